From an optimization exercise on the open Yosys and OpenROAD flow, aimed at small area; shortcuts taken in it are not production practice. Where RTL was checked, it was by simulation tests only, not by an equivalence proof against the original. The runs stand in the order in which they began. Some may have run side by side, so a run need not build on the results above it, and the first need not be the original design. Some runs may be left out. An edit can pass the tests and still lose a function that they never use. Function not checked in run 4: the RTL went through the layout flow alone. The clock cells of runs 10 to 16 come from the design's own scripts or RTL, not from TritonCTS. The clock input has no modelled driver; a real chip could not lean on it and would need a root buffer or a full tree. No activity file was given, so power comes from the tool's default toggle rates.

File: design/flow/run.sh
#!/bin/bash
# synth_recipe.tcl (not shown) runs the flow's synth.tcl, then flattens the netlist and writes it again
# the make line also repeats each setting of config.mk as NAME=value (left out here)
make -C /OpenROAD-flow-scripts/flow DESIGN_CONFIG=/design/flow/config.mk WORK_HOME=/design/flow/orfs CLKGATE_MAP_FILE= SYNTH_SCRIPT=/design/flow/synth_recipe.tcl finish
File: design/flow/config.mk
export PLATFORM = sky130hd
export DESIGN_NAME = matrix2
export DESIGN_NICKNAME = matrix2
export VERILOG_FILES = /design/flow/design.v
export SDC_FILE = /design/flow/constraint.sdc
export NUM_CORES = 4
export LEC_CHECK = 0
export CAP_MARGIN = 20
export CORE_MARGIN = 2
export CORE_UTILIZATION = 40
export SLEW_MARGIN = 20
File: design/flow/constraint.sdc
create_clock -name core_clock -period 10.0 [get_ports {clk}]
set_input_delay 2.0000 -clock core_clock [delete_from_list [all_inputs] [get_ports {clk}]]
set_output_delay 2.0000 -clock core_clock [all_outputs]
set_load 0.01 [all_outputs]
File: design/flow/design.v
module matrix2 (clk,reset,segout,scanout);
input clk,reset;
output reg[7:0] segout;
output reg[2:0] scanout;
localparam [12:0] DIV = 13'd6103;
reg[12:0] cnt_scan;
reg[6:0] i;
reg clk1;
reg [7:0] q[0:7] ;
wire step = (cnt_scan == DIV) && !clk1;
always@(posedge clk or negedge reset)
begin
	if(!reset) begin
		cnt_scan<=0;
		clk1<=1'b0;
	end
	else begin
		cnt_scan<=cnt_scan+1;
		if (cnt_scan == DIV) begin
			cnt_scan <=0;
			clk1 <= ~clk1;
		end
	end
end
always @(posedge clk or negedge reset)
begin
	if (reset == 0)
	begin
		i <= 7'd0;
		q[0] <= 8'b11111111;
		q[1] <= 8'b11111111;
		q[2] <= 8'b11111111;
		q[3] <= 8'b11111111;
		q[4] <= 8'b11111111;
		q[5] <= 8'b11111111;
		q[6] <= 8'b11111111;
		q[7] <= 8'b11111111;
	end
	else if (step) begin
		case(i)
		1:
		begin
		q[0] <= 8'b11101111;
		i <= i + 7'd1;
		end
		2:
		begin
		q[0] <= 8'b11011111;
		q[1] <= 8'b11011111;
		i <= i + 7'd1;
		end
		3:
		begin
		q[0] <= 8'b10111111;
		q[1] <= 8'b10111111;
		q[2] <= 8'b10111111;
		i <= i + 7'd1;
		end
		4:
		begin
		q[0] <= 8'b01111111;
		q[1] <= 8'b01111111;
		q[2] <= 8'b01111111;
		q[3] <= 8'b01111111;
		i <= i + 7'd1;
		end
		5:
		begin
		q[0] <= 8'b11111111;
		q[1] <= 8'b01111111;
		q[2] <= 8'b01111111;
		q[3] <= 8'b01111111;
		q[4] <= 8'b01111111;
		i <= i + 7'd1;
		end
		6:
		begin
		q[1] <= 8'b11111111;
		q[2] <= 8'b01111111;
		q[3] <= 8'b01111111;
		q[4] <= 8'b01111111;
		q[5] <= 8'b01111111;
		i <= i + 7'd1;
		end
		7:
		begin
		q[2] <= 8'b11111111;
		q[3] <= 8'b01111111;
		q[4] <= 8'b01111111;
		q[5] <= 8'b01111111;
		q[6] <= 8'b01111111;
		i <= i + 7'd1;
		end
		8:
		begin
		q[3] <= 8'b11111111;
		q[4] <= 8'b01111111;
		q[5] <= 8'b01111111;
		q[6] <= 8'b01111111;
		q[7] <= 8'b01111111;
		i <= i + 7'd1;
		end
		9:
		begin
		q[0] <= 8'b11101111;
		i <= i + 7'd1;
		end
		10:
		begin
		q[0] <= 8'b11100111;
		q[1] <= 8'b11101111;
		i <= i + 7'd1;
		end
		11:
		begin
		q[0] <= 8'b11101111;
		q[1] <= 8'b11100111;
		q[2] <= 8'b11101111;
		i <= i + 7'd1;
		end
		12:
		begin
		q[0] <= 8'b11011111;
		q[1] <= 8'b10001111;
		q[2] <= 8'b11111111;
		i <= i + 7'd1;
		end
		13:
		begin
		q[0] <= 8'b11111111;
		q[1] <= 8'b11011111;
		q[2] <= 8'b10001111;
		i <= i + 7'd1;
		end
		14:
		begin
		q[1] <= 8'b11111111;
		q[2] <= 8'b11011111;
		q[3] <= 8'b10001111;
		i <= i + 7'd1;
		end
		15:
		begin
		q[2] <= 8'b11111111;
		q[3] <= 8'b11011111;
		q[4] <= 8'b00001111;
		i <= i + 7'd1;
		end
		16:
		begin
		q[3] <= 8'b11111111;
		q[4] <= 8'b01011111;
		q[5] <= 8'b00001111;
		i <= i + 7'd1;
		end
		17:
		begin
		q[4] <= 8'b01111111;
		q[5] <= 8'b01011111;
		q[6] <= 8'b00001111;
		i <= i + 7'd1;
		end
		18:
		begin
		q[5] <= 8'b01111111;
		q[6] <= 8'b01011111;
		q[7] <= 8'b00001111;
		i <= i + 7'd1;
		end
		19:
		begin
		q[0] <= 8'b11101111;
		i <= i + 7'd1;
		end
		20:
		begin
		q[0] <= 8'b11101111;
		q[1] <= 8'b11101111;
		i <= i + 7'd1;
		end
		21:
		begin
		q[0] <= 8'b11100111;
		q[1] <= 8'b11110111;
		q[2] <= 8'b11110111;
		i <= i + 7'd1;
		end
		22:
		begin
		q[0] <= 8'b11111011;
		q[1] <= 8'b11100011;
		q[2] <= 8'b11111111;
		i <= i + 7'd1;
		end
		23:
		begin
		q[0] <= 8'b11111111;
		q[1] <= 8'b11111101;
		q[2] <= 8'b11110001;
		i <= i + 7'd1;
		end
		24:
		begin
		q[1] <= 8'b11111111;
		q[2] <= 8'b11111110;
		q[3] <= 8'b11111000;
		i <= i + 7'd1;
		end
		25:
		begin
		q[2] <= 8'b11111111;
		q[3] <= 8'b11111110;
		q[4] <= 8'b01111000;
		i <= i + 7'd1;
		end
		26:
		begin
		q[3] <= 8'b11111111;
		q[4] <= 8'b01111110;
		q[5] <= 8'b01111000;
		i <= i + 7'd1;
		end
		27:
		begin
		q[4] <= 8'b01111111;
		q[5] <= 8'b01111110;
		q[6] <= 8'b01011000;
		i <= i + 7'd1;
		end
		28:
		begin
		q[5] <= 8'b01111111;
		q[6] <= 8'b01011110;
		q[7] <= 8'b00001000;
		i <= i + 7'd1;
		end
		29:
		begin
		q[0] <= 8'b11101111;
		i <= i + 7'd1;
		end
		30:
		begin
		q[0] <= 8'b11100111;
		q[1] <= 8'b11101111;
		i <= i + 7'd1;
		end
		31:
		begin
		q[0] <= 8'b11101111;
		q[1] <= 8'b11100111;
		q[2] <= 8'b11101111;
		i <= i + 7'd1;
		end
		32:
		begin
		q[0] <= 8'b11111111;
		q[1] <= 8'b11110111;
		q[2] <= 8'b11110011;
		q[3] <= 8'b11110111;
		i <= i + 7'd1;
		end
		33:
		begin
		q[1] <= 8'b11111111;
		q[2] <= 8'b11110111;
		q[3] <= 8'b11110011;
		q[4] <= 8'b01110111;
		i <= i + 7'd1;
		end
		34:
		begin
		q[2] <= 8'b11111111;
		q[3] <= 8'b11110111;
		q[4] <= 8'b01110011;
		q[5] <= 8'b01110111;
		i <= i + 7'd1;
		end
		35:
		begin
		q[3] <= 8'b11111111;
		q[4] <= 8'b01110111;
		q[5] <= 8'b01110011;
		q[6] <= 8'b01010110;
		i <= i + 7'd1;
		end
		36:
		begin
		q[4] <= 8'b01111111;
		q[5] <= 8'b01110111;
		q[6] <= 8'b01010010;
		q[7] <= 8'b00000000;
		i <= i + 7'd1;
		end
		37:
		begin
		q[4] <= 8'b01111111;
		q[5] <= 8'b01110111;
		q[6] <= 8'b01010010;
		q[7] <= 8'b11111111;
		i <= i + 7'd1;
		end
		38:
		begin
		q[4] <= 8'b11111111;
		q[5] <= 8'b01111111;
		q[6] <= 8'b01110111;
		q[7] <= 8'b01010010;		
		i <= i + 7'd1;
		end
		39:
		begin
		q[0] <= 8'b11101111;
		i <= i + 7'd1;
		end
		40:
		begin
		q[0] <= 8'b11101111;
		q[1] <= 8'b11101111;
		i <= i + 7'd1;
		end
		41:
		begin
		q[0] <= 8'b11001111;
		q[1] <= 8'b11011111;
		q[2] <= 8'b11011111;
		i <= i + 7'd1;
		end
		42:
		begin
		q[0] <= 8'b11111111;
		q[1] <= 8'b11001111;
		q[2] <= 8'b11011111;
		q[3] <= 8'b11011111;
		i <= i + 7'd1;
		end
		43:
		begin
		q[1] <= 8'b11111111;
		q[2] <= 8'b10011111;
		q[3] <= 8'b10111111;
		q[4] <= 8'b10111111;
		i <= i + 7'd1;
		end
		44:
		begin
		q[2] <= 8'b11111111;
		q[3] <= 8'b10011111;
		q[4] <= 8'b10111111;
		q[5] <= 8'b00111111;
		i <= i + 7'd1;
		end
		45:
		begin
		q[3] <= 8'b11111111;
		q[4] <= 8'b10011111;
		q[5] <= 8'b00111111;
		q[6] <= 8'b00110111;
		i <= i + 7'd1;
		end
		46:
		begin
		q[4] <= 8'b11111111;
		q[5] <= 8'b00011111;
		q[6] <= 8'b00110111;
		q[7] <= 8'b00010010;
		i <= i + 7'd1;
		end
		47:
		begin
		q[0] <= 8'b11101111;
		i <= i + 7'd1;
		end
		48:
		begin
		q[0] <= 8'b11001111;
		q[1] <= 8'b11101111;
		i <= i + 7'd1;
		end
		49:
		begin
		q[0] <= 8'b11101111;
		q[1] <= 8'b11100111;
		q[2] <= 8'b11110111;
		i <= i + 7'd1;
		end
		50:
		begin
		q[0] <= 8'b11111111;
		q[1] <= 8'b11110111;
		q[2] <= 8'b11110011;
		q[3] <= 8'b11111011;
		i <= i + 7'd1;
		end
		51:
		begin
		q[1] <= 8'b11111111;
		q[2] <= 8'b11111011;
		q[3] <= 8'b11111001;
		q[4] <= 8'b11111101;
		i <= i + 7'd1;
		end
		52:
		begin
		q[2] <= 8'b11111111;
		q[3] <= 8'b11111011;
		q[4] <= 8'b11111001;
		q[5] <= 8'b00011101;
		i <= i + 7'd1;
		end
		53:
		begin
		q[3] <= 8'b11111111;
		q[4] <= 8'b11111011;
		q[5] <= 8'b00011001;
		q[6] <= 8'b00110101;
		i <= i + 7'd1;
		end
		54:
		begin
		q[4] <= 8'b11111111;
		q[5] <= 8'b00011011;
		q[6] <= 8'b00110001;
		q[7] <= 8'b00010000;
		i <= i + 7'd1;
		end
		55:
		begin
		q[0] <= 8'b10000111;
		i <= i + 7'd1;
		end
		56:
		begin
		q[0] <= 8'b11101111;
		q[1] <= 8'b11101111;
		i <= i + 7'd1;
		end
		57:
		begin
		q[0] <= 8'b11101111;
		q[1] <= 8'b11101111;
		q[2] <= 8'b11101111;
		i <= i + 7'd1;
		end
		58:
		begin
		q[0] <= 8'b11101111;
		q[1] <= 8'b11101111;
		q[2] <= 8'b11101111;
		q[3] <= 8'b11101111;
		i <= i + 7'd1;
		end
		59:
		begin
		q[0] <= 8'b11111111;
		q[1] <= 8'b11101111;
		q[2] <= 8'b11101111;
		q[3] <= 8'b11101111;
		q[4] <= 8'b11101111;
		i <= i + 7'd1;
		end
		60:
		begin
		q[1] <= 8'b11111111;
		q[2] <= 8'b11101111;
		q[3] <= 8'b11101111;
		q[4] <= 8'b11101111;
		q[5] <= 8'b00001011;
		i <= i + 7'd1;
		end
		61:
		begin
		q[2] <= 8'b11111111;
		q[3] <= 8'b11101111;
		q[4] <= 8'b11101111;
		q[5] <= 8'b00001011;
		q[6] <= 8'b00100001;
		i <= i + 7'd1;
		end
		62:
		begin
		q[3] <= 8'b11111111;
		q[4] <= 8'b11101111;
		q[5] <= 8'b00001011;
		q[6] <= 8'b00100001;
		q[7] <= 8'b00000000;
		i <= i + 7'd1;
		end
		63:
		begin
		q[7] <= 8'b11111111;
		i <= i + 7'd1;
		end
		64:
		begin
		q[4] <= 8'b11111111;
		q[5] <= 8'b11101111;
		q[6] <= 8'b00001011;
		q[7] <= 8'b00100001;
		i <= i + 7'd1;
		end
		65:
		begin
		q[4] <= 8'b11111111;
		q[5] <= 8'b11101111;
		q[6] <= 8'b00001011;
		q[7] <= 8'b00100001;
		i <= i + 7'd1;
		end
		default:
		begin
		q[0] <= 8'b11111111;
		q[1] <= 8'b11111111;
		q[2] <= 8'b11111111;
		q[3] <= 8'b11111111;
		q[4] <= 8'b11111111;
		q[5] <= 8'b11111111;
		q[6] <= 8'b11111111;
		q[7] <= 8'b11111111;
		i <= 7'd1;	
		end		
		endcase
	end
end
always@(*)
begin
	scanout = cnt_scan[5:3];
end
	always@(*) 
	begin
		case(scanout)
			0: segout=q[0];
			1: segout=q[1];
			2: segout=q[2];
			3: segout=q[3];
			4: segout=q[4];
			5: segout=q[5];
			6: segout=q[6];
			7: segout=q[7];
		default:
			segout=8'b11111111;
		endcase
	end
endmodule
==> results of run 1 <==
[layout by cell type, fill, tap and decap left out, types with 11 or more instances in the layout]
cell             Yosys  layout
a211oi_1            12      12
a21oi_1             26      26
buf_4                5      18
clkdlybuf4s50_1      0      11
dfrtp_1             21      21
dfstp_2             61      61
inv_1               18      18
mux2_2              59      59
mux2i_1             16      16
nand2_1             65      65
nand2b_1            14      14
nand3_1             39      39
nand4_1             13      13
nor2_1              72      72
nor2b_1             20      20
nor3_1              28      28
nor4_1              13      13
o211ai_1            14      14
o21ai_0             24      24
o22ai_1             15      15
[critical path: cells and delay by family, from the launching register on]
family	cells	cell delay, ps
AO/OA/AOI/OAI	3	460
AND/OR/NAND/NOR	1	380
buffers and inverters	2	960
flip-flops	1	890
[worst max path at each step]
stage / slack [ps] / from / end / cells past startpoint
finish: 4960 / cnt_scan[3] / segout[2] / 6
global route: 4810 / cnt_scan[3] / segout[2] / 6
CTS: 4990 / cnt_scan[3] / segout[2] / 6
detailed placement: 5350 / cnt_scan[3] / segout[2] / 6
global placement: 5440 / cnt_scan[3] / segout[2] / 6
floorplan: 6390 / cnt_scan[3] / segout[1] / 6
[per-stage QoR]
| stage | hold WS (ps) | util [%] | worst slack, ps |
|---|---|---|---|
| 4_1_cts | 472 | 43.9 | 4990 |
| 5_1_grt | 492 | 44.1 | 4810 |
| 2_1_floorplan | 433 | - | 6390 |
| 6_report | 468 | 44.1 | 4960 |
| 3_3_place_gp | 452 | 42.2 | 5440 |
| 3_5_place_dp | 464 | 42.2 | 5350 |
[per-layer routing]
layer	up-vias	share of wire, %	track usage, %
met5	-	0	0
met4	0	4.5	12.8
met3	82	8.7	7.02
met2	397	44	48.3
met1	3285	43	44.7
li1	2942	-	-
[cell families (layout without fill, tap and decap cells)]
kind of cell               count (synthesis)  in the layout  synth area share, %
xor gates and xnor gates                  13             13                 1.66
AOI/OAI and AO/OA                        173            173                 18.4
adders and majority gates                  5              5                0.912
DFF                                       82             82                 31.0
buffers and inverters                     84             65                 5.91
and+or+nand+nor                          359            359                 29.8
muxes                                     76             76                 12.3
[registers in the layout, summed over array words and instances (netlist names)]
name / count
i: 7
clk1: 1
q: 61
cnt_scan: 13
[layout make-up]
class / count / area (sq um)
clock inverters: 6 / 48.8
inverters: 18 / 67.6
multi-input cells: 626 / 4330
well taps: 220 / 275
fillers: 1695 / 9340
clock buffers: 10 / 239
flip-flops and latches: 82 / 2130
repair buffers: 31 / 270
==> impl_metrics.json, run 1 <==
{
  "ctsHoldBuffers": 0,
  "synth_ff_type": "dfstp_2",
  "yosysWarnings": 2,
  "final.setup.tns_ps": 0,
  "cts_root_buf": "clkbuf_16",
  "r2r-start": "i[5]",
  "reg2reg_depth": 8,
  "yosys-top-cells-area": "dfstp_2, mux2_2, dfrtp_1",
  "maxCapViolCount": 0,
  "synth_commonest_cells": "nor2_1, nand2_1, dfstp_2",
  "synthesis.area_sq_mm": 0.00686,
  "cts_resized": 0,
  "hold_depth": 1,
  "cts.clk_slew.worst_paths_ps": 60,
  "synth_fp_nets": 799,
  "drt_iter0_markers": 641,
  "crit_required_ps": 8000,
  "netlist-cell-type-count": 85,
  "placed_area_sq_mm": 0.00705,
  "arrival_ps": 3040,
  "grt-ovfl-total": 0,
  "syn_inst": 792,
  "path_class": "flop to output port",
  "clk_latency_ps": 350,
  "min-delay-start": "cnt_scan[0]",
  "dpl.hpwl_mm": 21.6,
  "antenna_found_initial": 0,
  "r2r-end": "q[1][2]",
  "slew_viol_final": 0,
  "clock_sinks": 82,
  "die_h_um": 135,
  "setup_viol": 0,
  "finalHoldViolCount": 0,
  "firstDrtPassIters": 6,
  "globalplace.congestion": 1.02,
  "wire_per_inst_um": 28.9,
  "relSlewSlack_pct": 24.2,
  "cp_cell_sequence": "inv_1 -> nor2_1 -> a221o_1 -> o21ai_0 -> o21ai_0 -> clkdlybuf4s50_1",
  "fp.dieW_um": 135,
  "cp-start-kind": "flop",
  "rows": 47,
  "rrSetupSlack_ps": 5650,
  "via_count": 6706,
  "cts_tree": "yes",
  "cp_max_fo": 22,
  "port_buffers": 12,
  "status": "complete, no violations",
  "instances_no_fill": 993,
  "finalCritPeriodShare_pct": 50.4,
  "hold_path.class": "flop to flop",
  "diodes": 0,
  "grt_pass1_vias": 6366,
  "cp_common_cell": "o21ai_0",
  "yosysMostFrequentCell": "nor2_1",
  "worstHoldEndpoint": "cnt_scan[0]",
  "postCtsSetupBuffers": 0,
  "nNetsFinal": 775,
  "viasPerCell": 6.75,
  "dp_cells": 976,
  "htreeDepth": 3,
  "min_period_ps": 5040,
  "clk_path_buf_depth": 2,
  "synth_top_area_share_pct": 23.4,
  "synth_edf_count": 0,
  "io_pins": 13,
  "finalWirelength_mm": 28.7,
  "syn_to_final_growth_pct": 7.22,
  "worst_pin_slew_ps": 1130,
  "ant_nets": 0,
  "slowest_delay_ps": 890,
  "async_flop_share_pct": 100,
  "dieArea_sq_mm": 0.0182,
  "yosysTopAreaCell": "dfstp_2",
  "rsz0062_at_grt": "false",
  "critPathCaptureType": "output port",
  "numCtsBuffers": 9,
  "synth.avg_cell_area_sq_um": 8.67,
  "cpMaxStageDelayCell": "dfrtp_1",
  "grt_max_degree": 83,
  "clock.fmax_mhz": 198,
  "core_sq_mm": 0.0167,
  "synth_seq_cells": 82,
  "route.detailed.drc": 0,
  "design_area_sq_mm": 0.00736,
  "grt_pass1_wl_mm": 42.8,
  "initial_utilization_pct": 41.1,
  "drive_gt1_share_pct": 24.6,
  "yosysSeqAreaShare_pct": 31.0,
  "fin_skew_ps": 9.87,
  "grt_usage_pct": 32.1
}
Power of run 1 is not shown: the default activity estimate is doubtful for this run.
==> run 2, diff against run 1 <==
==> design/flow/design.v (replaced) <==
module matrix2 (clk,reset,segout,scanout);
input clk,reset;
output [7:0] segout;
output [2:0] scanout;
reg [2:0] a;
reg [2:0] s;
reg [6:0] u;
reg p;           
reg [6:0] i;     
wire [7:0] seg;
wire [2:0] scan = s;
wire ta   = a[0] & a[1] & a[2];
wire ts   = ta & s[0] & s[1] & s[2];
wire last = u[6] & u[4] & u[3] & u[2] & u[1] & u[0];
wire wrap = ta & s[1] & last;
wire clr  = wrap | ~reset;
wire step = wrap & ~p;
wire iend = i[6] & i[1];
wire u1 = ts & u[0];
wire u2 = u1 & u[1];
wire u3 = u2 & u[2];
wire u4 = u3 & u[3];
wire u5 = u4 & u[4];
wire u6 = u5 & u[5];
wire i1 = step & i[0];
wire i2 = i1 & i[1];
wire i3 = i2 & i[2];
wire i4 = i3 & i[3];
wire i5 = i4 & i[4];
wire i6 = i5 & i[5];
always @(posedge clk) begin
  a <= {a[2] ^ (a[1] & a[0]), a[1] ^ a[0], ~a[0]} & {3{reset}};
  s <= {s[2] ^ (ta & s[1] & s[0]), s[1] ^ (ta & s[0]), s[0] ^ ta} & {3{~clr}};
  u <= (u ^ {u6, u5, u4, u3, u2, u1, ts}) & {7{~clr}};
  p <= (p ^ wrap) & reset;
  if (!reset)
    i <= 7'd0;
  else if (step & iend)
    i <= 7'd1;
  else
    i <= i ^ {i6, i5, i4, i3, i2, i1, step};
end
  wire n19, n20, n21, n22, n23, n24, n25,
    n26, n27, n28, n29, n30, n31, n32, n33,
    n34, n35, n36, n37, n38, n39, n40, n41,
    n42, n43, n44, n45, n46, n47, n48, n49,
    n50, n51, n52, n53, n54, n55, n56, n57,
    n58, n59, n60, n61, n62, n63, n64, n66,
    n67, n68, n69, n70, n71, n72, n73, n74,
    n75, n76, n77, n78, n79, n80, n81, n82,
    n83, n84, n85, n86, n87, n88, n89, n90,
    n91, n92, n93, n94, n95, n96, n97, n98,
    n99, n100, n101, n102, n103, n104, n105,
    n106, n107, n108, n109, n110, n111, n112,
    n113, n114, n115, n116, n117, n118, n119,
    n120, n121, n122, n123, n124, n125, n126,
    n127, n128, n129, n130, n131, n132, n133,
    n134, n135, n136, n137, n138, n139, n140,
    n141, n142, n143, n144, n145, n146, n147,
    n148, n150, n151, n152, n153, n154, n155,
    n156, n157, n158, n159, n160, n162, n163,
    n164, n165, n166, n167, n168, n169, n170,
    n171, n172, n173, n174, n175, n176, n177,
    n178, n179, n180, n181, n182, n183, n184,
    n185, n186, n187, n188, n190, n191, n192,
    n193, n194, n195, n196, n197, n198, n199,
    n200, n201, n202, n203, n204, n205, n206,
    n207, n208, n209, n210, n211, n212, n213,
    n214, n215, n216, n217, n218, n219, n220,
    n221, n222, n224, n225, n226, n227, n228,
    n229, n230, n231, n232, n233, n234, n235,
    n236, n237, n238, n239, n240, n241, n242,
    n243, n244, n245, n246, n247, n248, n249,
    n250, n251, n252, n254, n255, n256, n257,
    n258, n259, n260, n261, n263, n264, n265,
    n266;
  assign n19 = i[6] & scan[2];
  assign n20 = ~i[1] & ~i[0];
  assign n21 = ~scan[0] & ~n20;
  assign n22 = scan[0] & n20;
  assign n23 = ~n21 & ~n22;
  assign n24 = n19 & n23;
  assign n25 = scan[1] & n24;
  assign n26 = ~i[4] & ~i[3];
  assign n27 = ~i[5] & n26;
  assign n28 = i[1] & i[0];
  assign n29 = ~i[2] & ~n28;
  assign n30 = n27 & n29;
  assign n31 = i[6] & ~n30;
  assign n32 = ~n25 & ~n31;
  assign n33 = ~scan[1] & ~scan[0];
  assign n34 = scan[1] & scan[0];
  assign n35 = ~n33 & ~n34;
  assign n36 = ~n23 & n35;
  assign n37 = n19 & n36;
  assign n38 = n32 & ~n37;
  assign n39 = i[2] & ~n20;
  assign n40 = n27 & ~n39;
  assign n41 = ~scan[0] & ~n26;
  assign n42 = ~i[0] & scan[0];
  assign n43 = i[0] & ~scan[0];
  assign n44 = ~n42 & ~n43;
  assign n45 = i[2] & i[1];
  assign n46 = n26 & n45;
  assign n47 = ~n44 & n46;
  assign n48 = ~n41 & ~n47;
  assign n49 = i[5] & ~n35;
  assign n50 = ~n48 & n49;
  assign n51 = ~n40 & ~n50;
  assign n52 = i[1] & ~scan[1];
  assign n53 = ~n42 & n52;
  assign n54 = n27 & ~n53;
  assign n55 = ~i[5] & ~i[2];
  assign n56 = ~i[4] & n55;
  assign n57 = ~i[1] & scan[1];
  assign n58 = n42 & n57;
  assign n59 = n56 & n58;
  assign n60 = ~n54 & ~n59;
  assign n61 = scan[2] & ~n60;
  assign n62 = ~scan[2] & n60;
  assign n63 = ~n61 & ~n62;
  assign n64 = n51 & n63;
  assign seg[7] = n38 & ~n64;
  assign n66 = ~i[3] & ~i[2];
  assign n67 = ~scan[0] & ~n66;
  assign n68 = i[4] & i[3];
  assign n69 = ~i[2] & ~scan[2];
  assign n70 = i[5] & n69;
  assign n71 = ~n26 & ~n33;
  assign n72 = n20 & ~n71;
  assign n73 = n70 & n72;
  assign n74 = n68 & n73;
  assign n75 = ~scan[2] & ~n57;
  assign n76 = ~n42 & ~n57;
  assign n77 = ~n52 & ~n76;
  assign n78 = ~n53 & ~n77;
  assign n79 = ~n20 & ~n44;
  assign n80 = ~n78 & n79;
  assign n81 = ~n75 & ~n80;
  assign n82 = ~n52 & ~n57;
  assign n83 = n44 & ~n82;
  assign n84 = i[4] & ~i[3];
  assign n85 = ~n83 & n84;
  assign n86 = n81 & n85;
  assign n87 = scan[2] & n22;
  assign n88 = n55 & ~n87;
  assign n89 = n86 & n88;
  assign n90 = n44 & n89;
  assign n91 = ~n74 & ~n90;
  assign n92 = scan[2] & scan[1];
  assign n93 = ~i[5] & n68;
  assign n94 = ~i[5] & i[2];
  assign n95 = i[4] & n94;
  assign n96 = ~n93 & ~n95;
  assign n97 = n92 & ~n96;
  assign n98 = ~n28 & ~n52;
  assign n99 = n84 & n98;
  assign n100 = i[0] & n33;
  assign n101 = n70 & n100;
  assign n102 = n99 & n101;
  assign n103 = i[5] & i[4];
  assign n104 = scan[2] & n103;
  assign n105 = scan[0] & n104;
  assign n106 = ~n102 & ~n105;
  assign n107 = ~n97 & n106;
  assign n108 = n91 & n107;
  assign n109 = ~n67 & ~n108;
  assign n110 = ~i[4] & i[3];
  assign n111 = i[2] & scan[2];
  assign n112 = ~n69 & ~n111;
  assign n113 = ~n77 & n112;
  assign n114 = i[2] & ~scan[2];
  assign n115 = n77 & ~n114;
  assign n116 = i[5] & ~n115;
  assign n117 = ~n113 & n116;
  assign n118 = n83 & n117;
  assign n119 = ~i[5] & n114;
  assign n120 = ~n70 & ~n119;
  assign n121 = i[1] & ~n120;
  assign n122 = n78 & n121;
  assign n123 = ~n118 & ~n122;
  assign n124 = n110 & ~n123;
  assign n125 = n44 & n124;
  assign n126 = ~n109 & ~n125;
  assign n127 = ~i[5] & ~n126;
  assign n128 = i[5] & n92;
  assign n129 = scan[0] & n26;
  assign n130 = ~n45 & n129;
  assign n131 = n128 & n130;
  assign n132 = n38 & ~n131;
  assign n133 = ~n127 & n132;
  assign n134 = n81 & n117;
  assign n135 = n110 & n134;
  assign n136 = n35 & n70;
  assign n137 = ~n34 & ~n43;
  assign n138 = n119 & n137;
  assign n139 = ~n136 & ~n138;
  assign n140 = ~i[1] & n110;
  assign n141 = n119 & n140;
  assign n142 = i[0] & n141;
  assign n143 = n51 & ~n142;
  assign n144 = ~n139 & ~n143;
  assign n145 = ~n33 & n104;
  assign n146 = ~n144 & ~n145;
  assign n147 = ~n135 & n146;
  assign n148 = n91 & n147;
  assign seg[6] = n133 & n148;
  assign n150 = n48 & n128;
  assign n151 = ~n31 & ~n150;
  assign n152 = ~scan[1] & n142;
  assign n153 = ~scan[2] & ~scan[1];
  assign n154 = n28 & n153;
  assign n155 = n40 & n154;
  assign n156 = ~n37 & ~n155;
  assign n157 = ~n152 & n156;
  assign n158 = n151 & n157;
  assign n159 = ~n89 & n158;
  assign n160 = ~n124 & n159;
  assign seg[5] = n108 & n160;
  assign n162 = n68 & n117;
  assign n163 = i[1] & n84;
  assign n164 = ~n26 & ~n42;
  assign n165 = ~n163 & ~n164;
  assign n166 = i[5] & ~i[2];
  assign n167 = ~n165 & n166;
  assign n168 = i[3] & ~i[1];
  assign n169 = ~n42 & ~n168;
  assign n170 = n95 & n169;
  assign n171 = ~i[6] & i[1];
  assign n172 = ~scan[0] & n171;
  assign n173 = n56 & n172;
  assign n174 = ~n170 & ~n173;
  assign n175 = ~n167 & n174;
  assign n176 = scan[0] & ~n66;
  assign n177 = n28 & ~n176;
  assign n178 = n153 & ~n177;
  assign n179 = ~n175 & n178;
  assign n180 = ~n73 & ~n141;
  assign n181 = n137 & ~n180;
  assign n182 = ~n56 & ~n95;
  assign n183 = i[3] & n154;
  assign n184 = ~n182 & n183;
  assign n185 = ~n24 & ~n184;
  assign n186 = ~n181 & n185;
  assign n187 = ~n179 & n186;
  assign n188 = ~n162 & n187;
  assign seg[4] = n133 & n188;
  assign n190 = n42 & n141;
  assign n191 = ~n163 & ~n190;
  assign n192 = ~n139 & ~n191;
  assign n193 = i[2] & ~n42;
  assign n194 = n26 & ~n193;
  assign n195 = n128 & ~n194;
  assign n196 = ~n74 & ~n195;
  assign n197 = n32 & n196;
  assign n198 = ~n192 & n197;
  assign n199 = ~n28 & n111;
  assign n200 = ~n21 & n199;
  assign n201 = ~i[1] & scan[0];
  assign n202 = n69 & n201;
  assign n203 = ~n200 & ~n202;
  assign n204 = ~scan[1] & ~n203;
  assign n205 = scan[2] & n52;
  assign n206 = ~i[2] & n205;
  assign n207 = ~n42 & n206;
  assign n208 = scan[1] & ~n20;
  assign n209 = n69 & n208;
  assign n210 = i[1] & n43;
  assign n211 = n209 & ~n210;
  assign n212 = ~n207 & ~n211;
  assign n213 = ~n204 & n212;
  assign n214 = i[5] & n26;
  assign n215 = ~n213 & n214;
  assign n216 = ~i[2] & n44;
  assign n217 = n93 & n216;
  assign n218 = ~scan[2] & n57;
  assign n219 = n217 & n218;
  assign n220 = ~n184 & ~n219;
  assign n221 = ~scan[0] & ~n220;
  assign n222 = ~n215 & ~n221;
  assign seg[3] = n198 & n222;
  assign n224 = scan[1] & ~n166;
  assign n225 = ~scan[1] & ~n94;
  assign n226 = n28 & ~n225;
  assign n227 = ~n224 & n226;
  assign n228 = ~n134 & ~n227;
  assign n229 = ~scan[2] & n84;
  assign n230 = ~n228 & n229;
  assign n231 = ~n44 & ~n137;
  assign n232 = n215 & n231;
  assign n233 = scan[0] & n150;
  assign n234 = n38 & ~n233;
  assign n235 = ~n66 & n145;
  assign n236 = i[5] & ~i[3];
  assign n237 = n199 & n236;
  assign n238 = ~n235 & ~n237;
  assign n239 = ~i[4] & ~n36;
  assign n240 = n99 & ~n100;
  assign n241 = ~n239 & ~n240;
  assign n242 = ~n238 & n241;
  assign n243 = i[2] & n23;
  assign n244 = ~i[5] & ~n243;
  assign n245 = n68 & n92;
  assign n246 = ~n244 & n245;
  assign n247 = n205 & n217;
  assign n248 = ~n219 & ~n247;
  assign n249 = ~n246 & n248;
  assign n250 = ~n242 & n249;
  assign n251 = n234 & n250;
  assign n252 = ~n232 & n251;
  assign seg[2] = ~n230 & n252;
  assign n254 = n86 & n117;
  assign n255 = ~n45 & n78;
  assign n256 = ~n58 & n93;
  assign n257 = ~n255 & n256;
  assign n258 = n202 & n257;
  assign n259 = n32 & ~n131;
  assign n260 = n249 & n259;
  assign n261 = ~n258 & n260;
  assign seg[1] = ~n254 & n261;
  assign n263 = ~n52 & n111;
  assign n264 = ~n206 & ~n263;
  assign n265 = ~n209 & n264;
  assign n266 = n257 & ~n265;
  assign seg[0] = n151 & ~n266;
assign scanout = scan;
assign segout = seg;
endmodule
--- a/design/flow/config.mk
+++ b/design/flow/config.mk
@@ -10,2 +10,4 @@
 export CORE_UTILIZATION = 40
+export CTS_BUF_LIST = sky130_fd_sc_hd__clkbuf_4 sky130_fd_sc_hd__clkbuf_8
+export CTS_CLUSTER_SIZE = 30
 export SLEW_MARGIN = 20
==> impl_metrics.json, run 2 <==
{
  "status": "complete, no violations",
  "crit_required_ps": 8000,
  "maxCapViolCount": 0,
  "hold_path.class": "flop to flop",
  "antenna_found_initial": 0,
  "clk_path_buf_depth": 2,
  "io_pins": 13,
  "dieArea_sq_mm": 0.00563,
  "final_cell_mix": "ha_1, dfxtp_1, nor2_1",
  "drive_gt1_share_pct": 7.09,
  "grt_usage_pct": 21.2,
  "rows": 25,
  "clock.fmax_mhz": 181,
  "slowest_delay_ps": 780,
  "finalCritPeriodShare_pct": 55.1,
  "diodes": 0,
  "grt-busiest-layer": "met2",
  "rsz0062_at_grt": "false",
  "cts.clk_slew.worst_paths_ps": 70,
  "worst_pin_slew_ps": 711,
  "cts_resized": 0,
  "critPathCaptureType": "output port",
  "path_class": "flop to output port",
  "synth.avg_cell_area_sq_um": 8.08,
  "syn_inst": 250,
  "final.setup.tns_ps": 0,
  "synth_top_area_share_pct": 20.8,
  "setup_viol": 0,
  "arrival_ps": 3510,
  "synthesis.area_sq_mm": 0.00202,
  "grt-ovfl-total": 0,
  "grt_use_met2_pct": 31.4,
  "core_sq_mm": 0.00479,
  "slew_viol_final": 0,
  "synth_commonest_cells": "ha_1, dfxtp_1, nor2_1",
  "clk_latency_ps": 260,
  "final_common_cell": "ha_1",
  "numCtsBuffers": 3,
  "min_period_ps": 5510,
  "instances_no_fill": 321,
  "async_flop_share_pct": 0,
  "ctsHoldBuffers": 0,
  "grt_pass1_vias": 1859,
  "finalWirelength_mm": 5.62,
  "grt_pass1_wl_mm": 9.05,
  "design_area_sq_mm": 0.00222,
  "synth_seq_cells": 21,
  "synth_edf_count": 0,
  "relSlewSlack_pct": 52.5,
  "cp_cell_sequence": "inv_1 -> ha_1 -> and2_1 -> o221ai_1 -> o21ai_0 -> a311o_1 -> a2111oi_2 -> clkdlybuf4s50_1",
  "globalplace.congestion": 0.973,
  "clock_sinks": 21,
  "cp-start-kind": "flop",
  "grt_util_met3_pct": 3.35,
  "largestRegisters": "i (7), u (7)",
  "fin_skew_ps": 5.21,
  "fp.dieW_um": 75.1,
  "grt_use_met1_pct": 28.6,
  "route.detailed.drc": 0,
  "firstDrtPassIters": 7,
  "netlist-cell-type-count": 60,
  "yosysMostFrequentCell": "ha_1",
  "htreeDepth": 1,
  "viasPerCell": 6.35,
  "yosysWarnings": 1,
  "dpl.hpwl_mm": 4.05,
  "via_count": 2039,
  "finalHoldViolCount": 0,
  "drt_iter0_markers": 394,
  "die_h_um": 75.1,
  "synth_ff_type": "dfxtp_1",
  "placed_area_sq_mm": 0.00217,
  "postCtsSetupBuffers": 0,
  "cp_max_fo": 18,
  "initial_utilization_pct": 42.2,
  "cpMaxStageDelayCell": "dfxtp_1",
  "yosysSeqAreaShare_pct": 20.8,
  "grt_max_degree": 23,
  "port_buffers": 12,
  "yosys-top-cells-area": "dfxtp_1, ha_1, and2_1",
  "ant_nets": 0,
  "cts_tree": "yes",
  "dp_cells": 317,
  "syn_to_final_growth_pct": 9.91,
  "nNetsFinal": 286,
  "synth_fp_nets": 281,
  "yosysTopAreaCell": "dfxtp_1",
  "cts_root_buf": "clkbuf_8",
  "wire_per_inst_um": 17.5
}
-- run 2: changes by cell type after synthesis, moves of 24 or more --
cell and change:
nand3_1 -33, mux2_2 -59, nor2_1 -56, dfstp_2 -61
clkbuf_1 -29, ha_1 +24, nand2_1 -50
-- run 2: stage by stage --
step           hold WS [ps]  setup WS (ps)  util (%)
2_1_floorplan           398           5810         -
4_1_cts                 426           4510      46.4
6_report                425           4490      46.4
5_1_grt                 453           4270      46.4
3_5_place_dp            415           4820      45.4
3_3_place_gp            414           4810      45.4
-- run 2: area by class of cell --
cell class	instances	area, sq um
fillers	466	2570
multi-input cells	204	1490
flip-flops and latches	21	420
repair buffers	13	128
well taps	67	83.8
clock buffers	4	48.8
inverters	12	45.0
-- run 2: worst paths after layout --
kind | from | to | slack, ps | depth (start not counted)
hold / removal | a[0] | a[0] | 430 | 1
setup / recovery | s[2] | segout[6] | 4490 | 8
hold reg to reg | a[0] | a[0] | 430 | 1
setup reg to reg | a[0] | u[6] | 7300 | 13
-- run 2: cells by family (layout without fill, tap and decap cells) --
family                   Yosys count  in the layout  share of synthesized area, %
adder cells (fa/ha/maj)           29             29                          18.0
flip-flops                        21             21                          20.8
AO/OA/AOI/OAI                     59             59                          21.4
XOR/XNOR                           5              5                          2.17
AND/OR/NAND/NOR                  108            108                          31.0
multiplexers                       3              3                          1.49
buffers and inverters             25             29                          5.20
-- run 2: routing by layer --
metal / part of all wire [%] / up-vias / routed length, um
met5: 0 / - / 0
met2: 43 / 161 / 2400
met4: 4.5 / 0 / 252
met3: 9.8 / 35 / 549
met1: 43 / 906 / 2420
li1: - / 937 / -
-- run 2: worst max-delay path, delay by kind of cell (launching register included) --
family | cells | cell delay (ps)
buffers and inverters | 2 | 890
and+or+nand+nor | 1 | 210
adders and majority gates | 1 | 350
AOI/OAI and AO/OA | 4 | 1010
DFF | 1 | 780
Power of run 2 is not shown: the default activity estimate is doubtful for this run.
==> run 3, diff against run 2 <==
==> design/flow/flow/run.sh (new file) <==
#!/bin/bash
# Standard ORFS layout, with two changes to how it is made:
#  - synthesis maps logic with an area-oriented ABC script (flow/abc_area.script,
#    used through ABC_AREA=1 from a copy of the ORFS scripts folder);
#  - port buffers use the smallest buffer, sky130_fd_sc_hd__buf_1.
set -euo pipefail
W=$(pwd)
rm -rf "$W/scripts_own"
mkdir -p "$W/scripts_own"
cp -r "$FLOW_HOME/scripts/." "$W/scripts_own/"
cp "$W/flow/abc_area.script" "$W/scripts_own/abc_area.script"
export SCRIPTS_DIR="$W/scripts_own"
export BUFFER_PORTS_ARGS="-buffer_cell sky130_fd_sc_hd__buf_1"
bash "$W/standard.sh" > "$W/standard_flow.log" 2>&1
==> design/flow/flow/abc_area.script (new file) <==
strash
&get -n
&dch -f
&nf -R 1000 -p -F 8 -A 4
&put
topo
stime -c
==> design/flow/standard.sh (new file) <==
#!/bin/bash
# synth_recipe.tcl (not shown) runs the flow's synth.tcl, then flattens the netlist and writes it again
# the make line also repeats each setting of config.mk as NAME=value (left out here)
make -C /OpenROAD-flow-scripts/flow DESIGN_CONFIG=/design/flow/config.mk WORK_HOME=/design/flow/orfs CLKGATE_MAP_FILE= SYNTH_SCRIPT=/design/flow/synth_recipe.tcl "${@:-finish}"
--- a/design/flow/config.mk
+++ b/design/flow/config.mk
@@ -7,2 +7,3 @@
 export LEC_CHECK = 0
+export ABC_AREA = 1
 export CAP_MARGIN = 20
removed: design/flow/run.sh
==> impl_metrics.json, run 3 <==
{
  "cts_root_buf": "clkbuf_8",
  "via_count": 1831,
  "final.setup.tns_ps": 0,
  "cts_resized": 0,
  "synth_ff_type": "dfxtp_1",
  "hold_depth": 1,
  "dieArea_sq_mm": 0.00494,
  "fin_skew_ps": 5.00,
  "antenna_found_initial": 0,
  "yosysSeqAreaShare_pct": 23.9,
  "route.detailed.drc": 0,
  "fin_hold_ws_ps": 423,
  "maxCapViolCount": 0,
  "synth_fp_nets": 254,
  "finalHoldViolCount": 0,
  "grt-ovfl-total": 0,
  "yosys-top-cells-area": "dfxtp_1, ha_1, nor2b_1",
  "relSlewSlack_pct": 51.2,
  "cp_top_family": "compound AO/OA/AOI/OAI gates",
  "dpl.hpwl_mm": 3.60,
  "min_period_ps": 5730,
  "synth_commonest_cells": "ha_1, dfxtp_1, nor2_1",
  "critPathCaptureType": "output port",
  "syn_inst": 223,
  "slowest_delay_ps": 690,
  "ant_nets": 0,
  "clock.fmax_mhz": 174,
  "grt_max_degree": 22,
  "syn_to_final_growth_pct": 8.90,
  "viasPerCell": 6.29,
  "crit_required_ps": 8000,
  "final_common_cell": "ha_1",
  "die_h_um": 70.3,
  "synthesis.area_sq_mm": 0.00176,
  "synth_edf_count": 0,
  "yosysMostFrequentCell": "ha_1",
  "rsz0062_at_grt": "false",
  "wire_per_inst_um": 16.6,
  "clk_path_buf_depth": 2,
  "globalplace.congestion": 0.994,
  "cts_tree": "yes",
  "htreeDepth": 1,
  "cts.clk_slew.worst_paths_ps": 70,
  "largestRegisters": "i (7), u (7)",
  "rrSetupSlack_ps": 7330,
  "core_sq_mm": 0.00429,
  "initial_utilization_pct": 40.9,
  "hold_path.class": "flop to flop",
  "r2r-end": "u[5]",
  "finalWirelength_mm": 4.83,
  "clk_latency_ps": 260,
  "grt_usage_pct": 20.5,
  "port_buffers": 12,
  "finalCritPeriodShare_pct": 57.3,
  "clock_sinks": 21,
  "synth_seq_cells": 21,
  "slew_viol_final": 0,
  "synth.avg_cell_area_sq_um": 7.88,
  "cp_cell_sequence": "clkinv_1 -> ha_1 -> o31ai_1 -> o32a_1 -> nand2_1 -> a2111oi_0 -> a21oi_1 -> o211ai_1 -> o21ai_0 -> a21oi_1 -> nor3b_1 -> nor3b_1 -> buf_1",
  "setup_viol": 0,
  "status": "complete, no violations",
  "yosysTopAreaCell": "dfxtp_1",
  "ctsHoldBuffers": 0,
  "cpMaxStageDelayCell": "dfxtp_1",
  "drive_gt1_share_pct": 1.67,
  "reg2reg_depth": 12,
  "cp-start-kind": "flop",
  "arrival_ps": 3730,
  "yosysWarnings": 1,
  "numCtsBuffers": 3,
  "io_pins": 13,
  "crit_buf_inv": 2,
  "cp_max_fo": 15,
  "drt_iter0_markers": 326,
  "grt_pass1_wl_mm": 8.22,
  "netlist-cell-type-count": 42,
  "async_flop_share_pct": 0,
  "worstHoldEndpoint": "a[0]",
  "postCtsSetupBuffers": 0,
  "diodes": 0,
  "worst_pin_slew_ps": 731,
  "nNetsFinal": 271,
  "grt_pass1_vias": 1727,
  "final_cell_mix": "ha_1, dfxtp_1, nor2_1",
  "rows": 24,
  "r2r-start": "a[0]",
  "path_class": "flop to output port",
  "firstDrtPassIters": 7,
  "fp.dieW_um": 70.3,
  "min-delay-start": "a[0]",
  "synth_top_area_share_pct": 23.9
}
## run 3: cell types whose count changed in the layout (fill, tap and decap cells not counted), moves of 5 or more
cell	before	now
a21oi_1	7	12
and2_1	15	0
buf_1	0	12
clkdlybuf4s50_1	12	0
clkinv_1	1	11
inv_1	8	0
nand3_1	6	15
nor2b_1	8	13
## run 3: cells by family after synthesis
logic type,after synthesis,share of synthesized area (%)
xor gates and xnor gates,4,1.99
DFF,21,23.9
muxes,1,0.569
adders and majority gates,29,20.6
and+or+nand+nor,106,31.2
AOI/OAI and AO/OA,51,19.3
buffers and inverters,11,2.35
## run 3: stage by stage
step	instance area [sq um]	std cells	setup WS, ps	util, %
finish	1910	291	4270	44.6
global route	1910	291	3850	44.6
CTS	1910	291	4370	44.6
detailed placement	1870	287	4670	43.5
global placement	1870	287	4900	43.5
floorplan	1760	223	5270	-
## run 3: how the worst max path moves through the flow
| stage | start | slack, ps | cells past startpoint | end |
|---|---|---|---|---|
| after global routing | s[1] | 3850 | 13 | segout[6] |
| after floorplan | s[1] | 5270 | 12 | segout[4] |
| after global placement | s[1] | 4900 | 13 | segout[6] |
| after detailed placement | s[1] | 4670 | 13 | segout[6] |
| final | s[1] | 4270 | 13 | segout[6] |
| after CTS | s[1] | 4370 | 13 | segout[6] |
## run 3: per-layer routing
layer / vias up / part of all wire, % / track usage, % / routed length (um)
met1: 818 / 43 / 27.6 / 2090
li1: 861 / - / - / -
met3: 22 / 10 / 3.90 / 486
met5: - / 0 / 0 / 0
met4: 0 / 3.5 / 10.7 / 169
met2: 130 / 43 / 30.9 / 2080
## run 3: final cells by class
class	instances	area, sq um
fill	433	2380
multi-input combinational	191	1300
sequential	21	420
tap	52	65.1
timing repair buffer	12	45.0
clock buffer	3	41.3
inverter	11	41.3
clock inverter	1	5.00
Power of run 3 is not shown: the default activity estimate is doubtful for this run.
==> run 4, diff against run 3 <==
==> design/flow/design.v (replaced) <==
module matrix2 (clk,reset,segout,scanout);
input clk,reset;
output [7:0] segout;
output [2:0] scanout;
reg [2:0] a;
reg [2:0] s;
reg [6:0] u;
reg p;           
reg [2:0] k;
reg [3:0] t;
wire [7:0] seg;
wire [2:0] scan = s;
wire ta   = a[0] & a[1] & a[2];
wire last = u[6] & u[4] & u[3] & u[2] & u[1] & u[0];
wire wrap = ta & s[1] & last;
wire clr  = wrap | ~reset;
wire step = wrap & ~p;
wire ts = ta & s[0] & s[1] & s[2];
wire u1 = ts & u[0];
wire u2 = u1 & u[1];
wire u3 = u2 & u[2];
wire u4 = u3 & u[3];
wire u5 = u4 & u[4];
wire u6 = u5 & u[5];
reg kend;
reg [2:0] knext;
reg [3:0] tnext;
always @(*) begin
  kend = 1'b0; knext = 3'd0; tnext = 4'd0;
  case (k)
    3'd0: begin kend = (t == 4'd9); knext = 3'd1; tnext = 4'd0; end
    3'd1: begin kend = (t == 4'd9); knext = 3'd2; tnext = 4'd0; end
    3'd2: begin kend = (t == 4'd9); knext = 3'd3; tnext = 4'd0; end
    3'd3: begin kend = (t == 4'd9); knext = 3'd4; tnext = 4'd0; end
    3'd4: begin kend = (t == 4'd7); knext = 3'd5; tnext = 4'd0; end
    3'd5: begin kend = (t == 4'd7); knext = 3'd6; tnext = 4'd0; end
    3'd6: begin kend = (t == 4'd10); knext = 3'd0; tnext = 4'd1; end
    default: ;
  endcase
end
wire t1 = step & t[0];
wire t2 = t1 & t[1];
wire t3 = t2 & t[2];
always @(posedge clk) begin
  a <= {a[2] ^ (a[1] & a[0]), a[1] ^ a[0], ~a[0]} & {3{reset}};
  s <= {s[2] ^ (ta & s[1] & s[0]), s[1] ^ (ta & s[0]), s[0] ^ ta} & {3{~clr}};
  u <= (u ^ {u6, u5, u4, u3, u2, u1, ts}) & {7{~clr}};
  p <= (p ^ wrap) & reset;
  if (!reset) begin
    k <= 3'd0; t <= 4'd0;
  end else if (step & kend) begin
    k <= knext; t <= tnext;
  end else
    t <= t ^ {t3, t2, t1, step};
end
  wire n19, n20, n21, n22, n23, n24, n25,
    n26, n27, n28, n29, n30, n31, n32, n33,
    n34, n35, n36, n37, n38, n39, n40, n41,
    n42, n43, n44, n45, n46, n47, n48, n49,
    n50, n51, n52, n53, n54, n55, n56, n57,
    n58, n59, n60, n61, n62, n63, n64, n65,
    n66, n67, n68, n69, n70, n71, n72, n73,
    n74, n75, n76, n77, n78, n79, n80, n81,
    n82, n83, n84, n85, n86, n87, n88, n89,
    n90, n91, n92, n93, n95, n96, n97, n98,
    n99, n100, n101, n102, n103, n104, n105,
    n106, n107, n108, n109, n110, n111, n112,
    n113, n114, n115, n116, n117, n118, n119,
    n120, n121, n122, n123, n124, n125, n126,
    n127, n128, n129, n130, n131, n132, n133,
    n134, n135, n136, n137, n138, n139, n140,
    n141, n142, n143, n144, n145, n146, n147,
    n148, n149, n150, n151, n152, n153, n154,
    n155, n156, n157, n158, n159, n160, n161,
    n162, n163, n164, n165, n166, n167, n168,
    n169, n171, n172, n173, n174, n175, n176,
    n177, n178, n179, n180, n181, n182, n183,
    n184, n186, n187, n188, n189, n190, n191,
    n194, n195, n196, n197, n198, n199, n200,
    n201, n202, n204, n205, n206, n207, n208,
    n209, n211, n212, n213;
  assign n19 = ~t[0] & scan[0];
  assign n20 = scan[1] & n19;
  assign n21 = ~scan[1] & ~n19;
  assign n22 = ~n20 & ~n21;
  assign n23 = ~t[1] & n22;
  assign n24 = ~n20 & ~n23;
  assign n25 = ~scan[2] & n24;
  assign n26 = scan[2] & ~n24;
  assign n27 = t[2] & ~n26;
  assign n28 = ~n25 & n27;
  assign n29 = t[0] & ~scan[0];
  assign n30 = ~n19 & ~n29;
  assign n31 = t[1] & ~n22;
  assign n32 = ~n23 & ~n31;
  assign n33 = ~n30 & ~n32;
  assign n34 = ~t[2] & t[1];
  assign n35 = ~scan[2] & n34;
  assign n36 = n28 & ~n32;
  assign n37 = ~n35 & ~n36;
  assign n38 = ~n33 & ~n37;
  assign n39 = n28 & ~n33;
  assign n40 = t[0] & n35;
  assign n41 = scan[1] & n40;
  assign n42 = ~n39 & ~n41;
  assign n43 = ~n38 & ~n42;
  assign n44 = ~k[2] & ~n43;
  assign n45 = n28 & n44;
  assign n46 = t[3] & scan[2];
  assign n47 = n22 & n46;
  assign n48 = ~n45 & ~n47;
  assign n49 = t[3] & ~n19;
  assign n50 = ~k[1] & ~k[0];
  assign n51 = scan[2] & n50;
  assign n52 = ~n49 & n51;
  assign n53 = k[1] & k[0];
  assign n54 = t[3] & n53;
  assign n55 = ~n30 & n54;
  assign n56 = ~n52 & ~n55;
  assign n57 = n48 & ~n56;
  assign n58 = t[1] & n21;
  assign n59 = t[2] & n50;
  assign n60 = ~t[1] & ~t[0];
  assign n61 = n59 & ~n60;
  assign n62 = ~n58 & n61;
  assign n63 = ~k[1] & t[3];
  assign n64 = ~k[0] & n63;
  assign n65 = n20 & n64;
  assign n66 = ~scan[2] & ~n65;
  assign n67 = ~n62 & n66;
  assign n68 = ~k[2] & ~n67;
  assign n69 = ~n57 & n68;
  assign n70 = scan[2] & scan[1];
  assign n71 = k[2] & ~t[3];
  assign n72 = t[1] & n30;
  assign n73 = ~t[1] & ~n30;
  assign n74 = t[3] & ~n73;
  assign n75 = ~n72 & n74;
  assign n76 = ~n71 & ~n75;
  assign n77 = n70 & ~n76;
  assign n78 = k[2] & scan[2];
  assign n79 = ~t[3] & scan[0];
  assign n80 = scan[1] & ~scan[0];
  assign n81 = ~n79 & ~n80;
  assign n82 = ~n23 & n81;
  assign n83 = n78 & ~n82;
  assign n84 = ~n77 & ~n83;
  assign n85 = ~n53 & ~n63;
  assign n86 = k[2] & ~n85;
  assign n87 = t[1] & t[0];
  assign n88 = ~k[2] & t[1];
  assign n89 = ~t[2] & ~n88;
  assign n90 = ~n87 & n89;
  assign n91 = t[3] & ~n90;
  assign n92 = ~n86 & ~n91;
  assign n93 = n84 & n92;
  assign seg[7] = ~n69 & n93;
  assign n95 = ~k[1] & k[0];
  assign n96 = n30 & n95;
  assign n97 = n53 & n70;
  assign n98 = n79 & n97;
  assign n99 = n92 & ~n98;
  assign n100 = ~k[2] & ~k[1];
  assign n101 = k[0] & ~n100;
  assign n102 = n87 & n101;
  assign n103 = ~n19 & ~n100;
  assign n104 = ~k[0] & ~n103;
  assign n105 = ~t[3] & ~scan[1];
  assign n106 = ~n104 & n105;
  assign n107 = ~n102 & n106;
  assign n108 = n25 & n107;
  assign n109 = n75 & n78;
  assign n110 = ~k[0] & scan[1];
  assign n111 = ~scan[2] & ~scan[0];
  assign n112 = n88 & n111;
  assign n113 = ~n110 & n112;
  assign n114 = ~n109 & ~n113;
  assign n115 = ~n108 & n114;
  assign n116 = ~scan[0] & n87;
  assign n117 = ~t[2] & ~n116;
  assign n118 = ~n115 & n117;
  assign n119 = n99 & ~n118;
  assign n120 = n29 & ~n119;
  assign n121 = k[2] & n120;
  assign n122 = k[1] & ~k[0];
  assign n123 = ~k[2] & n122;
  assign n124 = n38 & n123;
  assign n125 = n42 & n124;
  assign n126 = ~scan[1] & scan[0];
  assign n127 = k[2] & n80;
  assign n128 = ~n126 & ~n127;
  assign n129 = n35 & ~n128;
  assign n130 = ~n120 & ~n129;
  assign n131 = k[1] & ~n84;
  assign n132 = ~scan[1] & n40;
  assign n133 = n100 & n132;
  assign n134 = ~n131 & ~n133;
  assign n135 = k[0] & n134;
  assign n136 = ~n130 & n135;
  assign n137 = k[2] & n77;
  assign n138 = n42 & ~n47;
  assign n139 = ~scan[2] & n60;
  assign n140 = ~scan[0] & n139;
  assign n141 = ~k[0] & ~n140;
  assign n142 = ~k[2] & k[1];
  assign n143 = ~n141 & n142;
  assign n144 = ~n138 & n143;
  assign n145 = ~n137 & ~n144;
  assign n146 = ~n136 & n145;
  assign n147 = ~n125 & n146;
  assign n148 = ~n121 & ~n147;
  assign n149 = n134 & n147;
  assign n150 = ~n148 & ~n149;
  assign n151 = ~n48 & n95;
  assign n152 = k[2] & n38;
  assign n153 = n50 & n152;
  assign n154 = k[1] & n71;
  assign n155 = n60 & n154;
  assign n156 = n92 & ~n155;
  assign n157 = ~n119 & ~n156;
  assign n158 = k[0] & scan[0];
  assign n159 = n78 & n158;
  assign n160 = ~n157 & ~n159;
  assign n161 = scan[0] & n70;
  assign n162 = n71 & n161;
  assign n163 = n56 & n97;
  assign n164 = ~n162 & ~n163;
  assign n165 = n70 & n123;
  assign n166 = n164 & ~n165;
  assign n167 = n160 & n166;
  assign n168 = ~n153 & n167;
  assign n169 = ~n151 & n168;
  assign seg[5] = ~n150 & n169;
  assign n171 = n96 & ~seg[5];
  assign n172 = k[2] & ~n42;
  assign n173 = n44 & n139;
  assign n174 = ~n172 & ~n173;
  assign n175 = n59 & ~n174;
  assign n176 = ~n83 & ~n137;
  assign n177 = ~n50 & ~n176;
  assign n178 = n99 & ~n177;
  assign n179 = ~n175 & n178;
  assign n180 = ~n171 & n179;
  assign n181 = n45 & n96;
  assign n182 = n123 & n161;
  assign n183 = ~n181 & ~n182;
  assign n184 = n160 & n183;
  assign seg[6] = n180 & n184;
  assign n186 = t[3] & ~n180;
  assign n187 = ~t[2] & n25;
  assign n188 = ~n28 & ~n187;
  assign n189 = n154 & ~n188;
  assign n190 = n119 & ~n189;
  assign n191 = n183 & n190;
  assign seg[4] = ~n186 & n191;
  assign seg[3] = ~n148 & ~n157;
  assign n194 = t[2] & n124;
  assign n195 = n99 & ~n194;
  assign n196 = n30 & ~n152;
  assign n197 = ~n42 & n101;
  assign n198 = ~n196 & n197;
  assign n199 = n123 & n132;
  assign n200 = ~n162 & ~n199;
  assign n201 = ~n131 & n200;
  assign n202 = ~n198 & n201;
  assign seg[2] = n195 & n202;
  assign n204 = n45 & n60;
  assign n205 = ~n77 & ~n204;
  assign n206 = n122 & ~n205;
  assign n207 = k[0] & ~n38;
  assign n208 = n172 & n207;
  assign n209 = n195 & ~n208;
  assign seg[1] = ~n206 & n209;
  assign n211 = n123 & ~n139;
  assign n212 = ~n48 & n211;
  assign n213 = n92 & n164;
  assign seg[0] = ~n212 & n213;
assign scanout = scan;
assign segout = seg;
endmodule
--- a/design/flow/flow/run.sh
+++ b/design/flow/flow/run.sh
@@ -1,6 +1,8 @@
 #!/bin/bash
-# Standard ORFS layout, with two changes to how it is made:
+# Standard ORFS layout (standard.sh), with three changes to how it is made:
 #  - synthesis maps logic with an area-oriented ABC script (flow/abc_area.script,
 #    used through ABC_AREA=1 from a copy of the ORFS scripts folder);
+#  - no half/full-adder cells are extracted before ABC (ADDER_MAP_FILE empty);
 #  - port buffers use the smallest buffer, sky130_fd_sc_hd__buf_1.
+# Registers, their names and cell types are those of the standard synthesis.
 set -euo pipefail
@@ -12,2 +14,3 @@
 export SCRIPTS_DIR="$W/scripts_own"
+export ADDER_MAP_FILE=
 export BUFFER_PORTS_ARGS="-buffer_cell sky130_fd_sc_hd__buf_1"
==> design/flow/flow/abc_area.script (replaced) <==
strash
dc2
&get -n
&dch -f
&nf -R 1000 -p -F 8 -A 4
&put
topo
stime -c
--- a/design/flow/config.mk
+++ b/design/flow/config.mk
@@ -11,4 +11,5 @@
 export CORE_UTILIZATION = 40
-export CTS_BUF_LIST = sky130_fd_sc_hd__clkbuf_4 sky130_fd_sc_hd__clkbuf_8
-export CTS_CLUSTER_SIZE = 30
+export CTS_BUF_LIST = sky130_fd_sc_hd__clkbuf_4
+export CTS_CLUSTER_DIAMETER = 100
+export CTS_CLUSTER_SIZE = 50
 export SLEW_MARGIN = 20
==> impl_metrics.json, run 4 <==
{
  "netlist-cell-type-count": 41,
  "rsz0062_at_grt": "false",
  "clock_sinks": 21,
  "yosysMostFrequentCell": "nor2_1",
  "maxCapViolCount": 0,
  "viasPerCell": 6.07,
  "cts_resized": 0,
  "path_class": "flop to output port",
  "instances_no_fill": 271,
  "setup_ws_ps": 3650,
  "fin_hold_ws_ps": 508,
  "cp-start-kind": "flop",
  "ctsHoldBuffers": 0,
  "ant_nets": 0,
  "firstDrtPassIters": 5,
  "clk_path_buf_depth": 2,
  "initial_utilization_pct": 42.4,
  "min_period_ps": 6350,
  "grt-ovfl-total": 0,
  "die_h_um": 64.2,
  "drt_iter0_markers": 214,
  "route.detailed.drc": 0,
  "cts_tree": "yes",
  "slew_viol_final": 0,
  "grt_max_degree": 21,
  "hold_path.class": "flop to flop",
  "core_sq_mm": 0.00342,
  "globalplace.congestion": 0.984,
  "synth_commonest_cells": "nor2_1, nand2_1, dfxtp_1",
  "numCtsBuffers": 3,
  "yosys-top-cells-area": "dfxtp_1, nor2_1, nand2_1",
  "pre_cts_slack_ps": 4040,
  "met3RoutedLength_um": 436,
  "synth_top_area_share_pct": 29.0,
  "grt_usage_pct": 20.8,
  "yosysTopAreaCell": "dfxtp_1",
  "final_common_cell": "nor2_1",
  "htreeDepth": 1,
  "dpl.hpwl_mm": 2.92,
  "largestRegisters": "u (7), t (4)",
  "fin_skew_ps": 8.66,
  "dieArea_sq_mm": 0.00412,
  "rows": 21,
  "io_pins": 13,
  "clk_latency_ps": 300,
  "synth_edf_count": 0,
  "synth_seq_cells": 21,
  "wl_met1_mm": 1.83,
  "postCtsSetupBuffers": 0,
  "synth_ff_type": "dfxtp_1",
  "grt_pass1_wl_mm": 6.92,
  "yosysSeqAreaShare_pct": 29.0,
  "port_buffers": 12,
  "largest_reg_flops": 7,
  "worst_pin_slew_ps": 672,
  "cts_root_buf": "clkbuf_4",
  "syn_inst": 209,
  "grt_pass1_vias": 1430,
  "critPathCaptureType": "output port",
  "wl_met2_mm": 1.63,
  "final_cell_mix": "nor2_1, nand2_1, dfxtp_1",
  "setup_viol": 0,
  "cts.clk_slew.worst_paths_ps": 120,
  "crit_required_ps": 8000,
  "diodes": 0,
  "dp_cells": 267,
  "finalWirelength_mm": 3.98,
  "drive_gt1_share_pct": 1.78,
  "antenna_found_initial": 0,
  "final.setup.tns_ps": 0,
  "synth.avg_cell_area_sq_um": 6.93,
  "fp.dieW_um": 64.2,
  "syn_to_final_growth_pct": 8.98,
  "synth_fp_nets": 211,
  "arrival_ps": 4350,
  "via_count": 1646,
  "top_layer_used": "met4",
  "finalHoldViolCount": 0,
  "regMostFlops": "u",
  "wire_per_inst_um": 14.7,
  "finalCritPeriodShare_pct": 63.5,
  "yosysWarnings": 1,
  "status": "complete, no violations",
  "clock.fmax_mhz": 158,
  "relSlewSlack_pct": 55.1,
  "nNetsFinal": 228,
  "async_flop_share_pct": 0,
  "cp_max_fo": 12,
  "synthesis.area_sq_mm": 0.00145
}
run 4: cell types whose count changed after synthesis, moves of 4 or more:
| cell | change |
|---|---|
| ha_1 | -29 |
| nor2_1 | +15 |
| nand3_1 | -11 |
| nand2_1 | +10 |
| clkinv_1 | -7 |
| nor2b_1 | -7 |
| nor3_1 | +7 |
| a21oi_1 | +4 |
| o21ai_0 | +4 |
run 4: final timing paths:
kind	endpoint	from	cells after the start	slack, ps
max	segout[4]	s[0]	19	3650
min	a[0]	a[0]	1	510
max reg2reg	u[6]	s[2]	8	7560
min reg2reg	a[0]	a[0]	1	510
run 4: final cells by class:
cell class / instances / area, sq um
Fill cell: 375 / 1840
Multi-Input combinational cell: 184 / 1010
Sequential cell: 21 / 420
Tap cell: 46 / 57.6
Timing Repair Buffer: 12 / 45.0
Clock buffer: 3 / 22.5
Inverter: 4 / 15.0
Clock inverter: 1 / 5.00
run 4: cells by family (layout without fill, tap and decap cells):
group	count (synthesis)	in the layout	synth area share [%]
AO/OA/AOI/OAI	62	62	27.7
XOR/XNOR	8	8	4.84
buffers and inverters	4	20	1.04
flip-flops	21	21	29.0
multiplexers	1	1	0.691
AND/OR/NAND/NOR	113	113	36.7
run 4: critical path, stage by stage (launching register included):
cell and delay (ps):
dfxtp_1 580, clkinv_1 220, nor2_1 220, and2_0 240, or2_0 210, nor2_1 80, or3_1 370, o22ai_1 140
o22ai_1 80, nor2_1 150, nor2_1 90, nor3b_1 270, a21o_1 120, nand3_1 70, nand4_1 150, mux2i_1 120
nor4_1 330, o21ai_0 170, a211oi_1 240, buf_1 170
run 4: through the flow:
stage | util, % | instance area (sq um)
floorplan | - | 1450
global placement | 45.4 | 1550
detailed placement | 45.4 | 1550
CTS | 46.2 | 1580
global route | 46.2 | 1580
finish | 46.2 | 1580
run 4: layer usage:
metal / track usage (%) / vias to the layer above
met4: 7.18 / 0
li1: - / 815
met5: 0 / -
met2: 28.9 / 89
met1: 30.3 / 726
met3: 5.81 / 16
Power of run 4 is not shown: the default activity estimate is doubtful for this run.
==> run 5, diff against run 4 <==
==> design/flow/design.v (replaced) <==
module matrix2 (clk,reset,segout,scanout);
input clk,reset;
output [7:0] segout;
output [2:0] scanout;
reg [2:0] a;
reg [2:0] s;
reg [6:0] u;
reg p;           
reg [2:0] k;
reg [3:0] t;
wire [7:0] seg;
wire [2:0] scan = s;
wire ta   = a[0] & a[1] & a[2];
wire last = u[6] & u[4] & u[3] & u[2] & u[1] & u[0];
wire wrap = ta & s[1] & last;
wire clr  = wrap | ~reset;
wire step = wrap & ~p;
wire ts = ta & s[0] & s[1] & s[2];
wire u1 = ts & u[0];
wire u2 = u1 & u[1];
wire u3 = u2 & u[2];
wire u4 = u3 & u[3];
wire u5 = u4 & u[4];
wire u6 = u5 & u[5];
reg kend;
reg [2:0] knext;
reg [3:0] tnext;
always @(*) begin
  kend = 1'b0; knext = 3'd0; tnext = 4'd0;
  case (k)
    3'd7: begin kend = (t == 4'd15); knext = 3'd6; tnext = 4'd0; end
    3'd6: begin kend = (t == 4'd9); knext = 3'd2; tnext = 4'd0; end
    3'd2: begin kend = (t == 4'd9); knext = 3'd3; tnext = 4'd0; end
    3'd3: begin kend = (t == 4'd9); knext = 3'd1; tnext = 4'd0; end
    3'd1: begin kend = (t == 4'd7); knext = 3'd5; tnext = 4'd0; end
    3'd5: begin kend = (t == 4'd7); knext = 3'd0; tnext = 4'd0; end
    3'd0: begin kend = (t == 4'd10); knext = 3'd7; tnext = 4'd7; end
    default: ;
  endcase
end
wire t1 = step & t[0];
wire t2 = t1 & t[1];
wire t3 = t2 & t[2];
wire ld = step & kend;
wire [2:0] kn = ({3{ld}} & knext) | ({3{~ld}} & k);
wire [3:0] tn = ({4{ld}} & tnext) | ({4{~ld}} & (t ^ {t3, t2, t1, step}));
always @(posedge clk) begin
  a <= {a[2] ^ (a[1] & a[0]), a[1] ^ a[0], ~a[0]} & {3{reset}};
  s <= {s[2] ^ (ta & s[1] & s[0]), s[1] ^ (ta & s[0]), s[0] ^ ta} & {3{~clr}};
  u <= (u ^ {u6, u5, u4, u3, u2, u1, ts}) & {7{~clr}};
  p <= (p ^ wrap) & reset;
  k <= (kn & {3{reset}}) | (3'd7 & {3{~reset}});
  t <= (tn & {4{reset}}) | (4'd6 & {4{~reset}});
end
  wire n19, n20, n21, n22, n23, n24, n25,
    n26, n27, n28, n29, n30, n31, n32, n33,
    n34, n35, n36, n37, n38, n39, n40, n41,
    n42, n43, n44, n45, n46, n47, n48, n49,
    n50, n51, n52, n53, n54, n55, n56, n57,
    n58, n59, n60, n61, n62, n63, n65, n66,
    n67, n68, n69, n70, n71, n72, n73, n74,
    n75, n76, n77, n78, n79, n80, n81, n82,
    n83, n84, n85, n86, n87, n88, n89, n90,
    n91, n92, n93, n94, n95, n96, n97, n98,
    n99, n100, n101, n103, n104, n105, n106,
    n107, n108, n109, n110, n111, n112, n113,
    n114, n115, n116, n117, n118, n119, n120,
    n121, n122, n123, n124, n125, n126, n127,
    n128, n130, n131, n132, n133, n134, n135,
    n136, n137, n138, n139, n140, n141, n142,
    n143, n144, n145, n146, n147, n148, n150,
    n151, n152, n153, n154, n155, n156, n157,
    n158, n159, n160, n161, n162, n163, n164,
    n165, n166, n167, n168, n169, n170, n171,
    n172, n173, n174, n175, n176, n177, n179,
    n180, n181, n182, n183, n184, n185, n186,
    n187, n188, n189, n190, n192, n193, n194,
    n196, n197, n198;
  assign n19 = ~t[1] & scan[1];
  assign n20 = ~t[0] & scan[0];
  assign n21 = t[1] & ~scan[1];
  assign n22 = ~n19 & ~n21;
  assign n23 = n20 & n22;
  assign n24 = ~n19 & ~n23;
  assign n25 = scan[2] & ~n24;
  assign n26 = ~scan[2] & n24;
  assign n27 = t[2] & ~n26;
  assign n28 = ~n25 & n27;
  assign n29 = ~t[2] & ~scan[2];
  assign n30 = t[1] & n29;
  assign n31 = t[0] & n30;
  assign n32 = ~n28 & ~n31;
  assign n33 = t[3] & ~n32;
  assign n34 = t[2] & t[1];
  assign n35 = ~t[3] & ~n34;
  assign n36 = k[1] & k[0];
  assign n37 = k[2] & n36;
  assign n38 = ~n35 & n37;
  assign n39 = ~n33 & n38;
  assign n40 = ~k[1] & ~k[0];
  assign n41 = ~n36 & ~n40;
  assign n42 = k[2] & ~n41;
  assign n43 = k[1] & ~t[1];
  assign n44 = ~n40 & ~n43;
  assign n45 = t[1] & t[0];
  assign n46 = ~t[2] & ~n45;
  assign n47 = ~n44 & n46;
  assign n48 = t[3] & ~n47;
  assign n49 = ~n42 & ~n48;
  assign n50 = ~n20 & ~n22;
  assign n51 = ~n23 & ~n50;
  assign n52 = ~k[1] & scan[0];
  assign n53 = t[0] & ~scan[0];
  assign n54 = ~n20 & ~n53;
  assign n55 = k[0] & ~n54;
  assign n56 = ~n52 & ~n55;
  assign n57 = t[3] & ~n56;
  assign n58 = n51 & n57;
  assign n59 = ~scan[1] & ~scan[0];
  assign n60 = ~k[1] & n59;
  assign n61 = scan[2] & ~n60;
  assign n62 = ~n58 & n61;
  assign n63 = n49 & ~n62;
  assign seg[7] = n39 | n63;
  assign n65 = ~n38 & ~n49;
  assign n66 = ~t[3] & n40;
  assign n67 = ~scan[1] & n29;
  assign n68 = n32 & n67;
  assign n69 = ~t[1] & ~t[0];
  assign n70 = ~n45 & ~n69;
  assign n71 = ~scan[0] & ~n70;
  assign n72 = n68 & n71;
  assign n73 = n66 & n72;
  assign n74 = ~n65 & ~n73;
  assign n75 = k[2] & ~k[1];
  assign n76 = ~n40 & ~n75;
  assign n77 = ~seg[7] & ~n76;
  assign n78 = n74 & ~n77;
  assign n79 = k[0] & t[3];
  assign n80 = scan[2] & scan[1];
  assign n81 = ~k[2] & k[1];
  assign n82 = n80 & n81;
  assign n83 = ~n79 & n82;
  assign n84 = scan[0] & n83;
  assign n85 = t[3] & scan[2];
  assign n86 = n32 & ~n85;
  assign n87 = ~n51 & ~n86;
  assign n88 = k[2] & ~k[0];
  assign n89 = n87 & n88;
  assign n90 = n54 & n89;
  assign n91 = ~n84 & ~n90;
  assign n92 = scan[1] & scan[0];
  assign n93 = n30 & ~n92;
  assign n94 = n39 & n93;
  assign n95 = ~n51 & ~n54;
  assign n96 = ~k[2] & ~n36;
  assign n97 = k[0] & n96;
  assign n98 = ~n95 & n97;
  assign n99 = n28 & n98;
  assign n100 = ~n94 & ~n99;
  assign n101 = n91 & n100;
  assign seg[6] = n78 & n101;
  assign n103 = t[1] & scan[0];
  assign n104 = t[3] & ~n103;
  assign n105 = ~k[1] & ~n104;
  assign n106 = ~k[2] & t[3];
  assign n107 = ~t[1] & n106;
  assign n108 = n54 & n107;
  assign n109 = ~n105 & ~n108;
  assign n110 = n80 & ~n109;
  assign n111 = ~n78 & ~n110;
  assign n112 = ~n30 & ~n87;
  assign n113 = n98 & ~n112;
  assign n114 = k[2] & k[0];
  assign n115 = ~n52 & n114;
  assign n116 = t[0] & n115;
  assign n117 = n68 & n116;
  assign n118 = ~k[1] & ~scan[0];
  assign n119 = n110 & ~n118;
  assign n120 = n59 & n70;
  assign n121 = ~k[1] & n85;
  assign n122 = ~n120 & n121;
  assign n123 = n119 & ~n122;
  assign n124 = ~n65 & ~n123;
  assign n125 = ~n83 & n124;
  assign n126 = ~n117 & n125;
  assign n127 = ~n89 & n126;
  assign n128 = ~n113 & n127;
  assign seg[5] = ~n111 & n128;
  assign n130 = n72 & n114;
  assign n131 = ~t[3] & ~n20;
  assign n132 = n68 & n131;
  assign n133 = ~n32 & n40;
  assign n134 = ~n93 & ~n122;
  assign n135 = t[0] & scan[0];
  assign n136 = ~n66 & ~n135;
  assign n137 = n96 & ~n136;
  assign n138 = ~t[0] & ~n96;
  assign n139 = ~n115 & n138;
  assign n140 = ~n137 & ~n139;
  assign n141 = ~n134 & ~n140;
  assign n142 = ~t[1] & n92;
  assign n143 = n122 & ~n142;
  assign n144 = ~n65 & ~n143;
  assign n145 = ~n141 & n144;
  assign n146 = ~n133 & n145;
  assign n147 = ~n132 & n146;
  assign n148 = ~n130 & n147;
  assign seg[4] = n91 & n148;
  assign n150 = ~k[0] & n81;
  assign n151 = k[1] & ~n54;
  assign n152 = n132 & n151;
  assign n153 = ~n32 & ~n95;
  assign n154 = n85 & n95;
  assign n155 = ~n153 & ~n154;
  assign n156 = n81 & ~n155;
  assign n157 = ~n110 & ~n156;
  assign n158 = ~n152 & n157;
  assign n159 = ~n150 & ~n158;
  assign n160 = ~n75 & ~n81;
  assign n161 = ~n139 & n160;
  assign n162 = scan[0] & ~n161;
  assign n163 = ~scan[2] & ~n70;
  assign n164 = n150 & ~n163;
  assign n165 = ~n51 & ~n150;
  assign n166 = n51 & ~n75;
  assign n167 = ~n165 & ~n166;
  assign n168 = ~n164 & n167;
  assign n169 = n28 & n168;
  assign n170 = ~n162 & n169;
  assign n171 = ~n93 & ~n170;
  assign n172 = scan[1] & n75;
  assign n173 = ~t[0] & n150;
  assign n174 = ~n172 & ~n173;
  assign n175 = ~n162 & n174;
  assign n176 = ~n171 & ~n175;
  assign n177 = n74 & ~n176;
  assign seg[3] = ~n159 & n177;
  assign n179 = ~n40 & ~n119;
  assign n180 = ~seg[7] & ~n179;
  assign n181 = t[2] & ~n36;
  assign n182 = ~n51 & n181;
  assign n183 = ~n55 & ~n182;
  assign n184 = ~n160 & ~n183;
  assign n185 = n153 & n184;
  assign n186 = k[0] & n84;
  assign n187 = ~n65 & ~n186;
  assign n188 = n31 & n167;
  assign n189 = n187 & ~n188;
  assign n190 = ~n185 & n189;
  assign seg[2] = ~n180 & n190;
  assign n192 = ~n110 & ~n185;
  assign n193 = ~k[0] & ~n192;
  assign n194 = ~n169 & n187;
  assign seg[1] = ~n193 & n194;
  assign n196 = n87 & n164;
  assign n197 = n83 & ~n164;
  assign n198 = n124 & ~n197;
  assign seg[0] = ~n196 & n198;
assign scanout = scan;
assign segout = seg;
endmodule
==> design/flow/flow/abc_area.script (replaced) <==
strash
&get -n
&dc2
&dch -f
&nf -R 1000 -p -F 8 -A 4
&put
topo
stime -c
--- a/design/flow/config.mk
+++ b/design/flow/config.mk
@@ -13,3 +13,3 @@
 export CTS_CLUSTER_DIAMETER = 100
-export CTS_CLUSTER_SIZE = 50
+export CTS_CLUSTER_SIZE = 10
 export SLEW_MARGIN = 20
==> impl_metrics.json, run 5 <==
{
  "min-delay-start": "u[6]",
  "finalHoldViolCount": 0,
  "largest_reg_flops": 7,
  "synth_mux_area_share_pct": 0,
  "grt_max_degree": 21,
  "dpl.hpwl_mm": 3.11,
  "clk_path_buf_depth": 2,
  "nFillCells": 379,
  "slew_viol_final": 0,
  "cts.clk_slew.worst_paths_ps": 100,
  "grt_pass1_vias": 1528,
  "grt_usage_pct": 21.6,
  "crit_start": "s[0]",
  "wire_per_inst_um": 15.7,
  "clk_latency_ps": 300,
  "cts_resized": 0,
  "nNetsFinal": 221,
  "regMostFlops": "u",
  "postCtsSetupBuffers": 0,
  "rows": 21,
  "seqCellArea_sq_um": 420,
  "cp_top_family": "simple AND/OR/NAND/NOR gates",
  "cp_max_fo": 14,
  "pre_cts_slack_ps": 5120,
  "relSlewSlack_pct": 52.8,
  "drive_gt1_share_pct": 1.83,
  "min_period_ps": 5320,
  "synth_top_family_by_area": "simple AND/OR/NAND/NOR gates",
  "clock_sinks": 21,
  "finalWirelength_mm": 4.14,
  "yosysTopAreaCell": "dfxtp_1",
  "numCtsBuffers": 3,
  "syn_inst": 202,
  "status": "complete, no violations",
  "firstDrtPassIters": 4,
  "viasPerCell": 6.10,
  "drt_iter0_markers": 189,
  "reg2reg_depth": 8,
  "slowest_delay_ps": 650,
  "final.setup.tns_ps": 0,
  "ant_nets": 0,
  "netlist-cell-type-count": 37,
  "cpMaxStageDelayCell": "dfxtp_1",
  "final_common_cell": "nand2_1",
  "via_count": 1610,
  "setup_viol": 0,
  "crit_buf_inv": 2,
  "critical_path_depth": 11,
  "synth_fp_nets": 204,
  "synthSimpleGateAreaFrac_pct": 31.9,
  "critPathCaptureType": "output port",
  "yosysWarnings": 1,
  "setup_ws_ps": 4680,
  "path_class": "flop to output port",
  "arrival_ps": 3320,
  "synth_seq_cells": 21,
  "cp-start-kind": "flop",
  "final_cell_mix": "nand2_1, a21oi_1, nor2_1",
  "diodes": 0,
  "maxCapViolCount": 0,
  "htreeDepth": 1,
  "yosysSeqAreaShare_pct": 29.8,
  "cts_root_buf": "clkbuf_4",
  "cts_tree": "yes",
  "dieArea_sq_mm": 0.00402,
  "core_sq_mm": 0.00336,
  "multi_input_area_sq_um": 972,
  "syn_to_final_growth_pct": 9.40,
  "ctsHoldBuffers": 0,
  "grt-ovfl-total": 0,
  "hold_path.class": "flop to flop",
  "synth_edf_count": 0,
  "globalplace.congestion": 0.977,
  "largestRegisters": "u (7), t (4)",
  "synth.avg_cell_area_sq_um": 6.99,
  "synthAdderAreaFrac_pct": 0.709,
  "synthesis.area_sq_mm": 0.00141,
  "r2r-start": "k[1]",
  "route.detailed.drc": 0,
  "rsz0062_at_grt": "false",
  "io_pins": 13,
  "grt_pass1_wl_mm": 6.90,
  "crit_required_ps": 8000,
  "antenna_found_initial": 0,
  "synth_top_area_share_pct": 29.8,
  "yosysMostFrequentCell": "nand2_1",
  "r2r-end": "t[1]",
  "port_buffers": 12,
  "cp_common_cell": "nand2_1",
  "synth_commonest_cells": "nand2_1, a21oi_1, nor2_1",
  "rrSetupSlack_ps": 7180,
  "yosys-top-cells-area": "dfxtp_1, a21oi_1, nand2_1",
  "finalCritPeriodShare_pct": 53.2,
  "initial_utilization_pct": 42.0,
  "crit_end": "segout[5]",
  "cp_cell_sequence": "clkinv_1 -> nor2_1 -> maj3_1 -> a21o_1 -> nand2_1 -> nor4_1 -> nand2_1 -> o21ai_0 -> nand2b_1 -> a211oi_1 -> buf_1",
  "fp.dieW_um": 63.4,
  "fin_skew_ps": 9.78,
  "synth_ff_type": "dfxtp_1",
  "synth_xor_area_share_pct": 4.96,
  "worst_pin_slew_ps": 707,
  "async_flop_share_pct": 0,
  "clock.fmax_mhz": 188,
  "die_h_um": 63.4,
  "synth-compound-area-share_pct": 31.3
}
## run 5: metrics by stage
stage               std cells  hold slack, ps  utilization [%]  cell area (sq um)
floorplan                 202             437                -               1410
global placement          260             450             45.0               1510
detailed placement        260             473             45.0               1510
CTS                       264             501             45.9               1540
global route              264             542             45.9               1540
finish                    264             497             45.9               1540
## run 5: cell type report
class                      instances  share of cell area, %
clock buffer                       4                   1.94
tap                               46                   3.73
timing repair buffer              12                   2.92
inverter                           5                   1.22
multi-input combinational        176                   63.0
sequential                        21                   27.2
## run 5: layer usage
layer | global-route usage, % | up-vias | share of wire [%]
met3 | 3.21 | 12 | 7.8
met1 | 25.1 | 749 | 41
met5 | 0 | - | 0
met4 | 11.1 | 0 | 2.8
li1 | - | 781 | -
met2 | 38.0 | 68 | 49
## run 5: kinds of logic (layout without fill, tap and decap cells)
group           count (synthesis)  count (layout)
simple gates                   96              96
compound gates                 71              71
fa+ha+maj                       1               1
xor+xnor                        8               8
buf+inv                         5              21
flops                          21              21
## run 5: worst min-delay path by stage
stage / slack [ps] / cells past startpoint / end
6_report: 500 / 2 / u[6]
5_1_grt: 540 / 1 / u[5]
4_1_cts: 500 / 2 / u[6]
3_5_place_dp: 470 / 2 / u[6]
3_3_place_gp: 450 / 2 / u[6]
2_1_floorplan: 440 / 2 / u[6]
## run 5: tightest hold or removal path, stage by stage (launching register included)
cell     delay (ps)
dfxtp_1         350
a21oi_1          50
nor2_1           70
Power of run 5 is not shown: the default activity estimate is doubtful for this run.
==> run 6, diff against run 5 <==
==> design/flow/design.v (replaced) <==
module matrix2 (clk,reset,segout,scanout);
input clk,reset;
output [7:0] segout;
output [2:0] scanout;
reg [2:0] a;
reg [2:0] s;
reg [6:0] u;
reg p;
reg [2:0] k;
reg [3:0] t;
wire [2:0] an, sn, kn2;
wire [6:0] un;
wire pn;
wire [3:0] tn2;
  wire c45, c46, c47, c49, c50, c51, c53,
    c54, c55, c56, c57, c58, c59, c60, c61,
    c62, c63, c65, c66, c67, c69, c70, c71,
    c73, c74, c75, c77, c78, c79, c81, c82,
    c83, c85, c86, c87, c89, c90, c91, c93,
    c94, c95, c97, c99, c100, c101, c103,
    c104, c105, c106, c107, c108, c109, c110,
    c111, c112, c113, c114, c115, c116, c117,
    c118, c119, c120, c121, c122, c123, c124,
    c125, c126, c128, c129, c130, c132, c133,
    c135, c136, c137, c139, c140, c142, c143,
    c144, c146, c147, c148, c149, c150;
  assign an[0] = reset & ~a[0];
  assign c45 = ~a[0] & ~a[1];
  assign c46 = a[0] & a[1];
  assign c47 = reset & ~c46;
  assign an[1] = ~c45 & c47;
  assign c49 = ~a[2] & ~c46;
  assign c50 = a[2] & c46;
  assign c51 = reset & ~c50;
  assign an[2] = ~c49 & c51;
  assign c53 = u[1] & u[2];
  assign c54 = u[6] & c53;
  assign c55 = u[3] & u[4];
  assign c56 = s[1] & u[0];
  assign c57 = c55 & c56;
  assign c58 = c54 & c57;
  assign c59 = c50 & c58;
  assign c60 = reset & ~c59;
  assign c61 = s[0] & c50;
  assign c62 = ~s[0] & ~c50;
  assign c63 = ~c61 & ~c62;
  assign sn[0] = c60 & c63;
  assign c65 = s[1] & c61;
  assign c66 = ~s[1] & ~c61;
  assign c67 = ~c65 & ~c66;
  assign sn[1] = c60 & c67;
  assign c69 = ~s[2] & ~c65;
  assign c70 = s[2] & c65;
  assign c71 = c60 & ~c70;
  assign sn[2] = ~c69 & c71;
  assign c73 = ~u[0] & ~c70;
  assign c74 = u[0] & c70;
  assign c75 = c60 & ~c74;
  assign un[0] = ~c73 & c75;
  assign c77 = ~u[1] & ~c74;
  assign c78 = u[1] & c74;
  assign c79 = c60 & ~c78;
  assign un[1] = ~c77 & c79;
  assign c81 = u[2] & c78;
  assign c82 = ~u[2] & ~c78;
  assign c83 = c60 & ~c82;
  assign un[2] = ~c81 & c83;
  assign c85 = ~u[3] & ~c81;
  assign c86 = u[3] & c81;
  assign c87 = c60 & ~c86;
  assign un[3] = ~c85 & c87;
  assign c89 = ~u[4] & ~c86;
  assign c90 = c55 & c81;
  assign c91 = c60 & ~c90;
  assign un[4] = ~c89 & c91;
  assign c93 = ~u[5] & ~c90;
  assign c94 = u[5] & c90;
  assign c95 = c60 & ~c94;
  assign un[5] = ~c93 & c95;
  assign c97 = ~u[6] & ~c94;
  assign un[6] = c60 & ~c97;
  assign c99 = ~p & c59;
  assign c100 = reset & c99;
  assign c101 = p & c60;
  assign pn = c100 | c101;
  assign c103 = k[0] & k[2];
  assign c104 = k[1] & ~t[2];
  assign c105 = t[3] & c104;
  assign c106 = ~c103 & c105;
  assign c107 = ~t[1] & ~c106;
  assign c108 = c100 & ~c107;
  assign c109 = ~k[1] & k[2];
  assign c110 = ~c104 & ~c109;
  assign c111 = ~k[0] & ~t[2];
  assign c112 = c110 & c111;
  assign c113 = ~t[0] & ~c112;
  assign c114 = k[0] & ~k[1];
  assign c115 = ~t[3] & ~c114;
  assign c116 = k[1] & k[2];
  assign c117 = t[3] & ~c116;
  assign c118 = t[2] & ~c117;
  assign c119 = t[0] & ~c118;
  assign c120 = ~c115 & ~c119;
  assign c121 = t[1] & ~c120;
  assign c122 = ~c113 & ~c121;
  assign c123 = c108 & c122;
  assign c124 = k[2] & c123;
  assign c125 = reset & ~c123;
  assign c126 = ~k[0] & c125;
  assign kn2[0] = ~c124 & ~c126;
  assign c128 = ~k[1] & c125;
  assign c129 = k[0] & ~c116;
  assign c130 = c123 & c129;
  assign kn2[1] = ~c128 & ~c130;
  assign c132 = ~c110 & c123;
  assign c133 = ~k[2] & c125;
  assign kn2[2] = ~c132 & ~c133;
  assign c135 = ~t[0] & ~c99;
  assign c136 = t[0] & c99;
  assign c137 = reset & ~c136;
  assign tn2[0] = ~c135 & c137;
  assign c139 = t[0] & c108;
  assign c140 = ~t[1] & c137;
  assign tn2[1] = ~c139 & ~c140;
  assign c142 = ~t[2] & c125;
  assign c143 = c139 & ~c142;
  assign c144 = ~c139 & c142;
  assign tn2[2] = ~c143 & ~c144;
  assign c146 = t[1] & t[2];
  assign c147 = c136 & c146;
  assign c148 = t[3] & c147;
  assign c149 = ~t[3] & ~c147;
  assign c150 = ~c148 & ~c149;
  assign tn2[3] = c125 & c150;
always @(posedge clk) begin
  a <= an;
  s <= sn;
  u <= un;
  p <= pn;
  k <= kn2;
  t <= tn2;
end
wire [7:0] seg;
  wire r19, r20, r21, r22, r23, r24, r25,
    r26, r27, r28, r29, r30, r31, r32, r33,
    r34, r35, r36, r37, r38, r39, r40, r41,
    r42, r43, r44, r45, r46, r47, r48, r49,
    r50, r51, r52, r53, r54, r55, r56, r57,
    r58, r59, r60, r61, r62, r63, r65, r66,
    r67, r68, r69, r70, r71, r72, r73, r74,
    r75, r76, r77, r78, r79, r80, r81, r82,
    r83, r84, r85, r86, r87, r88, r89, r90,
    r91, r92, r93, r94, r95, r96, r97, r98,
    r99, r100, r101, r103, r104, r105, r106,
    r107, r108, r109, r110, r111, r112, r113,
    r114, r115, r116, r117, r118, r119, r120,
    r121, r122, r123, r124, r125, r126, r127,
    r128, r130, r131, r132, r133, r134, r135,
    r136, r137, r138, r139, r140, r141, r142,
    r143, r144, r145, r146, r147, r148, r150,
    r151, r152, r153, r154, r155, r156, r157,
    r158, r159, r160, r161, r162, r163, r164,
    r165, r166, r167, r168, r169, r170, r171,
    r172, r173, r174, r175, r176, r177, r179,
    r180, r181, r182, r183, r184, r185, r186,
    r187, r188, r189, r190, r192, r193, r194,
    r196, r197, r198;
  assign r19 = ~t[1] & s[1];
  assign r20 = ~t[0] & s[0];
  assign r21 = t[1] & ~s[1];
  assign r22 = ~r19 & ~r21;
  assign r23 = r20 & r22;
  assign r24 = ~r19 & ~r23;
  assign r25 = s[2] & ~r24;
  assign r26 = ~s[2] & r24;
  assign r27 = t[2] & ~r26;
  assign r28 = ~r25 & r27;
  assign r29 = ~t[2] & ~s[2];
  assign r30 = t[1] & r29;
  assign r31 = t[0] & r30;
  assign r32 = ~r28 & ~r31;
  assign r33 = t[3] & ~r32;
  assign r34 = t[2] & t[1];
  assign r35 = ~t[3] & ~r34;
  assign r36 = k[1] & k[0];
  assign r37 = k[2] & r36;
  assign r38 = ~r35 & r37;
  assign r39 = ~r33 & r38;
  assign r40 = ~k[1] & ~k[0];
  assign r41 = ~r36 & ~r40;
  assign r42 = k[2] & ~r41;
  assign r43 = k[1] & ~t[1];
  assign r44 = ~r40 & ~r43;
  assign r45 = t[1] & t[0];
  assign r46 = ~t[2] & ~r45;
  assign r47 = ~r44 & r46;
  assign r48 = t[3] & ~r47;
  assign r49 = ~r42 & ~r48;
  assign r50 = ~r20 & ~r22;
  assign r51 = ~r23 & ~r50;
  assign r52 = ~k[1] & s[0];
  assign r53 = t[0] & ~s[0];
  assign r54 = ~r20 & ~r53;
  assign r55 = k[0] & ~r54;
  assign r56 = ~r52 & ~r55;
  assign r57 = t[3] & ~r56;
  assign r58 = r51 & r57;
  assign r59 = ~s[1] & ~s[0];
  assign r60 = ~k[1] & r59;
  assign r61 = s[2] & ~r60;
  assign r62 = ~r58 & r61;
  assign r63 = r49 & ~r62;
  assign seg[7] = r39 | r63;
  assign r65 = ~r38 & ~r49;
  assign r66 = ~t[3] & r40;
  assign r67 = ~s[1] & r29;
  assign r68 = r32 & r67;
  assign r69 = ~t[1] & ~t[0];
  assign r70 = ~r45 & ~r69;
  assign r71 = ~s[0] & ~r70;
  assign r72 = r68 & r71;
  assign r73 = r66 & r72;
  assign r74 = ~r65 & ~r73;
  assign r75 = k[2] & ~k[1];
  assign r76 = ~r40 & ~r75;
  assign r77 = ~seg[7] & ~r76;
  assign r78 = r74 & ~r77;
  assign r79 = k[0] & t[3];
  assign r80 = s[2] & s[1];
  assign r81 = ~k[2] & k[1];
  assign r82 = r80 & r81;
  assign r83 = ~r79 & r82;
  assign r84 = s[0] & r83;
  assign r85 = t[3] & s[2];
  assign r86 = r32 & ~r85;
  assign r87 = ~r51 & ~r86;
  assign r88 = k[2] & ~k[0];
  assign r89 = r87 & r88;
  assign r90 = r54 & r89;
  assign r91 = ~r84 & ~r90;
  assign r92 = s[1] & s[0];
  assign r93 = r30 & ~r92;
  assign r94 = r39 & r93;
  assign r95 = ~r51 & ~r54;
  assign r96 = ~k[2] & ~r36;
  assign r97 = k[0] & r96;
  assign r98 = ~r95 & r97;
  assign r99 = r28 & r98;
  assign r100 = ~r94 & ~r99;
  assign r101 = r91 & r100;
  assign seg[6] = r78 & r101;
  assign r103 = t[1] & s[0];
  assign r104 = t[3] & ~r103;
  assign r105 = ~k[1] & ~r104;
  assign r106 = ~k[2] & t[3];
  assign r107 = ~t[1] & r106;
  assign r108 = r54 & r107;
  assign r109 = ~r105 & ~r108;
  assign r110 = r80 & ~r109;
  assign r111 = ~r78 & ~r110;
  assign r112 = ~r30 & ~r87;
  assign r113 = r98 & ~r112;
  assign r114 = k[2] & k[0];
  assign r115 = ~r52 & r114;
  assign r116 = t[0] & r115;
  assign r117 = r68 & r116;
  assign r118 = ~k[1] & ~s[0];
  assign r119 = r110 & ~r118;
  assign r120 = r59 & r70;
  assign r121 = ~k[1] & r85;
  assign r122 = ~r120 & r121;
  assign r123 = r119 & ~r122;
  assign r124 = ~r65 & ~r123;
  assign r125 = ~r83 & r124;
  assign r126 = ~r117 & r125;
  assign r127 = ~r89 & r126;
  assign r128 = ~r113 & r127;
  assign seg[5] = ~r111 & r128;
  assign r130 = r72 & r114;
  assign r131 = ~t[3] & ~r20;
  assign r132 = r68 & r131;
  assign r133 = ~r32 & r40;
  assign r134 = ~r93 & ~r122;
  assign r135 = t[0] & s[0];
  assign r136 = ~r66 & ~r135;
  assign r137 = r96 & ~r136;
  assign r138 = ~t[0] & ~r96;
  assign r139 = ~r115 & r138;
  assign r140 = ~r137 & ~r139;
  assign r141 = ~r134 & ~r140;
  assign r142 = ~t[1] & r92;
  assign r143 = r122 & ~r142;
  assign r144 = ~r65 & ~r143;
  assign r145 = ~r141 & r144;
  assign r146 = ~r133 & r145;
  assign r147 = ~r132 & r146;
  assign r148 = ~r130 & r147;
  assign seg[4] = r91 & r148;
  assign r150 = ~k[0] & r81;
  assign r151 = k[1] & ~r54;
  assign r152 = r132 & r151;
  assign r153 = ~r32 & ~r95;
  assign r154 = r85 & r95;
  assign r155 = ~r153 & ~r154;
  assign r156 = r81 & ~r155;
  assign r157 = ~r110 & ~r156;
  assign r158 = ~r152 & r157;
  assign r159 = ~r150 & ~r158;
  assign r160 = ~r75 & ~r81;
  assign r161 = ~r139 & r160;
  assign r162 = s[0] & ~r161;
  assign r163 = ~s[2] & ~r70;
  assign r164 = r150 & ~r163;
  assign r165 = ~r51 & ~r150;
  assign r166 = r51 & ~r75;
  assign r167 = ~r165 & ~r166;
  assign r168 = ~r164 & r167;
  assign r169 = r28 & r168;
  assign r170 = ~r162 & r169;
  assign r171 = ~r93 & ~r170;
  assign r172 = s[1] & r75;
  assign r173 = ~t[0] & r150;
  assign r174 = ~r172 & ~r173;
  assign r175 = ~r162 & r174;
  assign r176 = ~r171 & ~r175;
  assign r177 = r74 & ~r176;
  assign seg[3] = ~r159 & r177;
  assign r179 = ~r40 & ~r119;
  assign r180 = ~seg[7] & ~r179;
  assign r181 = t[2] & ~r36;
  assign r182 = ~r51 & r181;
  assign r183 = ~r55 & ~r182;
  assign r184 = ~r160 & ~r183;
  assign r185 = r153 & r184;
  assign r186 = k[0] & r84;
  assign r187 = ~r65 & ~r186;
  assign r188 = r31 & r167;
  assign r189 = r187 & ~r188;
  assign r190 = ~r185 & r189;
  assign seg[2] = ~r180 & r190;
  assign r192 = ~r110 & ~r185;
  assign r193 = ~k[0] & ~r192;
  assign r194 = ~r169 & r187;
  assign seg[1] = ~r193 & r194;
  assign r196 = r87 & r164;
  assign r197 = r83 & ~r164;
  assign r198 = r124 & ~r197;
  assign seg[0] = ~r196 & r198;
assign scanout = s;
assign segout = seg;
endmodule
--- a/design/flow/flow/run.sh
+++ b/design/flow/flow/run.sh
@@ -15,2 +15,3 @@
 export ADDER_MAP_FILE=
+export CTS_ARGS="-sink_clustering_enable -sink_clustering_size 30 -sink_clustering_max_diameter 500 -buf_list sky130_fd_sc_hd__clkbuf_4 -root_buf sky130_fd_sc_hd__clkbuf_4 -dont_use_dummy_load -repair_clock_nets"
 export BUFFER_PORTS_ARGS="-buffer_cell sky130_fd_sc_hd__buf_1"
==> impl_metrics.json, run 6 <==
{
  "cts_tree": "yes",
  "crit_end": "segout[5]",
  "synth_top_area_share_pct": 30.4,
  "synth_seq_cells": 21,
  "drive_gt1_share_pct": 1.38,
  "via_count": 1608,
  "yosysTopAreaCell": "dfxtp_1",
  "rows": 21,
  "io_pins": 13,
  "cp_cell_sequence": "clkinv_1 -> nor2_1 -> nand2_1 -> o21ai_0 -> a21o_1 -> nand2_1 -> nor4_1 -> nand2_1 -> o21ai_0 -> or2_0 -> a2111oi_0 -> buf_1",
  "synth_ff_type": "dfxtp_1",
  "cpMaxStageDelayCell": "dfxtp_1",
  "synth_edf_count": 0,
  "largestRegisters": "u (7), t (4)",
  "async_flop_share_pct": 0,
  "final_cell_mix": "nand2_1, a21oi_1, nor2_1",
  "grt-ovfl-total": 0,
  "path_class": "flop to output port",
  "antenna_found_initial": 0,
  "port_buffers": 12,
  "grt_max_degree": 19,
  "crit_start": "s[0]",
  "netlist-cell-type-count": 36,
  "crit_required_ps": 8000,
  "cts.clk_slew.worst_paths_ps": 120,
  "maxCapViolCount": 0,
  "placed_area_sq_mm": 0.00149,
  "cts_resized": 0,
  "r2r-end": "t[2]",
  "pre_cts_slack_ps": 4870,
  "globalplace.congestion": 0.923,
  "diodes": 0,
  "worst_pin_slew_ps": 738,
  "grt_pass1_vias": 1440,
  "regMostFlops": "u",
  "dpl.hpwl_mm": 2.87,
  "design_area_sq_mm": 0.00151,
  "route.detailed.drc": 0,
  "slowest_delay_ps": 650,
  "wire_per_inst_um": 15.1,
  "fin_skew_ps": 25.5,
  "setup_viol": 0,
  "syn_to_final_growth_pct": 9.05,
  "synthesis.area_sq_mm": 0.00138,
  "synth_commonest_cells": "nand2_1, a21oi_1, nor2_1",
  "drt_iter0_markers": 166,
  "fp.dieW_um": 62.8,
  "clock.fmax_mhz": 178,
  "synth_fp_nets": 205,
  "htreeDepth": 1,
  "relSlewSlack_pct": 50.4,
  "final_common_cell": "nand2_1",
  "clock_sinks": 21,
  "yosysWarnings": 1,
  "clk_latency_ps": 300,
  "syn_inst": 203,
  "postCtsSetupBuffers": 0,
  "ctsHoldBuffers": 0,
  "min_period_ps": 5610,
  "viasPerCell": 6.09,
  "grt_usage_pct": 21.3,
  "finalWirelength_mm": 3.98,
  "yosysSeqAreaShare_pct": 30.4,
  "core_sq_mm": 0.00334,
  "synth.avg_cell_area_sq_um": 6.81,
  "hold_path.class": "flop to flop",
  "die_h_um": 62.8,
  "reg2reg_depth": 9,
  "r2r-start": "a[1]",
  "dieArea_sq_mm": 0.00394,
  "cp_common_cell": "nand2_1",
  "status": "complete, no violations",
  "setup_ws_ps": 4390,
  "critPathCaptureType": "output port",
  "yosysMostFrequentCell": "nand2_1",
  "firstDrtPassIters": 6,
  "final.setup.tns_ps": 0,
  "numCtsBuffers": 3,
  "grt_pass1_wl_mm": 6.78,
  "arrival_ps": 3610,
  "initial_utilization_pct": 41.4,
  "ant_nets": 0,
  "nNetsFinal": 222,
  "cts_root_buf": "clkbuf_4",
  "cp-start-kind": "flop",
  "rrSetupSlack_ps": 7580,
  "clk_path_buf_depth": 2,
  "rsz0062_at_grt": "false",
  "finalCritPeriodShare_pct": 56.1,
  "largest_reg_flops": 7,
  "cp_max_fo": 13,
  "slew_viol_final": 0,
  "finalHoldViolCount": 0,
  "yosys-top-cells-area": "dfxtp_1, a21oi_1, nand2_1"
}
[run 6: cell count changes in the layout (fill, tap and decap cells not counted), moves of 3 or more]
| cell | previous run | this run |
|---|---|---|
| a21oi_1 | 24 | 27 |
| a211oi_1 | 5 | 2 |
| nand2_1 | 28 | 34 |
| nor2b_1 | 4 | 1 |
| o21ai_0 | 15 | 18 |
| nor2_1 | 23 | 26 |
[run 6: per-stage QoR]
step / hold slack [ps] / util [%] / std cells
3_3_place_gp: 450 / 44.5 / 261
5_1_grt: 507 / 45.2 / 264
3_5_place_dp: 456 / 44.5 / 261
2_1_floorplan: 436 / - / 203
6_report: 476 / 45.2 / 264
4_1_cts: 475 / 45.2 / 264
[run 6: worst min path at each step]
stage	startpoint	depth (start not counted)	end	slack (ps)
after floorplan	u[6]	2	u[6]	440
after global placement	p	2	p	450
after detailed placement	p	2	p	460
after CTS	p	2	p	480
after global routing	p	2	p	510
final	p	2	p	480
[run 6: logic make-up after synthesis]
| logic type | share of synthesized area (%) |
|---|---|
| DFF | 30.4 |
| and+or+nand+nor | 31.6 |
| AOI/OAI and AO/OA | 31.3 |
| xor gates and xnor gates | 5.07 |
| buffers and inverters | 1.63 |
[run 6: layout make-up]
class	count	area, sq um
fill	389	1830
multi-input combinational	176	940
inverter	6	22.5
tap	46	57.6
timing repair buffer	12	45.0
sequential	21	420
clock buffer	3	22.5
[run 6: per-layer routing]
layer  GRT usage [%]  routed length, um  share of wire [%]
met1            29.5               1850                 47
met2            33.6               1770                 45
met3            4.14                284                7.1
met4            5.83                 67                1.7
met5               0                  0                  0
[run 6: worst max-delay path: cells and delay by family, from the launching register on]
family | cells | cell delay, ps
buffers and inverters | 2 | 490
AND/OR/NAND/NOR | 6 | 1410
AO/OA/AOI/OAI | 4 | 760
flip-flops | 1 | 650
Power of run 6 is not shown: the default activity estimate is doubtful for this run.
==> run 7, diff against run 6 <==
--- a/design/flow/flow/run.sh
+++ b/design/flow/flow/run.sh
@@ -15,3 +15,3 @@
 export ADDER_MAP_FILE=
-export CTS_ARGS="-sink_clustering_enable -sink_clustering_size 30 -sink_clustering_max_diameter 500 -buf_list sky130_fd_sc_hd__clkbuf_4 -root_buf sky130_fd_sc_hd__clkbuf_4 -dont_use_dummy_load -repair_clock_nets"
+export CTS_ARGS="-buf_list sky130_fd_sc_hd__clkbuf_8 -root_buf sky130_fd_sc_hd__clkbuf_8 -dont_use_dummy_load -repair_clock_nets"
 export BUFFER_PORTS_ARGS="-buffer_cell sky130_fd_sc_hd__buf_1"
==> impl_metrics.json, run 7 <==
{
  "nNetsFinal": 222,
  "wire_per_inst_um": 15.1,
  "critPathCaptureType": "output port",
  "instances_no_fill": 264,
  "via_count": 1581,
  "async_flop_share_pct": 0,
  "hold_depth": 2,
  "dpl.hpwl_mm": 2.87,
  "cp_max_fo": 13,
  "cp_common_cell": "nand2_1",
  "finalCritPeriodShare_pct": 55.4,
  "hold_path.class": "flop to flop",
  "grt-ovfl-total": 0,
  "cts_tree": "yes",
  "clk_latency_ps": 260,
  "worstHoldEndpoint": "p",
  "rows": 21,
  "syn_to_final_growth_pct": 10.4,
  "clock.fmax_mhz": 180,
  "htreeDepth": 1,
  "netlist-cell-type-count": 36,
  "fp.dieW_um": 62.8,
  "io_pins": 13,
  "postCtsSetupBuffers": 0,
  "status": "complete, no violations",
  "min-delay-start": "p",
  "regMostFlops": "u",
  "clock_sinks": 21,
  "final_common_cell": "nand2_1",
  "synth_ff_type": "dfxtp_1",
  "firstDrtPassIters": 4,
  "path_class": "flop to output port",
  "synthesis.area_sq_mm": 0.00138,
  "grt_use_met1_pct": 29.5,
  "yosysSeqAreaShare_pct": 30.4,
  "rrSetupSlack_ps": 7580,
  "fin_skew_ps": 15.8,
  "synth_top_area_share_pct": 30.4,
  "syn_inst": 203,
  "maxCapViolCount": 0,
  "drt_iter0_markers": 151,
  "cpMaxStageDelayCell": "dfxtp_1",
  "grt_use_met2_pct": 34.1,
  "yosysWarnings": 1,
  "worst_pin_slew_ps": 744,
  "rsz0062_at_grt": "false",
  "cp_cell_sequence": "clkinv_1 -> nor2_1 -> nand2_1 -> o21ai_0 -> a21o_1 -> nand2_1 -> nor4_1 -> nand2_1 -> o21ai_0 -> or2_0 -> a2111oi_0 -> buf_1",
  "synth_edf_count": 0,
  "ant_nets": 0,
  "finalWirelength_mm": 3.99,
  "globalplace.congestion": 0.923,
  "cts.clk_slew.worst_paths_ps": 80,
  "synth_commonest_cells": "nand2_1, a21oi_1, nor2_1",
  "core_sq_mm": 0.00334,
  "grt_util_met3_pct": 4.14,
  "synth.avg_cell_area_sq_um": 6.81,
  "die_h_um": 62.8,
  "cts_resized": 0,
  "arrival_ps": 3540,
  "final_cell_mix": "nand2_1, a21oi_1, nor2_1",
  "min_period_ps": 5540,
  "cts_root_buf": "clkbuf_8",
  "reg2reg_depth": 9,
  "grt-busiest-layer": "met2",
  "yosysTopAreaCell": "dfxtp_1",
  "synth_fp_nets": 205,
  "cp-start-kind": "flop",
  "grt_max_degree": 19,
  "viasPerCell": 5.99,
  "clk_path_buf_depth": 2,
  "slowest_delay_ps": 640,
  "numCtsBuffers": 3,
  "yosysMostFrequentCell": "nand2_1",
  "diodes": 0,
  "yosys-top-cells-area": "dfxtp_1, a21oi_1, nand2_1",
  "synth_seq_cells": 21,
  "largestRegisters": "u (7), t (4)",
  "largest_reg_flops": 7,
  "relSlewSlack_pct": 49.9,
  "final.setup.tns_ps": 0,
  "r2r-start": "a[0]",
  "setup_viol": 0,
  "antenna_found_initial": 0,
  "initial_utilization_pct": 41.4,
  "grt_usage_pct": 21.4,
  "dieArea_sq_mm": 0.00394,
  "port_buffers": 12,
  "dp_cells": 261,
  "route.detailed.drc": 0,
  "ctsHoldBuffers": 0,
  "r2r-end": "t[2]",
  "grt_pass1_wl_mm": 6.84,
  "finalHoldViolCount": 0,
  "drive_gt1_share_pct": 1.38,
  "grt_pass1_vias": 1450,
  "crit_required_ps": 8000,
  "slew_viol_final": 0
}
## run 7: layout make-up
type / count / area [sq um]
sequential: 21 / 420
clock buffer: 3 / 41.3
multi-input combinational: 176 / 940
tap: 46 / 57.6
inverter: 6 / 22.5
fill: 386 / 1810
timing repair buffer: 12 / 45.0
## run 7: cells by family (layout without fill, tap and decap cells)
| group | Yosys count | in the layout | share of synthesized area (%) |
|---|---|---|---|
| and+or+nand+nor | 97 | 97 | 31.6 |
| DFF | 21 | 21 | 30.4 |
| AOI/OAI and AO/OA | 71 | 71 | 31.3 |
| buffers and inverters | 6 | 21 | 1.63 |
| xor gates and xnor gates | 8 | 8 | 5.07 |
## run 7: routing by layer
| metal | routed length (um) | part of all wire (%) | vias to the layer above |
|---|---|---|---|
| met5 | 0 | 0 | - |
| met4 | 58 | 1.5 | 0 |
| met3 | 305 | 7.6 | 13 |
| met2 | 1820 | 46 | 67 |
| met1 | 1810 | 45 | 721 |
| li1 | - | - | 780 |
## run 7: worst max-delay path by stage
| stage | startpoint | end | slack [ps] | cells after the start |
|---|---|---|---|---|
| detailed placement | s[0] | segout[5] | 4870 | 12 |
| finish | s[0] | segout[5] | 4460 | 12 |
| global placement | s[0] | segout[5] | 4770 | 12 |
| global route | s[0] | segout[5] | 4160 | 12 |
| floorplan | s[0] | segout[5] | 5250 | 11 |
| CTS | s[0] | segout[5] | 4570 | 12 |
## run 7: metrics by stage
step                      setup slack [ps]  utilization [%]  instance area, sq um  hold WS [ps]
after global placement                4770             44.5                  1490           450
after global routing                  4160             45.7                  1530           501
after CTS                             4570             45.7                  1530           469
after floorplan                       5250                -                  1380           436
after detailed placement              4870             44.5                  1490           456
final                                 4460             45.7                  1530           477
## run 7: worst max-delay path: cells and delay by family (launching register included)
| kind | cells | cell delay [ps] |
|---|---|---|
| flops | 1 | 640 |
| simple gates | 6 | 1420 |
| compound gates | 4 | 740 |
| buf+inv | 2 | 500 |
Power of run 7 is not shown: the default activity estimate is doubtful for this run.
==> run 8, diff against run 7 <==
--- a/design/flow/flow/run.sh
+++ b/design/flow/flow/run.sh
@@ -5,3 +5,4 @@
 #  - no half/full-adder cells are extracted before ABC (ADDER_MAP_FILE empty);
-#  - port buffers use the smallest buffer, sky130_fd_sc_hd__buf_1.
+#  - port buffers use the smallest buffer, sky130_fd_sc_hd__buf_1;
+#  - clock tree synthesis uses clkbuf_4 buffers and no dummy loads (CTS_ARGS).
 # Registers, their names and cell types are those of the standard synthesis.
@@ -15,3 +16,3 @@
 export ADDER_MAP_FILE=
-export CTS_ARGS="-buf_list sky130_fd_sc_hd__clkbuf_8 -root_buf sky130_fd_sc_hd__clkbuf_8 -dont_use_dummy_load -repair_clock_nets"
+export CTS_ARGS="-sink_clustering_enable -sink_clustering_size 30 -sink_clustering_max_diameter 500 -buf_list sky130_fd_sc_hd__clkbuf_4 -root_buf sky130_fd_sc_hd__clkbuf_4 -dont_use_dummy_load -repair_clock_nets"
 export BUFFER_PORTS_ARGS="-buffer_cell sky130_fd_sc_hd__buf_1"
==> impl_metrics.json, run 8 <==
{
  "synth.avg_cell_area_sq_um": 6.81,
  "min-delay-start": "p",
  "hold_path.class": "flop to flop",
  "fin_skew_ps": 25.5,
  "crit_buf_inv": 2,
  "drt_iter0_markers": 166,
  "yosysTopAreaCell": "dfxtp_1",
  "wire_per_inst_um": 15.1,
  "cts_resized": 0,
  "worstHoldEndpoint": "p",
  "r2r-end": "t[2]",
  "finalWirelength_mm": 3.98,
  "route.detailed.drc": 0,
  "largestRegisters": "u (7), t (4)",
  "async_flop_share_pct": 0,
  "nFillCells": 389,
  "critPathCaptureType": "output port",
  "clock_sinks": 21,
  "cp_max_fo": 13,
  "synth_edf_count": 0,
  "yosysMostFrequentCell": "nand2_1",
  "final_cell_mix": "nand2_1, a21oi_1, nor2_1",
  "via_count": 1608,
  "clk_path_buf_depth": 2,
  "antenna_found_initial": 0,
  "maxCapViolCount": 0,
  "synthesis.area_sq_mm": 0.00138,
  "viasPerCell": 6.09,
  "clock.fmax_mhz": 178,
  "cp-start-kind": "flop",
  "nNetsFinal": 222,
  "netlist-cell-type-count": 36,
  "yosysWarnings": 1,
  "ctsHoldBuffers": 0,
  "synth_commonest_cells": "nand2_1, a21oi_1, nor2_1",
  "port_buffers": 12,
  "final.setup.tns_ps": 0,
  "cts_root_buf": "clkbuf_4",
  "cts.clk_slew.worst_paths_ps": 120,
  "postCtsSetupBuffers": 0,
  "numCtsBuffers": 3,
  "arrival_ps": 3610,
  "yosysSeqAreaShare_pct": 30.4,
  "diodes": 0,
  "grt_pass1_wl_mm": 6.78,
  "grt_pass1_vias": 1440,
  "fp.dieW_um": 62.8,
  "globalplace.congestion": 0.923,
  "cpMaxStageDelayCell": "dfxtp_1",
  "rsz0062_at_grt": "false",
  "synth_seq_cells": 21,
  "synth_top_area_share_pct": 30.4,
  "rrSetupSlack_ps": 7580,
  "relSlewSlack_pct": 50.4,
  "grt-ovfl-total": 0,
  "largest_reg_flops": 7,
  "reg2reg_depth": 9,
  "path_class": "flop to output port",
  "status": "complete, no violations",
  "setup_viol": 0,
  "dpl.hpwl_mm": 2.87,
  "core_sq_mm": 0.00334,
  "regMostFlops": "u",
  "worst_pin_slew_ps": 738,
  "cts_tree": "yes",
  "firstDrtPassIters": 6,
  "final_common_cell": "nand2_1",
  "r2r-start": "a[1]",
  "finalCritPeriodShare_pct": 56.1,
  "drive_gt1_share_pct": 1.38,
  "synth_fp_nets": 205,
  "syn_to_final_growth_pct": 9.05,
  "dieArea_sq_mm": 0.00394,
  "grt_usage_pct": 21.3,
  "slew_viol_final": 0,
  "rows": 21,
  "grt_max_degree": 19,
  "cp_top_family": "simple AND/OR/NAND/NOR gates",
  "min_period_ps": 5610,
  "htreeDepth": 1,
  "cp_cell_sequence": "clkinv_1 -> nor2_1 -> nand2_1 -> o21ai_0 -> a21o_1 -> nand2_1 -> nor4_1 -> nand2_1 -> o21ai_0 -> or2_0 -> a2111oi_0 -> buf_1",
  "crit_required_ps": 8000,
  "initial_utilization_pct": 41.4,
  "synth_ff_type": "dfxtp_1",
  "slowest_delay_ps": 650,
  "io_pins": 13,
  "cp_common_cell": "nand2_1",
  "finalHoldViolCount": 0,
  "clk_latency_ps": 300,
  "yosys-top-cells-area": "dfxtp_1, a21oi_1, nand2_1",
  "syn_inst": 203,
  "die_h_um": 62.8,
  "hold_depth": 2,
  "ant_nets": 0
}
-- run 8: cell counts after synthesis --
Identical to the previous run, type by type.
-- run 8: metrics by stage --
| stage | instances | instance area [sq um] | utilization (%) | hold WS, ps | setup slack [ps] |
|---|---|---|---|---|---|
| after floorplan | 203 | 1380 | - | 436 | 5250 |
| after global placement | 261 | 1490 | 44.5 | 450 | 4770 |
| after global routing | 264 | 1510 | 45.2 | 507 | 4090 |
| final | 264 | 1510 | 45.2 | 476 | 4390 |
| after detailed placement | 261 | 1490 | 44.5 | 456 | 4870 |
| after CTS | 264 | 1510 | 45.2 | 475 | 4500 |
-- run 8: cell families (layout without fill, tap and decap cells) --
group	count (synthesis)	after routing	synth area share, %
AND/OR/NAND/NOR	97	97	31.6
XOR/XNOR	8	8	5.07
AO/OA/AOI/OAI	71	71	31.3
flip-flops	21	21	30.4
buffers and inverters	6	21	1.63
-- run 8: metal layers --
metal	GRT usage [%]	vias up	share of wire, %
li1	-	777	-
met5	0	-	0
met1	29.5	729	47
met4	5.83	0	1.7
met2	33.6	88	45
met3	4.14	14	7.1
-- run 8: layout make-up --
class	count	area [sq um]	area share (%)
Inverter	6	22.5	1.49
Sequential cell	21	420	27.9
Multi-Input combinational cell	176	940	62.3
Timing Repair Buffer	12	45.0	2.99
Clock buffer	3	22.5	1.49
Tap cell	46	57.6	3.82
-- run 8: worst reg2reg max path: cells and delay by family, from the launching register on --
| kind | cells | cell delay [ps] |
|---|---|---|
| AOI/OAI and AO/OA | 2 | 600 |
| xor gates and xnor gates | 1 | 150 |
| DFF | 1 | 380 |
| and+or+nand+nor | 6 | 1140 |
-- run 8: how the worst max path moves through the flow --
stage          start        end  slack [ps]  depth (start not counted)
2_1_floorplan   s[0]  segout[5]        5250                         11
3_3_place_gp    s[0]  segout[5]        4770                         12
3_5_place_dp    s[0]  segout[5]        4870                         12
4_1_cts         s[0]  segout[5]        4500                         12
5_1_grt         s[0]  segout[5]        4090                         12
6_report        s[0]  segout[5]        4390                         12
Power of run 8 is not shown: the default activity estimate is doubtful for this run.
==> run 9, diff against run 8 <==
--- a/design/flow/flow/run.sh
+++ b/design/flow/flow/run.sh
@@ -1,3 +1,3 @@
 #!/bin/bash
-# Standard ORFS layout (standard.sh), with three changes to how it is made:
+# Standard ORFS layout (standard.sh), with four changes to how it is made:
 #  - synthesis maps logic with an area-oriented ABC script (flow/abc_area.script,
@@ -6,3 +6,3 @@
 #  - port buffers use the smallest buffer, sky130_fd_sc_hd__buf_1;
-#  - clock tree synthesis uses clkbuf_4 buffers and no dummy loads (CTS_ARGS).
+#  - the clock tree is one clkbuf_8 at the centre of the registers.
 # Registers, their names and cell types are those of the standard synthesis.
@@ -16,2 +16,7 @@
 export ADDER_MAP_FILE=
+# one clock buffer instead of TritonCTS (flow/cts_one_buffer.tcl)
+sed -i 's|^log_cmd clock_tree_synthesis {\*}\$cts_args|source $::env(ONE_CLOCK_TCL)|' "$W/scripts_own/cts.tcl"
+grep -q ONE_CLOCK_TCL "$W/scripts_own/cts.tcl"
+export ONE_CLOCK_TCL="$W/flow/cts_one_buffer.tcl"
+export ONE_CLOCK_BUFFER=sky130_fd_sc_hd__clkbuf_8
 export CTS_ARGS="-sink_clustering_enable -sink_clustering_size 30 -sink_clustering_max_diameter 500 -buf_list sky130_fd_sc_hd__clkbuf_4 -root_buf sky130_fd_sc_hd__clkbuf_4 -dont_use_dummy_load -repair_clock_nets"
==> design/flow/flow/cts_one_buffer.tcl (new file) <==
# Clock tree for a small design: one clock buffer between the clock port and
# every register, placed at the centre of the registers it drives. Used in
# place of clock_tree_synthesis (sourced from cts.tcl).
set block [ord::get_db_block]
set clk_net [$block findNet clk]
set xs 0
set ys 0
set n 0
foreach it [$clk_net getITerms] {
  set inst [$it getInst]
  set box [$inst getBBox]
  set xs [expr {$xs + ([$box xMin] + [$box xMax]) / 2}]
  set ys [expr {$ys + ([$box yMin] + [$box yMax]) / 2}]
  incr n
}
set dbu [$block getDbUnitsPerMicron]
set x [expr {double($xs) / $n / $dbu}]
set y [expr {double($ys) / $n / $dbu}]
puts "Clock buffer for $n sinks at $x $y"
insert_buffer -buffer_cell $::env(ONE_CLOCK_BUFFER) -net clk -location [list $x $y] \
  -buffer_name clkbuf_root -net_name clk_root
foreach net [list [$block findNet clk] [$block findNet clk_root]] {
  $net setSigType CLOCK
}
==> impl_metrics.json, run 9 <==
{
  "async_flop_share_pct": 0,
  "yosysSeqAreaShare_pct": 30.4,
  "synth_edf_count": 0,
  "dp_cells": 261,
  "initial_utilization_pct": 41.4,
  "io_pins": 13,
  "synth_top_area_share_pct": 30.4,
  "yosysWarnings": 1,
  "synth_xor_area_share_pct": 5.07,
  "dpl.hpwl_mm": 2.87,
  "synthSimpleGateAreaFrac_pct": 31.6,
  "synth-compound-area-share_pct": 31.3,
  "synth_ff_type": "dfxtp_1",
  "haltStage": "4_1_cts",
  "synth_commonest_cells": "nand2_1, a21oi_1, nor2_1",
  "rows": 21,
  "synth_mux_area_share_pct": 0,
  "status": "did not finish",
  "netlist-cell-type-count": 36,
  "synthAdderAreaFrac_pct": 0,
  "syn_inst": 203,
  "yosysMostFrequentCell": "nand2_1",
  "error": "Error: cts.tcl, 36 invalid command name \"NULL\"",
  "fp.dieW_um": 62.8,
  "synthesis.area_sq_mm": 0.00138,
  "synth_fp_nets": 205,
  "placed_area_sq_mm": 0.00149,
  "die_h_um": 62.8,
  "yosysTopAreaCell": "dfxtp_1",
  "synth_seq_cells": 21,
  "synth_top_family_by_area": "simple AND/OR/NAND/NOR gates",
  "yosys-top-cells-area": "dfxtp_1, a21oi_1, nand2_1",
  "globalplace.congestion": 0.923,
  "port_buffers": 12,
  "synth.avg_cell_area_sq_um": 6.81
}
run 9: stage by stage:
stage,hold WS [ps],worst slack [ps]
after detailed placement,456,4870
after global placement,450,4770
after floorplan,436,5250
run 9: worst max-delay path by stage:
stage	start	to	slack [ps]	depth (start not counted)
floorplan	s[0]	segout[5]	5250	11
global placement	s[0]	segout[5]	4770	12
detailed placement	s[0]	segout[5]	4870	12
run 9: power groups by stage:
stage / Combinational (mW) / Clock, mW / Sequential, mW
2_1_floorplan: 0.00216 / 0 / 0.0871
3_3_place_gp: 0.00329 / 0 / 0.0872
3_5_place_dp: 0.00331 / 0 / 0.0872
run 9: logic make-up after synthesis:
kind of cell / after synthesis
flip-flops: 21
AO/OA/AOI/OAI: 71
XOR/XNOR: 8
AND/OR/NAND/NOR: 97
buffers and inverters: 6
==> run 10, diff against run 9 <==
--- a/design/flow/flow/cts_one_buffer.tcl
+++ b/design/flow/flow/cts_one_buffer.tcl
@@ -21,4 +21 @@
   -buffer_name clkbuf_root -net_name clk_root
-foreach net [list [$block findNet clk] [$block findNet clk_root]] {
-  $net setSigType CLOCK
-}
==> impl_metrics.json, run 10 <==
{
  "port_buffers": 12,
  "firstDrtPassIters": 5,
  "syn_inst": 203,
  "critPathCaptureType": "output port",
  "slowest_delay_ps": 650,
  "netlist-cell-type-count": 36,
  "synth_commonest_cells": "nand2_1, a21oi_1, nor2_1",
  "yosysSeqAreaShare_pct": 30.4,
  "synth_top_area_share_pct": 30.4,
  "status": "complete, no violations",
  "cpMaxStageDelayCell": "dfxtp_1",
  "dpl.hpwl_mm": 2.87,
  "via_count": 1573,
  "final_cell_mix": "nand2_1, a21oi_1, nor2_1",
  "setup_viol": 0,
  "finalWirelength_mm": 4.01,
  "rows": 21,
  "ctsHoldBuffers": 0,
  "globalplace.congestion": 0.923,
  "synth_edf_count": 0,
  "route.detailed.drc": 0,
  "synth.avg_cell_area_sq_um": 6.81,
  "drive_gt1_share_pct": 0.463,
  "slew_viol_final": 0,
  "yosys-top-cells-area": "dfxtp_1, a21oi_1, nand2_1",
  "path_class": "flop to output port",
  "largest_reg_flops": 7,
  "postCtsSetupBuffers": 0,
  "fin_skew_ps": 3.27,
  "synth_seq_cells": 21,
  "wl_met1_mm": 1.82,
  "final_common_cell": "nand2_1",
  "regMostFlops": "u",
  "cp-start-kind": "flop",
  "cp_cell_sequence": "clkinv_1 -> nor2_1 -> nand2_1 -> o21ai_0 -> a21o_1 -> nand2_1 -> nor4_1 -> nand2_1 -> o21ai_0 -> or2_0 -> a2111oi_0 -> buf_1",
  "rsz0062_at_grt": "false",
  "synth_xor_area_share_pct": 5.07,
  "drt_iter0_markers": 150,
  "initial_utilization_pct": 41.4,
  "async_flop_share_pct": 0,
  "wire_per_inst_um": 15.3,
  "clk_latency_ps": 180,
  "hold_path.class": "flop to flop",
  "synth_fp_nets": 205,
  "cp_top_family": "simple AND/OR/NAND/NOR gates",
  "arrival_ps": 3550,
  "crit_required_ps": 8000,
  "synth_mux_area_share_pct": 0,
  "final.setup.tns_ps": 0,
  "finalCritPeriodShare_pct": 55.5,
  "ant_nets": 0,
  "cts.clk_slew.worst_paths_ps": 120,
  "yosysMostFrequentCell": "nand2_1",
  "grt_pass1_vias": 1430,
  "finalHoldViolCount": 0,
  "synthAdderAreaFrac_pct": 0,
  "yosysWarnings": 1,
  "synthSimpleGateAreaFrac_pct": 31.6,
  "io_pins": 13,
  "antenna_found_initial": 0,
  "synth_ff_type": "dfxtp_1",
  "relSlewSlack_pct": 45.1,
  "cp_max_fo": 13,
  "cp_common_cell": "nand2_1",
  "cts_resized": 0,
  "maxCapViolCount": 0,
  "largestRegisters": "u (7), t (4)",
  "min_period_ps": 5550,
  "syn_to_final_growth_pct": 8.42,
  "viasPerCell": 6.00,
  "top_layer_used": "met4",
  "grt_usage_pct": 20.3,
  "fp.dieW_um": 62.8,
  "clock.fmax_mhz": 180,
  "synth-compound-area-share_pct": 31.3,
  "wl_met2_mm": 1.80,
  "synthesis.area_sq_mm": 0.00138,
  "dieArea_sq_mm": 0.00394,
  "nNetsFinal": 220,
  "grt-ovfl-total": 0,
  "worst_pin_slew_ps": 816,
  "synth_top_family_by_area": "simple AND/OR/NAND/NOR gates",
  "die_h_um": 62.8,
  "grt_pass1_wl_mm": 6.78,
  "crit_buf_inv": 2,
  "core_sq_mm": 0.00334,
  "met3RoutedLength_um": 319,
  "diodes": 0,
  "grt_max_degree": 22,
  "yosysTopAreaCell": "dfxtp_1"
}
-- run 10: cell counts after synthesis --
Identical to the previous run, type by type.
-- run 10: stage by stage --
stage / setup WS, ps / instance area, sq um / instances / hold slack [ps] / utilization, %
after global routing: 4230 / 1500 / 262 / 506 / 44.9
final: 4450 / 1500 / 262 / 480 / 44.9
after floorplan: 5250 / 1380 / 203 / 436 / -
after global placement: 4770 / 1490 / 261 / 450 / 44.5
after detailed placement: 4870 / 1490 / 261 / 456 / 44.5
after CTS: 4860 / 1500 / 262 / 458 / 44.9
-- run 10: tightest hold or removal path, cell delays in order, from the launching register on --
cell      delay, ps
dfxtp_1         330
clkinv_1         40
o21ai_0          70
-- run 10: cell type report, without the clock buffers --
class                      instances  area, sq um
fill                             389         1840
multi-input combinational        176          940
sequential                        21          420
tap                               46         57.6
timing repair buffer              12         45.0
inverter                           6         22.5
-- run 10: layer usage --
metal	track usage (%)	up-vias
met3	1.80	10
li1	-	772
met1	29.4	724
met5	0	-
met2	33.7	67
met4	2.78	0
-- run 10: path summary, 6_finish.rpt --
kind                            startpoint        end  slack, ps  depth (start not counted)
worst min register to register           p          p        480                          2
worst min-delay path                     p          p        480                          2
worst max register to register        a[0]       t[2]       7560                          9
worst max-delay path                  s[0]  segout[5]       4450                         12
-- run 10: cells by family (layout without fill, tap and decap cells) --
family,after synthesis,in the layout
compound gates,71,71
xor+xnor,8,8
buf+inv,6,19
flops,21,21
simple gates,97,97
Power of run 10 is not shown: the default activity estimate is doubtful for this run.
==> run 11, diff against run 10 <==
--- a/design/flow/flow/run.sh
+++ b/design/flow/flow/run.sh
@@ -6,3 +6,4 @@
 #  - port buffers use the smallest buffer, sky130_fd_sc_hd__buf_1;
-#  - the clock tree is one clkbuf_8 at the centre of the registers.
+#  - the clock tree is two clkbuf_4, each at the centre of half the registers,
+#    driven from the clock port (flow/cts_one_buffer.tcl).
 # Registers, their names and cell types are those of the standard synthesis.
@@ -20,3 +21,4 @@
 export ONE_CLOCK_TCL="$W/flow/cts_one_buffer.tcl"
-export ONE_CLOCK_BUFFER=sky130_fd_sc_hd__clkbuf_8
+export ONE_CLOCK_BUFFER=sky130_fd_sc_hd__clkbuf_4
+export ONE_CLOCK_GROUPS=2
 export CTS_ARGS="-sink_clustering_enable -sink_clustering_size 30 -sink_clustering_max_diameter 500 -buf_list sky130_fd_sc_hd__clkbuf_4 -root_buf sky130_fd_sc_hd__clkbuf_4 -dont_use_dummy_load -repair_clock_nets"
==> design/flow/flow/cts_one_buffer.tcl (replaced) <==
# Clock tree for a small design, used in place of clock_tree_synthesis
# (sourced from cts.tcl): the registers are split into ONE_CLOCK_GROUPS groups
# along the longer side of their spread, and each group gets one clock buffer
# (ONE_CLOCK_BUFFER) at its centre, driven straight from the clock port.
set block [ord::get_db_block]
set dbu [$block getDbUnitsPerMicron]
set clk_net [$block findNet clk]
set sinks {}
foreach it [$clk_net getITerms] {
  set box [[$it getInst] getBBox]
  set x [expr {([$box xMin] + [$box xMax]) / 2.0 / $dbu}]
  set y [expr {([$box yMin] + [$box yMax]) / 2.0 / $dbu}]
  lappend sinks [list $x $y [$it getInst] [[$it getMTerm] getName]]
}
set xs [lsort -real [lmap s $sinks {lindex $s 0}]]
set ys [lsort -real [lmap s $sinks {lindex $s 1}]]
set axis [expr {([lindex $xs end] - [lindex $xs 0]) >= ([lindex $ys end] - [lindex $ys 0]) ? 0 : 1}]
set sinks [lsort -real -index $axis $sinks]
set n [llength $sinks]
set groups $::env(ONE_CLOCK_GROUPS)
for {set g 0} {$g < $groups} {incr g} {
  set lo [expr {$g * $n / $groups}]
  set hi [expr {($g + 1) * $n / $groups - 1}]
  set part [lrange $sinks $lo $hi]
  set cx 0.0
  set cy 0.0
  set pins {}
  foreach s $part {
    set cx [expr {$cx + [lindex $s 0]}]
    set cy [expr {$cy + [lindex $s 1]}]
    lappend pins [get_pins "[[lindex $s 2] getName]/[lindex $s 3]"]
  }
  set cx [expr {$cx / [llength $part]}]
  set cy [expr {$cy / [llength $part]}]
  puts "Clock buffer $g for [llength $part] sinks at $cx $cy"
  insert_buffer -buffer_cell $::env(ONE_CLOCK_BUFFER) -net clk -load_pins $pins \
    -location [list $cx $cy] -buffer_name clkbuf_g$g -net_name clk_g$g
}
==> impl_metrics.json, run 11 <==
{
  "yosysSeqAreaShare_pct": 30.4,
  "clock.fmax_mhz": 181,
  "setup_ws_ps": 4480,
  "synth_commonest_cells": "nand2_1, a21oi_1, nor2_1",
  "grt_usage_pct": 20.5,
  "slowest_delay_ps": 650,
  "path_class": "flop to output port",
  "pre_cts_slack_ps": 4870,
  "synth_top_area_share_pct": 30.4,
  "maxCapViolCount": 0,
  "postCtsSetupBuffers": 0,
  "arrival_ps": 3520,
  "cp_cell_sequence": "clkinv_1 -> nor2_1 -> nand2_1 -> o21ai_0 -> a21o_1 -> nand2_1 -> nor4_1 -> nand2_1 -> o21ai_0 -> or2_0 -> a2111oi_0 -> buf_1",
  "synth.avg_cell_area_sq_um": 6.81,
  "status": "complete, no violations",
  "clk_latency_ps": 170,
  "setup_viol": 0,
  "ctsHoldBuffers": 0,
  "worst_pin_slew_ps": 797,
  "drive_gt1_share_pct": 0.922,
  "fin_skew_ps": 5.89,
  "fp.dieW_um": 62.8,
  "crit_required_ps": 8000,
  "final_common_cell": "nand2_1",
  "rsz0062_at_grt": "false",
  "synth_edf_count": 0,
  "antenna_found_initial": 0,
  "cpMaxStageDelayCell": "dfxtp_1",
  "min_period_ps": 5520,
  "yosysMostFrequentCell": "nand2_1",
  "nNetsFinal": 221,
  "viasPerCell": 6.13,
  "synthesis.area_sq_mm": 0.00138,
  "syn_to_final_growth_pct": 8.51,
  "final_cell_mix": "nand2_1, a21oi_1, nor2_1",
  "nFillCells": 389,
  "finalCritPeriodShare_pct": 55.2,
  "die_h_um": 62.8,
  "min-delay-start": "p",
  "diodes": 0,
  "grt_max_degree": 19,
  "yosysWarnings": 1,
  "via_count": 1613,
  "r2r-start": "a[0]",
  "core_sq_mm": 0.00334,
  "grt_pass1_wl_mm": 6.78,
  "relSlewSlack_pct": 46.3,
  "finalHoldViolCount": 0,
  "firstDrtPassIters": 6,
  "grt_pass1_vias": 1440,
  "port_buffers": 12,
  "syn_inst": 203,
  "async_flop_share_pct": 0,
  "largest_reg_flops": 7,
  "netlist-cell-type-count": 36,
  "synth_seq_cells": 21,
  "dpl.hpwl_mm": 2.87,
  "dieArea_sq_mm": 0.00394,
  "yosysTopAreaCell": "dfxtp_1",
  "slew_viol_final": 0,
  "cp_max_fo": 13,
  "largestRegisters": "u (7), t (4)",
  "route.detailed.drc": 0,
  "cts_resized": 0,
  "critPathCaptureType": "output port",
  "regMostFlops": "u",
  "grt-ovfl-total": 0,
  "hold_path.class": "flop to flop",
  "ant_nets": 0,
  "crit_start": "s[0]",
  "initial_utilization_pct": 41.4,
  "drt_iter0_markers": 210,
  "synth_fp_nets": 205,
  "yosys-top-cells-area": "dfxtp_1, a21oi_1, nand2_1",
  "fin_hold_ws_ps": 481,
  "cp-start-kind": "flop",
  "utilization_pct": 45.0,
  "cp_common_cell": "nand2_1",
  "globalplace.congestion": 0.923,
  "final.setup.tns_ps": 0,
  "synth_ff_type": "dfxtp_1",
  "wire_per_inst_um": 15.2,
  "finalWirelength_mm": 4.00,
  "rows": 21,
  "io_pins": 13,
  "cts.clk_slew.worst_paths_ps": 110
}
-- run 11: final timing paths --
path | endpoint | cells after the start | slack (ps)
hold / removal | p | 2 | 480
setup / recovery | segout[5] | 12 | 4480
setup reg to reg | t[2] | 9 | 7570
hold reg to reg | p | 2 | 480
-- run 11: cell families after synthesis --
family / synth area share [%]
buffers and inverters: 1.63
DFF: 30.4
and+or+nand+nor: 31.6
AOI/OAI and AO/OA: 31.3
xor gates and xnor gates: 5.07
-- run 11: layout make-up, without the clock buffers --
type	count	area, sq um	share of cell area (%)
multi-input cells	176	940	62.6
inverters	6	22.5	1.50
flip-flops and latches	21	420	28.0
repair buffers	12	45.0	3.00
well taps	46	57.6	3.84
-- run 11: critical path: cells and delay by family (launching register included) --
| kind | cells | cell delay [ps] |
|---|---|---|
| and+or+nand+nor | 6 | 1450 |
| buffers and inverters | 2 | 500 |
| DFF | 1 | 650 |
| AOI/OAI and AO/OA | 4 | 760 |
-- run 11: routing by layer --
layer  vias to the layer above  global-route usage, %  share of wire [%]
li1                        779                      -                  -
met1                       733                   29.5                 46
met2                        77                   33.5                 44
met3                        24                   2.16                7.4
met4                         0                   3.33                2.6
met5                         -                      0                  0
-- run 11: stage by stage --
step / std cells / area, sq um
final: 263 / 1500
after global routing: 263 / 1500
after CTS: 263 / 1500
after detailed placement: 261 / 1490
after global placement: 261 / 1490
after floorplan: 203 / 1380
Power of run 11 is not shown: the default activity estimate is doubtful for this run.
==> run 12, diff against run 11 <==
==> design/flow/design.v (replaced) <==
module matrix2 (clk,reset,segout,scanout);
input clk,reset;
output [7:0] segout;
output [2:0] scanout;
reg [2:0] a;
reg [2:0] s;
reg [6:0] u;
reg p;
reg [2:0] k;
reg [3:0] t;
wire [2:0] an, sn, kn2;
wire [6:0] un;
wire pn;
wire [3:0] tn2;
  wire c45, c46, c47, c49, c50, c51, c53,
    c54, c55, c56, c57, c58, c59, c60, c61,
    c62, c63, c65, c66, c67, c69, c70, c71,
    c73, c74, c75, c77, c78, c79, c81, c82,
    c83, c85, c86, c87, c89, c90, c91, c93,
    c94, c95, c97, c99, c100, c101, c103,
    c104, c105, c106, c107, c108, c109, c110,
    c111, c112, c113, c114, c115, c116, c117,
    c118, c119, c120, c121, c122, c123, c124,
    c125, c126, c128, c129, c130, c132, c133,
    c135, c136, c137, c139, c140, c142, c143,
    c144, c146, c147, c148, c149, c150;
  assign an[0] = reset & ~a[0];
  assign c45 = ~a[0] & ~a[1];
  assign c46 = a[0] & a[1];
  assign c47 = reset & ~c46;
  assign an[1] = ~c45 & c47;
  assign c49 = ~a[2] & ~c46;
  assign c50 = a[2] & c46;
  assign c51 = reset & ~c50;
  assign an[2] = ~c49 & c51;
  assign c53 = u[1] & u[2];
  assign c54 = u[6] & c53;
  assign c55 = u[3] & u[4];
  assign c56 = s[1] & u[0];
  assign c57 = c55 & c56;
  assign c58 = c54 & c57;
  assign c59 = c50 & c58;
  assign c60 = reset & ~c59;
  assign c61 = s[0] & c50;
  assign c62 = ~s[0] & ~c50;
  assign c63 = ~c61 & ~c62;
  assign sn[0] = c60 & c63;
  assign c65 = s[1] & c61;
  assign c66 = ~s[1] & ~c61;
  assign c67 = ~c65 & ~c66;
  assign sn[1] = c60 & c67;
  assign c69 = ~s[2] & ~c65;
  assign c70 = s[2] & c65;
  assign c71 = c60 & ~c70;
  assign sn[2] = ~c69 & c71;
  assign c73 = ~u[0] & ~c70;
  assign c74 = u[0] & c70;
  assign c75 = c60 & ~c74;
  assign un[0] = ~c73 & c75;
  assign c77 = ~u[1] & ~c74;
  assign c78 = u[1] & c74;
  assign c79 = c60 & ~c78;
  assign un[1] = ~c77 & c79;
  assign c81 = u[2] & c78;
  assign c82 = ~u[2] & ~c78;
  assign c83 = c60 & ~c82;
  assign un[2] = ~c81 & c83;
  assign c85 = ~u[3] & ~c81;
  assign c86 = u[3] & c81;
  assign c87 = c60 & ~c86;
  assign un[3] = ~c85 & c87;
  assign c89 = ~u[4] & ~c86;
  assign c90 = c55 & c81;
  assign c91 = c60 & ~c90;
  assign un[4] = ~c89 & c91;
  assign c93 = ~u[5] & ~c90;
  assign c94 = u[5] & c90;
  assign c95 = c60 & ~c94;
  assign un[5] = ~c93 & c95;
  assign c97 = ~u[6] & ~c94;
  assign un[6] = c60 & ~c97;
  assign c99 = ~p & c59;
  assign c100 = reset & c99;
  assign c101 = p & c60;
  assign pn = c100 | c101;
  assign c103 = k[0] & k[2];
  assign c104 = k[1] & ~t[2];
  assign c105 = t[3] & c104;
  assign c106 = ~c103 & c105;
  assign c107 = ~t[1] & ~c106;
  assign c108 = c100 & ~c107;
  assign c109 = ~k[1] & k[2];
  assign c110 = ~c104 & ~c109;
  assign c111 = ~k[0] & ~t[2];
  assign c112 = c110 & c111;
  assign c113 = ~t[0] & ~c112;
  assign c114 = k[0] & ~k[1];
  assign c115 = ~t[3] & ~c114;
  assign c116 = k[1] & k[2];
  assign c117 = t[3] & ~c116;
  assign c118 = t[2] & ~c117;
  assign c119 = t[0] & ~c118;
  assign c120 = ~c115 & ~c119;
  assign c121 = t[1] & ~c120;
  assign c122 = ~c113 & ~c121;
  assign c123 = c108 & c122;
  assign c124 = k[2] & c123;
  assign c125 = reset & ~c123;
  assign c126 = ~k[0] & c125;
  assign kn2[0] = ~c124 & ~c126;
  assign c128 = ~k[1] & c125;
  assign c129 = k[0] & ~c116;
  assign c130 = c123 & c129;
  assign kn2[1] = ~c128 & ~c130;
  assign c132 = ~c110 & c123;
  assign c133 = ~k[2] & c125;
  assign kn2[2] = ~c132 & ~c133;
  assign c135 = ~t[0] & ~c99;
  assign c136 = t[0] & c99;
  assign c137 = reset & ~c136;
  assign tn2[0] = ~c135 & c137;
  assign c139 = t[0] & c108;
  assign c140 = ~t[1] & c137;
  assign tn2[1] = ~c139 & ~c140;
  assign c142 = ~t[2] & c125;
  assign c143 = c139 & ~c142;
  assign c144 = ~c139 & c142;
  assign tn2[2] = ~c143 & ~c144;
  assign c146 = t[1] & t[2];
  assign c147 = c136 & c146;
  assign c148 = t[3] & c147;
  assign c149 = ~t[3] & ~c147;
  assign c150 = ~c148 & ~c149;
  assign tn2[3] = c125 & c150;
always @(posedge clk) begin
  a <= an;
  s <= sn;
  u <= un;
  p <= pn;
  k <= kn2;
  t <= tn2;
end
wire [7:0] seg;
  wire r19, r20, r21, r22, r23, r24, r25,
    r26, r27, r28, r29, r30, r31, r32, r33,
    r34, r35, r36, r37, r38, r39, r40, r41,
    r42, r43, r44, r45, r46, r47, r48, r49,
    r50, r51, r52, r53, r54, r55, r56, r57,
    r58, r59, r60, r61, r62, r64, r65, r66,
    r67, r68, r69, r70, r71, r72, r73, r74,
    r75, r76, r77, r78, r79, r80, r81, r82,
    r83, r84, r85, r86, r87, r88, r89, r90,
    r91, r92, r93, r94, r95, r96, r97, r98,
    r99, r100, r101, r102, r104, r105, r106,
    r107, r108, r109, r110, r111, r112, r113,
    r114, r115, r116, r117, r118, r119, r120,
    r121, r122, r123, r124, r125, r127, r128,
    r129, r130, r131, r132, r133, r134, r135,
    r136, r137, r138, r139, r140, r141, r142,
    r143, r144, r145, r147, r148, r149, r150,
    r151, r152, r153, r154, r155, r156, r157,
    r158, r159, r160, r161, r162, r163, r164,
    r165, r166, r167, r168, r169, r170, r171,
    r172, r174, r175, r176, r177, r178, r179,
    r180, r181, r182, r183, r185, r186, r187,
    r188, r189, r191, r192, r193;
  assign r19 = k[1] & k[0];
  assign r20 = k[2] & r19;
  assign r21 = t[2] & t[1];
  assign r22 = ~t[3] & ~r21;
  assign r23 = r20 & ~r22;
  assign r24 = ~t[1] & s[1];
  assign r25 = ~t[0] & s[0];
  assign r26 = t[1] & ~s[1];
  assign r27 = ~r24 & ~r26;
  assign r28 = r25 & r27;
  assign r29 = ~r24 & ~r28;
  assign r30 = s[2] & ~r29;
  assign r31 = ~s[2] & r29;
  assign r32 = t[2] & ~r31;
  assign r33 = ~r30 & r32;
  assign r34 = ~t[2] & ~s[2];
  assign r35 = t[1] & t[0];
  assign r36 = r34 & r35;
  assign r37 = ~r33 & ~r36;
  assign r38 = t[3] & ~r37;
  assign r39 = r23 & ~r38;
  assign r40 = ~k[1] & ~k[0];
  assign r41 = ~r19 & ~r40;
  assign r42 = k[2] & ~r41;
  assign r43 = k[1] & ~t[1];
  assign r44 = ~r40 & ~r43;
  assign r45 = ~t[2] & ~r35;
  assign r46 = ~r44 & r45;
  assign r47 = t[3] & ~r46;
  assign r48 = ~r42 & ~r47;
  assign r49 = ~r25 & ~r27;
  assign r50 = ~r28 & ~r49;
  assign r51 = ~k[1] & s[0];
  assign r52 = t[0] & ~s[0];
  assign r53 = ~r25 & ~r52;
  assign r54 = k[0] & ~r53;
  assign r55 = ~r51 & ~r54;
  assign r56 = t[3] & ~r55;
  assign r57 = r50 & r56;
  assign r58 = ~s[1] & ~s[0];
  assign r59 = ~k[1] & r58;
  assign r60 = s[2] & ~r59;
  assign r61 = ~r57 & r60;
  assign r62 = r48 & ~r61;
  assign seg[7] = r39 | r62;
  assign r64 = ~k[2] & k[0];
  assign r65 = t[3] & s[2];
  assign r66 = r64 & r65;
  assign r67 = s[2] & s[1];
  assign r68 = ~k[2] & k[1];
  assign r69 = r67 & r68;
  assign r70 = ~r66 & r69;
  assign r71 = s[0] & r70;
  assign r72 = r37 & ~r65;
  assign r73 = ~r50 & ~r72;
  assign r74 = k[2] & ~k[0];
  assign r75 = r73 & r74;
  assign r76 = r53 & r75;
  assign r77 = ~r71 & ~r76;
  assign r78 = ~r23 & ~r48;
  assign r79 = ~s[1] & ~r25;
  assign r80 = ~r35 & r79;
  assign r81 = ~t[3] & r34;
  assign r82 = r80 & r81;
  assign r83 = ~t[1] & ~t[0];
  assign r84 = r40 & r83;
  assign r85 = r82 & r84;
  assign r86 = ~r78 & ~r85;
  assign r87 = ~k[1] & ~r64;
  assign r88 = ~seg[7] & r87;
  assign r89 = r86 & ~r88;
  assign r90 = ~r50 & ~r53;
  assign r91 = ~k[1] & r64;
  assign r92 = ~r90 & r91;
  assign r93 = r33 & r92;
  assign r94 = t[1] & r34;
  assign r95 = s[1] & s[0];
  assign r96 = r94 & ~r95;
  assign r97 = ~k[2] & ~r19;
  assign r98 = t[0] & ~r97;
  assign r99 = r96 & ~r98;
  assign r100 = r20 & r99;
  assign r101 = ~r93 & ~r100;
  assign r102 = r89 & r101;
  assign seg[6] = r77 & r102;
  assign r104 = s[0] & ~r83;
  assign r105 = ~s[0] & r83;
  assign r106 = ~r104 & ~r105;
  assign r107 = t[3] & r106;
  assign r108 = r67 & ~r107;
  assign r109 = ~r89 & ~r108;
  assign r110 = ~r73 & ~r94;
  assign r111 = r92 & ~r110;
  assign r112 = ~t[3] & ~r51;
  assign r113 = t[3] & ~r68;
  assign r114 = ~r112 & ~r113;
  assign r115 = r108 & r114;
  assign r116 = ~r78 & ~r115;
  assign r117 = k[2] & k[0];
  assign r118 = r34 & r117;
  assign r119 = t[0] & ~r51;
  assign r120 = r118 & r119;
  assign r121 = r80 & r120;
  assign r122 = ~r70 & ~r121;
  assign r123 = r116 & r122;
  assign r124 = ~r75 & r123;
  assign r125 = ~r111 & r124;
  assign seg[5] = ~r109 & r125;
  assign r127 = ~s[1] & ~r106;
  assign r128 = r89 & ~r127;
  assign r129 = ~k[1] & r65;
  assign r130 = ~s[0] & r118;
  assign r131 = ~r129 & ~r130;
  assign r132 = ~r128 & ~r131;
  assign r133 = ~t[3] & r96;
  assign r134 = r37 & ~r133;
  assign r135 = r40 & ~r134;
  assign r136 = ~r97 & ~r117;
  assign r137 = k[2] & ~k[1];
  assign r138 = ~t[0] & ~r137;
  assign r139 = s[0] & ~r138;
  assign r140 = ~r136 & ~r139;
  assign r141 = r99 & ~r140;
  assign r142 = ~r82 & ~r141;
  assign r143 = ~r78 & r142;
  assign r144 = ~r135 & r143;
  assign r145 = r77 & r144;
  assign seg[4] = ~r132 & r145;
  assign r147 = r52 & r82;
  assign r148 = ~r68 & ~r137;
  assign r149 = ~r90 & ~r148;
  assign r150 = ~r37 & r149;
  assign r151 = ~r147 & ~r150;
  assign r152 = ~k[0] & r68;
  assign r153 = ~r35 & ~r83;
  assign r154 = ~s[2] & ~r153;
  assign r155 = r152 & ~r154;
  assign r156 = r50 & ~r137;
  assign r157 = ~r50 & ~r152;
  assign r158 = ~r156 & ~r157;
  assign r159 = ~r155 & r158;
  assign r160 = r97 & ~r159;
  assign r161 = k[1] & ~r160;
  assign r162 = ~r151 & r161;
  assign r163 = r25 & r136;
  assign r164 = ~r58 & r137;
  assign r165 = ~r155 & ~r164;
  assign r166 = ~r163 & r165;
  assign r167 = r96 & ~r166;
  assign r168 = ~r50 & r66;
  assign r169 = ~k[1] & r108;
  assign r170 = ~r168 & ~r169;
  assign r171 = r86 & r170;
  assign r172 = ~r167 & r171;
  assign seg[3] = ~r162 & r172;
  assign r174 = r40 & ~seg[7];
  assign r175 = r36 & r158;
  assign r176 = t[2] & ~r64;
  assign r177 = ~r50 & r176;
  assign r178 = ~r54 & ~r177;
  assign r179 = r150 & ~r178;
  assign r180 = r71 & ~r155;
  assign r181 = r116 & ~r180;
  assign r182 = ~r179 & r181;
  assign r183 = ~r175 & r182;
  assign seg[2] = ~r174 & r183;
  assign r185 = r33 & r159;
  assign r186 = ~r169 & r182;
  assign r187 = k[0] & ~r71;
  assign r188 = ~r78 & r187;
  assign r189 = ~r186 & ~r188;
  assign seg[1] = ~r185 & ~r189;
  assign r191 = r73 & r155;
  assign r192 = r70 & ~r155;
  assign r193 = r116 & ~r192;
  assign seg[0] = ~r191 & r193;
assign scanout = s;
assign segout = seg;
endmodule
==> impl_metrics.json, run 12 <==
{
  "netlist-cell-type-count": 36,
  "grt-ovfl-total": 0,
  "initial_utilization_pct": 41.5,
  "yosysSeqAreaShare_pct": 30.6,
  "firstDrtPassIters": 6,
  "cts_resized": 0,
  "diodes": 0,
  "arrival_ps": 3190,
  "placed_area_sq_mm": 0.00148,
  "min_period_ps": 5190,
  "peakVddDrop_v": 0.0000589,
  "synth_fp_nets": 203,
  "crit_required_ps": 8000,
  "final_common_cell": "nand2_1",
  "nFillCells": 375,
  "finalCritPeriodShare_pct": 51.9,
  "ant_nets": 0,
  "via_count": 1574,
  "yosysTopAreaCell": "dfxtp_1",
  "rsz0062_at_grt": "false",
  "synthSimpleGateAreaFrac_pct": 33.6,
  "synthAdderAreaFrac_pct": 0.728,
  "viasPerCell": 6.03,
  "finalWirelength_mm": 3.69,
  "async_flop_share_pct": 0,
  "slew_viol_final": 0,
  "setup_viol": 0,
  "syn_to_final_growth_pct": 8.55,
  "synth_xor_area_share_pct": 5.10,
  "synth_commonest_cells": "nand2_1, nor2_1, a21oi_1",
  "worstHoldEndpoint": "p",
  "route.detailed.drc": 0,
  "seqCellArea_sq_um": 420,
  "cts.clk_slew.worst_paths_ps": 110,
  "clock.fmax_mhz": 193,
  "nNetsFinal": 219,
  "hold_depth": 2,
  "grt_pass1_vias": 1404,
  "drive_gt1_share_pct": 0.930,
  "synth_mux_area_share_pct": 0,
  "synth_top_area_share_pct": 30.6,
  "clk_latency_ps": 160,
  "grt_usage_pct": 18.0,
  "relSlewSlack_pct": 39.8,
  "synth_ff_type": "dfxtp_1",
  "fin_hold_ws_ps": 487,
  "hold_path.class": "flop to flop",
  "design_area_sq_mm": 0.00149,
  "io_pins": 13,
  "r2r-start": "a[0]",
  "synth_top_family_by_area": "simple AND/OR/NAND/NOR gates",
  "status": "complete, no violations",
  "min-delay-start": "p",
  "fp.dieW_um": 62.6,
  "synth-compound-area-share_pct": 28.1,
  "maxCapViolCount": 0,
  "rrSetupSlack_ps": 7240,
  "finalHoldViolCount": 0,
  "syn_inst": 201,
  "largest_reg_flops": 7,
  "die_h_um": 62.6,
  "yosysWarnings": 1,
  "worst_pin_slew_ps": 880,
  "drt_iter0_markers": 119,
  "largestRegisters": "u (7), t (4)",
  "synthesis.area_sq_mm": 0.00138,
  "synth.avg_cell_area_sq_um": 6.84,
  "critPathCaptureType": "output port",
  "final_cell_mix": "nand2_1, nor2_1, a21oi_1",
  "synth_edf_count": 0,
  "reg2reg_depth": 10,
  "power_density_mw_per_mm2": 79.1,
  "ctsHoldBuffers": 0,
  "leakagePower_nw": 0.551,
  "port_buffers": 12,
  "postCtsSetupBuffers": 0,
  "wire_per_inst_um": 14.1,
  "antenna_found_initial": 0,
  "grt_pass1_wl_mm": 6.06,
  "grt_max_degree": 18,
  "yosysMostFrequentCell": "nand2_1",
  "fin_skew_ps": 6.24,
  "r2r-end": "t[2]",
  "dpl.hpwl_mm": 2.83,
  "rows": 21,
  "final.setup.tns_ps": 0,
  "regMostFlops": "u",
  "yosys-top-cells-area": "dfxtp_1, nand2_1, a21oi_1",
  "cp_max_fo": 14,
  "cp-start-kind": "flop",
  "multi_input_area_sq_um": 928,
  "path_class": "flop to output port",
  "synth_seq_cells": 21,
  "dieArea_sq_mm": 0.00392,
  "globalplace.congestion": 0.911,
  "core_sq_mm": 0.00331
}
==> run 12: cell types whose count changed in the layout (fill, tap and decap cells not counted), moves of 3 or more <==
cell	delta
a21oi_1	-5
a31oi_1	+4
nand2_1	-3
nor3_1	-4
nor2_1	+3
o31ai_1	+3
==> run 12: routing by layer <==
metal | GRT usage (%) | part of all wire, % | vias to the layer above
met5 | 0 | 0 | -
met2 | 31.9 | 48 | 86
met4 | 6.67 | 3.4 | 0
li1 | - | - | 764
met3 | 1.62 | 8.0 | 25
met1 | 22.6 | 41 | 699
==> run 12: report_power, final <==
part	total, mW	switching [mW]	internal (mW)
Sequential	0.0855	0.00102	0.0845
Combinational	0.00315	0.00215	0.00100
Clock	0.0294	0.0198	0.00960
==> run 12: worst max-delay path by stage <==
stage                      endpoint  slack [ps]  depth (start not counted)  startpoint
after floorplan           segout[5]        5600                         10        s[0]
after global placement    segout[6]        5090                         11        s[0]
after detailed placement  segout[6]        5080                         11        s[0]
after CTS                 segout[6]        5070                         11        s[0]
after global routing      segout[6]        4630                         11        s[0]
final                     segout[6]        4810                         11        s[0]
==> run 12: final cells by class, without the clock buffers <==
cell class	count	area share [%]
flip-flops and latches	21	28.2
multi-input cells	173	62.2
repair buffers	12	3.02
inverters	7	1.76
well taps	46	3.86
==> run 12: stage by stage <==
stage	setup WS (ps)	cells	util (%)	power (mW)
2_1_floorplan	5600	201	-	0.0894
5_1_grt	4630	261	45.1	0.124
3_3_place_gp	5090	259	44.6	0.0904
3_5_place_dp	5080	259	44.6	0.0906
4_1_cts	5070	261	45.1	0.113
6_report	4810	261	45.1	0.118
==> run 12: worst max-delay path, cell delays in order (launching register included) <==
cell      delay [ps]
dfxtp_1          660
nor2b_1          350
maj3_1           270
o21ai_0           80
a21oi_1          280
nand2b_1         280
a21oi_1           50
or2_0            290
o41ai_1          410
a41o_1           150
a211oi_1          50
buf_1            150
==> run 12: cell families (layout without fill, tap and decap cells) <==
group	count (synthesis)	after routing
adder cells (fa/ha/maj)	1	1
buffers and inverters	7	21
XOR/XNOR	8	8
flip-flops	21	21
AO/OA/AOI/OAI	64	64
AND/OR/NAND/NOR	100	100
==> run 13, diff against run 12 <==
==> design/flow/flow/abc_area.script (replaced) <==
strash
dc2
dch -f
amap
topo
stime -c
==> impl_metrics.json, run 13 <==
{
  "finalWirelength_mm": 4.13,
  "finalHoldViolCount": 0,
  "core_sq_mm": 0.00331,
  "slowest_delay_ps": 410,
  "rows": 21,
  "viasPerCell": 5.75,
  "synth_commonest_cells": "nor2_1, clkinv_1, dfxtp_1",
  "cts_resized": 0,
  "final.setup.tns_ps": 0,
  "synthesis.area_sq_mm": 0.00137,
  "yosysMostFrequentCell": "nor2_1",
  "clk_latency_ps": 160,
  "yosysTopAreaCell": "dfxtp_1",
  "cp-start-kind": "flop",
  "grt_pass1_vias": 1471,
  "async_flop_share_pct": 0,
  "min_period_ps": 5330,
  "relSlewSlack_pct": 61.6,
  "syn_inst": 211,
  "maxCapViolCount": 0,
  "critPathCaptureType": "output port",
  "synth_seq_cells": 21,
  "setup_viol": 0,
  "status": "complete, no violations",
  "ant_nets": 0,
  "ctsHoldBuffers": 0,
  "regMostFlops": "u",
  "via_count": 1558,
  "fin_skew_ps": 3.59,
  "largestRegisters": "u (7), t (4)",
  "synth_top_area_share_pct": 30.7,
  "route.detailed.drc": 0,
  "utilization_pct": 45.0,
  "antenna_found_initial": 0,
  "drive_gt1_share_pct": 0.889,
  "grt-ovfl-total": 0,
  "pre_cts_slack_ps": 4950,
  "yosys-top-cells-area": "dfxtp_1, nor2_1, clkinv_1",
  "wire_per_inst_um": 15.2,
  "cp_common_cell": "clkinv_1",
  "dieArea_sq_mm": 0.00391,
  "grt_pass1_wl_mm": 7.13,
  "cp_max_fo": 11,
  "globalplace.congestion": 0.995,
  "synth.avg_cell_area_sq_um": 6.50,
  "slew_viol_final": 0,
  "crit_required_ps": 8000,
  "dp_cells": 269,
  "worst_pin_slew_ps": 576,
  "firstDrtPassIters": 5,
  "yosysWarnings": 1,
  "crit_start": "s[0]",
  "dpl.hpwl_mm": 3.20,
  "instances_no_fill": 271,
  "grt_usage_pct": 21.7,
  "diodes": 0,
  "die_h_um": 62.6,
  "syn_to_final_growth_pct": 8.58,
  "finalCritPeriodShare_pct": 53.3,
  "clock.fmax_mhz": 187,
  "synth_fp_nets": 213,
  "rrSetupSlack_ps": 7610,
  "path_class": "flop to output port",
  "grt_max_degree": 13,
  "io_pins": 13,
  "arrival_ps": 3330,
  "cts.clk_slew.worst_paths_ps": 100,
  "r2r-end": "t[2]",
  "crit_end": "segout[5]",
  "postCtsSetupBuffers": 0,
  "setup_ws_ps": 4670,
  "final_cell_mix": "nor2_1, clkinv_1, dfxtp_1",
  "largest_reg_flops": 7,
  "initial_utilization_pct": 41.4,
  "cpMaxStageDelayCell": "dfxtp_1",
  "drt_iter0_markers": 163,
  "cp_cell_sequence": "clkinv_1 -> nor2_1 -> nand2_1 -> o21ai_0 -> a21oi_1 -> a21oi_1 -> clkinv_1 -> o21ai_0 -> clkinv_1 -> o21a_1 -> a2111oi_0 -> buf_1",
  "r2r-start": "k[1]",
  "rsz0062_at_grt": "false",
  "synth_edf_count": 0,
  "reg2reg_depth": 9,
  "final_common_cell": "nor2_1",
  "netlist-cell-type-count": 32,
  "yosysSeqAreaShare_pct": 30.7,
  "synth_ff_type": "dfxtp_1",
  "hold_path.class": "flop to flop",
  "fp.dieW_um": 62.6,
  "port_buffers": 12,
  "nNetsFinal": 229
}
run 13: cell count changes in the layout (fill, tap and decap cells not counted), moves of 6 or more:
cell / delta
clkinv_1: +19
nor2_1: +27
a21oi_1: -13
a211oi_1: +6
nand2_1: -16
run 13: critical path: cells and delay by family (launching register included):
kind,cells,cell delay (ps)
buf+inv,4,800
simple gates,2,450
compound gates,6,1510
flops,1,410
run 13: metal layers:
layer	wire, um	GRT usage (%)	vias up
met5	0	0	-
met4	233	8.33	0
met3	308	1.80	21
met2	1890	37.8	85
met1	1710	27.7	665
li1	-	-	787
run 13: cell families (layout without fill, tap and decap cells):
kind of cell / Yosys count / in the layout / synth area share, %
compound gates: 62 / 62 / 29.9
flops: 21 / 21 / 30.7
simple gates: 102 / 102 / 32.3
buf+inv: 26 / 40 / 7.12
run 13: layout make-up, without the clock buffers:
| type | instances | area, sq um |
|---|---|---|
| fillers | 374 | 1820 |
| multi-input cells | 164 | 853 |
| flip-flops and latches | 21 | 420 |
| inverters | 26 | 97.6 |
| well taps | 46 | 57.6 |
| repair buffers | 12 | 45.0 |
run 13: how the worst min path moves through the flow:
stage               from   end  slack, ps  cells past startpoint
global route        a[0]  a[0]        450                      1
CTS                 a[0]  a[0]        420                      1
floorplan           a[0]  a[0]        390                      1
finish              a[0]  a[0]        430                      1
global placement    a[0]  a[0]        420                      1
detailed placement  a[0]  a[0]        420                      1
run 13: stage by stage:
step                hold slack, ps  area [sq um]
detailed placement             419          1470
CTS                            419          1490
finish                         432          1490
global route                   450          1490
floorplan                      395          1370
global placement               415          1470
Power of run 13 is not shown: the default activity estimate is doubtful for this run.
==> run 14, diff against run 13 <==
==> design/flow/design.v (replaced) <==
module matrix2 (clk,reset,segout,scanout);
input clk,reset;
output [7:0] segout;
output [2:0] scanout;
reg [2:0] a;
reg [2:0] s;
reg [6:0] u;
reg p;
reg [2:0] k;
reg [3:0] t;
wire [2:0] an, sn, kn2;
wire [6:0] un;
wire pn;
wire [3:0] tn2;
  wire c45, c46, c47, c49, c50, c51, c53,
    c54, c55, c56, c57, c58, c59, c60, c61,
    c62, c63, c65, c66, c67, c69, c70, c71,
    c73, c74, c75, c77, c78, c79, c81, c82,
    c83, c85, c86, c87, c89, c90, c91, c93,
    c94, c95, c97, c99, c100, c101, c103,
    c104, c105, c106, c107, c108, c109, c110,
    c111, c112, c113, c114, c115, c116, c117,
    c118, c119, c120, c121, c122, c123, c124,
    c125, c126, c128, c129, c130, c132, c133,
    c135, c136, c137, c139, c140, c142, c143,
    c144, c146, c147, c148, c149, c150;
  assign an[0] = reset & ~a[0];
  assign c45 = ~a[0] & ~a[1];
  assign c46 = a[0] & a[1];
  assign c47 = reset & ~c46;
  assign an[1] = ~c45 & c47;
  assign c49 = ~a[2] & ~c46;
  assign c50 = a[2] & c46;
  assign c51 = reset & ~c50;
  assign an[2] = ~c49 & c51;
  assign c53 = u[1] & u[2];
  assign c54 = u[6] & c53;
  assign c55 = u[3] & u[4];
  assign c56 = s[1] & u[0];
  assign c57 = c55 & c56;
  assign c58 = c54 & c57;
  assign c59 = c50 & c58;
  assign c60 = reset & ~c59;
  assign c61 = s[0] & c50;
  assign c62 = ~s[0] & ~c50;
  assign c63 = ~c61 & ~c62;
  assign sn[0] = c60 & c63;
  assign c65 = s[1] & c61;
  assign c66 = ~s[1] & ~c61;
  assign c67 = ~c65 & ~c66;
  assign sn[1] = c60 & c67;
  assign c69 = ~s[2] & ~c65;
  assign c70 = s[2] & c65;
  assign c71 = c60 & ~c70;
  assign sn[2] = ~c69 & c71;
  assign c73 = ~u[0] & ~c70;
  assign c74 = u[0] & c70;
  assign c75 = c60 & ~c74;
  assign un[0] = ~c73 & c75;
  assign c77 = ~u[1] & ~c74;
  assign c78 = u[1] & c74;
  assign c79 = c60 & ~c78;
  assign un[1] = ~c77 & c79;
  assign c81 = u[2] & c78;
  assign c82 = ~u[2] & ~c78;
  assign c83 = c60 & ~c82;
  assign un[2] = ~c81 & c83;
  assign c85 = ~u[3] & ~c81;
  assign c86 = u[3] & c81;
  assign c87 = c60 & ~c86;
  assign un[3] = ~c85 & c87;
  assign c89 = ~u[4] & ~c86;
  assign c90 = c55 & c81;
  assign c91 = c60 & ~c90;
  assign un[4] = ~c89 & c91;
  assign c93 = ~u[5] & ~c90;
  assign c94 = u[5] & c90;
  assign c95 = c60 & ~c94;
  assign un[5] = ~c93 & c95;
  assign c97 = ~u[6] & ~c94;
  assign un[6] = c60 & ~c97;
  assign c99 = ~p & c59;
  assign c100 = reset & c99;
  assign c101 = p & c60;
  assign pn = c100 | c101;
  assign c103 = k[0] & k[2];
  assign c104 = k[1] & ~t[2];
  assign c105 = t[3] & c104;
  assign c106 = ~c103 & c105;
  assign c107 = ~t[1] & ~c106;
  assign c108 = c100 & ~c107;
  assign c109 = ~k[1] & k[2];
  assign c110 = ~c104 & ~c109;
  assign c111 = ~k[0] & ~t[2];
  assign c112 = c110 & c111;
  assign c113 = ~t[0] & ~c112;
  assign c114 = k[0] & ~k[1];
  assign c115 = ~t[3] & ~c114;
  assign c116 = k[1] & k[2];
  assign c117 = t[3] & ~c116;
  assign c118 = t[2] & ~c117;
  assign c119 = t[0] & ~c118;
  assign c120 = ~c115 & ~c119;
  assign c121 = t[1] & ~c120;
  assign c122 = ~c113 & ~c121;
  assign c123 = c108 & c122;
  assign c124 = k[2] & c123;
  assign c125 = reset & ~c123;
  assign c126 = ~k[0] & c125;
  assign kn2[0] = ~c124 & ~c126;
  assign c128 = ~k[1] & c125;
  assign c129 = k[0] & ~c116;
  assign c130 = c123 & c129;
  assign kn2[1] = ~c128 & ~c130;
  assign c132 = ~c110 & c123;
  assign c133 = ~k[2] & c125;
  assign kn2[2] = ~c132 & ~c133;
  assign c135 = ~t[0] & ~c99;
  assign c136 = t[0] & c99;
  assign c137 = reset & ~c136;
  assign tn2[0] = ~c135 & c137;
  assign c139 = t[0] & c108;
  assign c140 = ~t[1] & c137;
  assign tn2[1] = ~c139 & ~c140;
  assign c142 = ~t[2] & c125;
  assign c143 = c139 & ~c142;
  assign c144 = ~c139 & c142;
  assign tn2[2] = ~c143 & ~c144;
  assign c146 = t[1] & t[2];
  assign c147 = c136 & c146;
  assign c148 = t[3] & c147;
  assign c149 = ~t[3] & ~c147;
  assign c150 = ~c148 & ~c149;
  assign tn2[3] = c125 & c150;
always @(posedge clk) begin
  a <= an;
  s <= sn;
  u <= un;
  p <= pn;
  k <= kn2;
  t <= tn2;
end
wire [7:0] seg;
  wire r20, r62, r30, r31, r32, r33, r34, r35, r36, r37, r38, r39, r40, r41, r42, r43, r44, r45, r46, r47, r48, r49, r50, r51, r52, r53, r54, r55, r56, r57, r58, r59, r64, r66, r67, r68, r69, r70, r71, r72, r73, r74, r75, r76, r77, r78, r79, r80, r81, r82, r83, r84, r85, r86, r87, r88, r89, r90, r93, r94, r95, r96, r19, r97, r98, r100, r101, r102, r103, r104, r105, r106, r107, r108, r109, r110, r111, r112, r113, r114, r116, r117, r118, r119, r120, r121, r122, r123, r124, r125, r127, r128, r129, r131, r132, r133, r134, r135, r136, r137, r138, r139, r140, r141, r21, r142, r143, r144, r146, r147, r149, r150, r151, r152, r153, r154, r155, r156, r157, r158, r159, r160, r161, r162, r164, r165, r166, r167, r168, r169, r170, r171, r172, r173, r174, r175, r176, r177, r178, r180, r181, r183, r184, r185, r187, r188, r189;
  assign r20 = k[1] & k[0];
  assign r62 = k[2] & r20;
  assign r30 = ~s[1] & ~s[0];
  assign r31 = ~t[1] & s[1];
  assign r32 = t[1] & ~s[1];
  assign r33 = ~r31 & ~r32;
  assign r34 = ~t[0] & s[0];
  assign r35 = r33 & r34;
  assign r36 = ~r33 & ~r34;
  assign r37 = ~r35 & ~r36;
  assign r38 = s[0] & r37;
  assign r39 = ~r30 & ~r38;
  assign r40 = t[0] & ~s[0];
  assign r41 = ~r34 & ~r40;
  assign r42 = k[0] & t[3];
  assign r43 = ~r41 & r42;
  assign r44 = ~t[3] & s[0];
  assign r45 = ~k[1] & ~r44;
  assign r46 = ~r43 & ~r45;
  assign r47 = ~r39 & ~r46;
  assign r48 = s[2] & ~r47;
  assign r49 = ~r62 & ~r48;
  assign r50 = ~r31 & ~r35;
  assign r51 = s[2] & ~r50;
  assign r52 = ~s[2] & r50;
  assign r53 = t[2] & ~r52;
  assign r54 = ~r51 & r53;
  assign r55 = ~t[2] & ~s[2];
  assign r56 = t[1] & r55;
  assign r57 = t[0] & r56;
  assign r58 = ~r54 & ~r57;
  assign r59 = t[3] & ~r58;
  assign r64 = ~r59 & r62;
  assign seg[7] = r49 | r64;
  assign r66 = s[2] & s[1];
  assign r67 = ~k[2] & k[1];
  assign r68 = r66 & r67;
  assign r69 = ~r42 & r68;
  assign r70 = s[0] & r69;
  assign r71 = ~t[1] & ~t[0];
  assign r72 = ~s[0] & ~r71;
  assign r73 = s[0] & r71;
  assign r74 = ~r72 & ~r73;
  assign r75 = ~r39 & ~r74;
  assign r76 = t[3] & s[2];
  assign r77 = ~r75 & r76;
  assign r78 = r58 & ~r77;
  assign r79 = ~r37 & ~r78;
  assign r80 = ~k[0] & r79;
  assign r81 = k[0] & ~r44;
  assign r82 = ~s[1] & r55;
  assign r83 = t[0] & r82;
  assign r84 = r81 & r83;
  assign r85 = ~r79 & r84;
  assign r86 = ~r80 & ~r85;
  assign r87 = k[2] & ~r86;
  assign r88 = ~r33 & r41;
  assign r89 = r87 & r88;
  assign r90 = ~r70 & ~r89;
  assign r93 = r71 & r62;
  assign r94 = t[3] & ~r93;
  assign r95 = r82 & ~r94;
  assign r96 = ~r34 & r95;
  assign r19 = ~k[1] & ~k[0];
  assign r97 = r19 & r71;
  assign r98 = r96 & r97;
  assign r100 = ~k[2] & k[0];
  assign r101 = ~k[1] & ~r100;
  assign r102 = ~seg[7] & r101;
  assign r103 = ~r98 & ~r102;
  assign r104 = s[1] & s[0];
  assign r105 = r56 & ~r104;
  assign r106 = ~t[0] & r105;
  assign r107 = r62 & r106;
  assign r108 = k[0] & r37;
  assign r109 = ~r88 & ~r108;
  assign r110 = ~k[1] & r100;
  assign r111 = ~r109 & r110;
  assign r112 = r54 & r111;
  assign r113 = ~r107 & ~r112;
  assign r114 = r103 & r113;
  assign seg[6] = r90 & r114;
  assign r116 = ~k[1] & r66;
  assign r117 = t[3] & ~r74;
  assign r118 = r116 & ~r117;
  assign r119 = ~r103 & ~r118;
  assign r120 = ~r56 & ~r79;
  assign r121 = r111 & ~r120;
  assign r122 = t[3] & r41;
  assign r123 = r68 & r122;
  assign r124 = r44 & r116;
  assign r125 = ~r123 & ~r124;
  assign r127 = ~r69 & r125;
  assign r128 = ~r121 & r127;
  assign r129 = ~r87 & r128;
  assign seg[5] = ~r119 & r129;
  assign r131 = ~r58 & ~r109;
  assign r132 = ~k[2] & r131;
  assign r133 = ~r57 & ~r71;
  assign r134 = ~r41 & r133;
  assign r135 = r95 & r134;
  assign r136 = ~r132 & ~r135;
  assign r137 = ~r20 & ~r136;
  assign r138 = ~r78 & ~r137;
  assign r139 = r96 & ~r138;
  assign r140 = r19 & ~r78;
  assign r141 = k[2] & ~r81;
  assign r21 = ~r19 & ~r20;
  assign r142 = ~t[3] & ~r21;
  assign r143 = ~r141 & ~r142;
  assign r144 = r106 & ~r143;
  assign r146 = ~r140 & ~r144;
  assign r147 = ~r139 & r146;
  assign seg[4] = r90 & r147;
  assign r149 = ~k[0] & r67;
  assign r150 = ~s[2] & ~r133;
  assign r151 = r149 & ~r150;
  assign r152 = k[1] & ~r151;
  assign r153 = ~r136 & r152;
  assign r154 = k[2] & ~k[1];
  assign r155 = ~r30 & r154;
  assign r156 = ~r151 & ~r155;
  assign r157 = r105 & ~r156;
  assign r158 = ~r37 & r100;
  assign r159 = r76 & r158;
  assign r160 = ~r118 & ~r159;
  assign r161 = ~r157 & r160;
  assign r162 = ~r98 & r161;
  assign seg[3] = ~r153 & r162;
  assign r164 = r19 & ~seg[7];
  assign r165 = r37 & ~r154;
  assign r166 = ~r37 & ~r149;
  assign r167 = ~r165 & ~r166;
  assign r168 = r57 & r167;
  assign r169 = t[2] & ~r33;
  assign r170 = ~r40 & ~r169;
  assign r171 = ~r67 & ~r154;
  assign r172 = ~r170 & ~r171;
  assign r173 = ~r158 & r172;
  assign r174 = r131 & r173;
  assign r175 = k[0] & r70;
  assign r176 = r125 & ~r175;
  assign r177 = ~r174 & r176;
  assign r178 = ~r168 & r177;
  assign seg[2] = ~r164 & r178;
  assign r180 = ~r118 & r177;
  assign r181 = k[0] & ~r70;
  assign r183 = ~r180 & ~r181;
  assign r184 = ~r151 & r167;
  assign r185 = r54 & r184;
  assign seg[1] = ~r183 & ~r185;
  assign r187 = r79 & r151;
  assign r188 = r69 & ~r151;
  assign r189 = r125 & ~r188;
  assign seg[0] = ~r187 & r189;
assign scanout = s;
assign segout = seg;
endmodule
==> design/flow/flow/abc_area.script (replaced) <==
strash
&get -n
&dc2
&dch -f
&nf -R 1000 -p -F 8 -A 4
&put
topo
stime -c
==> impl_metrics.json, run 14 <==
{
  "initial_utilization_pct": 42.6,
  "die_h_um": 61.3,
  "slowest_delay_ps": 600,
  "clk_latency_ps": 170,
  "path_class": "flop to output port",
  "syn_inst": 185,
  "reg2reg_depth": 10,
  "finalWirelength_mm": 3.50,
  "slew_viol_final": 0,
  "route.detailed.drc": 0,
  "synth_seq_cells": 21,
  "ant_nets": 0,
  "finalCritPeriodShare_pct": 52.5,
  "grt_pass1_vias": 1234,
  "critical_path_depth": 10,
  "cts_resized": 0,
  "final.setup.tns_ps": 0,
  "cts.clk_slew.worst_paths_ps": 120,
  "regMostFlops": "u",
  "clock.fmax_mhz": 190,
  "fin_hold_ws_ps": 490,
  "worst_pin_slew_ps": 535,
  "grt-ovfl-total": 0,
  "synth_edf_count": 0,
  "yosysMostFrequentCell": "nand2_1",
  "fp.dieW_um": 61.3,
  "grt_max_degree": 16,
  "final_common_cell": "nand2_1",
  "worstHoldEndpoint": "p",
  "crit_required_ps": 8000,
  "wire_per_inst_um": 14.4,
  "largest_reg_flops": 7,
  "hold_path.class": "flop to flop",
  "r2r-start": "a[0]",
  "setup_viol": 0,
  "firstDrtPassIters": 10,
  "cp_cell_sequence": "nor2b_1 -> xor2_1 -> mux2i_1 -> nand2_1 -> a31o_1 -> nand2_1 -> o211ai_1 -> o21ai_0 -> a2111oi_0 -> buf_1",
  "relSlewSlack_pct": 64.2,
  "maxCapViolCount": 0,
  "fin_skew_ps": 9.82,
  "antenna_found_initial": 0,
  "cp_common_cell": "nand2_1",
  "status": "complete, no violations",
  "async_flop_share_pct": 0,
  "drive_gt1_share_pct": 1.01,
  "rows": 20,
  "final_cell_mix": "nand2_1, nor2_1, a21oi_1, dfxtp_1, buf_1",
  "power_density_mw_per_mm2": 84.5,
  "port_buffers": 12,
  "drt_iter0_markers": 114,
  "cp_max_fo": 12,
  "synth_commonest_cells": "nand2_1, nor2_1, a21oi_1, dfxtp_1",
  "grt_pass1_wl_mm": 5.64,
  "nNetsFinal": 203,
  "synth_ff_type": "dfxtp_1",
  "grt_usage_pct": 19.4,
  "syn_to_final_growth_pct": 8.78,
  "r2r-end": "t[2]",
  "yosys-top-cells-area": "dfxtp_1, a21oi_1, nand2_1",
  "critPathCaptureType": "output port",
  "min_period_ps": 5250,
  "largestRegisters": "u (7), t (4)",
  "dieArea_sq_mm": 0.00375,
  "dpl.hpwl_mm": 2.56,
  "io_pins": 13,
  "core_sq_mm": 0.00308,
  "min-delay-start": "p",
  "synthesis.area_sq_mm": 0.00131,
  "cp_top_family": "compound AO/OA/AOI/OAI gates",
  "viasPerCell": 6.13,
  "ctsHoldBuffers": 0,
  "postCtsSetupBuffers": 0,
  "cpMaxStageDelayCell": "dfxtp_1",
  "finalHoldViolCount": 0,
  "yosysTopAreaCell": "dfxtp_1",
  "yosysWarnings": 1,
  "crit_buf_inv": 1,
  "hold_depth": 2,
  "yosysSeqAreaShare_pct": 32.1,
  "synth.avg_cell_area_sq_um": 7.09,
  "rrSetupSlack_ps": 7680,
  "netlist-cell-type-count": 34,
  "arrival_ps": 3250,
  "synth_top_area_share_pct": 32.1,
  "globalplace.congestion": 0.943,
  "cp-start-kind": "flop",
  "power_uw": 120,
  "diodes": 0,
  "synth_fp_nets": 187,
  "via_count": 1489,
  "leakagePower_nw": 0.504,
  "rsz0062_at_grt": "false",
  "nFillCells": 333,
  "peakVddDrop_v": 0.0000508
}
-- run 14: worst max-delay path by stage --
stage,startpoint,end,slack (ps)
after global placement,t[0],segout[4],5240
after global routing,s[0],segout[4],4560
after detailed placement,s[0],segout[4],5090
after floorplan,t[0],segout[4],5320
final,s[0],segout[4],4750
after CTS,s[0],segout[4],5080
-- run 14: cell type report, without the clock buffers --
class / count / area [sq um] / area share (%)
sequential: 21 / 420 / 29.5
timing repair buffer: 12 / 45.0 / 3.16
multi-input combinational: 156 / 861 / 60.4
tap: 44 / 55.1 / 3.86
inverter: 8 / 30.0 / 2.11
-- run 14: worst min-delay path: cells and delay by family, from the launching register on --
kind            cells  cell delay [ps]
compound gates      1               80
flops               1              330
buf+inv             1               40
-- run 14: metal layers --
layer  vias up  global-route usage, %  wire length [um]
met5         -                      0                 0
li1        709                      -                 -
met3        25                   1.47               324
met1       651                   29.2              1530
met4         0                   5.90               140
met2       104                   29.6              1500
-- run 14: cells by family (layout without fill, tap and decap cells) --
group	Yosys count	count (layout)	synth area share, %
and+or+nand+nor	86	86	30.0
AOI/OAI and AO/OA	62	62	30.2
DFF	21	21	32.1
buffers and inverters	8	22	2.29
xor gates and xnor gates	6	6	4.01
adders and majority gates	1	1	0.763
muxes	1	1	0.763
-- run 14: metrics by stage --
step / instance area (sq um) / setup WS [ps] / util (%) / std cells
CTS: 1430 / 5080 / 46.3 / 243
global route: 1430 / 4560 / 46.3 / 243
floorplan: 1310 / 5320 / - / 185
finish: 1430 / 4750 / 46.3 / 243
detailed placement: 1410 / 5090 / 45.9 / 241
global placement: 1410 / 5240 / 45.9 / 241
-- run 14: where the power goes --
group / internal, mW / switching, mW / total (mW) / leakage [nW]
registers: 0.0845 / 0.00102 / 0.0855 / 0.170
logic: 0.000999 / 0.00227 / 0.00327 / 0.325
clock network: 0.00963 / 0.0221 / 0.0317 / 0.00920
==> run 15, diff against run 14 <==
--- a/design/flow/design.v
+++ b/design/flow/design.v
@@ -14,14 +14,3 @@
 wire [3:0] tn2;
-  wire c45, c46, c47, c49, c50, c51, c53,
-    c54, c55, c56, c57, c58, c59, c60, c61,
-    c62, c63, c65, c66, c67, c69, c70, c71,
-    c73, c74, c75, c77, c78, c79, c81, c82,
-    c83, c85, c86, c87, c89, c90, c91, c93,
-    c94, c95, c97, c99, c100, c101, c103,
-    c104, c105, c106, c107, c108, c109, c110,
-    c111, c112, c113, c114, c115, c116, c117,
-    c118, c119, c120, c121, c122, c123, c124,
-    c125, c126, c128, c129, c130, c132, c133,
-    c135, c136, c137, c139, c140, c142, c143,
-    c144, c146, c147, c148, c149, c150;
+  wire c45, c46, c47, c49, c50, c51, c53, c54, c55, c56, c57, c58, c59, c60, c61, c62, c63, c65, c66, c67, c69, c70, c71, c73, c74, c75, c77, c78, c79, c81, c82, c83, c85, c86, c87, c89, c90, c91, c93, c94, c95, c97, c99, c100, c101, c103, c104, c105, c106, c107, c108, c109, c110, c112, c113, c114, c115, c119, c120, c121, c122, c123, c124, c125, c126, c128, c116, c129, c130, c132, c133, c135, c136, c137, c139, c140, c142, c143, c144, c149;
   assign an[0] = reset & ~a[0];
@@ -93,4 +82,3 @@
   assign c110 = ~c104 & ~c109;
-  assign c111 = ~k[0] & ~t[2];
-  assign c112 = c110 & c111;
+  assign c112 = c110 & ~k[0];
   assign c113 = ~t[0] & ~c112;
@@ -98,6 +86,3 @@
   assign c115 = ~t[3] & ~c114;
-  assign c116 = k[1] & k[2];
-  assign c117 = t[3] & ~c116;
-  assign c118 = t[2] & ~c117;
-  assign c119 = t[0] & ~c118;
+  assign c119 = t[0] & ~t[2];
   assign c120 = ~c115 & ~c119;
@@ -111,2 +96,3 @@
   assign c128 = ~k[1] & c125;
+  assign c116 = k[1] & k[2];
   assign c129 = k[0] & ~c116;
@@ -128,8 +114,4 @@
   assign tn2[2] = ~c143 & ~c144;
-  assign c146 = t[1] & t[2];
-  assign c147 = c136 & c146;
-  assign c148 = t[3] & c147;
-  assign c149 = ~t[3] & ~c147;
-  assign c150 = ~c148 & ~c149;
-  assign tn2[3] = c125 & c150;
+  assign c149 = ~t[3] & ~c143;
+  assign tn2[3] = c125 & ~c149;
 always @(posedge clk) begin
==> design/flow/flow/abc_area.script (replaced) <==
strash
dc2
dch -f
amap
topo
stime -c
==> impl_metrics.json, run 15 <==
{
  "yosysMostFrequentCell": "nor2_1",
  "antenna_found_initial": 0,
  "clock.fmax_mhz": 189,
  "initial_utilization_pct": 42.1,
  "dieArea_sq_mm": 0.00371,
  "yosysSeqAreaShare_pct": 32.4,
  "route.detailed.drc": 0,
  "final_cell_mix": "nor2_1, clkinv_1, dfxtp_1",
  "finalCritPeriodShare_pct": 53.0,
  "cts.clk_slew.worst_paths_ps": 100,
  "grt-ovfl-total": 0,
  "arrival_ps": 3300,
  "path_class": "flop to output port",
  "yosys-top-cells-area": "dfxtp_1, nor2_1, clkinv_1",
  "grt_pass1_vias": 1414,
  "firstDrtPassIters": 4,
  "hold_path.class": "flop to flop",
  "diodes": 0,
  "synth.avg_cell_area_sq_um": 6.42,
  "nNetsFinal": 220,
  "synth_fp_nets": 204,
  "regMostFlops": "u",
  "grt_usage_pct": 23.0,
  "setup_viol": 0,
  "relSlewSlack_pct": 61.0,
  "min_period_ps": 5300,
  "wire_per_inst_um": 15.4,
  "fp.dieW_um": 60.9,
  "critPathCaptureType": "output port",
  "ctsHoldBuffers": 0,
  "io_pins": 13,
  "port_buffers": 12,
  "rows": 20,
  "largest_reg_flops": 7,
  "postCtsSetupBuffers": 0,
  "maxCapViolCount": 0,
  "globalplace.congestion": 0.999,
  "slew_viol_final": 0,
  "yosysWarnings": 1,
  "design_area_sq_mm": 0.00141,
  "cts_resized": 0,
  "syn_to_final_growth_pct": 8.88,
  "core_sq_mm": 0.00308,
  "synth_edf_count": 0,
  "synth_seq_cells": 21,
  "final_common_cell": "nor2_1",
  "placed_area_sq_mm": 0.00140,
  "utilization_pct": 45.9,
  "final.setup.tns_ps": 0,
  "cp-start-kind": "flop",
  "finalWirelength_mm": 3.99,
  "finalHoldViolCount": 0,
  "hold_depth": 1,
  "viasPerCell": 5.73,
  "drt_iter0_markers": 110,
  "reg2reg_depth": 13,
  "fin_hold_ws_ps": 439,
  "ant_nets": 0,
  "status": "complete, no violations",
  "cp_max_fo": 7,
  "rsz0062_at_grt": "false",
  "die_h_um": 60.9,
  "drive_gt1_share_pct": 0.926,
  "clk_latency_ps": 160,
  "syn_inst": 202,
  "worst_pin_slew_ps": 584,
  "async_flop_share_pct": 0,
  "fin_skew_ps": 3.45,
  "synthesis.area_sq_mm": 0.00130,
  "crit_required_ps": 8000,
  "synth_ff_type": "dfxtp_1",
  "netlist-cell-type-count": 28,
  "grt_max_degree": 12,
  "synth_commonest_cells": "nor2_1, clkinv_1, dfxtp_1",
  "dpl.hpwl_mm": 3.22,
  "via_count": 1491,
  "largestRegisters": "u (7), t (4)",
  "yosysTopAreaCell": "dfxtp_1",
  "grt_pass1_wl_mm": 6.50,
  "synth_top_area_share_pct": 32.4
}
run 15: cell count changes after synthesis, moves of 4 or more:
| cell | before | now |
|---|---|---|
| nor2_1 | 23 | 56 |
| clkinv_1 | 8 | 24 |
| nand2_1 | 26 | 17 |
| a21oi_1 | 21 | 14 |
| nand3_1 | 8 | 2 |
| nand2b_1 | 5 | 0 |
| xor2_1 | 5 | 0 |
| a22oi_1 | 0 | 4 |
| o22ai_1 | 0 | 4 |
run 15: per-stage QoR:
| stage | worst slack (ps) | instances |
|---|---|---|
| finish | 4700 | 260 |
| CTS | 4940 | 260 |
| detailed placement | 4960 | 258 |
| global route | 4250 | 260 |
| floorplan | 5030 | 202 |
| global placement | 4970 | 258 |
run 15: critical path, stage by stage, from the launching register on:
cell and delay (ps):
dfxtp_1 460, clkinv_1 210, o22ai_1 430, nor2_1 70, a21oi_1 350, a22oi_1 170
o21bai_1 190, a31oi_1 220, clkinv_1 150, a31oi_1 240, clkinv_1 80, a2111oi_0 370
buf_1 200
run 15: per-layer routing:
| layer | track usage, % | part of all wire, % | up-vias |
|---|---|---|---|
| met5 | 0 | 0 | - |
| met4 | 12.7 | 6.3 | 0 |
| met3 | 1.71 | 5.6 | 20 |
| met2 | 42.2 | 50 | 75 |
| met1 | 26.2 | 38 | 662 |
| li1 | - | - | 734 |
run 15: path summary, 6_finish.rpt:
check | startpoint | endpoint | slack [ps]
hold reg to reg | a[0] | a[0] | 440
setup reg to reg | a[0] | t[2] | 7520
hold / removal | a[0] | a[0] | 440
setup / recovery | s[1] | segout[6] | 4700
run 15: cell type report, without the clock buffers:
class                           instances  area [sq um]
Fill cell                             341          1670
Tap cell                               44          55.1
Inverter                               24          90.1
Multi-Input combinational cell        157           786
Timing Repair Buffer                   12          45.0
Sequential cell                        21           420
run 15: cell families (layout without fill, tap and decap cells):
group / count (synthesis) / count (layout) / synth area share, %
compound gates: 56 / 56 / 27.2
flops: 21 / 21 / 32.4
buf+inv: 24 / 38 / 6.95
simple gates: 101 / 101 / 33.4
Power of run 15 is not shown: the default activity estimate is doubtful for this run.
==> run 16, diff against run 15 <==
--- a/design/flow/design.v
+++ b/design/flow/design.v
@@ -125,3 +125,3 @@
 wire [7:0] seg;
-  wire r20, r62, r30, r31, r32, r33, r34, r35, r36, r37, r38, r39, r40, r41, r42, r43, r44, r45, r46, r47, r48, r49, r50, r51, r52, r53, r54, r55, r56, r57, r58, r59, r64, r66, r67, r68, r69, r70, r71, r72, r73, r74, r75, r76, r77, r78, r79, r80, r81, r82, r83, r84, r85, r86, r87, r88, r89, r90, r93, r94, r95, r96, r19, r97, r98, r100, r101, r102, r103, r104, r105, r106, r107, r108, r109, r110, r111, r112, r113, r114, r116, r117, r118, r119, r120, r121, r122, r123, r124, r125, r127, r128, r129, r131, r132, r133, r134, r135, r136, r137, r138, r139, r140, r141, r21, r142, r143, r144, r146, r147, r149, r150, r151, r152, r153, r154, r155, r156, r157, r158, r159, r160, r161, r162, r164, r165, r166, r167, r168, r169, r170, r171, r172, r173, r174, r175, r176, r177, r178, r180, r181, r183, r184, r185, r187, r188, r189;
+  wire r20, r62, r30, r31, r32, r33, r34, r35, r36, r37, r38, r39, r40, r41, r42, r43, r44, r45, r46, r47, r48, r49, r50, r51, r52, r53, r54, r55, r56, r57, r58, r59, r64, r66, r67, r68, r69, r70, r71, r72, r73, r74, r75, r76, r77, r78, r79, r80, r81, r82, r83, r84, r85, r86, r87, r88, r89, r90, r93, r94, r95, r96, r19, r97, r98, r100, r101, r102, r103, r104, r105, r106, r107, r108, r109, r110, r111, r112, r113, r114, r116, r117, r118, r119, r120, r121, r122, r123, r124, r125, r127, r128, r129, r131, r132, r133, r134, r135, r136, r137, r138, r139, r140, r141, r21, r142, r143, r144, r146, r147, r149, r150, r151, r152, r153, r154, r155, r156, r157, r158, r159, r160, r161, r162, r164, r165, r166, r167, r168, r169, r170, r171, r172, r173, r174, r175, r176, r177, r178, r180, r181, r183, r184, r185, r187, dc507;
   assign r20 = k[1] & k[0];
@@ -278,5 +278,4 @@
   assign r187 = r79 & r151;
-  assign r188 = r69 & ~r151;
-  assign r189 = r125 & ~r188;
-  assign seg[0] = ~r187 & r189;
+  assign dc507 = ~r127 & ~r149;
+  assign seg[0] = ~r187 & ~dc507;
 assign scanout = s;
==> design/flow/flow/abc_area.script (replaced) <==
strash
dch -f
amap -m
topo
stime -c
==> impl_metrics.json, run 16 <==
{
  "grt_usage_pct": 21.8,
  "core_sq_mm": 0.00305,
  "syn_to_final_growth_pct": 8.92,
  "nFillCells": 360,
  "ant_nets": 0,
  "synth_fp_nets": 199,
  "power_density_mw_per_mm2": 82.9,
  "yosys-top-cells-area": "dfxtp_1, nor2_1, clkinv_1",
  "viasPerCell": 5.73,
  "drive_gt1_share_pct": 0.948,
  "worstHoldEndpoint": "a[0]",
  "finalCritPeriodShare_pct": 54.2,
  "synth.avg_cell_area_sq_um": 6.55,
  "r2r-start": "k[2]",
  "grt_pass1_vias": 1375,
  "cp_common_cell": "clkinv_1",
  "synth_edf_count": 0,
  "synthesis.area_sq_mm": 0.00129,
  "ctsHoldBuffers": 0,
  "final_cell_mix": "nor2_1, clkinv_1, dfxtp_1",
  "drt_iter0_markers": 54,
  "yosysTopAreaCell": "dfxtp_1",
  "clock.fmax_mhz": 185,
  "route.detailed.drc": 0,
  "multi_input_area_sq_um": 783,
  "status": "complete, no violations",
  "port_buffers": 12,
  "yosysMostFrequentCell": "nor2_1",
  "grt_max_degree": 12,
  "rows": 20,
  "dieArea_sq_mm": 0.00370,
  "final_common_cell": "nor2_1",
  "dp_cells": 253,
  "setup_viol": 0,
  "regMostFlops": "u",
  "globalplace.congestion": 0.921,
  "dpl.hpwl_mm": 3.06,
  "synth_seq_cells": 21,
  "slowest_delay_ps": 440,
  "finalHoldViolCount": 0,
  "initial_utilization_pct": 42.3,
  "wire_per_inst_um": 14.4,
  "leakagePower_nw": 0.451,
  "fp.dieW_um": 60.8,
  "hold_path.class": "flop to flop",
  "cpMaxStageDelayCell": "dfxtp_1",
  "arrival_ps": 3420,
  "fin_hold_ws_ps": 433,
  "die_h_um": 60.8,
  "slew_viol_final": 0,
  "diodes": 0,
  "rrSetupSlack_ps": 7560,
  "reg2reg_depth": 13,
  "cp_max_fo": 7,
  "grt_pass1_wl_mm": 6.15,
  "clk_latency_ps": 160,
  "via_count": 1462,
  "min-delay-start": "a[0]",
  "cp-start-kind": "flop",
  "hold_depth": 1,
  "nNetsFinal": 215,
  "maxCapViolCount": 0,
  "finalWirelength_mm": 3.66,
  "synth_commonest_cells": "nor2_1, clkinv_1, dfxtp_1",
  "worst_pin_slew_ps": 556,
  "relSlewSlack_pct": 62.9,
  "yosysWarnings": 1,
  "peakVddDrop_v": 0.000108,
  "critPathCaptureType": "output port",
  "grt-ovfl-total": 0,
  "cts.clk_slew.worst_paths_ps": 100,
  "io_pins": 13,
  "r2r-end": "t[3]",
  "cp_cell_sequence": "clkinv_1 -> o22ai_1 -> clkinv_1 -> o21ai_0 -> clkinv_1 -> o22ai_1 -> nor2_1 -> o31ai_1 -> nand2_1 -> o221ai_1 -> o21ai_0 -> a2111oi_0 -> buf_1",
  "crit_required_ps": 8000,
  "synth_ff_type": "dfxtp_1",
  "postCtsSetupBuffers": 0,
  "largestRegisters": "u (7), t (4)",
  "rsz0062_at_grt": "false",
  "antenna_found_initial": 0,
  "seqCellArea_sq_um": 420,
  "fin_skew_ps": 2.19,
  "final.setup.tns_ps": 0,
  "min_period_ps": 5420,
  "netlist-cell-type-count": 29,
  "cts_resized": 0,
  "largest_reg_flops": 7,
  "instances_no_fill": 255,
  "firstDrtPassIters": 5,
  "yosysSeqAreaShare_pct": 32.6,
  "async_flop_share_pct": 0,
  "synth_top_area_share_pct": 32.6,
  "syn_inst": 197,
  "path_class": "flop to output port"
}
## run 16: worst max path at each step
stage | start | endpoint | slack [ps]
3_3_place_gp | s[0] | segout[1] | 4850
3_5_place_dp | s[1] | segout[6] | 4840
2_1_floorplan | s[1] | segout[6] | 5050
4_1_cts | s[1] | segout[6] | 4850
6_report | s[1] | segout[6] | 4580
5_1_grt | s[1] | segout[6] | 4220
## run 16: area by class of cell, without the clock buffers
type / instances / share of cell area [%]
Multi-Input combinational cell: 153 / 55.7
Tap cell: 44 / 3.92
Timing Repair Buffer: 12 / 3.21
Inverter: 23 / 6.14
Sequential cell: 21 / 29.9
## run 16: layer usage
metal	up-vias	share of wire [%]	global-route usage (%)
met5	-	0	0
met4	0	7.3	11.5
met3	25	4.9	1.07
met2	57	49	40.4
met1	657	39	24.9
li1	723	-	-
## run 16: critical path: cells and delay by family (launching register included)
kind,cells,cell delay (ps)
and+or+nand+nor,2,200
buffers and inverters,4,730
DFF,1,440
AOI/OAI and AO/OA,7,1890
## run 16: logic make-up after synthesis
group	synth area share [%]
AOI/OAI and AO/OA	28.6
buffers and inverters	6.69
DFF	32.6
and+or+nand+nor	32.1
## run 16: stage by stage
step	instance area (sq um)	util (%)	power (mW)	setup slack [ps]
after floorplan	1290	-	0.0893	5050
after global placement	1390	45.5	0.0902	4850
after detailed placement	1390	45.5	0.0904	4840
after CTS	1410	46.0	0.113	4850
after global routing	1410	46.0	0.121	4220
final	1410	46.0	0.117	4580
## run 16: power by group
group / internal [mW] / leakage [nW] / switching [mW] / total [mW]
Combinational: 0.000975 / 0.272 / 0.00243 / 0.00341
Clock: 0.00959 / 0.00920 / 0.0185 / 0.0281
Sequential: 0.0845 / 0.170 / 0.000538 / 0.0850

## afterwards: timing with drivers on the ports
No port has a modelled driver above. Below, the same layouts with a new extraction and two added sets of constraints. Step 1: set_driving_cell puts a clkbuf_16 on clk and a buf_2 on each other input, an assumption about the parent block. Step 2, shift: input delay + t, output delay - t, t = (earliest + latest rising clock arrival at the registers) / 2. This alone moves slack from input paths to output paths. Three values: ideal, step 1, step 2; two values: the first two.
run | t (ns) | setup slack, ns | worst setup path after step 2 | worst slew at a driven data input, ns
run 1 | 0.393 | 4.960 / 4.912 / 5.305 | register to output | 0.03
run 2 | 0.282 | 4.489 / 4.467 / 4.750 | register to output | 0.03
run 3 | 0.277 | 4.268 / 4.244 / 4.520 | register to output | 0.03
run 4 | 0.322 | 3.653 / 3.630 / 3.951 | register to output | 0.03
run 5 | 0.320 | 4.684 / 4.660 / 4.980 | register to output | 0.03
run 6 | 0.309 | 4.391 / 4.368 / 4.677 | register to output | 0.03
run 7 | 0.273 | 4.456 / 4.431 / 4.703 | register to output | 0.03
run 8 | 0.309 | 4.391 / 4.368 / 4.677 | register to output | 0.03
run 10 | 0.198 | 4.452 / 4.427 / 4.625 | register to output | 0.03
run 11 | 0.194 | 4.476 / 4.445 / 4.639 | register to output | 0.03
run 12 | 0.189 | 4.812 / 4.785 / 4.974 | register to output | 0.03
run 13 | 0.190 | 4.666 / 4.637 / 4.827 | register to output | 0.03
run 14 | 0.200 | 4.750 / 4.719 / 4.919 | register to output | 0.03
run 15 | 0.185 | 4.700 / 4.673 / 4.858 | register to output | 0.03
run 16 | 0.184 | 4.583 / 4.556 / 4.741 | register to output | 0.03
After both steps setup and hold are still met in every run listed.
